Background: an optimization exercise with open tools, aiming at small area and a short achievable clock period. Do not read the settings as production practice.
Function was checked by simulation only, so behaviour that the tests miss may differ from the original.
The runs stand in the order in which they began. Some may have run side by side, so a run need not build on the results above it, and the first need not be the original design.
The series may have gaps, and a smaller design here may also do less where the tests do not look.
Power and IR drop assume default switching activity.

**flow/config.mk**
```make
export PLATFORM = sky130hd
export DESIGN_NAME = cam_core
export DESIGN_NICKNAME = cam_core
export VERILOG_FILES = /design/flow/design.v
export SDC_FILE = /design/flow/constraint.sdc
export NUM_CORES = 4
export LEC_CHECK = 0
export CAP_MARGIN = 20
export CORE_MARGIN = 2
export CORE_UTILIZATION = 50
export PLACE_DENSITY = 0.65
export SLEW_MARGIN = 20
```
**flow/constraint.sdc**
```tcl
create_clock -name core_clock -period 3.2 [get_ports {clk}]
set_input_delay 0.6400 -clock core_clock [delete_from_list [all_inputs] [get_ports {clk}]]
set_output_delay 0.6400 -clock core_clock [all_outputs]
set_load 0.01 [all_outputs]
```
**flow/design.v**
```verilog
module cam_core #(
  parameter DATA_WIDTH = 32,
  parameter ADDR_WIDTH = 5
  ) (
  input  logic                  clk,
  input  logic                  reset,
  input  logic                  cam_we,
  input  logic [ADDR_WIDTH-1:0] cam_addr,
  input  logic [DATA_WIDTH-1:0] cam_data,
  input  logic                  cam_valid,
  input  logic [DATA_WIDTH-1:0] lookup_data,
  output logic [ADDR_WIDTH-1:0] lookup_addr,
  output logic                  lookup_hit
);
  localparam ADDR_DEPTH = 2**ADDR_WIDTH;
  logic [DATA_WIDTH-1:0] lookup_table [ADDR_DEPTH];
  logic [ADDR_DEPTH-1:0] lookup_valid;
  logic [ADDR_DEPTH-1:0] lookup_hit_onehot;
  logic [ADDR_DEPTH-1:0] lookup_hit_bin;
  always_ff @(posedge clk) begin
    if (cam_we) begin
      lookup_table[cam_addr] <= cam_data;
    end
  end
  always_ff @(posedge clk) begin
    if (reset) begin
      lookup_valid <= '0;
    end else if (cam_we) begin
      lookup_valid[cam_addr] <= cam_valid;
    end
  end
  genvar i;
  generate for (i=0; i<ADDR_DEPTH; i++) begin : lookup_gen
    assign lookup_hit_onehot[i] = {lookup_valid[i],lookup_table[i]} == {1'b1,lookup_data};
  end endgenerate
  always_comb begin
    lookup_hit_bin = 0;
    for (int j=0; j<ADDR_DEPTH; j++) begin
      if (lookup_hit_onehot[j]) begin
        lookup_hit_bin |= j[ADDR_DEPTH-1:0];
      end
    end
  end
  always_ff @(posedge clk) begin
    if (reset) begin
      lookup_addr <= '0;
      lookup_hit  <= 1'b0;
    end else begin
      lookup_addr <= lookup_hit_bin;
      lookup_hit  <= |lookup_hit_onehot;
    end
  end
endmodule
```
**flow/run.sh**
```bash
#!/bin/bash
# synth_recipe.tcl (not shown) runs the flow's synth.tcl, then flattens the netlist and writes it again
# the make line also repeats each setting of config.mk as NAME=value (left out here)
make -C /OpenROAD-flow-scripts/flow DESIGN_CONFIG=/design/flow/config.mk WORK_HOME=/design/flow/orfs CLKGATE_MAP_FILE= SYNTH_SCRIPT=/design/flow/synth_recipe.tcl finish
```
==> run notes, run 1 <==
* Setup Fix Bufs, Post-CTS at 0
* Switch share at 22.9%
* Routed vias/inst at 6.13
* Fin nets at 3193
* Relative slew slack at 25.3%
* Top Ports at 79
* Critical path endpoint category: register
* Critical path data required time at around 3800 ps
* DR iter-0 viols at 4035
* Area leader, netlist: edfxtp_1
* DIE WIDTH at between 300 and 400 um
* Register share of total power at 50.2%
* Crit path DAT at 3280 ps
* Die Footprint at 92200 um2
* Number of synthesized flops with an enable pin at approximately 1000
* Placed Cells at 4169
* Layout area overhead at 17.6%
* Type of the worst min-delay path: input pin to register
* Register area share after synthesis at between 70% and 80%
* Final worst slack at 502 ps
* #FFs+latches synth at 1062
* Fillers at 6755
* Vias in the first global route at 25900
* HPWL Detailed at 93.0 mm
* Num Clock Sinks at approximately 1100
* Clk slew on worst S/H paths at 60 ps
* Startpoint Class: input pin
* Clock power share at 41.7%
* First-pass GRT wire length at 207 mm
* Die height at just over 300 um
* Synth Cell Area at 44900 um2
* # rows at 109
* Effective utilization at floorplan at 50.7%
* Layout cells sized above 1 at 16.5%
* Pleak at 0.0166 uW
* DP Area at slightly below 50000 um2
* RSZ-0062 raised after global routing: no
* CTS tree: yes
* H-tree Lvls at 3
* FFs w/ async S/R, synth at 0%
* Clk Latency, worst-skew pair at 680 ps
* Residual DRC count at 0
* Count of final setup violators at 0
* DRT Wirelength at 151 mm
* Fin cells at around 4400
* Ys Warns at 1
* Combinational share of power at 8.1%
* Switch Pwr at between 7000 and 8000 uW
* Post-synthesis net count at 2888
* Pin count of the biggest net entering global routing at 39
* Main area contributors after synthesis: edfxtp_1, xnor2_1, xor2_1, nand4_1, dfxtp_1
* Post-place setup slack at -107 ps
* Final min period at 2700 ps
* Core Box Area at 88600 um2
* DR WL/cell at 34.5 um
* Initial antenna violation count at 20
* Slew Limit Fails at 0
* Placer Congestion at 0.950
* Power Density at 583 nW/um2
* Post_cts resized at 0
* Final Cycle Share at 84.3%
* Top cells by count, synth: edfxtp_1, xnor2_1, xor2_1
* Most numerous cell in the Yosys netlist: edfxtp_1
* CTS root buffer: clkbuf_16
* 1st-pass router iterations at 6
* CTS Buffer Depth at 3
* Ys flop type: edfxtp_1
* Cell count after synthesis at 2811
* Status: finished clean
* Overall routing resource usage at 32.6%
* Detailed-route via count at 26900
* Internal at 23700 uW
* Detail Route Antenna Nets at 0
* Fmax at 371 MHz
* Post-route cell area at around 53000 um2
* Grt ovf at 0
* Synth top area share at 68.5%
* Avg Inst Size Synth at 16.0 um2
* Kind of critical path: input pin to register
* Max-Cap Viols at 0
* Port bufs at 78
* Worst vdd ir at 0.463 mV
* Setup_tns at 0 ps
* Final Skew at 21.8 ps
* Slew @ Worst Pin at around 1100 ps
* Final hold vios at 0
* TritonCTS Buffers at 109
* Hold buffer count at CTS at 0
* Count of cell types in the netlist at 47
* Worst Path Max Fanout at 9
==> flip-flops by register name (all words and copies together), names as in the netlist <==
register,flops
lookup_table,1024
lookup_valid,32
lookup_addr,5
lookup_hit,1
==> per-layer routing <==
metal  share of wire [%]  GRT usage [%]
met4                 4.8           13.7
met5               0.020              0
met3                  10           5.35
met2                  47           52.2
met1                  38           44.5
==> power groups by stage <==
stage          Clock [uW]  Combinational (uW)  Sequential, uW
2_1_floorplan           0                1130           15800
3_3_place_gp            0                2410           15800
3_5_place_dp            0                2430           15800
4_1_cts             13000                2450           15500
5_1_grt             13500                2540           15500
6_report            12900                2480           15500
==> final timing paths <==
check,from,to,slack [ps],depth (start not counted)
worst max-delay path,lookup_data[19],lookup_addr[3]$_SDFF_PP0_,500,11
worst min register to register,lookup_valid[10]$_SDFFE_PP0P_,lookup_valid[10]$_SDFFE_PP0P_,550,2
worst max register to register,lookup_table[9][2]$_DFFE_PP_,lookup_addr[3]$_SDFF_PP0_,570,9
worst min-delay path,cam_data[1],lookup_table[19][1]$_DFFE_PP_,380,1
==> through the flow <==
| stage | util, % | hold slack, ps | power [uW] |
|---|---|---|---|
| finish | 59.6 | 384 | 30800 |
| global route | 59.6 | 351 | 31500 |
| CTS | 59.5 | 355 | 30900 |
| detailed placement | 55.5 | 519 | 18200 |
| global placement | 55.5 | 499 | 18200 |
| floorplan | - | 449 | 16900 |
==> cells by family (layout without fill, tap and decap cells) <==
| family | Yosys count | after routing | share of synthesized area (%) |
|---|---|---|---|
| flip-flops | 1062 | 1062 | 70.2 |
| XOR/XNOR | 1024 | 1024 | 20.0 |
| AO/OA/AOI/OAI | 43 | 43 | 0.789 |
| other | 0 | 1 | 0 |
| adder cells (fa/ha/maj) | 4 | 4 | 0.111 |
| AND/OR/NAND/NOR | 516 | 516 | 6.36 |
| buffers and inverters | 148 | 548 | 2.25 |
| multiplexers | 14 | 14 | 0.312 |
==> critical path, stage by stage <==
cell and delay, ps:
buf_2 180, buf_4 320, xnor2_1 170, nand4_1 130
nor4_1 240, buf_4 170, nand4_1 90, o41ai_1 800
buf_4 230, nor3_1 70, a21oi_1 210
==> layout by cell type, fill, tap and decap left out, types with 3 or more instances in the layout <==
cell type / synthesis / final
clkinvlp_4: 0 / 3
edfxtp_1: 1024 / 1024
nand3b_1: 4 / 4
xor2_1: 213 / 213
clkdlybuf4s50_1: 0 / 13
nand4_1: 195 / 195
nor3_1: 32 / 32
inv_1: 7 / 7
xnor2_1: 809 / 809
dfxtp_1: 38 / 38
clkinv_2: 0 / 27
bufinv_16: 0 / 12
nor4_1: 81 / 81
nor2_1: 83 / 51
mux2i_1: 14 / 14
o21ai_0: 3 / 3
buf_4: 23 / 150
clkinv_1: 0 / 21
o41ai_1: 4 / 4
nor2_2: 0 / 32
nand3_1: 54 / 54
or4_1: 3 / 3
o41ai_2: 3 / 3
buf_2: 75 / 64
buf_12: 2 / 107
a22oi_1: 16 / 16
a21oi_1: 6 / 6
clkbuf_16: 0 / 113
nand2_1: 37 / 37
clkbuf_8: 0 / 3
clkbuf_1: 9 / 22
and3_1: 17 / 17
ha_1: 4 / 4
==> layout make-up <==
type | count | area (um2) | share of cell area [%]
inverters | 7 | 26.3 | 0.0497
clock inverters | 68 | 656 | 1.24
flip-flops and latches | 1062 | 31500 | 59.7
repair buffers | 335 | 3750 | 7.09
diodes | 1 | 2.50 | 0.00474
multi-input cells | 1601 | 12500 | 23.6
clock buffers | 138 | 2950 | 5.59
well taps | 1165 | 1460 | 2.76
==> run 2, diff against run 1 <==
--- a/flow/config.mk
+++ b/flow/config.mk
@@ -7,6 +7,7 @@
 export LEC_CHECK = 0
 export CAP_MARGIN = 20
 export CORE_MARGIN = 2
-export CORE_UTILIZATION = 50
-export PLACE_DENSITY = 0.65
+export CORE_UTILIZATION = 65
+export PLACE_DENSITY = 0.75
+export SETUP_SLACK_MARGIN = 1.3
 export SLEW_MARGIN = 20
==> run notes, run 2 <==
* Status: finished clean
* Port bufs at 78 (unchanged)
* Power Density at 580 nW/um2 (-0.54%)
* CTS Buffer Depth at 3 (unchanged)
* Slew Limit Fails at 0 (unchanged)
* HPWL Detailed at 84.0 mm (-9.7%)
* Worst Setup SP: lookup_table[29][30]$_DFFE_PP_
* Top Ports at 79 (unchanged)
* Final core utilization at 77.6% (+18 points)
* Worst Path Max Fanout at 2 (-7)
* Worst vdd ir at 0.498 mV (+7.5%)
* Fin nets at 3201 (+0.25%)
* Most used cell along the critical path: buf_4
* DRT Wirelength at 145 mm (-4.1%)
* Biggest registers after layout: lookup_table (1024), lookup_valid (32), lookup_addr (5)
* Number of flip-flops in the largest register at 1024 (unchanged)
* Grt ovf at 0 (unchanged)
* R2R depth at 9 (unchanged)
* Slowest stage cell, crit path: or4_4
* Internal at 23900 uW (+0.53%)
* Placer Congestion at 0.958 (+0.82%)
* RSZ-0062 raised after global routing: yes
* Slew @ Worst Pin at 1150 ps (+29.3 ps)
* Synth top area share at 68.5% (unchanged)
* Core Box Area at 68500 um2 (-23%)
* Residual DRC count at 0 (unchanged)
* Critical path endpoint category: register
* Switch share at 22.6% (-0.32 points)
* Vias in the first global route at 26300 (+1.5%)
* Die Footprint at 71200 um2 (-23%)
* Count of cell types in the netlist at 47 (unchanged)
* Cell count after synthesis at 2811 (unchanged)
* Setup_tns at 0 ps (unchanged)
* Pleak at 0.0168 uW (+1.1%)
* Layout cells sized above 1 at 19.2% (+2.8 points)
* #FFs+latches synth at 1062 (unchanged)
* Worst path cell trace: xor2_1 -> nor4_2 -> buf_4 -> nand4_1 -> or4_4 -> o2111ai_4 -> buf_4 -> nor2_1 -> a21oi_1
* Final Skew at 15.2 ps (-6.56 ps)
* R2R Path Start: lookup_table[29][30]$_DFFE_PP_
* # rows at 96 (-12%)
* Placed Cells at 3861 (-7.4%)
* First-pass GRT wire length at 199 mm (-3.9%)
* Hold buffer count at CTS at 0 (unchanged)
* Avg Inst Size Synth at 16.0 um2 (unchanged)
* Final hold vios at 0 (unchanged)
* DR WL/cell at 35.3 um (+2.4%)
* Top cells by count, synth: edfxtp_1, xnor2_1, xor2_1
* Final Cycle Share at 74.2% (-10 points)
* Die height at 267 um (-12%)
* Relative slew slack at 23.4% (-2.0 points)
* H-tree Lvls at 3 (unchanged)
* Kind of critical path: register to register
* Register area share after synthesis at 70.2% (unchanged)
* CTS root buffer: clkbuf_16
* Crit path to: lookup_addr[4]$_SDFF_PP0_
* 1st-pass router iterations at 5 (-1)
* TritonCTS Buffers at 107 (-1.8%)
* Critical path's largest stage delay at 630 ps (-170 ps)
* FFs w/ async S/R, synth at 0% (unchanged)
* Most common cell after layout, fill and taps aside: edfxtp_1
* Number of synthesized flops with an enable pin at 1024 (unchanged)
* DR iter-0 viols at 4414 (+9.4%)
* Effective utilization at floorplan at 65.6% (+15 points)
* Fillers at 3862 (-43%)
* Crit path DAT at 2960 ps (-320 ps)
* Ys flop type: edfxtp_1
* Overall routing resource usage at 41.0% (+8.4 points)
* Clk slew on worst S/H paths at 70 ps (about the same)
* Clock power share at 41.6% (about the same)
* Main area contributors after synthesis: edfxtp_1, xnor2_1, xor2_1, nand4_1, dfxtp_1
* Switch Pwr at 6980 uW (-1.3%)
* Area leader, netlist: edfxtp_1
* Num Clock Sinks at 1062 (unchanged)
* Detailed-route via count at 27300 (+1.7%)
* R2R Path End: lookup_addr[4]$_SDFF_PP0_
* Ys Warns at 1 (unchanged)
* Register share of total power at 50.2% (about the same)
* Fmax at 421 MHz (+14%)
* R2r setup slk at 820 ps (+250 ps)
* Clk Latency, worst-skew pair at 670 ps (about the same)
* Final min period at 2380 ps (-322 ps)
* Fin cells at 4099 (-6.4%)
* Count of final setup violators at 0 (unchanged)
* CTS tree: yes
* Pin count of the biggest net entering global routing at 40 (+2.6%)
* Synth Cell Area at 44900 um2 (unchanged)
* Most numerous cell in the Yosys netlist: edfxtp_1
* Startpoint Class: register
* Highest-count cells in the layout ignoring fill and taps: edfxtp_1, xnor2_1, xor2_1
* Layout area overhead at 18.4%
* Reg with most FFs: lookup_table
* Critical path data required time at 3790 ps (about the same)
* DIE WIDTH at 267 um (-12%)
* Max-Cap Viols at 0 (unchanged)
* Routed vias/inst at 6.66 (+8.6%)
* Combinational share of power at 8.2% (about the same)
* Initial antenna violation count at 10 (-50%)
* Type of the worst min-delay path: input pin to register
* Detail Route Antenna Nets at 0 (unchanged)
* Post-synthesis net count at 2888 (unchanged)
==> run 2: cell counts after synthesis <==
No cell type changed its count.
==> run 2: layout make-up <==
| class | instances | area (um2) | share of cell area, % |
|---|---|---|---|
| Sequential cell | 1062 | 31500 | 59.3 |
| Multi-Input combinational cell | 1601 | 13200 | 24.8 |
| Timing Repair Buffer | 345 | 3750 | 7.06 |
| Clock buffer | 128 | 2840 | 5.35 |
| Tap cell | 882 | 1100 | 2.08 |
| Clock inverter | 70 | 733 | 1.38 |
| Inverter | 7 | 43.8 | 0.0824 |
| Antenna cell | 4 | 10.0 | 0.0188 |
==> run 2: worst max-delay path: cells and delay by family, from the launching register on <==
family          cells  cell delay (ps)
flops               1              390
xor+xnor            1              170
compound gates      2              270
buf+inv             2              310
simple gates        4             1150
==> run 2: what timing repair did <==
action                     4_1_cts  5_1_grt
resized for setup              110       59
setup endpoints to repair     1029       87
buffers inserted                15       17
cloned                           2        2
pin swaps                       20       37
==> run 2: cells by family (layout without fill, tap and decap cells) <==
logic type      after synthesis  count (layout)  share of synthesized area [%]
xor+xnor                   1024            1024                           20.0
fa+ha+maj                     4               4                          0.111
simple gates                516             516                           6.36
mux                          14              14                          0.312
buf+inv                     148             550                           2.25
flops                      1062            1062                           70.2
other cells                   0               4                              0
compound gates               43              43                          0.789
==> run 2: worst min path at each step <==
| stage | startpoint | endpoint | slack [ps] | cells after the start |
|---|---|---|---|---|
| 2_1_floorplan | lookup_valid[24]$_SDFFE_PP0P_ | lookup_valid[24]$_SDFFE_PP0P_ | 450 | 2 |
| 3_3_place_gp | lookup_valid[8]$_SDFFE_PP0P_ | lookup_valid[8]$_SDFFE_PP0P_ | 490 | 2 |
| 3_5_place_dp | lookup_valid[9]$_SDFFE_PP0P_ | lookup_valid[9]$_SDFFE_PP0P_ | 490 | 2 |
| 4_1_cts | cam_data[31] | lookup_table[22][31]$_DFFE_PP_ | 230 | 1 |
| 5_1_grt | cam_data[31] | lookup_table[22][31]$_DFFE_PP_ | 260 | 1 |
| 6_report | cam_data[31] | lookup_table[22][31]$_DFFE_PP_ | 250 | 1 |
==> run 2: layer usage <==
layer	global-route usage, %	vias up	share of wire (%)
li1	-	10900	-
met1	57.1	13700	35
met2	63.0	2306	46
met3	8.88	420	14
met4	18.3	8	5.1
met5	0	-	0.041
==> run 2: power groups by stage <==
stage | sequential (uW) | combinational (uW) | clock [uW]
finish | 15500 | 2540 | 12800
CTS | 15500 | 2390 | 12800
global route | 15500 | 2580 | 13400
floorplan | 15800 | 1150 | 0
detailed placement | 15800 | 2300 | 0
global placement | 15800 | 2260 | 0
==> run 2: metrics by stage <==
step / hold slack (ps) / power [uW] / cell area, um2 / setup WS, ps
after floorplan: 449 / 16900 / 45200 / 839
after global placement: 492 / 18000 / 48500 / 70.4
after detailed placement: 493 / 18100 / 48600 / 86.4
after CTS: 234 / 30700 / 52700 / 868
after global routing: 256 / 31400 / 53200 / 795
final: 254 / 30800 / 53200 / 824
==> run 3, diff against run 2 <==
--- a/flow/config.mk
+++ b/flow/config.mk
@@ -8,6 +8,8 @@
 export CAP_MARGIN = 20
 export CORE_MARGIN = 2
 export CORE_UTILIZATION = 65
+export CTS_CLUSTER_DIAMETER = 80
+export CTS_CLUSTER_SIZE = 30
 export PLACE_DENSITY = 0.75
 export SETUP_SLACK_MARGIN = 1.3
 export SLEW_MARGIN = 20
==> run notes, run 3 <==
* Layout cells sized above 1 at 16.3% (-3.0 points)
* Critical path endpoint category: register
* Relative slew slack at 25.7% (+2.3 points)
* DR iter-0 viols at 4287 (-2.9%)
* # rows at 96 (unchanged)
* Overall routing resource usage at 40.2% (-0.88 points)
* Clk slew on worst S/H paths at 120 ps (+50 ps)
* Synth top area share at 68.5% (unchanged)
* R2R depth at 8 (-1)
* Highest-count cells in the layout ignoring fill and taps: edfxtp_1, xnor2_1, xor2_1
* Final min period at 2310 ps (-62.3 ps)
* Num Clock Sinks at 1062 (unchanged)
* DIE WIDTH at 267 um (unchanged)
* Number of flip-flops in the largest register at 1024 (unchanged)
* Die height at 267 um (unchanged)
* Hold path depth at 1 (unchanged)
* GR peak layer: met2
* Detailed-route via count at 26500 (-2.9%)
* Count of cell types in the netlist at 47 (unchanged)
* Worst Path Max Fanout at 2 (unchanged)
* Top cells by count, synth: edfxtp_1, xnor2_1, xor2_1
* Layout area overhead at 12.8%
* Routed vias/inst at 6.71 (+0.70%)
* Hold endpoint: lookup_table[5][24]$_DFFE_PP_
* Area leader, netlist: edfxtp_1
* Fillers at 4188 (+8.4%)
* Top Ports at 79 (unchanged)
* Critical path data required time at 3780 ps (about the same)
* Startpoint Class: register
* R2r setup slk at 890 ps (+60 ps)
* Max-Cap Viols at 0 (unchanged)
* Core Box Area at 68500 um2 (unchanged)
* Number of synthesized flops with an enable pin at 1024 (unchanged)
* RSZ-0062 raised after global routing: yes
* First-pass GRT wire length at 194 mm (-2.3%)
* Clk Latency, worst-skew pair at 650 ps (-20 ps)
* Initial antenna violation count at 9 (-1)
* 1st-pass router iterations at 5 (unchanged)
* Final Cycle Share at 72.3% (-1.9 points)
* Port bufs at 78 (unchanged)
* Post-place setup slack at 86.4 ps (unchanged)
* Setup_tns at 0 ps (unchanged)
* Residual DRC count at 0 (unchanged)
* TritonCTS Buffers at 44 (-59%)
* Type of the worst min-delay path: input pin to register
* Placer Congestion at 0.958 (unchanged)
* Status: finished clean
* Pleak at 0.0156 uW (-7.3%)
* R2R Path End: lookup_addr[2]$_SDFF_PP0_
* Effective utilization at floorplan at 65.6% (unchanged)
* M2 GR Usage at 63.1% (+0.084 points)
* Avg Inst Size Synth at 16.0 um2 (unchanged)
* Die Footprint at 71200 um2 (unchanged)
* Slew Limit Fails at 0 (unchanged)
* Ys Warns at 1 (unchanged)
* H-tree Lvls at 2 (-1)
* Pin count of the biggest net entering global routing at 40 (unchanged)
* Final worst slack at 886 ps (+62.3 ps)
* Detail Route Antenna Nets at 0 (unchanged)
* CTS Buffer Depth at 3 (unchanged)
* Final hold vios at 0 (unchanged)
* Grt ovf at 0 (unchanged)
* Met1 usage in global routing at 56.7% (-0.38 points)
* CTS tree: yes
* Post-synthesis net count at 2888 (unchanged)
* HPWL Detailed at 84.0 mm (unchanged)
* Most numerous cell in the Yosys netlist: edfxtp_1
* GRT met3 Usage at 8.15% (-0.74 points)
* CTS root buffer: clkbuf_16
* Fmax at 432 MHz (+2.7%)
* Count of final setup violators at 0 (unchanged)
* Hold path startpoint: cam_data[24]
* Final Skew at 32.0 ps (+16.8 ps)
* Slew @ Worst Pin at 1120 ps (-33.9 ps)
* Main area contributors after synthesis: edfxtp_1, xnor2_1, xor2_1, nand4_1, dfxtp_1
* DR WL/cell at 35.5 um (+0.44%)
* Vias in the first global route at 25200 (-4.1%)
* Power Density at 494 nW/um2 (-15%)
* R2R Path Start: lookup_table[29][30]$_DFFE_PP_
* Reg with most FFs: lookup_table
* Biggest registers after layout: lookup_table (1024), lookup_valid (32), lookup_addr (5)
* Worst Setup SP: lookup_table[29][30]$_DFFE_PP_
* #FFs+latches synth at 1062 (unchanged)
* Cell count after synthesis at 2811 (unchanged)
* DRT Wirelength at 140 mm (-3.1%)
* Worst vdd ir at 0.585 mV (+17%)
* Ys flop type: edfxtp_1
* Register area share after synthesis at 70.2% (unchanged)
* Fin nets at 3121 (-2.5%)
* Synth Cell Area at 44900 um2 (unchanged)
* Most common cell after layout, fill and taps aside: edfxtp_1
* FFs w/ async S/R, synth at 0% (unchanged)
* Crit path DAT at 2890 ps (-70 ps)
* Kind of critical path: register to register
[run 3: timing repair]
action / 4_1_cts / 5_1_grt
hold buffers: 0 / 0
endpoints found under the setup margin: 1032 / 54
setup buffers: 13 / 4
pin swaps: 18 / 13
cloned: 2 / 0
resized for setup: 105 / 44
[run 3: layout make-up]
class	instances	area (um2)	share of cell area (%)
antenna	2	5.00	0.00988
clock buffer	54	1160	2.29
clock inverter	17	179	0.353
inverter	7	43.8	0.0865
multi-input combinational	1601	13100	25.8
sequential	1062	31500	62.2
tap	882	1100	2.18
timing repair buffer	328	3570	7.06
[run 3: how the worst max path moves through the flow]
stage	end	depth (start not counted)
finish	lookup_addr[2]$_SDFF_PP0_	8
global route	lookup_hit$_SDFF_PP0_	11
CTS	lookup_addr[4]$_SDFF_PP0_	9
detailed placement	lookup_hit$_SDFF_PP0_	10
global placement	lookup_hit$_SDFF_PP0_	10
floorplan	lookup_valid[26]$_SDFFE_PP0P_	9
[run 3: kinds of logic (layout without fill, tap and decap cells)]
group                    after synthesis  count (layout)  synth area share, %
AO/OA/AOI/OAI                         43              43                0.789
AND/OR/NAND/NOR                      516             516                 6.36
other                                  0               2                    0
multiplexers                          14              14                0.312
buffers and inverters                148             406                 2.25
adder cells (fa/ha/maj)                4               4                0.111
XOR/XNOR                            1024            1024                 20.0
flip-flops                          1062            1062                 70.2
[run 3: metal layers]
layer,routed length (um),vias up
met5,26,-
met4,6110,4
met3,19200,343
met2,64900,2059
met1,50000,13500
li1,-,10600
[run 3: critical path: stages (launching register included)]
cell	delay, ps
edfxtp_1	410
xor2_1	170
nor4_2	260
buf_4	160
nand4_1	190
or4_4	640
nand4_1	180
nor3_1	60
a21oi_1	160
[run 3: power by group]
group          internal, uW  switching, uW  leakage (uW)
logic                   861           1620       0.00540
registers             15400           69.0       0.00953
clock network          2770           4300      0.000650
[run 3: metrics by stage]
stage	power [uW]	std cells	instance area, um2	hold slack, ps	util (%)
6_report	25000	3953	50600	261	74.0
5_1_grt	25500	3951	50600	256	74.0
4_1_cts	24900	3947	50400	240	73.7
3_5_place_dp	18100	3861	48600	493	70.9
3_3_place_gp	18000	3860	48500	492	70.9
2_1_floorplan	16900	2811	45200	449	-
==> run 4, diff against run 3 <==
==> flow/design.v (replaced) <==
module cam_xnor2 (input logic a, b, output logic y);
  assign y = ~(a ^ b);
endmodule
module cam_nand4 (input logic a, b, c, d, output logic y);
  assign y = ~(a & b & c & d);
endmodule
module cam_nor4 (input logic a, b, c, d, output logic y);
  assign y = ~(a | b | c | d);
endmodule
module cam_nand3 (input logic a, b, c, output logic y);
  assign y = ~(a & b & c);
endmodule
module cam_nor2 (input logic a, b, output logic y);
  assign y = ~(a | b);
endmodule
module cam_match (
  input  logic [31:0] entry,
  input  logic        valid,
  input  logic [31:0] key,
  output logic        miss
);
  logic [31:0] eq;
  logic [7:0]  ne4;
  logic [1:0]  eq16;
  genvar j;
  generate
    for (j=0; j<32; j++) begin : bit_gen
      cam_xnor2 u_x (.a(entry[j]), .b(key[j]), .y(eq[j]));
    end
    for (j=0; j<8; j++) begin : n4_gen
      cam_nand4 u_n (.a(eq[4*j]), .b(eq[4*j+1]), .c(eq[4*j+2]), .d(eq[4*j+3]), .y(ne4[j]));
    end
    for (j=0; j<2; j++) begin : h_gen
      cam_nor4 u_h (.a(ne4[4*j]), .b(ne4[4*j+1]), .c(ne4[4*j+2]), .d(ne4[4*j+3]), .y(eq16[j]));
    end
  endgenerate
  cam_nand3 u_m (.a(eq16[0]), .b(eq16[1]), .c(valid), .y(miss));
endmodule
module cam_or16 (
  input  logic [15:0] miss,
  input  logic        reset,
  output logic        y
);
  logic [3:0] any4;
  logic       none;
  genvar j;
  generate for (j=0; j<4; j++) begin : g_gen
    cam_nand4 u_a (.a(miss[4*j]), .b(miss[4*j+1]), .c(miss[4*j+2]), .d(miss[4*j+3]), .y(any4[j]));
  end endgenerate
  cam_nor4 u_n (.a(any4[0]), .b(any4[1]), .c(any4[2]), .d(any4[3]), .y(none));
  cam_nor2 u_r (.a(none), .b(reset), .y(y));
endmodule
module cam_or32 (
  input  logic [31:0] miss,
  input  logic        reset,
  output logic        y
);
  logic [7:0] any4;
  logic [1:0] none;
  genvar j;
  generate
    for (j=0; j<8; j++) begin : g_gen
      cam_nand4 u_a (.a(miss[4*j]), .b(miss[4*j+1]), .c(miss[4*j+2]), .d(miss[4*j+3]), .y(any4[j]));
    end
    for (j=0; j<2; j++) begin : n_gen
      cam_nor4 u_n (.a(any4[4*j]), .b(any4[4*j+1]), .c(any4[4*j+2]), .d(any4[4*j+3]), .y(none[j]));
    end
  endgenerate
  logic both_none;
  assign both_none = none[0] & none[1];
  cam_nor2 u_r (.a(both_none), .b(reset), .y(y));
endmodule
module cam_core #(
  parameter DATA_WIDTH = 32,
  parameter ADDR_WIDTH = 5
  ) (
  input  logic                  clk,
  input  logic                  reset,
  input  logic                  cam_we,
  input  logic [ADDR_WIDTH-1:0] cam_addr,
  input  logic [DATA_WIDTH-1:0] cam_data,
  input  logic                  cam_valid,
  input  logic [DATA_WIDTH-1:0] lookup_data,
  output logic [ADDR_WIDTH-1:0] lookup_addr,
  output logic                  lookup_hit
);
  localparam ADDR_DEPTH = 2**ADDR_WIDTH;
  logic [DATA_WIDTH-1:0] lookup_table [ADDR_DEPTH];
  logic [ADDR_DEPTH-1:0] lookup_valid;
  logic [ADDR_DEPTH-1:0] lookup_miss;
  logic [ADDR_WIDTH-1:0] lookup_addr_d;
  logic                  lookup_hit_d;
  always_ff @(posedge clk) begin
    if (cam_we) begin
      lookup_table[cam_addr] <= cam_data;
    end
  end
  always_ff @(posedge clk) begin
    if (reset) begin
      lookup_valid <= '0;
    end else if (cam_we) begin
      lookup_valid[cam_addr] <= cam_valid;
    end
  end
  genvar i, k;
  generate for (i=0; i<ADDR_DEPTH; i++) begin : lookup_gen
    cam_match u_match (
      .entry(lookup_table[i]), .valid(lookup_valid[i]), .key(lookup_data),
      .miss(lookup_miss[i])
    );
  end endgenerate
  generate for (k=0; k<ADDR_WIDTH; k++) begin : enc_gen
    logic [15:0] sel;
    for (i=0; i<16; i++) begin : sel_gen
      localparam int IDX = ((i >> k) << (k+1)) | (1 << k) | (i & ((1 << k) - 1));
      assign sel[i] = lookup_miss[IDX];
    end
    cam_or16 u_or (.miss(sel), .reset(reset), .y(lookup_addr_d[k]));
  end endgenerate
  cam_or32 u_hit (.miss(lookup_miss), .reset(reset), .y(lookup_hit_d));
  always_ff @(posedge clk) begin
    lookup_addr <= lookup_addr_d;
    lookup_hit  <= lookup_hit_d;
  end
endmodule
--- a/flow/config.mk
+++ b/flow/config.mk
@@ -8,8 +8,7 @@
 export CAP_MARGIN = 20
 export CORE_MARGIN = 2
 export CORE_UTILIZATION = 65
-export CTS_CLUSTER_DIAMETER = 80
-export CTS_CLUSTER_SIZE = 30
 export PLACE_DENSITY = 0.75
-export SETUP_SLACK_MARGIN = 1.3
+export SETUP_SLACK_MARGIN = 1.4
 export SLEW_MARGIN = 20
+export SYNTH_HIERARCHICAL = 1
==> run notes, run 4 <==
* First-pass GRT wire length at 168 mm (-14%)
* Pleak at 0.0165 uW (+6.0%)
* Critical path's largest stage delay at 470 ps (-170 ps)
* DR WL met2 at 56.9 mm (-12%)
* Final worst slack at 1040 ps (+155 ps)
* DIE WIDTH at 266 um (-0.45%)
* Num Clock Sinks at 1062 (unchanged)
* Critical path data required time at 3780 ps (about the same)
* Post-place setup slack at 166 ps (+79.5 ps)
* Synth top area share at 69.1% (+0.63 points)
* Sequential Area at 31500 um2 (about the same)
* Effective utilization at floorplan at 65.9% (+0.32 points)
* Top layer in use: met5
* Core Box Area at 67500 um2 (-1.4%)
* Status: finished clean
* Number of flip-flops in the largest register at 1024 (unchanged)
* Final min period at 2160 ps (-155 ps)
* Crit path DAT at 2740 ps (-150 ps)
* Met3 Wirelength at 14.2 mm (-26%)
* Register area share after synthesis at 70.8% (+0.65 points)
* Cell count after synthesis at 2667 (-5.1%)
* FFs w/ async S/R, synth at 0% (unchanged)
* Power Density at 558 nW/um2 (+13%)
* Layout area overhead at 20.9%
* DRT Wirelength at 121 mm (-14%)
* Worst Path Max Fanout at 7 (+5)
* Area leader, netlist: edfxtp_1
* Multi-input logic area at 13800 um2 (+5.3%)
* Met1 WL at 45.1 mm (-9.8%)
* Main area contributors after synthesis: edfxtp_1, xnor2_1, nand4_1, nor4_2, dfxtp_1
* Final Skew at 23.7 ps (-8.29 ps)
* Final Cycle Share at 67.5% (-4.8 points)
* Worst vdd ir at 0.620 mV (+5.9%)
* Fillers at 3607 (-14%)
* Ys flop type: edfxtp_1
* TritonCTS Buffers at 104 (+140%)
* Detail Route Antenna Nets at 0 (unchanged)
* Clk slew on worst S/H paths at 60 ps (-60 ps)
* H-tree Lvls at 3 (+1)
* R2r setup slk at 1140 ps (+250 ps)
* Port bufs at 78 (unchanged)
* Pin count of the biggest net entering global routing at 33 (-18%)
* Residual DRC count at 0 (unchanged)
* Count of final setup violators at 0 (unchanged)
* Slew @ Worst Pin at 1040 ps (-71.6 ps)
* Worst path cell trace: buf_6 -> buf_12 -> buf_6 -> xnor2_1 -> nand4_1 -> nor4_4 -> nand3_2 -> nand4_1 -> nor4_2 -> and2_1 -> nor2_1
* Avg Inst Size Synth at 16.7 um2 (+4.4%)
* Grt ovf at 0 (unchanged)
* Post-synthesis net count at 2744 (-5.0%)
* Highest-count cells in the layout ignoring fill and taps: edfxtp_1, xnor2_1, nand4_1
* Buf/Inv on CP at 3 (+2)
* Fin nets at 3166 (+1.4%)
* Synth Cell Area at 44500 um2 (-0.91%)
* CTS root buffer: clkbuf_16
* Critical path endpoint category: register
* Relative slew slack at 30.4% (+4.8 points)
* Number of synthesized flops with an enable pin at 1024 (unchanged)
* 1st-pass router iterations at 5 (unchanged)
* Slew Limit Fails at 0 (unchanged)
* DR iter-0 viols at 2801 (-35%)
* CTS tree: yes
* Final hold vios at 0 (unchanged)
* Type of the worst min-delay path: register to register
* Slowest stage cell, crit path: nor4_4
* Fin cells at 4046 (+2.4%)
* Detailed-route via count at 25700 (-3.0%)
* Routed vias/inst at 6.36 (-5.2%)
* Fmax at 463 MHz (+7.2%)
* #FFs+latches synth at 1062 (unchanged)
* Layout cells sized above 1 at 20.1% (+3.8 points)
* # rows at 95 (-1.0%)
* Vias in the first global route at 25500 (+1.0%)
* Final core utilization at 79.6% (+5.7 points)
* Biggest registers after layout: lookup_table (1024), lookup_valid (32), lookup_addr (5)
* Setup_tns at 0 ps (unchanged)
* Most common cell after layout, fill and taps aside: edfxtp_1
* HPWL Detailed at 64.1 mm (-24%)
* Max-Cap Viols at 0 (unchanged)
* CTS Buffer Depth at 3 (unchanged)
* Largest delay contributor family on the critical path: simple AND/OR/NAND/NOR gates
* Startpoint Class: input pin
* Count of cell types in the netlist at 44 (-6.4%)
* DR WL/cell at 29.8 um (-16%)
* Die height at 266 um (-0.45%)
* Die Footprint at 70600 um2 (-0.90%)
* N_diodes at 0 (-2)
* Overall routing resource usage at 33.7% (-6.4 points)
* Top Ports at 79 (unchanged)
* Placed Cells at 3766 (-2.5%)
* Placer Congestion at 0.957 (-0.10%)
* Tot Pwr at 30000 uW (+20%)
* Reg with most FFs: lookup_table
* Ys Warns at 7 (+6)
* Kind of critical path: input pin to register
* RSZ-0062 raised after global routing: yes
* Top cells by count, synth: edfxtp_1, xnor2_1, nand4_1
* Hold buffer count at CTS at 0 (unchanged)
* Clk Latency, worst-skew pair at 660 ps (about the same)
* Initial antenna violation count at 2 (-7)
-- run 4: cell type report --
type                    count  share of cell area [%]
multi-input cells        1579                    25.6
inverters                   8                  0.0954
repair buffers            334                    7.34
flip-flops and latches   1062                    58.6
well taps                 873                    2.03
clock buffers             124                    5.06
clock inverters            66                    1.26
-- run 4: cells by family (layout without fill, tap and decap cells) --
logic type	Yosys count	count (layout)	share of synthesized area (%)
flops	1062	1062	70.8
xor+xnor	1026	1027	20.2
simple gates	476	476	7.29
compound gates	64	64	1.11
buf+inv	27	532	0.256
mux	8	8	0.180
fa+ha+maj	4	4	0.112
-- run 4: metrics by stage --
step | cell area, um2 | hold slack [ps]
after detailed placement | 48400 | 448
after global placement | 48400 | 447
after CTS | 53100 | 476
after floorplan | 45000 | 435
final | 53800 | 491
after global routing | 53800 | 507
-- run 4: final timing paths --
kind / cells after the start / start / to
min reg2reg: 2 / lookup_valid[10]$_SDFFE_PP0P_ / lookup_valid[10]$_SDFFE_PP0P_
max reg2reg: 8 / lookup_table[13][18]$_DFFE_PP_ / lookup_hit$_DFF_P_
min: 2 / lookup_valid[10]$_SDFFE_PP0P_ / lookup_valid[10]$_SDFFE_PP0P_
max: 11 / lookup_data[20] / lookup_hit$_DFF_P_
-- run 4: where the power goes --
| part | switching, uW | total (uW) | internal [uW] | leakage [uW] |
|---|---|---|---|---|
| combinational | 1410 | 2340 | 935 | 0.00532 |
| clock | 5050 | 12200 | 7160 | 0.00166 |
| sequential | 66.7 | 15500 | 15400 | 0.00953 |
| total | 6520 | 30000 | 23500 | 0.0165 |
-- run 4: worst min-delay path: stages (launching register included) --
cell and delay [ps]:
dfxtp_1 330, nand2_1 60, mux2i_1 50
-- run 4: per-module statistics from Yosys, one instance, submodules excluded, excerpt --
module	flops+latches	cell area (um2)	times used	cells
cam_nand4	0	6.26	284	1
cam_or32	0	6.26	1	1
cam_nor4	0	12.5	71	1
cam_nor2	0	3.75	6	1
cam_xnor2	0	8.76	1024	1
cam_core	1062	32700	1	1249
cam_nand3	0	5.00	32	1
-- run 4: layer usage --
layer,vias to the layer above,global-route usage (%)
met5,-,0.832
met4,4,13.9
met3,237,8.42
met2,1465,53.2
met1,13100,45.5
li1,10900,-
-- run 4: what timing repair did --
item,CTS,global route
endpoints found under the setup margin,1068,417
pin swaps,41,22
cloned,18,10
resized for setup,138,45
buffers inserted,23,39
==> run 5, diff against run 4 <==
--- a/flow/design.v
+++ b/flow/design.v
@@ -12,6 +12,9 @@
 endmodule
 module cam_nor2 (input logic a, b, output logic y);
   assign y = ~(a | b);
+endmodule
+module cam_hold (input logic q, d, we, we_n, output logic y);
+  assign y = (we & d) | (we_n & q);
 endmodule
 module cam_match (
   input  logic [31:0] entry,
@@ -90,11 +93,19 @@
   logic [ADDR_DEPTH-1:0] lookup_miss;
   logic [ADDR_WIDTH-1:0] lookup_addr_d;
   logic                  lookup_hit_d;
-  always_ff @(posedge clk) begin
-    if (cam_we) begin
-      lookup_table[cam_addr] <= cam_data;
+  logic [ADDR_DEPTH-1:0] wsel, wsel_n;
+  genvar i, k;
+  generate for (i=0; i<ADDR_DEPTH; i++) begin : store_gen
+    logic [DATA_WIDTH-1:0] nxt;
+    assign wsel[i]   = cam_we & (cam_addr == i);
+    assign wsel_n[i] = ~wsel[i];
+    for (k=0; k<DATA_WIDTH; k++) begin : bit_gen
+      cam_hold u_h (.q(lookup_table[i][k]), .d(cam_data[k]), .we(wsel[i]), .we_n(wsel_n[i]), .y(nxt[k]));
     end
-  end
+    always_ff @(posedge clk) begin
+      lookup_table[i] <= nxt;
+    end
+  end endgenerate
   always_ff @(posedge clk) begin
     if (reset) begin
       lookup_valid <= '0;
@@ -102,7 +113,6 @@
       lookup_valid[cam_addr] <= cam_valid;
     end
   end
-  genvar i, k;
   generate for (i=0; i<ADDR_DEPTH; i++) begin : lookup_gen
     cam_match u_match (
       .entry(lookup_table[i]), .valid(lookup_valid[i]), .key(lookup_data),
--- a/flow/config.mk
+++ b/flow/config.mk
@@ -8,6 +8,8 @@
 export CAP_MARGIN = 20
 export CORE_MARGIN = 2
 export CORE_UTILIZATION = 65
+export CTS_CLUSTER_DIAMETER = 80
+export CTS_CLUSTER_SIZE = 25
 export PLACE_DENSITY = 0.75
 export SETUP_SLACK_MARGIN = 1.4
 export SLEW_MARGIN = 20
==> run notes, run 5 <==
* Status: finished clean
* Largest delay contributor family on the critical path: buffers and inverters
* CTS Buffer Depth at 3 (unchanged)
* Met1 WL at 58.9 mm (+31%)
* Critical path endpoint category: register
* Cell count after synthesis at 3729 (+40%)
* Worst path cell trace: buf_12 -> buf_12 -> buf_16 -> buf_4 -> xnor2_1 -> nand4_1 -> nor4_2 -> buf_4 -> nand3_1 -> buf_4 -> nand4_1 -> nor4_2 -> and2_4 -> nor2_4
* Most used cell along the critical path: buf_4
* Worst Path Max Fanout at 7 (unchanged)
* DP Area at 47600 um2 (-1.8%)
* Relative slew slack at 17.7% (-13 points)
* Synth Cell Area at 43300 um2 (-2.6%)
* Final Cycle Share at 64.5% (-3.0 points)
* Slowest stage cell, crit path: nor4_2
* Synth top area share at 49.0% (-20 points)
* Top Ports at 79 (unchanged)
* Placer Congestion at 0.922 (-3.6%)
* Area leader, netlist: dfxtp_1
* Layout cells sized above 1 at 17.4% (-2.7 points)
* Port bufs at 78 (unchanged)
* # rows at 94 (-1.1%)
* FFs w/ async S/R, synth at 0% (unchanged)
* R2R Path End: lookup_hit$_DFF_P_
* H-tree Lvls at 2 (-1)
* Final min period at 2060 ps (-94.9 ps)
* Clk slew on worst S/H paths at 100 ps (+40 ps)
* Detail Route Antenna Nets at 0 (unchanged)
* Kind of critical path: input pin to register
* Placed Cells at 4875 (+29%)
* Stages on worst setup path at 14 (+3)
* Grt ovf at 0 (unchanged)
* Register area share after synthesis at 49.0% (-22 points)
* Critical path's largest stage delay at 240 ps (-230 ps)
* Post-route cell area at 51900 um2 (-3.6%)
* DR WL/cell at 30.5 um (+2.2%)
* Core Box Area at 65900 um2 (-2.4%)
* Clk Latency, worst-skew pair at 660 ps (about the same)
* Count of final setup violators at 0 (unchanged)
* Power Density at 622 nW/um2 (+11%)
* Count of cell types in the netlist at 34 (-23%)
* #FFs+latches synth at 1062 (unchanged)
* Number of synthesized flops with an enable pin at 0 (-100%)
* Num Clock Sinks at 1062 (unchanged)
* DR WL met2 at 69.3 mm (+22%)
* Layout area overhead at 19.6%
* Residual DRC count at 0 (unchanged)
* Vias in the first global route at 34800 (+37%)
* Startpoint Class: input pin
* Fillers at 4093 (+13%)
* Setup_tns at 0 ps (unchanged)
* DIE WIDTH at 262 um (-1.3%)
* Worst Setup SP: lookup_data[11]
* R2r setup slk at 1160 ps (+20 ps)
* Detailed-route via count at 36000 (+40%)
* Final hold vios at 0 (unchanged)
* Most common cell after layout, fill and taps aside: dfxtp_1
* First-pass GRT wire length at 222 mm (+32%)
* Critical path data required time at 3780 ps (about the same)
* Biggest registers after layout: lookup_table (1024), lookup_valid (32), lookup_addr (5)
* Main area contributors after synthesis: dfxtp_1, xnor2_1, a22o_1, nand4_1, nor4_2
* Die Footprint at 68800 um2 (-2.5%)
* Slew Limit Fails at 0 (unchanged)
* RSZ-0062 raised after global routing: yes
* Most numerous cell in the Yosys netlist: dfxtp_1
* Final Skew at 27.0 ps (+3.29 ps)
* Type of the worst min-delay path: register to register
* TritonCTS Buffers at 49 (-53%)
* Max-Cap Viols at 0 (unchanged)
* 1st-pass router iterations at 7 (+2)
* Ys flop type: dfxtp_1
* DR iter-0 viols at 4247 (+52%)
* CTS tree: yes
* Initial antenna violation count at 2 (unchanged)
* R2R Path Start: lookup_table[20][23]$_DFF_P_
* Fmax at 484 MHz (+4.6%)
* Crit path DAT at 2650 ps (-90 ps)
* Post-synthesis net count at 3808 (+39%)
* Met3 Wirelength at 17.0 mm (+19%)
* Pin count of the biggest net entering global routing at 34 (+3.0%)
* Buf/Inv on CP at 6 (+3)
* Fin cells at 5082 (+26%)
* Top cells by count, synth: dfxtp_1, xnor2_1, a22o_1
* Die height at 262 um (-1.3%)
* Reg with most FFs: lookup_table
* Top layer in use: met5
* DRT Wirelength at 155 mm (+28%)
* CTS root buffer: clkbuf_16
* Highest-count cells in the layout ignoring fill and taps: dfxtp_1, a22o_1, xnor2_1
* Number of flip-flops in the largest register at 1024 (unchanged)
* HPWL Detailed at 88.8 mm (+38%)
* Pleak at 0.0202 uW (+22%)
* Avg Inst Size Synth at 11.6 um2 (-30%)
* Effective utilization at floorplan at 65.8% (-0.091 points)
* N_diodes at 0 (unchanged)
* WHS at 472 ps (-18.7 ps)
* Ys Warns at 9 (+2)
* Crit path to: lookup_hit$_DFF_P_
* Worst vdd ir at 0.606 mV (-2.3%)
* Fin nets at 4286 (+35%)
* Routed vias/inst at 7.08 (+11%)
* Slew @ Worst Pin at 1230 ps (+190 ps)
* Final core utilization at 78.7% (-0.92 points)
* R2R depth at 8 (unchanged)
* Overall routing resource usage at 42.0% (+8.3 points)
run 5: cell types whose count changed after synthesis, moves of 29 or more:
| cell | before | now |
|---|---|---|
| edfxtp_1 | 1024 | 0 |
| nor2_1 | 42 | 13 |
| a22o_1 | 0 | 1024 |
| nand2_1 | 21 | 62 |
| inv_1 | 7 | 36 |
| dfxtp_1 | 38 | 1062 |
run 5: where the power goes:
group / total, uW / switching, uW / internal (uW) / leakage (uW)
combinational: 7190 / 3090 / 4100 / 0.0107
clock: 7410 / 4270 / 3140 / 0.000691
sequential: 17700 / 1900 / 15800 / 0.00883
total: 32300 / 9260 / 23000 / 0.0202
run 5: cell type report:
class / instances / area (um2) / share of cell area, %
clock inverter: 7 / 131 / 0.253
clock buffer: 55 / 1290 / 2.49
timing repair buffer: 434 / 4650 / 8.96
sequential: 1062 / 21300 / 41.0
multi-input combinational: 2621 / 23200 / 44.7
tap: 864 / 1080 / 2.08
inverter: 36 / 265 / 0.512
timing repair inverter: 3 / 22.5 / 0.0434
run 5: tightest hold or removal path: cells and delay by family (launching register included):
kind | cells | cell delay, ps
DFF | 1 | 320
muxes | 1 | 60
and+or+nand+nor | 1 | 50
run 5: per-module statistics from Yosys (local to each module, per instance), excerpt:
module	flops+latches	cells inside
cam_nand3	0	1
cam_nor4	0	1
cam_hold	0	1
cam_nand4	0	1
cam_xnor2	0	1
cam_core	1062	1287
cam_or32	0	1
cam_nor2	0	1
run 5: what timing repair did:
item                        CTS  global route
pin swaps                    55            91
setup buffers                62            55
setup endpoints to repair  1068           519
hold endpoints to repair      0             0
cloned                       17            11
gates resized for setup     208            95
hold buffers                  0             0
run 5: per-stage QoR:
stage          worst slack, ps  total power (uW)
5_1_grt                   1080             33300
2_1_floorplan              637             22200
3_5_place_dp              66.4             24300
3_3_place_gp              66.5             23800
4_1_cts                   1260             31800
6_report                  1140             32300
run 5: layer usage:
layer / track usage (%) / up-vias
met2: 66.2 / 2412
met1: 55.2 / 17900
li1: - / 15200
met4: 22.9 / 4
met3: 6.96 / 529
met5: 0 / -
run 5: worst min path at each step:
| stage | start | to | cells past startpoint |
|---|---|---|---|
| global route | lookup_valid[6]$_SDFFE_PP0P_ | lookup_valid[6]$_SDFFE_PP0P_ | 2 |
| detailed placement | lookup_valid[6]$_SDFFE_PP0P_ | lookup_valid[6]$_SDFFE_PP0P_ | 2 |
| floorplan | lookup_valid[2]$_SDFFE_PP0P_ | lookup_valid[2]$_SDFFE_PP0P_ | 2 |
| finish | lookup_valid[6]$_SDFFE_PP0P_ | lookup_valid[6]$_SDFFE_PP0P_ | 2 |
| global placement | lookup_valid[6]$_SDFFE_PP0P_ | lookup_valid[6]$_SDFFE_PP0P_ | 2 |
| CTS | lookup_valid[6]$_SDFFE_PP0P_ | lookup_valid[6]$_SDFFE_PP0P_ | 2 |
run 5: kinds of logic (layout without fill, tap and decap cells):
| logic type | Yosys count | in the layout | share of synthesized area, % |
|---|---|---|---|
| buf+inv | 54 | 535 | 0.546 |
| mux | 18 | 18 | 0.459 |
| xor+xnor | 1026 | 1026 | 20.7 |
| fa+ha+maj | 6 | 6 | 0.173 |
| flops | 1062 | 1062 | 49.0 |
| simple gates | 511 | 519 | 7.86 |
| compound gates | 1052 | 1052 | 21.2 |
==> run 6, diff against run 5 <==
==> flow/design.v (replaced) <==
module cam_xnor2 (input logic a, b, output logic y);
  assign y = ~(a ^ b);
endmodule
module cam_nand4 (input logic a, b, c, d, output logic y);
  assign y = ~(a & b & c & d);
endmodule
module cam_nand2 (input logic a, b, output logic y);
  assign y = ~(a & b);
endmodule
module cam_nor3 (input logic a, b, c, output logic y);
  assign y = ~(a | b | c);
endmodule
module cam_nor2 (input logic a, b, output logic y);
  assign y = ~(a | b);
endmodule
module cam_or2 (input logic a, b, output logic y);
  assign y = a | b;
endmodule
module cam_hold (input logic q, d, we, we_n, output logic y);
  assign y = (we & d) | (we_n & q);
endmodule
module cam_match (
  input  logic [31:0] entry,
  input  logic        off,
  input  logic [31:0] key,
  output logic        miss
);
  logic [31:0] eq;
  logic [7:0]  ne4;
  logic [3:0]  eq8;
  genvar j;
  generate
    for (j=0; j<32; j++) begin : bit_gen
      cam_xnor2 u_x (.a(entry[j]), .b(key[j]), .y(eq[j]));
    end
    for (j=0; j<8; j++) begin : n4_gen
      cam_nand4 u_n (.a(eq[4*j]), .b(eq[4*j+1]), .c(eq[4*j+2]), .d(eq[4*j+3]), .y(ne4[j]));
    end
    for (j=1; j<4; j++) begin : e8_gen
      cam_nor2 u_e (.a(ne4[2*j]), .b(ne4[2*j+1]), .y(eq8[j]));
    end
  endgenerate
  cam_nor3 u_e0 (.a(ne4[0]), .b(ne4[1]), .c(off), .y(eq8[0]));
  cam_nand4 u_m (.a(eq8[0]), .b(eq8[1]), .c(eq8[2]), .d(eq8[3]), .y(miss));
endmodule
module cam_any16 (
  input  logic [15:0] miss,
  output logic        y
);
  logic [3:0] any4;
  logic [1:0] none8;
  genvar j;
  generate
    for (j=0; j<4; j++) begin : a_gen
      cam_nand4 u_a (.a(miss[4*j]), .b(miss[4*j+1]), .c(miss[4*j+2]), .d(miss[4*j+3]), .y(any4[j]));
    end
    for (j=0; j<2; j++) begin : n_gen
      cam_nor2 u_n (.a(any4[2*j]), .b(any4[2*j+1]), .y(none8[j]));
    end
  endgenerate
  cam_nand2 u_y (.a(none8[0]), .b(none8[1]), .y(y));
endmodule
module cam_any32 (
  input  logic [31:0] miss,
  output logic        y
);
  logic [7:0] any4;
  logic [3:0] none8;
  genvar j;
  generate
    for (j=0; j<8; j++) begin : a_gen
      cam_nand4 u_a (.a(miss[4*j]), .b(miss[4*j+1]), .c(miss[4*j+2]), .d(miss[4*j+3]), .y(any4[j]));
    end
    for (j=0; j<4; j++) begin : n_gen
      cam_nor2 u_n (.a(any4[2*j]), .b(any4[2*j+1]), .y(none8[j]));
    end
  endgenerate
  cam_nand4 u_y (.a(none8[0]), .b(none8[1]), .c(none8[2]), .d(none8[3]), .y(y));
endmodule
module cam_core #(
  parameter DATA_WIDTH = 32,
  parameter ADDR_WIDTH = 5
  ) (
  input  logic                  clk,
  input  logic                  reset,
  input  logic                  cam_we,
  input  logic [ADDR_WIDTH-1:0] cam_addr,
  input  logic [DATA_WIDTH-1:0] cam_data,
  input  logic                  cam_valid,
  input  logic [DATA_WIDTH-1:0] lookup_data,
  output logic [ADDR_WIDTH-1:0] lookup_addr,
  output logic                  lookup_hit
);
  localparam ADDR_DEPTH = 2**ADDR_WIDTH;
  logic [DATA_WIDTH-1:0] lookup_table [ADDR_DEPTH];
  logic [ADDR_DEPTH-1:0] lookup_inval;
  logic [ADDR_DEPTH-1:0] lookup_off;
  logic [ADDR_DEPTH-1:0] lookup_miss;
  logic [ADDR_WIDTH-1:0] lookup_addr_d;
  logic                  lookup_hit_d;
  logic [ADDR_DEPTH-1:0] wsel, wsel_n;
  genvar i, k;
  generate for (i=0; i<ADDR_DEPTH; i++) begin : store_gen
    logic [DATA_WIDTH-1:0] nxt;
    assign wsel[i]   = cam_we & (cam_addr == i);
    assign wsel_n[i] = ~wsel[i];
    for (k=0; k<DATA_WIDTH; k++) begin : bit_gen
      cam_hold u_h (.q(lookup_table[i][k]), .d(cam_data[k]), .we(wsel[i]), .we_n(wsel_n[i]), .y(nxt[k]));
    end
    always_ff @(posedge clk) begin
      lookup_table[i] <= nxt;
    end
  end endgenerate
  always_ff @(posedge clk) begin
    if (reset) begin
      lookup_inval <= '1;
    end else if (cam_we) begin
      lookup_inval[cam_addr] <= ~cam_valid;
    end
  end
  generate for (i=0; i<ADDR_DEPTH; i++) begin : lookup_gen
    cam_or2 u_off (.a(lookup_inval[i]), .b(reset), .y(lookup_off[i]));
    cam_match u_match (
      .entry(lookup_table[i]), .off(lookup_off[i]), .key(lookup_data),
      .miss(lookup_miss[i])
    );
  end endgenerate
  generate for (k=0; k<ADDR_WIDTH; k++) begin : enc_gen
    logic [15:0] sel;
    for (i=0; i<16; i++) begin : sel_gen
      localparam int IDX = ((i >> k) << (k+1)) | (1 << k) | (i & ((1 << k) - 1));
      assign sel[i] = lookup_miss[IDX];
    end
    cam_any16 u_or (.miss(sel), .y(lookup_addr_d[k]));
  end endgenerate
  cam_any32 u_hit (.miss(lookup_miss), .y(lookup_hit_d));
  always_ff @(posedge clk) begin
    lookup_addr <= lookup_addr_d;
    lookup_hit  <= lookup_hit_d;
  end
endmodule
==> run notes, run 6 <==
* WHS at 356 ps (-116 ps)
* Worst Path Max Fanout at 16 (+9)
* Avg Inst Size Synth at 11.3 um2 (-2.5%)
* Crit path DAT at 2460 ps (-190 ps)
* Detail Route Antenna Nets at 0 (unchanged)
* First-pass GRT wire length at 236 mm (+6.3%)
* Largest delay contributor family on the critical path: simple AND/OR/NAND/NOR gates
* HPWL Detailed at 88.5 mm (-0.30%)
* Count of cell types in the netlist at 41 (+21%)
* Top Ports at 79 (unchanged)
* Grt ovf at 0 (unchanged)
* Biggest registers after layout: lookup_table (1024), lookup_inval (32), lookup_addr (5)
* Effective utilization at floorplan at 65.9% (about the same)
* Die height at 263 um (+0.13%)
* Hold path startpoint: reset
* Final Cycle Share at 62.7% (-1.8 points)
* Detailed-route via count at 37000 (+2.9%)
* Number of synthesized flops with an enable pin at 0 (unchanged)
* Final Skew at 24.2 ps (-2.82 ps)
* Pin count of the biggest net entering global routing at 37 (+8.8%)
* Critical path's largest stage delay at 410 ps (+170 ps)
* Placer Congestion at 0.917 (-0.62%)
* Ys flop type: dfxtp_1
* Hold path depth at 2 (unchanged)
* TritonCTS Buffers at 50 (+2.0%)
* Worst path cell trace: buf_4 -> bufbuf_16 -> xnor2_1 -> nand4_1 -> nor2_1 -> buf_4 -> nand4_1 -> nand4_1 -> nor2_1 -> nand4_1
* CTS tree: yes
* Top cells by count, synth: dfxtp_1, xnor2_1, a22o_1
* Port bufs at 78 (unchanged)
* Highest-count cells in the layout ignoring fill and taps: dfxtp_1, a22o_1, xnor2_1
* Layout cells sized above 1 at 14.1% (-3.3 points)
* Final hold vios at 0 (unchanged)
* Num Clock Sinks at 1062 (unchanged)
* #FFs+latches synth at 1062 (unchanged)
* Multi-input logic area at 22800 um2 (-1.3%)
* Fmax at 499 MHz (+2.9%)
* Slew Limit Fails at 0 (unchanged)
* Power Density at 632 nW/um2 (+1.5%)
* Final min period at 2010 ps (-58.7 ps)
* Initial antenna violation count at 5 (+3)
* Overall routing resource usage at 45.6% (+3.6 points)
* Synth top area share at 48.9% (-0.13 points)
* FFs w/ async S/R, synth at 0% (unchanged)
* Slew @ Worst Pin at 1230 ps (-4.02 ps)
* Kind of critical path: input pin to register
* Area leader, netlist: dfxtp_1
* Critical path endpoint category: register
* Status: finished clean
* Count of final setup violators at 0 (unchanged)
* Type of the worst min-delay path: input pin to register
* Number of flip-flops in the largest register at 1024 (unchanged)
* R2R Path Start: lookup_table[11][1]$_DFF_P_
* Clk Latency, worst-skew pair at 660 ps (about the same)
* R2R depth at 8 (unchanged)
* H-tree Lvls at 2 (unchanged)
* Fin nets at 4313 (+0.63%)
* Startpoint Class: input pin
* Relative slew slack at 18.0% (+0.27 points)
* DRT Wirelength at 168 mm (+8.2%)
* Residual DRC count at 0 (unchanged)
* DR WL/cell at 32.8 um (+7.5%)
* Core Box Area at 66000 um2 (+0.18%)
* Placed Cells at 4907 (+0.66%)
* 1st-pass router iterations at 6 (-1)
* Die Footprint at 68900 um2 (+0.26%)
* DIE WIDTH at 263 um (+0.13%)
* Hold endpoint: lookup_inval[8]$_SDFFE_PP1P_
* Ys Warns at 9 (unchanged)
* Most common cell after layout, fill and taps aside: dfxtp_1
* Synth Cell Area at 43500 um2 (+0.26%)
* Hold buffer count at CTS at 0 (unchanged)
* CTS Buffer Depth at 3 (unchanged)
* Register area share after synthesis at 48.9% (-0.13 points)
* Most used cell along the critical path: nand4_1
* Cell count after synthesis at 3834 (+2.8%)
* CTS root buffer: clkbuf_16
* Sequential Area at 21300 um2 (about the same)
* Reg with most FFs: lookup_table
* Clk slew on worst S/H paths at 100 ps (about the same)
* Vias in the first global route at 35500 (+2.1%)
* Layout area overhead at 17.7%
* Max-Cap Viols at 0 (unchanged)
* Pleak at 0.0193 uW (-4.5%)
* R2R Path End: lookup_hit$_DFF_P_
* R2r setup slk at 1250 ps (+90 ps)
* Critical path data required time at 3650 ps (-130 ps)
* Fin cells at 5114 (+0.63%)
* DR iter-0 viols at 5612 (+32%)
* Fillers at 4193 (+2.4%)
* Most numerous cell in the Yosys netlist: dfxtp_1
* Worst vdd ir at 0.542 mV (-10%)
* Buf/Inv on CP at 3 (-3)
* Post-synthesis net count at 3913 (+2.8%)
* Routed vias/inst at 7.24 (+2.2%)
* RSZ-0062 raised after global routing: yes
* Slowest stage cell, crit path: bufbuf_16
* # rows at 94 (unchanged)
* Final core utilization at 77.5% (-1.2 points)
* Main area contributors after synthesis: dfxtp_1, xnor2_1, a22o_1, nand4_1, nor2_1
## run 6: per-stage QoR
step	total power [uW]	setup TNS (ps)	setup slack (ps)	instance area (um2)
3_5_place_dp	24300	-60.6	-15.6	47200
3_3_place_gp	23900	0	89.8	47200
2_1_floorplan	22200	0	738	44300
5_1_grt	33300	0	1200	51100
4_1_cts	31800	0	1400	50400
6_report	32300	0	1190	51100
## run 6: worst max-delay path by stage
stage	start	cells past startpoint	slack, ps	endpoint
2_1_floorplan	cam_addr[3]	8	740	lookup_inval[25]$_SDFFE_PP1P_
3_3_place_gp	cam_addr[1]	8	90	lookup_table[11][19]$_DFF_P_
3_5_place_dp	cam_addr[1]	7	-20	lookup_table[30][12]$_DFF_P_
4_1_cts	cam_addr[1]	8	1400	lookup_table[14][28]$_DFF_P_
5_1_grt	lookup_data[21]	10	1200	lookup_hit$_DFF_P_
6_report	lookup_data[10]	10	1190	lookup_hit$_DFF_P_
## run 6: cell type report
cell class	count	area share (%)
diodes	1	0.00489
clock buffers	56	2.64
clock inverters	11	0.206
inverters	35	0.538
multi-input cells	2726	44.7
flip-flops and latches	1062	41.6
well taps	864	2.11
repair buffers	339	7.93
repair inverters	20	0.294
## run 6: power by group
group,internal (uW),switching (uW),leakage [uW],total [uW]
clock network,3120,4350,0.000713,7470
registers,15800,1870,0.00883,17600
logic,4030,3150,0.00974,7190
total,22900,9380,0.0193,32300
## run 6: kinds of logic (layout without fill, tap and decap cells)
kind of cell	after synthesis	in the layout	share of synthesized area, %
xor gates and xnor gates	1026	1026	20.7
and+or+nand+nor	614	618	8.05
buffers and inverters	50	461	0.443
DFF	1062	1062	48.9
adders and majority gates	6	6	0.173
AOI/OAI and AO/OA	1072	1072	21.6
other	0	1	0
muxes	4	4	0.0921
## run 6: modules after synthesis (local to each module, per instance), excerpt
module | area, um2 | cells inside | copies in the design | flip-flops and latches
cam_core | 22600 | 1290 | 1 | 1062
cam_hold | 8.76 | 1 | 1024 | 0
cam_nand2 | 3.75 | 1 | 5 | 0
cam_nand4 | 6.26 | 1 | 317 | 0
cam_nor2 | 3.75 | 1 | 110 | 0
cam_nor3 | 10.0 | 1 | 32 | 0
cam_or2 | 6.26 | 1 | 32 | 0
cam_xnor2 | 8.76 | 1 | 1024 | 0
## run 6: layer usage
metal	share of wire [%]	up-vias	global-route usage, %	wire (um)
met2	42	2791	67.1	70400
met3	15	650	13.6	25000
li1	-	15300	-	-
met5	0.062	-	0.762	104
met4	6.7	8	26.8	11200
met1	36	18300	59.5	61000
## run 6: what timing repair did
item / in CTS / in global routing
pin swaps: 51 / 23
resized for setup: 160 / 56
gates cloned: 37 / 11
buffers inserted: 68 / 23
setup endpoints to repair: 1068 / 429
==> run 7, diff against run 6 <==
--- a/flow/design.v
+++ b/flow/design.v
@@ -15,6 +15,15 @@
 endmodule
 module cam_or2 (input logic a, b, output logic y);
   assign y = a | b;
+endmodule
+module cam_and2 (input logic a, b, output logic y);
+  assign y = a & b;
+endmodule
+module cam_dec2 (input logic [1:0] a, output logic [3:0] y);
+  always_comb for (int n=0; n<4; n++) y[n] = (a == n);
+endmodule
+module cam_dec3 (input logic en, input logic [2:0] a, output logic [7:0] y);
+  always_comb for (int n=0; n<8; n++) y[n] = en & (a == n);
 endmodule
 module cam_hold (input logic q, d, we, we_n, output logic y);
   assign y = (we & d) | (we_n & q);
@@ -98,26 +107,32 @@
   logic [ADDR_DEPTH-1:0] lookup_miss;
   logic [ADDR_WIDTH-1:0] lookup_addr_d;
   logic                  lookup_hit_d;
+  logic [3:0] dec_lo;
+  logic [7:0] dec_hi;
   logic [ADDR_DEPTH-1:0] wsel, wsel_n;
+  logic cam_valid_n;
+  cam_dec2 u_dec_lo (.a(cam_addr[1:0]), .y(dec_lo));
+  cam_dec3 u_dec_hi (.en(cam_we), .a(cam_addr[4:2]), .y(dec_hi));
+  assign cam_valid_n = ~cam_valid;
   genvar i, k;
   generate for (i=0; i<ADDR_DEPTH; i++) begin : store_gen
     logic [DATA_WIDTH-1:0] nxt;
-    assign wsel[i]   = cam_we & (cam_addr == i);
-    assign wsel_n[i] = ~wsel[i];
+    logic inval_nxt;
+    cam_and2  u_ws  (.a(dec_lo[i%4]), .b(dec_hi[i/4]), .y(wsel[i]));
+    cam_nand2 u_wsn (.a(dec_lo[i%4]), .b(dec_hi[i/4]), .y(wsel_n[i]));
     for (k=0; k<DATA_WIDTH; k++) begin : bit_gen
       cam_hold u_h (.q(lookup_table[i][k]), .d(cam_data[k]), .we(wsel[i]), .we_n(wsel_n[i]), .y(nxt[k]));
     end
     always_ff @(posedge clk) begin
       lookup_table[i] <= nxt;
     end
+    logic inval_hold;
+    cam_hold u_vh (.q(lookup_inval[i]), .d(cam_valid_n), .we(wsel[i]), .we_n(wsel_n[i]), .y(inval_hold));
+    cam_or2 u_vr (.a(inval_hold), .b(reset), .y(inval_nxt));
+    always_ff @(posedge clk) begin
+      lookup_inval[i] <= inval_nxt;
+    end
   end endgenerate
-  always_ff @(posedge clk) begin
-    if (reset) begin
-      lookup_inval <= '1;
-    end else if (cam_we) begin
-      lookup_inval[cam_addr] <= ~cam_valid;
-    end
-  end
   generate for (i=0; i<ADDR_DEPTH; i++) begin : lookup_gen
     cam_or2 u_off (.a(lookup_inval[i]), .b(reset), .y(lookup_off[i]));
     cam_match u_match (
==> run notes, run 7 <==
* Register area share after synthesis at 49.4% (+0.45 points)
* Num Clock Sinks at 1062 (unchanged)
* Number of flip-flops in the largest register at 1024 (unchanged)
* DRT Wirelength at 163 mm (-3.1%)
* Final Skew at 15.2 ps (-8.95 ps)
* Layout cells sized above 1 at 14.5% (+0.38 points)
* DIE WIDTH at 261 um (-0.45%)
* Final hold vios at 0 (unchanged)
* Kind of critical path: input pin to register
* Clk slew on worst S/H paths at 100 ps (about the same)
* HPWL Detailed at 94.1 mm (+6.3%)
* Worst vdd ir at 0.537 mV (-0.91%)
* Max-Cap Viols at 0 (unchanged)
* Main area contributors after synthesis: dfxtp_1, a22o_1, xnor2_1, nand4_1, nor2_1
* Die Footprint at 68300 um2 (-0.90%)
* Count of cell types in the netlist at 17 (-59%)
* Die height at 261 um (-0.45%)
* Hold path depth at 2 (unchanged)
* Ys Warns at 11 (+2)
* Vias in the first global route at 34400 (-3.2%)
* Post-synthesis net count at 3820 (-2.4%)
* Type of the worst min-delay path: input pin to register
* Critical path data required time at 3780 ps (+130 ps)
* Reg with most FFs: lookup_table
* Power Density at 633 nW/um2 (+0.29%)
* Cell count after synthesis at 3747 (-2.3%)
* Overall routing resource usage at 43.4% (-2.2 points)
* Count of final setup violators at 0 (unchanged)
* Hold endpoint: lookup_table[24][1]$_DFF_P_
* Final Cycle Share at 58.3% (-4.4 points)
* Setup_tns at 0 ps (unchanged)
* Most numerous cell in the Yosys netlist: dfxtp_1
* Detailed-route via count at 36500 (-1.3%)
* N_diodes at 0 (-1)
* Highest-count cells in the layout ignoring fill and taps: a22o_1, dfxtp_1, xnor2_1
* Clk Latency, worst-skew pair at 650 ps (about the same)
* Worst Path Max Fanout at 8 (-8)
* Top Ports at 79 (unchanged)
* # rows at 94 (unchanged)
* Critical path endpoint category: register
* Initial antenna violation count at 1 (-4)
* Residual DRC count at 0 (unchanged)
* Core Box Area at 65600 um2 (-0.53%)
* Worst Setup SP: lookup_data[18]
* #FFs+latches synth at 1062 (unchanged)
* Number of synthesized flops with an enable pin at 0 (unchanged)
* Pleak at 0.0195 uW (+0.87%)
* Fin cells at 5106 (-0.16%)
* Avg Inst Size Synth at 11.5 um2 (+1.4%)
* Crit path DAT at 2440 ps (-20 ps)
* Fin nets at 4309 (-0.093%)
* Detail Route Antenna Nets at 0 (unchanged)
* Slew @ Worst Pin at 1240 ps (+10.7 ps)
* Routed vias/inst at 7.16 (-1.1%)
* Area leader, netlist: dfxtp_1
* Hold path startpoint: cam_data[1]
* Placed Cells at 4908 (+0.020%)
* Relative slew slack at 17.3% (-0.71 points)
* R2R depth at 7 (-1)
* Synth Cell Area at 43100 um2 (-0.92%)
* Placer Congestion at 0.927 (+1.2%)
* FFs w/ async S/R, synth at 0% (unchanged)
* R2r setup slk at 1420 ps (+170 ps)
* Port bufs at 78 (unchanged)
* Effective utilization at floorplan at 65.6% (-0.26 points)
* CTS root buffer: clkbuf_16
* Pin count of the biggest net entering global routing at 35 (-5.4%)
* 1st-pass router iterations at 6 (unchanged)
* R2R Path Start: lookup_table[26][4]$_DFF_P_
* DR iter-0 viols at 5426 (-3.3%)
* Hold buffer count at CTS at 0 (unchanged)
* R2R Path End: lookup_addr[1]$_DFF_P_
* Most used cell along the critical path: nand4_1
* Top cells by count, synth: dfxtp_1, a22o_1, xnor2_1
* Biggest registers after layout: lookup_table (1024), lookup_inval (32), lookup_addr (5)
* First-pass GRT wire length at 221 mm (-6.3%)
* CTS Buffer Depth at 3 (unchanged)
* Ys flop type: dfxtp_1
* Slew Limit Fails at 0 (unchanged)
* Final min period at 1860 ps (-141 ps)
* Worst path cell trace: clkbuf_4 -> buf_16 -> buf_4 -> xnor2_1 -> nand4_1 -> nor2_1 -> nand4_1 -> buf_4 -> nand4_1 -> nor2_4 -> nand4_1
* RSZ-0062 raised after global routing: yes
* CTS tree: yes
* Slowest stage cell, crit path: nor2_1
* Critical path's largest stage delay at 250 ps (-160 ps)
* Layout area overhead at 16.4%
* Grt ovf at 0 (unchanged)
* Final core utilization at 76.4% (-1.1 points)
* Startpoint Class: input pin
* H-tree Lvls at 2 (unchanged)
* Synth top area share at 49.4% (+0.45 points)
* DR WL/cell at 31.8 um (-2.9%)
* Fmax at 536 MHz (+7.6%)
* TritonCTS Buffers at 48 (-4.0%)
* Status: finished clean
==> run 7: repair_timing <==
| item | CTS | global route |
|---|---|---|
| setup buffers | 11 | 119 |
| pin swaps | 15 | 42 |
| gates cloned | 1 | 11 |
| resized for setup | 82 | 57 |
| setup endpoints to repair | 1047 | 80 |
==> run 7: worst max path at each step <==
stage          depth (start not counted)                      endpoint
3_3_place_gp                           5      lookup_inval[26]$_DFF_P_
3_5_place_dp                           5  lookup_table[30][20]$_DFF_P_
4_1_cts                                1                lookup_addr[1]
5_1_grt                                9        lookup_addr[1]$_DFF_P_
6_report                              11            lookup_hit$_DFF_P_
2_1_floorplan                          4       lookup_inval[1]$_DFF_P_
==> run 7: cell families after synthesis <==
group / share of synthesized area [%]
and+or+nand+nor: 8.31
xor gates and xnor gates: 20.8
DFF: 49.4
AOI/OAI and AO/OA: 21.5
buffers and inverters: 0.00871
==> run 7: per-layer routing <==
layer / track usage [%] / wire length [um] / vias up
met5: 0 / 13 / -
met4: 23.7 / 10500 / 2
met3: 8.76 / 22700 / 568
met2: 64.4 / 68600 / 2650
met1: 59.5 / 60800 / 18200
li1: - / - / 15100
==> run 7: cell type report <==
type                       count  area, um2
multi-input combinational   2685      22100
sequential                  1062      21300
fill                        4327      15500
timing repair buffer         438       4360
clock buffer                  54       1260
tap                          864       1080
clock inverter                 2       10.0
inverter                       1       3.75
==> run 7: critical path: cells and delay by family <==
kind                   cells  cell delay (ps)
buffers and inverters      4              800
XOR/XNOR                   1              110
AND/OR/NAND/NOR            6              880
==> run 7: per-stage QoR <==
step	area, um2	setup slack [ps]	hold slack [ps]	total power [uW]
after floorplan	43200	1130	461	22100
after detailed placement	47100	310	474	24400
final	50100	1340	326	31700
after global placement	47100	360	473	23900
after global routing	50100	1360	321	32700
after CTS	48600	1360	282	31200
==> run 7: modules after synthesis, one instance, submodules excluded, excerpt <==
module | flip-flops and latches | times used | cell area (um2)
cam_hold | 0 | 1056 | 8.76
cam_core | 1062 | 1 | 21300
cam_or2 | 0 | 64 | 6.26
cam_xnor2 | 0 | 1024 | 8.76
cam_nand4 | 0 | 317 | 6.26
cam_dec3 | 0 | 1 | 96.3
cam_nor2 | 0 | 110 | 3.75
cam_nand2 | 0 | 37 | 3.75
cam_nor3 | 0 | 32 | 10.0
cam_dec2 | 0 | 1 | 26.3
cam_and2 | 0 | 32 | 6.26
==> run 7: where the power goes <==
group / internal (uW) / switching [uW] / total [uW]
Sequential: 15800 / 1860 / 17600
Combinational: 4010 / 3080 / 7090
Clock: 2820 / 4220 / 7040
Total: 22600 / 9160 / 31700
==> run 8, diff against run 7 <==
--- a/flow/config.mk
+++ b/flow/config.mk
@@ -11,6 +11,6 @@
 export CTS_CLUSTER_DIAMETER = 80
 export CTS_CLUSTER_SIZE = 25
 export PLACE_DENSITY = 0.75
-export SETUP_SLACK_MARGIN = 1.4
+export SETUP_SLACK_MARGIN = 1.8
 export SLEW_MARGIN = 20
 export SYNTH_HIERARCHICAL = 1
==> run notes, run 8 <==
* Buf/Inv on CP at 1 (-3)
* Most numerous cell in the Yosys netlist: dfxtp_1
* Setup_tns at 0 ps (unchanged)
* Placed Cells at 4865 (-0.88%)
* Number of flip-flops in the largest register at 1024 (unchanged)
* Critical path's largest stage delay at 380 ps (+130 ps)
* Critical path endpoint category: output port
* Kind of critical path: register to output port
* 1st-pass router iterations at 9 (+3)
* Type of the worst min-delay path: input pin to register
* Slowest stage cell, crit path: dfxtp_4
* Layout area overhead at 23.3%
* Count of cell types in the netlist at 17 (unchanged)
* Largest delay contributor family on the critical path: flip-flops
* Residual DRC count at 0 (unchanged)
* Fin nets at 4398 (+2.1%)
* Register area share after synthesis at 49.4% (unchanged)
* Reg with most FFs: lookup_table
* Highest-count cells in the layout ignoring fill and taps: a22o_1, dfxtp_1, xnor2_1
* Area leader, netlist: dfxtp_1
* Max-Cap Viols at 0 (unchanged)
* Die Footprint at 68300 um2 (unchanged)
* Fmax at 555 MHz (+3.5%)
* Core Box Area at 65600 um2 (unchanged)
* Vias in the first global route at 36300 (+5.4%)
* DRT Wirelength at 179 mm (+10%)
* Crit path DAT at 1160 ps (-1280 ps)
* Layout cells sized above 1 at 18.0% (+3.5 points)
* HPWL Detailed at 87.4 mm (-7.1%)
* Synth Cell Area at 43100 um2 (unchanged)
* Effective utilization at floorplan at 65.6% (unchanged)
* Overall routing resource usage at 50.2% (+6.8 points)
* Cell count after synthesis at 3747 (unchanged)
* Slew @ Worst Pin at 998 ps (-242 ps)
* Number of synthesized flops with an enable pin at 0 (unchanged)
* Ys flop type: dfxtp_1
* Sequential Area at 21300 um2 (about the same)
* Top cells by count, synth: dfxtp_1, a22o_1, xnor2_1
* Worst vdd ir at 0.480 mV (-11%)
* Synth top area share at 49.4% (unchanged)
* Final worst slack at 1400 ps (+62.4 ps)
* RSZ-0062 raised after global routing: yes
* Die height at 261 um (unchanged)
* Critical path data required time at 2560 ps (-1220 ps)
* Multi-input logic area at 22900 um2 (+3.4%)
* Avg Inst Size Synth at 11.5 um2 (unchanged)
* Clk Latency, worst-skew pair at 660 ps (about the same)
* Placer Congestion at 0.935 (+0.78%)
* Pleak at 0.0208 uW (+7.1%)
* Final min period at 1800 ps (-62.4 ps)
* Initial antenna violation count at 5 (+4)
* Final hold vios at 0 (unchanged)
* Relative slew slack at 33.4% (+16 points)
* Slew Limit Fails at 0 (unchanged)
* Hold buffer count at CTS at 0 (unchanged)
* Final Cycle Share at 56.3% (-1.9 points)
* Detail Route Antenna Nets at 0 (unchanged)
* # rows at 94 (unchanged)
* H-tree Lvls at 2 (unchanged)
* Detailed-route via count at 38100 (+4.4%)
* CTS tree: yes
* Clk slew on worst S/H paths at 110 ps (about the same)
* Main area contributors after synthesis: dfxtp_1, a22o_1, xnor2_1, nand4_1, nor2_1
* Post-synthesis net count at 3820 (unchanged)
* Port bufs at 78 (unchanged)
* Grt ovf at 0 (unchanged)
* Count of final setup violators at 0 (unchanged)
* Power Density at 611 nW/um2 (-3.5%)
* Final Skew at 32.0 ps (+16.8 ps)
* R2r setup slk at 1480 ps (+60 ps)
* Biggest registers after layout: lookup_table (1024), lookup_inval (32), lookup_addr (5)
* DR WL/cell at 34.5 um (+8.4%)
* Worst Path Max Fanout at 1 (-7)
* Fillers at 3787 (-12%)
* Ys Warns at 11 (unchanged)
* Startpoint Class: register
* FFs w/ async S/R, synth at 0% (unchanged)
* Routed vias/inst at 7.34 (+2.5%)
* DIE WIDTH at 261 um (unchanged)
* First-pass GRT wire length at 248 mm (+12%)
* Top Ports at 79 (unchanged)
* TritonCTS Buffers at 48 (unchanged)
* DR iter-0 viols at 5935 (+9.4%)
* Pin count of the biggest net entering global routing at 65 (+86%)
* Fin cells at 5199 (+1.8%)
* CTS root buffer: clkbuf_16
* Most common cell after layout, fill and taps aside: a22o_1
* #FFs+latches synth at 1062 (unchanged)
* Status: finished clean
* Post-place setup slack at 368 ps (+58.0 ps)
* Worst path cell trace: buf_6
* Num Clock Sinks at 1062 (unchanged)
* CTS Buffer Depth at 3 (unchanged)
run 8: changes by cell type in the layout (fill, tap and decap cells not counted), moves of 13 or more:
cell | previous run | this run
nor2_2 | 5 | 18
buf_16 | 10 | 47
buf_6 | 13 | 46
xnor2_2 | 8 | 62
buf_2 | 56 | 42
buf_4 | 275 | 238
xnor2_1 | 1016 | 960
buf_12 | 59 | 110
run 8: power breakdown:
group / switching (uW) / internal (uW) / total, uW
clock network: 4260 / 2820 / 7080
registers: 1930 / 15800 / 17700
logic: 3330 / 4340 / 7670
total: 9520 / 22900 / 32400
run 8: cell type report:
cell class                      count  area share (%)
Inverter                            1         0.00707
Clock inverter                      1          0.0141
Multi-Input combinational cell   2705            43.1
Sequential cell                  1062            40.1
Clock buffer                       55            2.39
Antenna cell                        4          0.0189
Timing Repair Buffer              507            12.3
Tap cell                          864            2.04
run 8: through the flow:
stage                     utilization, %  instance area [um2]  power (uW)  hold slack, ps
after detailed placement            71.7                47100       24400             474
after global placement              71.7                47100       23900             473
after CTS                           79.8                52400       31800             454
after floorplan                        -                43500       22200             461
final                               80.9                53100       32400             482
after global routing                80.9                53100       33300             470
run 8: per-layer routing:
metal / global-route usage (%) / share of wire (%) / up-vias / wire, um
met5: 0 / 0.014 / - / 26
met4: 40.2 / 9.8 / 4 / 17500
met3: 16.8 / 15 / 926 / 27400
met2: 71.1 / 40 / 3226 / 72400
met1: 62.4 / 35 / 18600 / 62100
li1: - / - / 15400 / -
run 8: cell families (layout without fill, tap and decap cells):
family          after synthesis  in the layout  share of synthesized area (%)
xor+xnor                   1024           1024                           20.8
buf+inv                       1            564                        0.00871
simple gates                604            625                           8.31
flops                      1062           1062                           49.4
compound gates             1056           1056                           21.5
other cells                   0              4                              0
run 8: modules after synthesis (local to each module, per instance), excerpt:
module     copies in the design  cell area [um2]  flip-flops and latches
cam_xnor2                  1024             8.76                       0
cam_nor2                    110             3.75                       0
cam_hold                   1056             8.76                       0
cam_dec3                      1             96.3                       0
cam_nand2                    37             3.75                       0
cam_dec2                      1             26.3                       0
cam_or2                      64             6.26                       0
cam_and2                     32             6.26                       0
run 8: repair_timing:
action,in CTS,in global routing
gates cloned,53,8
endpoints found under the setup margin,1068,476
setup buffers,193,20
resized for setup,276,52
pin swaps,108,53
run 8: worst paths after layout:
path,startpoint,to,cells past startpoint
max reg2reg,lookup_table[5][5]$_DFF_P_,lookup_addr[2]$_DFF_P_,7
min reg2reg,lookup_table[5][4]$_DFF_P_,lookup_table[5][4]$_DFF_P_,1
max,lookup_addr[2]$_DFF_P_,lookup_addr[2],1
min,cam_data[16],lookup_table[13][16]$_DFF_P_,2
==> run 9, diff against run 8 <==
--- a/flow/config.mk
+++ b/flow/config.mk
@@ -11,6 +11,7 @@
 export CTS_CLUSTER_DIAMETER = 80
 export CTS_CLUSTER_SIZE = 25
 export PLACE_DENSITY = 0.75
-export SETUP_SLACK_MARGIN = 1.8
+export SETUP_SLACK_MARGIN = 1.5
 export SLEW_MARGIN = 20
 export SYNTH_HIERARCHICAL = 1
+export TNS_END_PERCENT = 5
==> run notes, run 9 <==
* Ys flop type: dfxtp_1
* Final Skew at 14.2 ps (-17.8 ps)
* Die Footprint at 68300 um2 (unchanged)
* # rows at 94 (unchanged)
* FFs w/ async S/R, synth at 0% (unchanged)
* Num Clock Sinks at 1062 (unchanged)
* Ys Warns at 11 (unchanged)
* Startpoint Class: input pin
* Setup_tns at 0 ps (unchanged)
* Post-route cell area at 50800 um2 (-4.2%)
* Count of final setup violators at 0 (unchanged)
* Final worst slack at 1320 ps (-80.9 ps)
* Crit path DAT at 2460 ps (+1300 ps)
* Synth top area share at 49.4% (unchanged)
* Slew Limit Fails at 0 (unchanged)
* Count of cell types in the netlist at 17 (unchanged)
* Power Density at 633 nW/um2 (+3.5%)
* Worst vdd ir at 0.511 mV (+6.4%)
* Layout cells sized above 1 at 14.7% (-3.3 points)
* Vias in the first global route at 34200 (-5.7%)
* Detailed-route via count at 36500 (-4.4%)
* RSZ-0062 raised after global routing: yes
* Placer Congestion at 0.919 (-1.7%)
* Worst path cell trace: buf_4 -> bufbuf_16 -> xnor2_1 -> nand4_1 -> nor2_1 -> nand4_1 -> nand4_1 -> nor2_1 -> nand2_2
* Residual DRC count at 0 (unchanged)
* Cell count after synthesis at 3747 (unchanged)
* Number of flip-flops in the largest register at 1024 (unchanged)
* Reg with most FFs: lookup_table
* Relative slew slack at 40.1% (+6.7 points)
* Core Box Area at 65600 um2 (unchanged)
* Critical path data required time at 3770 ps (+1210 ps)
* Main area contributors after synthesis: dfxtp_1, a22o_1, xnor2_1, nand4_1, nor2_1
* Die height at 261 um (unchanged)
* Type of the worst min-delay path: input pin to register
* Status: finished clean
* Pin count of the biggest net entering global routing at 35 (-46%)
* Post-synthesis net count at 3820 (unchanged)
* Clk Latency, worst-skew pair at 660 ps (about the same)
* DIE WIDTH at 261 um (unchanged)
* Number of synthesized flops with an enable pin at 0 (unchanged)
* Overall routing resource usage at 46.1% (-4.1 points)
* Slew @ Worst Pin at 899 ps (-99.9 ps)
* Largest delay contributor family on the critical path: simple AND/OR/NAND/NOR gates
* Biggest registers after layout: lookup_table (1024), lookup_inval (32), lookup_addr (5)
* Top Ports at 79 (unchanged)
* Routed vias/inst at 7.17 (-2.3%)
* DR WL/cell at 33.1 um (-4.2%)
* Most common cell after layout, fill and taps aside: a22o_1
* Avg Inst Size Synth at 11.5 um2 (unchanged)
* Pleak at 0.0197 uW (-5.5%)
* Highest-count cells in the layout ignoring fill and taps: a22o_1, dfxtp_1, xnor2_1
* DR iter-0 viols at 5567 (-6.2%)
* Grt ovf at 0 (unchanged)
* Initial antenna violation count at 2 (-3)
* Most used cell along the critical path: nand4_1
* DRT Wirelength at 168 mm (-6.2%)
* Final hold vios at 0 (unchanged)
* CTS root buffer: clkbuf_16
* Fillers at 4250 (+12%)
* Final Cycle Share at 58.8% (+2.5 points)
* Layout area overhead at 18.1%
* Fmax at 531 MHz (-4.3%)
* Clk slew on worst S/H paths at 100 ps (about the same)
* Area leader, netlist: dfxtp_1
* R2r setup slk at 1320 ps (-160 ps)
* Kind of critical path: input pin to register
* CTS tree: yes
* Post-place setup slack at 326 ps (-42.5 ps)
* H-tree Lvls at 2 (unchanged)
* #FFs+latches synth at 1062 (unchanged)
* Max-Cap Viols at 0 (unchanged)
* Hold buffer count at CTS at 0 (unchanged)
* Buf/Inv on CP at 2 (+1)
* Critical path endpoint category: register
* Port bufs at 78 (unchanged)
* Detail Route Antenna Nets at 0 (unchanged)
* First-pass GRT wire length at 230 mm (-7.3%)
* Most numerous cell in the Yosys netlist: dfxtp_1
* Fin nets at 4287 (-2.5%)
* TritonCTS Buffers at 49 (+2.1%)
* Register area share after synthesis at 49.4% (unchanged)
* Top cells by count, synth: dfxtp_1, a22o_1, xnor2_1
* Effective utilization at floorplan at 65.6% (unchanged)
* 1st-pass router iterations at 9 (unchanged)
* Synth Cell Area at 43100 um2 (unchanged)
* Slowest stage cell, crit path: bufbuf_16
* Critical path's largest stage delay at 370 ps (about the same)
* DP Area at 47100 um2 (about the same)
* Worst Path Max Fanout at 6 (+5)
* Final min period at 1880 ps (+80.9 ps)
* HPWL Detailed at 91.0 mm (+4.2%)
* CTS Buffer Depth at 3 (unchanged)
-- run 9: worst register-to-register path, cell delays in order (launching register included) --
cell and delay (ps):
dfxtp_4 400, xnor2_4 280, nand4_1 240, nor3_2 210, nand4_1 120, buf_6 160
nand4_1 190, nor2_2 80, nand2_2 130
-- run 9: worst paths after layout --
check | cells after the start | to | startpoint
setup / recovery | 9 | lookup_addr[0]$_DFF_P_ | lookup_data[16]
setup reg to reg | 8 | lookup_addr[0]$_DFF_P_ | lookup_table[7][3]$_DFF_P_
hold / removal | 3 | lookup_inval[27]$_DFF_P_ | reset
hold reg to reg | 1 | lookup_table[29][6]$_DFF_P_ | lookup_table[29][6]$_DFF_P_
-- run 9: cell type report --
class / count / area (um2) / share of cell area (%)
clock buffer: 52 / 1260 / 2.47
multi-input combinational: 2684 / 22300 / 43.9
inverter: 1 / 6.26 / 0.0123
tap: 864 / 1080 / 2.13
timing repair buffer: 416 / 4840 / 9.52
antenna: 3 / 7.51 / 0.0148
clock inverter: 6 / 68.8 / 0.135
sequential: 1062 / 21300 / 41.9
-- run 9: per-module statistics from Yosys (local to each module, per instance), a selection --
module | area (um2) | cells | flip-flops and latches
cam_dec2 | 26.3 | 4 | 0
cam_nand2 | 3.75 | 1 | 0
cam_nand4 | 6.26 | 1 | 0
cam_hold | 8.76 | 1 | 0
cam_or2 | 6.26 | 1 | 0
cam_nor3 | 10.0 | 1 | 0
cam_dec3 | 96.3 | 8 | 0
-- run 9: power by group --
part	internal, uW	switching (uW)	total [uW]
Sequential	15800	1910	17700
Combinational	4120	3150	7280
Clock	2910	4300	7210
-- run 9: routing by layer --
metal	vias up	part of all wire [%]	GRT usage, %	routed length, um
met4	2	8.1	30.0	13500
met1	17900	36	60.5	61300
li1	15100	-	-	-
met2	2752	41	66.4	69200
met3	661	14	13.3	24200
met5	-	0.0048	0	8
-- run 9: kinds of logic after synthesis --
| logic type | after synthesis | share of synthesized area, % |
|---|---|---|
| flops | 1062 | 49.4 |
| compound gates | 1056 | 21.5 |
| xor+xnor | 1024 | 20.8 |
| simple gates | 604 | 8.31 |
| buf+inv | 1 | 0.00871 |
-- run 9: stage by stage --
stage	hold slack, ps	total power (uW)	std cells	utilization [%]
final	482	32200	5088	77.5
after global routing	481	33100	5085	77.5
after CTS	464	31600	5017	75.7
after detailed placement	474	24400	4894	71.7
after global placement	473	23900	4894	71.7
after floorplan	461	22100	3747	-
-- run 9: what timing repair did --
item	in CTS	in global routing
endpoints found under the hold margin	0	0
cloned	17	7
resized for setup	114	94
setup endpoints to repair	1065	275
pin swaps	41	54
buffers inserted	48	61
==> run 10, diff against run 9 <==
--- a/flow/config.mk
+++ b/flow/config.mk
@@ -7,11 +7,10 @@
 export LEC_CHECK = 0
 export CAP_MARGIN = 20
 export CORE_MARGIN = 2
-export CORE_UTILIZATION = 65
+export CORE_UTILIZATION = 75
 export CTS_CLUSTER_DIAMETER = 80
 export CTS_CLUSTER_SIZE = 25
-export PLACE_DENSITY = 0.75
-export SETUP_SLACK_MARGIN = 1.5
+export PLACE_DENSITY = 0.85
+export SETUP_SLACK_MARGIN = 1.4
 export SLEW_MARGIN = 20
 export SYNTH_HIERARCHICAL = 1
-export TNS_END_PERCENT = 5
==> run notes, run 10 <==
* # rows at 87 (-7.4%)
* Status: finished clean
* Slowest stage cell, crit path: nand4_1
* Layout area overhead at 14.7%
* Most numerous cell in the Yosys netlist: dfxtp_1
* Power Density at 645 nW/um2 (+2.0%)
* R2R depth at 7 (-1)
* Ys flop type: dfxtp_1
* 1st-pass router iterations at 9 (unchanged)
* Worst path cell trace: clkbuf_4 -> buf_16 -> buf_12 -> xnor2_1 -> nand4_1 -> nor2_1 -> nand4_1 -> nand4_1 -> nor2_4 -> nand2_1
* Detail Route Antenna Nets at 0 (unchanged)
* Fillers at 2776 (-35%)
* Combinational share of power at 22.4% (-0.2 points)
* TritonCTS Buffers at 48 (-2.0%)
* Hold buffer count at CTS at 0 (unchanged)
* Crit path DAT at 2560 ps (+100 ps)
* Critical path's largest stage delay at 380 ps (about the same)
* Worst Setup SP: lookup_data[27]
* Overall routing resource usage at 48.6% (+2.5 points)
* Most common cell after layout, fill and taps aside: dfxtp_1
* R2R Path End: lookup_addr[1]$_DFF_P_
* Largest delay contributor family on the critical path: simple AND/OR/NAND/NOR gates
* Final min period at 1970 ps (+87.8 ps)
* Highest-count cells in the layout ignoring fill and taps: dfxtp_1, a22o_1, xnor2_1
* Switch share at 29.3% (+0.16 points)
* HPWL Detailed at 84.1 mm (-7.6%)
* Avg Inst Size Synth at 11.5 um2 (unchanged)
* Final Cycle Share at 61.6% (+2.7 points)
* Count of cell types in the netlist at 17 (unchanged)
* Synth Cell Area at 43100 um2 (unchanged)
* Internal at 22600 uW (-1.1%)
* Residual DRC count at 0 (unchanged)
* Placer Congestion at 0.894 (-2.7%)
* Synth top area share at 49.4% (unchanged)
* FFs w/ async S/R, synth at 0% (unchanged)
* Most used cell along the critical path: nand4_1
* Final Skew at 14.8 ps (+0.624 ps)
* Num Clock Sinks at 1062 (unchanged)
* Final hold vios at 0 (unchanged)
* Count of final setup violators at 0 (unchanged)
* Hold path depth at 2 (-1)
* Die Footprint at 59300 um2 (-13%)
* DRT Wirelength at 161 mm (-4.4%)
* Worst vdd ir at 0.556 mV (+8.8%)
* Kind of critical path: input pin to register
* Startpoint Class: input pin
* Post-place setup slack at 240 ps (-85.6 ps)
* Clock power share at 22.0% (-0.4 points)
* Effective utilization at floorplan at 76.1% (+10 points)
* Final worst slack at 1230 ps (-87.8 ps)
* Vias in the first global route at 36000 (+5.3%)
* Pin count of the biggest net entering global routing at 34 (-2.9%)
* Biggest registers after layout: lookup_table (1024), lookup_inval (32), lookup_addr (5)
* Cell count after synthesis at 3747 (unchanged)
* CTS tree: yes
* Hold path startpoint: cam_data[6]
* Initial antenna violation count at 1 (-1)
* Post-synthesis net count at 3820 (unchanged)
* #FFs+latches synth at 1062 (unchanged)
* Layout cells sized above 1 at 12.7% (-2.0 points)
* R2r setup slk at 1330 ps (about the same)
* Routed vias/inst at 7.61 (+6.2%)
* Clk slew on worst S/H paths at 100 ps (about the same)
* Fmax at 507 MHz (-4.5%)
* Detailed-route via count at 37400 (+2.6%)
* Switch Pwr at 9330 uW (-0.35%)
* Top Ports at 79 (unchanged)
* H-tree Lvls at 2 (unchanged)
* Max-Cap Viols at 0 (unchanged)
* DR WL/cell at 32.7 um (-0.98%)
* Number of flip-flops in the largest register at 1024 (unchanged)
* DR iter-0 viols at 6428 (+15%)
* Core Box Area at 56600 um2 (-14%)
* Critical path data required time at 3790 ps (+20 ps)
* CTS Buffer Depth at 3 (unchanged)
* Type of the worst min-delay path: input pin to register
* Register area share after synthesis at 49.4% (unchanged)
* Top cells by count, synth: dfxtp_1, a22o_1, xnor2_1
* Critical path endpoint category: register
* Die height at 244 um (-6.8%)
* Relative slew slack at 7.05% (-33 points)
* R2R Path Start: lookup_table[22][7]$_DFF_P_
* Worst Path Max Fanout at 15 (+9)
* Number of synthesized flops with an enable pin at 0 (unchanged)
* Ys Warns at 11 (unchanged)
* Reg with most FFs: lookup_table
* CTS root buffer: clkbuf_16
* Slew Limit Fails at 0 (unchanged)
* Buf/Inv on CP at 3 (+1)
* Setup_tns at 0 ps (unchanged)
* Hold endpoint: lookup_table[26][6]$_DFF_P_
* Port bufs at 78 (unchanged)
* Clk Latency, worst-skew pair at 640 ps (-20 ps)
* Slew @ Worst Pin at 1390 ps (+496 ps)
* Main area contributors after synthesis: dfxtp_1, a22o_1, xnor2_1, nand4_1, nor2_1
* First-pass GRT wire length at 219 mm (-4.7%)
* RSZ-0062 raised after global routing: yes
* Grt ovf at 0 (unchanged)
* DIE WIDTH at 244 um (-6.8%)
* Fin nets at 4226 (-1.4%)
* Register share of total power at 55.5% (+0.6 points)
* Pleak at 0.0190 uW (-3.4%)
* Area leader, netlist: dfxtp_1
## run 10: logic make-up (layout without fill, tap and decap cells)
| logic type | count (synthesis) | after routing | synth area share [%] |
|---|---|---|---|
| other | 0 | 2 | 0 |
| AOI/OAI and AO/OA | 1056 | 1056 | 21.5 |
| buffers and inverters | 1 | 408 | 0.00871 |
| DFF | 1062 | 1062 | 49.4 |
| xor gates and xnor gates | 1024 | 1024 | 20.8 |
| and+or+nand+nor | 604 | 605 | 8.31 |
## run 10: worst max-delay path by stage
stage	to	slack, ps	cells past startpoint
after floorplan	lookup_inval[1]$_DFF_P_	1130	4
after global placement	lookup_table[3][2]$_DFF_P_	340	5
after detailed placement	lookup_table[3][4]$_DFF_P_	240	5
after CTS	lookup_addr[2]	1290	1
after global routing	lookup_addr[0]$_DFF_P_	1240	11
final	lookup_addr[1]$_DFF_P_	1230	10
## run 10: repair_timing
action | 4_1_cts | 5_1_grt
pin swaps | 14 | 55
resized for setup | 70 | 74
setup buffers | 29 | 73
setup endpoints to repair | 986 | 107
endpoints found under the hold margin | 0 | 0
gates cloned | 6 | 13
## run 10: layout make-up
class | instances | area, um2 | share of cell area, %
Multi-Input combinational cell | 2685 | 22200 | 44.8
Sequential cell | 1062 | 21300 | 43.1
Timing Repair Buffer | 355 | 3750 | 7.59
Clock buffer | 50 | 1230 | 2.49
Tap cell | 756 | 946 | 1.91
Clock inverter | 2 | 38.8 | 0.0785
Inverter | 1 | 7.51 | 0.0152
Antenna cell | 2 | 5.00 | 0.0101
## run 10: power groups by stage
stage	clock network, uW	registers, uW	logic (uW)
finish	7020	17700	7150
global route	7380	17900	7420
CTS	6890	17600	6580
detailed placement	0	17900	6410
global placement	0	17600	6020
floorplan	0	17400	4660
## run 10: Yosys stat by module (local to each module, per instance), a selection
| module | times used | area [um2] | flip-flops and latches |
|---|---|---|---|
| cam_dec2 | 1 | 26.3 | 0 |
| cam_and2 | 32 | 6.26 | 0 |
| cam_nand4 | 317 | 6.26 | 0 |
| cam_nand2 | 37 | 3.75 | 0 |
| cam_dec3 | 1 | 96.3 | 0 |
| cam_nor3 | 32 | 10.0 | 0 |
| cam_hold | 1056 | 8.76 | 0 |
| cam_nor2 | 110 | 3.75 | 0 |
| cam_or2 | 64 | 6.26 | 0 |
| cam_core | 1 | 21300 | 1062 |
| cam_xnor2 | 1024 | 8.76 | 0 |
## run 10: stage by stage
step	total power (uW)	util, %	cells	cell area [um2]	hold WS (ps)
floorplan	22100	-	3747	43200	461
global placement	23700	81.9	4737	46400	473
detailed placement	24300	81.9	4737	46400	474
CTS	31100	85.1	4824	48200	381
global route	32700	87.3	4911	49400	376
finish	31900	87.3	4913	49400	395
## run 10: metal layers
layer | GRT usage, % | up-vias | routed length, um
met5 | 0.899 | - | 28
met4 | 29.4 | 2 | 12700
met3 | 15.6 | 943 | 27400
met2 | 71.3 | 3443 | 65800
met1 | 62.6 | 18000 | 54900
li1 | - | 15000 | -
==> run 11, diff against run 10 <==
==> flow/config.mk (replaced) <==
export PLATFORM = sky130hd
export DESIGN_NAME = cam_core
export DESIGN_NICKNAME = cam_core
export VERILOG_FILES = /design/flow/design.v
export SDC_FILE = /design/flow/constraint.sdc
export NUM_CORES = 4
export LEC_CHECK = 0
export CAP_MARGIN = 5
export CORE_MARGIN = 2
export CORE_UTILIZATION = 65
export CTS_CLUSTER_DIAMETER = 80
export CTS_CLUSTER_SIZE = 25
export PLACE_DENSITY = 0.75
export SETUP_SLACK_MARGIN = 1.4
export SLEW_MARGIN = 5
export SYNTH_HIERARCHICAL = 1
==> run notes, run 11 <==
* Type of the worst min-delay path: input pin to register
* Power Density at 633 nW/um2 (-1.9%)
* CTS Buffer Depth at 3 (unchanged)
* Pleak at 0.0195 uW (+2.3%)
* Die Footprint at 68300 um2 (+15%)
* # rows at 94 (+8.0%)
* Main area contributors after synthesis: dfxtp_1, a22o_1, xnor2_1, nand4_1, nor2_1
* Register area share after synthesis at 49.4% (unchanged)
* Most numerous cell in the Yosys netlist: dfxtp_1
* Fmax at 536 MHz (+5.7%)
* Worst Path Max Fanout at 8 (-7)
* Layout area overhead at 16.4%
* Avg Inst Size Synth at 11.5 um2 (unchanged)
* GRT met3 Usage at 8.76% (-6.8 points)
* Crit path DAT at 2440 ps (-120 ps)
* Slew @ Worst Pin at 1240 ps (-153 ps)
* Effective utilization at floorplan at 65.6% (-10 points)
* Status: finished clean
* Area leader, netlist: dfxtp_1
* RSZ-0062 raised after global routing: yes
* 1st-pass router iterations at 6 (-3)
* Biggest registers after layout: lookup_table (1024), lookup_inval (32), lookup_addr (5)
* Synth Cell Area at 43100 um2 (unchanged)
* Startpoint Class: input pin
* DRT Wirelength at 163 mm (+1.1%)
* Kind of critical path: input pin to register
* HPWL Detailed at 94.1 mm (+12%)
* Detail Route Antenna Nets at 0 (unchanged)
* GR peak layer: met2
* Routed vias/inst at 7.16 (-6.0%)
* Vias in the first global route at 34400 (-4.5%)
* Met1 usage in global routing at 59.5% (-3.1 points)
* Critical path endpoint category: register
* DIE WIDTH at 261 um (+7.3%)
* N_diodes at 0 (-2)
* Residual DRC count at 0 (unchanged)
* M2 GR Usage at 64.4% (-6.9 points)
* Clk Latency, worst-skew pair at 650 ps (about the same)
* Count of cell types in the netlist at 17 (unchanged)
* Critical path data required time at 3780 ps (about the same)
* Relative slew slack at 17.3% (+10 points)
* Fin nets at 4309 (+2.0%)
* Detailed-route via count at 36500 (-2.3%)
* Final Skew at 15.2 ps (+0.450 ps)
* Max-Cap Viols at 0 (unchanged)
* #FFs+latches synth at 1062 (unchanged)
* Post-synthesis net count at 3820 (unchanged)
* WHS at 326 ps (-68.8 ps)
* Overall routing resource usage at 43.4% (-5.2 points)
* Final core utilization at 76.4% (-11 points)
* Count of final setup violators at 0 (unchanged)
* Num Clock Sinks at 1062 (unchanged)
* Ys Warns at 11 (unchanged)
* TritonCTS Buffers at 48 (unchanged)
* Die height at 261 um (+7.3%)
* DR iter-0 viols at 5426 (-16%)
* CTS root buffer: clkbuf_16
* DR WL/cell at 31.8 um (-2.7%)
* CTS tree: yes
* Layout cells sized above 1 at 14.5% (+1.8 points)
* Reg with most FFs: lookup_table
* Fillers at 4327 (+56%)
* Final Cycle Share at 58.3% (-3.3 points)
* Final min period at 1860 ps (-106 ps)
* Pin count of the biggest net entering global routing at 35 (+2.9%)
* Highest-count cells in the layout ignoring fill and taps: a22o_1, dfxtp_1, xnor2_1
* Placer Congestion at 0.927 (+3.8%)
* Number of synthesized flops with an enable pin at 0 (unchanged)
* First-pass GRT wire length at 221 mm (+0.70%)
* Synth top area share at 49.4% (unchanged)
* Hold buffer count at CTS at 0 (unchanged)
* Slew Limit Fails at 0 (unchanged)
* Post-route cell area at 50100 um2 (+1.5%)
* DP Area at 47100 um2 (+1.5%)
* H-tree Lvls at 2 (unchanged)
* Top Ports at 79 (unchanged)
* Initial antenna violation count at 1 (unchanged)
* Final hold vios at 0 (unchanged)
* Clk slew on worst S/H paths at 100 ps (about the same)
* Grt ovf at 0 (unchanged)
* Core Box Area at 65600 um2 (+16%)
* Top cells by count, synth: dfxtp_1, a22o_1, xnor2_1
* Ys flop type: dfxtp_1
* Cell count after synthesis at 3747 (unchanged)
* Setup_tns at 0 ps (unchanged)
* Number of flip-flops in the largest register at 1024 (unchanged)
* FFs w/ async S/R, synth at 0% (unchanged)
* Worst vdd ir at 0.537 mV (-3.4%)
* Tot Pwr at 31700 uW (-0.41%)
* Port bufs at 78 (unchanged)
-- run 11: area by class of cell --
type	count	area, um2	share of cell area [%]
flip-flops and latches	1062	21300	42.4
clock buffers	54	1260	2.52
clock inverters	2	10.0	0.0200
inverters	1	3.75	0.00749
well taps	864	1080	2.16
multi-input cells	2685	22100	44.2
repair buffers	438	4360	8.69
-- run 11: stage by stage --
step | instances | worst slack [ps]
finish | 5106 | 1340
global route | 5106 | 1360
CTS | 4976 | 1360
detailed placement | 4908 | 310
global placement | 4908 | 360
floorplan | 3747 | 1130
-- run 11: final timing paths --
| kind | startpoint | to | slack, ps | cells after the start |
|---|---|---|---|---|
| min reg2reg | lookup_table[26][7]$_DFF_P_ | lookup_table[26][7]$_DFF_P_ | 490 | 1 |
| max | lookup_data[18] | lookup_hit$_DFF_P_ | 1340 | 11 |
| max reg2reg | lookup_table[26][4]$_DFF_P_ | lookup_addr[1]$_DFF_P_ | 1420 | 7 |
| min | cam_data[1] | lookup_table[24][1]$_DFF_P_ | 330 | 2 |
-- run 11: critical path: stages --
cell,delay [ps]
clkbuf_4,230
buf_16,210
buf_4,170
xnor2_1,110
nand4_1,130
nor2_1,250
nand4_1,160
buf_4,190
nand4_1,150
nor2_4,90
nand4_1,100
-- run 11: cells by family (layout without fill, tap and decap cells) --
family	count (synthesis)	count (layout)	synth area share, %
simple gates	604	605	8.31
compound gates	1056	1056	21.5
xor+xnor	1024	1024	20.8
flops	1062	1062	49.4
buf+inv	1	495	0.00871
-- run 11: what timing repair did --
| action | CTS | global route |
|---|---|---|
| resized for setup | 82 | 57 |
| setup endpoints to repair | 1047 | 80 |
| cloned | 1 | 11 |
| pin swaps | 15 | 42 |
| setup buffers | 11 | 119 |
-- run 11: metal layers --
metal | part of all wire, % | vias to the layer above
li1 | - | 15100
met1 | 37 | 18200
met2 | 42 | 2650
met3 | 14 | 568
met4 | 6.5 | 2
met5 | 0.0080 | -
-- run 11: power by group --
group | internal [uW] | switching (uW)
logic | 4010 | 3080
clock network | 2820 | 4220
registers | 15800 | 1860
total | 22600 | 9160
-- run 11: modules after synthesis (local to each module, per instance), excerpt --
module | cells inside | flip-flops and latches | area, um2
cam_core | 1063 | 1062 | 21300
cam_dec2 | 4 | 0 | 26.3
cam_hold | 1 | 0 | 8.76
cam_nand2 | 1 | 0 | 3.75
cam_nor2 | 1 | 0 | 3.75
cam_xnor2 | 1 | 0 | 8.76
==> run 12, diff against run 11 <==
--- a/flow/design.v
+++ b/flow/design.v
@@ -52,39 +52,27 @@
   cam_nor3 u_e0 (.a(ne4[0]), .b(ne4[1]), .c(off), .y(eq8[0]));
   cam_nand4 u_m (.a(eq8[0]), .b(eq8[1]), .c(eq8[2]), .d(eq8[3]), .y(miss));
 endmodule
-module cam_any16 (
-  input  logic [15:0] miss,
-  output logic        y
+module cam_grp4 (
+  input  logic [3:0] miss,
+  output logic       any, b0, b1
 );
-  logic [3:0] any4;
-  logic [1:0] none8;
+  cam_nand4 u_any (.a(miss[0]), .b(miss[1]), .c(miss[2]), .d(miss[3]), .y(any));
+  cam_nand2 u_b0  (.a(miss[1]), .b(miss[3]), .y(b0));
+  cam_nand2 u_b1  (.a(miss[2]), .b(miss[3]), .y(b1));
+endmodule
+module cam_or8 (input logic [7:0] a, output logic y);
+  logic [3:0] n;
   genvar j;
-  generate
-    for (j=0; j<4; j++) begin : a_gen
-      cam_nand4 u_a (.a(miss[4*j]), .b(miss[4*j+1]), .c(miss[4*j+2]), .d(miss[4*j+3]), .y(any4[j]));
-    end
-    for (j=0; j<2; j++) begin : n_gen
-      cam_nor2 u_n (.a(any4[2*j]), .b(any4[2*j+1]), .y(none8[j]));
-    end
-  endgenerate
-  cam_nand2 u_y (.a(none8[0]), .b(none8[1]), .y(y));
+  generate for (j=0; j<4; j++) begin : n_gen
+    cam_nor2 u_n (.a(a[2*j]), .b(a[2*j+1]), .y(n[j]));
+  end endgenerate
+  cam_nand4 u_y (.a(n[0]), .b(n[1]), .c(n[2]), .d(n[3]), .y(y));
 endmodule
-module cam_any32 (
-  input  logic [31:0] miss,
-  output logic        y
-);
-  logic [7:0] any4;
-  logic [3:0] none8;
-  genvar j;
-  generate
-    for (j=0; j<8; j++) begin : a_gen
-      cam_nand4 u_a (.a(miss[4*j]), .b(miss[4*j+1]), .c(miss[4*j+2]), .d(miss[4*j+3]), .y(any4[j]));
-    end
-    for (j=0; j<4; j++) begin : n_gen
-      cam_nor2 u_n (.a(any4[2*j]), .b(any4[2*j+1]), .y(none8[j]));
-    end
-  endgenerate
-  cam_nand4 u_y (.a(none8[0]), .b(none8[1]), .c(none8[2]), .d(none8[3]), .y(y));
+module cam_or4 (input logic [3:0] a, output logic y);
+  logic [1:0] n;
+  cam_nor2 u_n0 (.a(a[0]), .b(a[1]), .y(n[0]));
+  cam_nor2 u_n1 (.a(a[2]), .b(a[3]), .y(n[1]));
+  cam_nand2 u_y (.a(n[0]), .b(n[1]), .y(y));
 endmodule
 module cam_core #(
   parameter DATA_WIDTH = 32,
@@ -140,15 +128,16 @@
       .miss(lookup_miss[i])
     );
   end endgenerate
-  generate for (k=0; k<ADDR_WIDTH; k++) begin : enc_gen
-    logic [15:0] sel;
-    for (i=0; i<16; i++) begin : sel_gen
-      localparam int IDX = ((i >> k) << (k+1)) | (1 << k) | (i & ((1 << k) - 1));
-      assign sel[i] = lookup_miss[IDX];
-    end
-    cam_any16 u_or (.miss(sel), .y(lookup_addr_d[k]));
+  logic [7:0] grp_any, grp_b0, grp_b1;
+  generate for (k=0; k<8; k++) begin : grp_gen
+    cam_grp4 u_g (.miss(lookup_miss[4*k +: 4]), .any(grp_any[k]), .b0(grp_b0[k]), .b1(grp_b1[k]));
   end endgenerate
-  cam_any32 u_hit (.miss(lookup_miss), .y(lookup_hit_d));
+  cam_or8 u_a0 (.a(grp_b0), .y(lookup_addr_d[0]));
+  cam_or8 u_a1 (.a(grp_b1), .y(lookup_addr_d[1]));
+  cam_or4 u_a2 (.a({grp_any[7], grp_any[5], grp_any[3], grp_any[1]}), .y(lookup_addr_d[2]));
+  cam_or4 u_a3 (.a({grp_any[7], grp_any[6], grp_any[3], grp_any[2]}), .y(lookup_addr_d[3]));
+  cam_or4 u_a4 (.a({grp_any[7], grp_any[6], grp_any[5], grp_any[4]}), .y(lookup_addr_d[4]));
+  cam_or8 u_hit (.a(grp_any), .y(lookup_hit_d));
   always_ff @(posedge clk) begin
     lookup_addr <= lookup_addr_d;
     lookup_hit  <= lookup_hit_d;
--- a/flow/config.mk
+++ b/flow/config.mk
@@ -5,12 +5,12 @@
 export SDC_FILE = /design/flow/constraint.sdc
 export NUM_CORES = 4
 export LEC_CHECK = 0
-export CAP_MARGIN = 5
+export CAP_MARGIN = 20
 export CORE_MARGIN = 2
 export CORE_UTILIZATION = 65
 export CTS_CLUSTER_DIAMETER = 80
 export CTS_CLUSTER_SIZE = 25
 export PLACE_DENSITY = 0.75
 export SETUP_SLACK_MARGIN = 1.4
-export SLEW_MARGIN = 5
+export SLEW_MARGIN = 20
 export SYNTH_HIERARCHICAL = 1
==> run notes, run 12 <==
* Status: finished clean
* Ys Warns at 11 (unchanged)
* Fin cells at 5071 (-0.69%)
* Relative slew slack at 29.1% (+12 points)
* Vias in the first global route at 34500 (+0.23%)
* CTS Buffer Depth at 3 (unchanged)
* Number of flip-flops in the largest register at 1024 (unchanged)
* Met1 usage in global routing at 58.8% (-0.68 points)
* Final hold vios at 0 (unchanged)
* Critical path endpoint category: register
* Combinational share of power at 22.0% (-0.3 points)
* Detail Route Antenna Nets at 0 (unchanged)
* Pin count of the biggest net entering global routing at 38 (+8.6%)
* CTS root buffer: clkbuf_16
* Clock power share at 23.1% (+0.9 points)
* GRT met3 Usage at 11.2% (+2.5 points)
* Highest-count cells in the layout ignoring fill and taps: a22o_1, dfxtp_1, xnor2_1
* WHS at 224 ps (-102 ps)
* Max-Cap Viols at 0 (unchanged)
* Slowest stage cell, crit path: nand4_1
* TritonCTS Buffers at 49 (+2.1%)
* Die Footprint at 68300 um2 (-0.10%)
* Synth Cell Area at 43000 um2 (-0.10%)
* Buf/Inv on CP at 4 (unchanged)
* Residual DRC count at 0 (unchanged)
* Main area contributors after synthesis: dfxtp_1, a22o_1, xnor2_1, nand4_1, nor2_1
* Overall routing resource usage at 44.4% (+1.0 points)
* Fin nets at 4267 (-0.97%)
* Number of synthesized flops with an enable pin at 0 (unchanged)
* Worst vdd ir at 0.564 mV (+4.9%)
* Final core utilization at 76.4% (unchanged)
* Largest delay contributor family on the critical path: simple AND/OR/NAND/NOR gates
* Detailed-route via count at 35800 (-2.0%)
* Fmax at 524 MHz (-2.3%)
* Post-place setup slack at 350 ps (+39.9 ps)
* Pleak at 0.0194 uW (-0.50%)
* Grt ovf at 0 (unchanged)
* RSZ-0062 raised after global routing: yes
* DRT Wirelength at 158 mm (-2.6%)
* H-tree Lvls at 2 (unchanged)
* Num Clock Sinks at 1062 (unchanged)
* Core Box Area at 65600 um2 (unchanged)
* M2 GR Usage at 64.7% (+0.34 points)
* Port bufs at 78 (unchanged)
* Cell count after synthesis at 3747 (unchanged)
* Initial antenna violation count at 4 (+3)
* Power Density at 640 nW/um2 (+1.1%)
* Clk slew on worst S/H paths at 100 ps (about the same)
* R2r setup slk at 1420 ps (about the same)
* Final Cycle Share at 59.6% (+1.4 points)
* Effective utilization at floorplan at 65.5% (-0.069 points)
* Slew @ Worst Pin at 1060 ps (-177 ps)
* Die height at 261 um (about the same)
* Layout cells sized above 1 at 13.9% (-0.61 points)
* Ys flop type: dfxtp_1
* Most numerous cell in the Yosys netlist: dfxtp_1
* Placed Cells at 4925 (+0.35%)
* Kind of critical path: input pin to register
* HPWL Detailed at 94.9 mm (+0.89%)
* Critical path's largest stage delay at 330 ps (+80 ps)
* Type of the worst min-delay path: input pin to register
* #FFs+latches synth at 1062 (unchanged)
* Post-synthesis net count at 3820 (unchanged)
* Synth top area share at 49.4% (+0.052 points)
* Switch share at 28.7% (-0.13 points)
* CTS tree: yes
* Placer Congestion at 0.907 (-2.2%)
* GR peak layer: met2
* Area leader, netlist: dfxtp_1
* Critical path data required time at 3740 ps (-40 ps)
* Register share of total power at 54.9% (-0.6 points)
* DR WL/cell at 31.2 um (-1.9%)
* Worst Path Max Fanout at 7 (-1)
* Top Ports at 79 (unchanged)
* Crit path DAT at 2450 ps (about the same)
* Register area share after synthesis at 49.4% (+0.052 points)
* Biggest registers after layout: lookup_table (1024), lookup_inval (32), lookup_addr (5)
* Startpoint Class: input pin
* DIE WIDTH at 261 um (about the same)
* Worst path cell trace: buf_8 -> buf_12 -> buf_16 -> buf_6 -> xnor2_2 -> nand4_1 -> nor2_1 -> nand4_1 -> nand4_1 -> nor2_1 -> nand4_1
* # rows at 94 (unchanged)
* First-pass GRT wire length at 224 mm (+1.7%)
* Reg with most FFs: lookup_table
* Final min period at 1910 ps (+44.0 ps)
* Layout area overhead at 16.5%
* Switch Pwr at 9210 uW (+0.61%)
* Most used cell along the critical path: nand4_1
* Final Skew at 33.7 ps (+18.4 ps)
* Setup_tns at 0 ps (unchanged)
* Internal at 22900 uW (+1.3%)
* 1st-pass router iterations at 6 (unchanged)
* Avg Inst Size Synth at 11.5 um2 (-0.10%)
* Fillers at 4357 (+0.69%)
* FFs w/ async S/R, synth at 0% (unchanged)
* Count of cell types in the netlist at 17 (unchanged)
* Slew Limit Fails at 0 (unchanged)
* Clk Latency, worst-skew pair at 660 ps (about the same)
* Final worst slack at 1290 ps (-44.0 ps)
* Routed vias/inst at 7.06 (-1.3%)
* Most common cell after layout, fill and taps aside: a22o_1
* Top cells by count, synth: dfxtp_1, a22o_1, xnor2_1
* Count of final setup violators at 0 (unchanged)
* DR iter-0 viols at 4730 (-13%)
==> run 12: cell types whose count changed after synthesis <==
cell     previous run  this run
nand2_1            37        51
nor2_1            111       115
nand4_1           317       299
==> run 12: power groups by stage <==
| stage | clock network (uW) | registers [uW] | logic [uW] |
|---|---|---|---|
| 2_1_floorplan | 0 | 17400 | 4660 |
| 5_1_grt | 7840 | 17900 | 7430 |
| 6_report | 7420 | 17600 | 7060 |
| 3_3_place_gp | 0 | 17700 | 6220 |
| 4_1_cts | 7380 | 17600 | 6730 |
| 3_5_place_dp | 0 | 17800 | 6520 |
==> run 12: worst reg2reg max path, stage by stage (launching register included) <==
cell	delay, ps
dfxtp_1	390
xnor2_1	140
nand4_1	150
nor3_2	260
nand4_1	280
nand2_1	170
nor2_2	60
nand4_1	210
==> run 12: layer usage <==
metal	up-vias	part of all wire, %
li1	15000	-
met1	17700	37
met2	2524	42
met3	582	14
met4	2	7.5
met5	-	0.0050
==> run 12: layout make-up <==
class,count,area (um2),share of cell area [%]
multi-input cells,2686,22100,44.2
flip-flops and latches,1062,21300,42.5
repair buffers,394,4210,8.40
clock buffers,54,1310,2.61
well taps,864,1080,2.16
clock inverters,8,105,0.210
diodes,2,5.00,0.00998
inverters,1,3.75,0.00749
==> run 12: repair_timing <==
| action | CTS | global route |
|---|---|---|
| cloned | 7 | 4 |
| setup buffers | 34 | 37 |
| endpoints found under the hold margin | 0 | 0 |
| resized for setup | 106 | 83 |
| pin swaps | 16 | 50 |
| endpoints found under the setup margin | 996 | 31 |
| hold buffers | 0 | 0 |
==> run 12: path summary, 6_finish.rpt <==
kind,depth (start not counted),startpoint,to
max,11,lookup_data[25],lookup_hit$_DFF_P_
min,2,cam_data[7],lookup_table[7][7]$_DFF_P_
max reg2reg,7,lookup_table[13][7]$_DFF_P_,lookup_addr[0]$_DFF_P_
min reg2reg,1,lookup_table[9][31]$_DFF_P_,lookup_table[9][31]$_DFF_P_
==> run 12: modules after synthesis (local to each module, per instance), excerpt <==
module | cells inside | cell area (um2) | times used | flops+latches
cam_hold | 1 | 8.76 | 1056 | 0
cam_nor2 | 1 | 3.75 | 114 | 0
cam_or2 | 1 | 6.26 | 64 | 0
cam_and2 | 1 | 6.26 | 32 | 0
cam_dec3 | 8 | 96.3 | 1 | 0
cam_nand2 | 1 | 3.75 | 51 | 0
==> run 12: through the flow <==
step	total power (uW)	cell area (um2)
after floorplan	22100	43200
after detailed placement	24400	47200
after global placement	23900	47200
after global routing	33100	50100
after CTS	31700	49400
final	32100	50100
==> run 12: kinds of logic (layout without fill, tap and decap cells) <==
logic type	count (synthesis)	in the layout	share of synthesized area, %
other	0	2	0
and+or+nand+nor	604	606	8.21
xor gates and xnor gates	1024	1024	20.8
AOI/OAI and AO/OA	1056	1056	21.5
DFF	1062	1062	49.4
buffers and inverters	1	457	0.00872
==> run 13, diff against run 12 <==
==> flow/design.v: back to that of run 7 <==
--- a/flow/config.mk
+++ b/flow/config.mk
@@ -11,6 +11,6 @@
 export CTS_CLUSTER_DIAMETER = 80
 export CTS_CLUSTER_SIZE = 25
 export PLACE_DENSITY = 0.75
-export SETUP_SLACK_MARGIN = 1.4
+export SETUP_SLACK_MARGIN = 1.6
 export SLEW_MARGIN = 20
 export SYNTH_HIERARCHICAL = 1
==> run notes, run 13 <==
* Port bufs at 78 (unchanged)
* Max-Cap Viols at 0 (unchanged)
* DP Area at 47000 um2 (-0.44%)
* Pleak at 0.0204 uW (+5.2%)
* Effective utilization at floorplan at 65.6% (+0.069 points)
* Vias in the first global route at 35200 (+2.1%)
* Overall routing resource usage at 47.0% (+2.6 points)
* Post-synthesis net count at 3820 (unchanged)
* Number of flip-flops in the largest register at 1024 (unchanged)
* Slowest stage cell, crit path: dfxtp_2
* Layout cells sized above 1 at 17.2% (+3.3 points)
* Power Density at 625 nW/um2 (-2.3%)
* Ys flop type: dfxtp_1
* Pin count of the biggest net entering global routing at 34 (-11%)
* Post-Synth XOR/XNOR Area at 20.8% (-0.022 points)
* Main combinational cell family by area after synthesis: compound AO/OA/AOI/OAI gates
* Die height at 261 um (about the same)
* Clk slew on worst S/H paths at 110 ps (about the same)
* Top Ports at 79 (unchanged)
* Count of cell types in the netlist at 17 (unchanged)
* Cell count after synthesis at 3747 (unchanged)
* Top cells by count, synth: dfxtp_1, a22o_1, xnor2_1
* Fin nets at 4351 (+2.0%)
* Area leader, netlist: dfxtp_1
* Highest-count cells in the layout ignoring fill and taps: a22o_1, dfxtp_1, xnor2_1
* Placer Congestion at 0.922 (+1.7%)
* DRT Wirelength at 172 mm (+8.7%)
* Initial antenna violation count at 5 (+1)
* CTS Buffer Depth at 3 (unchanged)
* FFs w/ async S/R, synth at 0% (unchanged)
* Clk Latency, worst-skew pair at 660 ps (about the same)
* 1st-pass router iterations at 6 (unchanged)
* Worst vdd ir at 0.508 mV (-9.9%)
* HPWL Detailed at 90.3 mm (-4.8%)
* #FFs+latches synth at 1062 (unchanged)
* Slew Limit Fails at 0 (unchanged)
* Register area share after synthesis at 49.4% (-0.052 points)
* Type of the worst min-delay path: input pin to register
* Hold buffer count at CTS at 0 (unchanged)
* Crit path DAT at 2400 ps (-50 ps)
* Startpoint Class: register
* Core Box Area at 65600 um2 (unchanged)
* Synth Cell Area at 43100 um2 (+0.10%)
* Most used cell along the critical path: nand4_1
* Detailed-route via count at 37300 (+4.2%)
* Grt ovf at 0 (unchanged)
* CTS root buffer: clkbuf_16
* Most common cell after layout, fill and taps aside: a22o_1
* Buf/Inv on CP at 0 (-4)
* Multiplexer area fraction after synthesis at 0% (unchanged)
* Routed vias/inst at 7.24 (+2.6%)
* Synth Area in Simple Gates at 8.31% (+0.096 points)
* Reg with most FFs: lookup_table
* Relative slew slack at 36.9% (+7.8 points)
* RSZ-0062 raised after global routing: yes
* Layout area overhead at 21.2%
* Residual DRC count at 0 (unchanged)
* Number of synthesized flops with an enable pin at 0 (unchanged)
* Biggest registers after layout: lookup_table (1024), lookup_inval (32), lookup_addr (5)
* Main area contributors after synthesis: dfxtp_1, a22o_1, xnor2_1, nand4_1, nor2_1
* Setup_tns at 0 ps (unchanged)
* DIE WIDTH at 261 um (about the same)
* Num Clock Sinks at 1062 (unchanged)
* Final hold vios at 0 (unchanged)
* Largest delay contributor family on the critical path: simple AND/OR/NAND/NOR gates
* First-pass GRT wire length at 235 mm (+4.8%)
* Tot Pwr at 32600 uW (+1.7%)
* Post-route cell area at 52200 um2 (+4.1%)
* Most numerous cell in the Yosys netlist: dfxtp_1
* # rows at 94 (unchanged)
* Slew @ Worst Pin at 946 ps (-118 ps)
* Kind of critical path: register to register
* Final Cycle Share at 56.8% (-2.8 points)
* Compound-Gate Fraction of Synth Area at 21.5% (-0.022 points)
* Count of final setup violators at 0 (unchanged)
* DR WL/cell at 33.4 um (+7.1%)
* Status: finished clean
* Avg Inst Size Synth at 11.5 um2 (+0.10%)
* Final Skew at 23.9 ps (-9.81 ps)
* Critical path's largest stage delay at 340 ps (about the same)
* Worst path cell trace: xnor2_1 -> nand4_1 -> nor3_4 -> nand4_1 -> nand4_1 -> nor2_4 -> nand4_1
* Final min period at 1820 ps (-90.5 ps)
* Critical path endpoint category: register
* Synth top area share at 49.4% (-0.052 points)
* H-tree Lvls at 2 (unchanged)
* Adder-Cell Fraction of Synth Area at 0% (unchanged)
* Die Footprint at 68300 um2 (+0.10%)
* Detail Route Antenna Nets at 0 (unchanged)
* Critical path data required time at 3780 ps (+40 ps)
* N_diodes at 0 (-2)
* Fmax at 550 MHz (+5.0%)
* CTS tree: yes
* TritonCTS Buffers at 49 (unchanged)
* Ys Warns at 11 (unchanged)
* Worst Path Max Fanout at 2 (-5)
* DR iter-0 viols at 5856 (+24%)
## run 13: cell types whose count changed in the layout (fill, tap and decap cells not counted), moves of 13 or more
cell and delta:
nand4_1 +18, buf_16 +24, buf_12 +13, nand2_1 -16, dfxtp_2 +18, xnor2_2 +25, buf_4 +27, nor2_1 -20
dfxtp_1 -16, buf_6 +22, xnor2_1 -30
## run 13: kinds of logic (layout without fill, tap and decap cells)
logic type	count (synthesis)	count (layout)
DFF	1062	1062
and+or+nand+nor	604	607
xor gates and xnor gates	1024	1024
AOI/OAI and AO/OA	1056	1056
buffers and inverters	1	537
## run 13: what timing repair did
action                     in CTS  in global routing
pin swaps                      80                 86
setup buffers                 103                 69
gates cloned                   29                 10
setup endpoints to repair    1068                 14
gates resized for setup       219                110
## run 13: path summary, 6_finish.rpt
kind	from	end	slack, ps	cells after the start
max reg2reg	lookup_table[0][1]$_DFF_P_	lookup_hit$_DFF_P_	1380	7
min	cam_data[16]	lookup_table[3][16]$_DFF_P_	270	2
min reg2reg	lookup_table[10][4]$_DFF_P_	lookup_table[10][4]$_DFF_P_	480	1
max	lookup_table[0][1]$_DFF_P_	lookup_hit$_DFF_P_	1380	7
## run 13: where the power goes
part | internal [uW] | total (uW) | switching [uW]
registers | 15800 | 17700 | 1920
clock network | 3070 | 7390 | 4320
logic | 4290 | 7550 | 3260
## run 13: cell type report
class / count / area [um2]
multi-input cells: 2687 / 22600
flip-flops and latches: 1062 / 21300
fillers: 4040 / 13400
repair buffers: 477 / 5830
clock buffers: 52 / 1260
well taps: 864 / 1080
clock inverters: 7 / 120
inverters: 1 / 6.26
## run 13: per-stage QoR
stage                     worst slack [ps]  hold slack [ps]  std cells  util, %
after floorplan                       1130              461       3747        -
after global placement                 347              473       4880     71.6
after detailed placement               354              474       4880     71.6
after CTS                             1410              240       5071     77.3
after global routing                  1390              284       5150     79.5
final                                 1380              266       5150     79.5
## run 13: modules after synthesis (local to each module, per instance), excerpt
module / cell area, um2 / cells / flip-flops and latches
cam_core: 21300 / 1063 / 1062
cam_dec3: 96.3 / 8 / 0
cam_dec2: 26.3 / 4 / 0
cam_xnor2: 8.76 / 1 / 0
cam_hold: 8.76 / 1 / 0
cam_and2: 6.26 / 1 / 0
cam_or2: 6.26 / 1 / 0
cam_nand4: 6.26 / 1 / 0
cam_nand2: 3.75 / 1 / 0
## run 13: per-layer routing
| metal | global-route usage [%] | share of wire [%] | vias up |
|---|---|---|---|
| li1 | - | - | 15300 |
| met4 | 33.9 | 8.1 | 8 |
| met2 | 67.5 | 41 | 2960 |
| met5 | 0 | 0.031 | - |
| met1 | 60.7 | 36 | 18300 |
| met3 | 13.3 | 15 | 758 |
==> run 14, diff against run 13 <==
==> flow/flow/run.sh (new file) <==
#!/bin/bash
# Standard layout, but let timing repair resize gates to any footprint
# (the platform default restricts it to same-footprint swaps).
set -o pipefail
bash standard.sh MATCH_CELL_FOOTPRINT=0 finish > standard.log 2>&1
==> flow/standard.sh (new file) <==
#!/bin/bash
# synth_recipe.tcl (not shown) runs the flow's synth.tcl, then flattens the netlist and writes it again
# the make line also repeats each setting of config.mk as NAME=value (left out here)
make -C /OpenROAD-flow-scripts/flow DESIGN_CONFIG=/design/flow/config.mk WORK_HOME=/design/flow/orfs CLKGATE_MAP_FILE= SYNTH_SCRIPT=/design/flow/synth_recipe.tcl "${@:-finish}"
--- a/flow/config.mk
+++ b/flow/config.mk
@@ -11,6 +11,6 @@
 export CTS_CLUSTER_DIAMETER = 80
 export CTS_CLUSTER_SIZE = 25
 export PLACE_DENSITY = 0.75
-export SETUP_SLACK_MARGIN = 1.6
+export SETUP_SLACK_MARGIN = 1.4
 export SLEW_MARGIN = 20
 export SYNTH_HIERARCHICAL = 1
removed: flow/run.sh
==> run notes, run 14 <==
* Status: finished clean
* Initial antenna violation count at 0 (-5)
* N_diodes at 0 (unchanged)
* Fillers at 4378 (+8.4%)
* DIE WIDTH at 261 um (unchanged)
* Avg Inst Size Synth at 11.5 um2 (unchanged)
* Slew @ Worst Pin at 1260 ps (+316 ps)
* Multi-input logic area at 22100 um2 (-2.0%)
* Routed vias/inst at 7.10 (-2.0%)
* FFs w/ async S/R, synth at 0% (unchanged)
* DP Area at 47100 um2 (+0.16%)
* Post-route cell area at 49800 um2 (-4.7%)
* RSZ-0062 raised after global routing: yes
* Fmax at 524 MHz (-4.8%)
* TritonCTS Buffers at 48 (-2.0%)
* Type of the worst min-delay path: input pin to register
* Top cells by count, synth: dfxtp_1, a22o_1, xnor2_1
* Final Cycle Share at 59.6% (+2.8 points)
* DRT Wirelength at 159 mm (-7.9%)
* Clk slew on worst S/H paths at 100 ps (about the same)
* Detail Route Antenna Nets at 0 (unchanged)
* Hold buffer count at CTS at 0 (unchanged)
* DR iter-0 viols at 5327 (-9.0%)
* R2R Path End: lookup_addr[1]$_DFF_P_
* Overall routing resource usage at 43.4% (-3.6 points)
* WHS at 327 ps (+61.2 ps)
* Placer Congestion at 0.927 (+0.59%)
* Hold path startpoint: cam_data[1]
* Worst vdd ir at 0.526 mV (+3.7%)
* Layout cells sized above 1 at 13.7% (-3.5 points)
* Layout area overhead at 15.6%
* Synth top area share at 49.4% (unchanged)
* Number of synthesized flops with an enable pin at 0 (unchanged)
* Kind of critical path: input pin to register
* Main area contributors after synthesis: dfxtp_1, a22o_1, xnor2_1, nand4_1, nor2_1
* Synth Cell Area at 43100 um2 (unchanged)
* Worst Path Max Fanout at 16 (+14)
* Final hold vios at 0 (unchanged)
* Cell count after synthesis at 3747 (unchanged)
* CTS Buffer Depth at 3 (unchanged)
* R2R depth at 7 (unchanged)
* Max-Cap Viols at 0 (unchanged)
* Final Skew at 16.1 ps (-7.78 ps)
* Grt ovf at 0 (unchanged)
* Pin count of the biggest net entering global routing at 35 (+2.9%)
* Most common cell after layout, fill and taps aside: a22o_1
* Pleak at 0.0193 uW (-5.1%)
* Most numerous cell in the Yosys netlist: dfxtp_1
* R2r setup slk at 1410 ps (+30 ps)
* 1st-pass router iterations at 8 (+2)
* #FFs+latches synth at 1062 (unchanged)
* Port bufs at 78 (unchanged)
* H-tree Lvls at 2 (unchanged)
* Critical path endpoint category: register
* Die height at 261 um (unchanged)
* Count of cell types in the netlist at 17 (unchanged)
* Area leader, netlist: dfxtp_1
* Number of flip-flops in the largest register at 1024 (unchanged)
* Count of final setup violators at 0 (unchanged)
* Num Clock Sinks at 1062 (unchanged)
* Ys Warns at 11 (unchanged)
* Residual DRC count at 0 (unchanged)
* # rows at 94 (unchanged)
* Reg with most FFs: lookup_table
* Final min period at 1910 ps (+90.8 ps)
* Final core utilization at 75.8% (-3.7 points)
* Crit path DAT at 2490 ps (+90 ps)
* Top Ports at 79 (unchanged)
* R2R Path Start: lookup_table[26][5]$_DFF_P_
* DR WL/cell at 31.3 um (-6.4%)
* CTS root buffer: clkbuf_16
* Hold path depth at 2 (unchanged)
* Vias in the first global route at 34400 (-2.3%)
* Relative slew slack at 15.9% (-21 points)
* First-pass GRT wire length at 221 mm (-6.2%)
* Die Footprint at 68300 um2 (unchanged)
* Startpoint Class: input pin
* Hold endpoint: lookup_table[24][1]$_DFF_P_
* Post-synthesis net count at 3820 (unchanged)
* Ys flop type: dfxtp_1
* Placed Cells at 4908 (+0.57%)
* Effective utilization at floorplan at 65.6% (unchanged)
* Detailed-route via count at 36000 (-3.6%)
* Highest-count cells in the layout ignoring fill and taps: a22o_1, dfxtp_1, xnor2_1
* Clk Latency, worst-skew pair at 650 ps (about the same)
* HPWL Detailed at 94.1 mm (+4.2%)
* Fin cells at 5069 (-1.6%)
* Setup_tns at 0 ps (unchanged)
* Fin nets at 4272 (-1.8%)
* Power Density at 636 nW/um2 (+1.7%)
* Sequential Area at 21300 um2 (-0.14%)
* Slew Limit Fails at 0 (unchanged)
* Register area share after synthesis at 49.4% (unchanged)
* Biggest registers after layout: lookup_table (1024), lookup_inval (32), lookup_addr (5)
* Core Box Area at 65600 um2 (unchanged)
* CTS tree: yes
* Critical path data required time at 3780 ps (about the same)
-- run 14: cell types whose count changed in the layout (fill, tap and decap cells not counted), sizes merged --
cell and delta:
clkinvlp -1, bufbuf -8, dlymetal6s2s +9, inv -1, buf -74, bufinv -3, clkdlybuf4s15 -1, and2 -1
and4bb -1
-- run 14: stage by stage --
step | setup slack [ps] | total power, uW
floorplan | 1130 | 22100
global placement | 360 | 23900
detailed placement | 310 | 24400
CTS | 1370 | 31200
global route | 1310 | 32600
finish | 1290 | 31700
-- run 14: worst max-delay path, stage by stage --
cell and delay, ps:
clkbuf_4 230, buf_16 260, xnor2_1 150, nand4_1 110, nor3_2 220, nand4_1 300, nand4_1 350, nor2_4 100
nand2_2 110
-- run 14: logic make-up after synthesis --
kind of cell / share of synthesized area [%]
DFF: 49.4
AOI/OAI and AO/OA: 21.5
xor gates and xnor gates: 20.8
and+or+nand+nor: 8.31
buffers and inverters: 0.00871
-- run 14: per-module statistics from Yosys (local to each module, per instance), excerpt --
| module | cells inside | copies in the design | cell area (um2) |
|---|---|---|---|
| cam_dec3 | 8 | 1 | 96.3 |
| cam_hold | 1 | 1056 | 8.76 |
| cam_nor3 | 1 | 32 | 10.0 |
| cam_dec2 | 4 | 1 | 26.3 |
| cam_nand2 | 1 | 37 | 3.75 |
| cam_core | 1063 | 1 | 21300 |
| cam_or2 | 1 | 64 | 6.26 |
| cam_xnor2 | 1 | 1024 | 8.76 |
| cam_nand4 | 1 | 317 | 6.26 |
| cam_nor2 | 1 | 110 | 3.75 |
| cam_and2 | 1 | 32 | 6.26 |
-- run 14: where the power goes --
part | switching [uW] | internal [uW]
Combinational | 3020 | 3980
Clock | 4200 | 2820
Sequential | 1870 | 15800
Total | 9100 | 22600
-- run 14: layout make-up --
cell class / count / share of cell area, %
Multi-Input combinational cell: 2685 / 44.5
Sequential cell: 1062 / 42.7
Timing Repair Buffer: 401 / 8.01
Clock buffer: 54 / 2.54
Tap cell: 864 / 2.17
Clock inverter: 2 / 0.0201
Inverter: 1 / 0.00754
-- run 14: how the worst max path moves through the flow --
stage                       start                      endpoint  slack (ps)  cells past startpoint
3_3_place_gp          cam_addr[1]      lookup_inval[26]$_DFF_P_         360                      5
2_1_floorplan         cam_addr[3]       lookup_inval[1]$_DFF_P_        1130                      4
3_5_place_dp          cam_addr[1]  lookup_table[30][20]$_DFF_P_         310                      5
4_1_cts        lookup_hit$_DFF_P_                    lookup_hit        1370                      1
6_report           lookup_data[0]        lookup_addr[1]$_DFF_P_        1290                      9
5_1_grt            lookup_data[0]        lookup_addr[1]$_DFF_P_        1310                      9
-- run 14: per-layer routing --
metal	up-vias	global-route usage, %	part of all wire [%]
met4	0	23.3	5.5
li1	15100	-	-
met1	17800	59.7	38
met2	2637	64.4	43
met3	515	8.94	13
met5	-	0	0
-- run 14: timing repair --
| item | 4_1_cts | 5_1_grt |
|---|---|---|
| pin swaps | 13 | 35 |
| buffers inserted | 13 | 85 |
| gates resized for setup | 39 | 64 |
| setup endpoints to repair | 1047 | 91 |
| cloned | 1 | 6 |
==> run 15, diff against run 14 <==
--- a/flow/design.v
+++ b/flow/design.v
@@ -52,39 +52,14 @@
   cam_nor3 u_e0 (.a(ne4[0]), .b(ne4[1]), .c(off), .y(eq8[0]));
   cam_nand4 u_m (.a(eq8[0]), .b(eq8[1]), .c(eq8[2]), .d(eq8[3]), .y(miss));
 endmodule
-module cam_any16 (
-  input  logic [15:0] miss,
-  output logic        y
+module cam_none8 (
+  input  logic [7:0] miss,
+  output logic       none8
 );
-  logic [3:0] any4;
-  logic [1:0] none8;
-  genvar j;
-  generate
-    for (j=0; j<4; j++) begin : a_gen
-      cam_nand4 u_a (.a(miss[4*j]), .b(miss[4*j+1]), .c(miss[4*j+2]), .d(miss[4*j+3]), .y(any4[j]));
-    end
-    for (j=0; j<2; j++) begin : n_gen
-      cam_nor2 u_n (.a(any4[2*j]), .b(any4[2*j+1]), .y(none8[j]));
-    end
-  endgenerate
-  cam_nand2 u_y (.a(none8[0]), .b(none8[1]), .y(y));
-endmodule
-module cam_any32 (
-  input  logic [31:0] miss,
-  output logic        y
-);
-  logic [7:0] any4;
-  logic [3:0] none8;
-  genvar j;
-  generate
-    for (j=0; j<8; j++) begin : a_gen
-      cam_nand4 u_a (.a(miss[4*j]), .b(miss[4*j+1]), .c(miss[4*j+2]), .d(miss[4*j+3]), .y(any4[j]));
-    end
-    for (j=0; j<4; j++) begin : n_gen
-      cam_nor2 u_n (.a(any4[2*j]), .b(any4[2*j+1]), .y(none8[j]));
-    end
-  endgenerate
-  cam_nand4 u_y (.a(none8[0]), .b(none8[1]), .c(none8[2]), .d(none8[3]), .y(y));
+  logic [1:0] any4;
+  cam_nand4 u_a0 (.a(miss[0]), .b(miss[1]), .c(miss[2]), .d(miss[3]), .y(any4[0]));
+  cam_nand4 u_a1 (.a(miss[4]), .b(miss[5]), .c(miss[6]), .d(miss[7]), .y(any4[1]));
+  cam_nor2  u_n  (.a(any4[0]), .b(any4[1]), .y(none8));
 endmodule
 module cam_core #(
   parameter DATA_WIDTH = 32,
@@ -105,8 +80,6 @@
   logic [ADDR_DEPTH-1:0] lookup_inval;
   logic [ADDR_DEPTH-1:0] lookup_off;
   logic [ADDR_DEPTH-1:0] lookup_miss;
-  logic [ADDR_WIDTH-1:0] lookup_addr_d;
-  logic                  lookup_hit_d;
   logic [3:0] dec_lo;
   logic [7:0] dec_hi;
   logic [ADDR_DEPTH-1:0] wsel, wsel_n;
@@ -140,17 +113,27 @@
       .miss(lookup_miss[i])
     );
   end endgenerate
+  logic [1:0] addr_none_d [ADDR_WIDTH];
+  logic [1:0] addr_none_q [ADDR_WIDTH];
+  logic [3:0] hit_none_d, hit_none_q;
   generate for (k=0; k<ADDR_WIDTH; k++) begin : enc_gen
     logic [15:0] sel;
     for (i=0; i<16; i++) begin : sel_gen
       localparam int IDX = ((i >> k) << (k+1)) | (1 << k) | (i & ((1 << k) - 1));
       assign sel[i] = lookup_miss[IDX];
     end
-    cam_any16 u_or (.miss(sel), .y(lookup_addr_d[k]));
+    cam_none8 u_n0 (.miss(sel[7:0]),  .none8(addr_none_d[k][0]));
+    cam_none8 u_n1 (.miss(sel[15:8]), .none8(addr_none_d[k][1]));
+    always_ff @(posedge clk) begin
+      addr_none_q[k] <= addr_none_d[k];
+    end
+    cam_nand2 u_out (.a(addr_none_q[k][0]), .b(addr_none_q[k][1]), .y(lookup_addr[k]));
   end endgenerate
-  cam_any32 u_hit (.miss(lookup_miss), .y(lookup_hit_d));
+  generate for (k=0; k<4; k++) begin : hit_gen
+    cam_none8 u_n (.miss(lookup_miss[8*k +: 8]), .none8(hit_none_d[k]));
+  end endgenerate
   always_ff @(posedge clk) begin
-    lookup_addr <= lookup_addr_d;
-    lookup_hit  <= lookup_hit_d;
+    hit_none_q <= hit_none_d;
   end
+  cam_nand4 u_hit (.a(hit_none_q[0]), .b(hit_none_q[1]), .c(hit_none_q[2]), .d(hit_none_q[3]), .y(lookup_hit));
 endmodule
==> flow/run.sh (new file) <==
#!/bin/bash
# synth_recipe.tcl (not shown) runs the flow's synth.tcl, then flattens the netlist and writes it again
# the make line also repeats each setting of config.mk as NAME=value (left out here)
make -C /OpenROAD-flow-scripts/flow DESIGN_CONFIG=/design/flow/config.mk WORK_HOME=/design/flow/orfs CLKGATE_MAP_FILE= SYNTH_SCRIPT=/design/flow/synth_recipe.tcl finish
removed: flow/flow/run.sh
removed: flow/standard.sh
==> run notes, run 15 <==
* Setup_tns at 0 ps (unchanged)
* Critical path endpoint category: output port
* TritonCTS Buffers at 49 (+2.1%)
* Relative slew slack at 25.5% (+9.7 points)
* Ys flop type: dfxtp_1
* Port bufs at 78 (unchanged)
* Die height at 262 um (+0.18%)
* CTS tree: yes
* CTS Buffer Depth at 3 (unchanged)
* Clk slew on worst S/H paths at 100 ps (about the same)
* Most common cell after layout, fill and taps aside: dfxtp_1
* DR iter-0 viols at 5185 (-2.7%)
* Number of synthesized flops with an enable pin at 0 (unchanged)
* Placer Congestion at 0.898 (-3.1%)
* Detailed-route via count at 36300 (+0.96%)
* Top Ports at 79 (unchanged)
* Fmax at 511 MHz (-2.4%)
* Die Footprint at 68600 um2 (+0.36%)
* Fin nets at 4224 (-1.1%)
* Pleak at 0.0189 uW (-2.2%)
* Avg Inst Size Synth at 11.5 um2 (+0.16%)
* Post-route cell area at 49300 um2 (-0.85%)
* Main area contributors after synthesis: dfxtp_1, a22o_1, xnor2_1, nand4_1, nor2_1
* Worst vdd ir at 0.630 mV (+20%)
* Ys Warns at 14 (+3)
* Biggest registers after layout: lookup_table (1024), lookup_inval (32), addr_none_q (10)
* DP Area at 47100 um2 (about the same)
* H-tree Lvls at 2 (unchanged)
* Worst Path Max Fanout at 1 (-15)
* Kind of critical path: register to output port
* Highest-count cells in the layout ignoring fill and taps: dfxtp_1, a22o_1, xnor2_1
* CTS root buffer: clkbuf_16
* Vias in the first global route at 34400 (+0.029%)
* Startpoint Class: register
* Placed Cells at 4896 (-0.24%)
* Clk Latency, worst-skew pair at 650 ps (about the same)
* # rows at 94 (unchanged)
* DR WL/cell at 32.7 um (+4.6%)
* Num Clock Sinks at 1070 (+0.75%)
* WHS at 262 ps (-65.5 ps)
* Overall routing resource usage at 45.1% (+1.7 points)
* Final min period at 1960 ps (+47.6 ps)
* Grt ovf at 0 (unchanged)
* First-pass GRT wire length at 227 mm (+2.9%)
* Layout cells sized above 1 at 12.2% (-1.5 points)
* Count of final setup violators at 0 (unchanged)
* FFs w/ async S/R, synth at 0% (unchanged)
* Reg with most FFs: lookup_table
* Top cells by count, synth: dfxtp_1, a22o_1, xnor2_1
* RSZ-0062 raised after global routing: yes
* HPWL Detailed at 90.9 mm (-3.4%)
* Number of flip-flops in the largest register at 1024 (unchanged)
* Crit path DAT at 1320 ps (-1170 ps)
* Synth Cell Area at 43200 um2 (+0.37%)
* Initial antenna violation count at 6 (+6)
* Status: finished clean
* Slew Limit Fails at 0 (unchanged)
* Residual DRC count at 0 (unchanged)
* Count of cell types in the netlist at 17 (unchanged)
* #FFs+latches synth at 1070 (+0.75%)
* Register area share after synthesis at 49.6% (+0.19 points)
* Final Skew at 22.2 ps (+6.16 ps)
* Slew @ Worst Pin at 1120 ps (-145 ps)
* Type of the worst min-delay path: input pin to register
* Routed vias/inst at 7.23 (+1.9%)
* Core Box Area at 65700 um2 (+0.18%)
* Fin cells at 5021 (-0.95%)
* DIE WIDTH at 262 um (+0.18%)
* Post-synthesis net count at 3828 (+0.21%)
* Detail Route Antenna Nets at 0 (unchanged)
* Final Cycle Share at 61.1% (+1.5 points)
* 1st-pass router iterations at 6 (-2)
* Tot Pwr at 31700 uW (+0.26%)
* Critical path data required time at 2560 ps (-1220 ps)
* Pin count of the biggest net entering global routing at 35 (unchanged)
* Cell count after synthesis at 3755 (+0.21%)
* Area leader, netlist: dfxtp_1
* Most numerous cell in the Yosys netlist: dfxtp_1
* Synth top area share at 49.6% (+0.19 points)
* DRT Wirelength at 164 mm (+3.6%)
* Layout area overhead at 14.1%
* Effective utilization at floorplan at 65.7% (+0.13 points)
* Final hold vios at 0 (unchanged)
* Max-Cap Viols at 0 (unchanged)
* Power Density at 643 nW/um2 (+1.1%)
[run 15: per-module statistics from Yosys (local to each module, per instance), a selection]
module	flip-flops and latches	copies in the design	cells inside
cam_nor2	0	110	1
cam_dec2	0	1	4
cam_xnor2	0	1024	1
cam_hold	0	1056	1
cam_core	1070	1	1071
cam_nor3	0	32	1
cam_and2	0	32	1
cam_or2	0	64	1
[run 15: timing repair]
action / CTS / global route
gates cloned: 2 / 7
hold buffers: 0 / 0
hold endpoints to repair: 0 / 0
pin swaps: 16 / 29
endpoints found under the setup margin: 997 / 238
setup buffers: 20 / 39
gates resized for setup: 83 / 23
[run 15: routing by layer]
metal | wire (um) | vias to the layer above | track usage (%)
li1 | - | 15000 | -
met1 | 60100 | 17900 | 59.2
met2 | 69200 | 2792 | 67.0
met3 | 23300 | 681 | 11.9
met4 | 11700 | 6 | 26.8
met5 | 40 | - | 0
[run 15: report_power, final]
group | internal (uW) | switching (uW) | total, uW
Clock | 2790 | 4290 | 7070
Sequential | 15900 | 1860 | 17700
Combinational | 3890 | 3060 | 6950
Total | 22500 | 9200 | 31700
[run 15: cell type report]
type | instances | area (um2)
diodes | 2 | 5.00
clock buffers | 52 | 1240
clock inverters | 3 | 33.8
fillers | 4466 | 16400
inverters | 1 | 3.75
multi-input cells | 2685 | 22000
flip-flops and latches | 1070 | 21400
well taps | 864 | 1080
repair buffers | 344 | 3480
[run 15: worst paths after layout]
path / from / to / slack [ps] / cells after the start
hold / removal: cam_data[1] / lookup_table[5][1]$_DFF_P_ / 260 / 2
setup reg to reg: lookup_table[8][6]$_DFF_P_ / hit_none_q[1]$_DFF_P_ / 1580 / 6
hold reg to reg: lookup_table[17][21]$_DFF_P_ / lookup_table[17][21]$_DFF_P_ / 500 / 1
setup / recovery: hit_none_q[3]$_DFF_P_ / lookup_hit / 1240 / 2
[run 15: cell families (layout without fill, tap and decap cells)]
| family | Yosys count | count (layout) | share of synthesized area, % |
|---|---|---|---|
| AOI/OAI and AO/OA | 1056 | 1056 | 21.4 |
| DFF | 1070 | 1070 | 49.6 |
| buffers and inverters | 1 | 400 | 0.00868 |
| xor gates and xnor gates | 1024 | 1024 | 20.8 |
| and+or+nand+nor | 604 | 605 | 8.28 |
| other | 0 | 2 | 0 |
[run 15: metrics by stage]
stage	utilization (%)	worst slack (ps)
2_1_floorplan	-	1130
3_3_place_gp	71.6	355
3_5_place_dp	71.6	329
4_1_cts	74.0	1240
5_1_grt	75.0	1230
6_report	75.0	1240
[run 15: critical path: stages (launching register included)]
cell     delay, ps
dfxtp_2        330
nand4_1        150
buf_2          190
==> run 16, diff against run 15 <==
==> flow/flow/run.sh (new file) <==
#!/bin/bash
# Standard layout, but let timing repair resize gates to any footprint
# (the platform default restricts it to same-footprint swaps).
set -o pipefail
bash standard.sh MATCH_CELL_FOOTPRINT=0 finish > standard.log 2>&1
==> flow/standard.sh (new file) <==
#!/bin/bash
# synth_recipe.tcl (not shown) runs the flow's synth.tcl, then flattens the netlist and writes it again
# the make line also repeats each setting of config.mk as NAME=value (left out here)
make -C /OpenROAD-flow-scripts/flow DESIGN_CONFIG=/design/flow/config.mk WORK_HOME=/design/flow/orfs CLKGATE_MAP_FILE= SYNTH_SCRIPT=/design/flow/synth_recipe.tcl "${@:-finish}"
removed: flow/run.sh
==> run notes, run 16 <==
* DR WL/cell at 32.4 um (-0.95%)
* Biggest registers after layout: lookup_table (1024), lookup_inval (32), addr_none_q (10)
* CTS Buffer Depth at 3 (unchanged)
* Slew Limit Fails at 0 (unchanged)
* Die Footprint at 68600 um2 (unchanged)
* FFs w/ async S/R, synth at 0% (unchanged)
* Main area contributors after synthesis: dfxtp_1, a22o_1, xnor2_1, nand4_1, nor2_1
* Power Density at 644 nW/um2 (about the same)
* Slew @ Worst Pin at 1090 ps (-27.2 ps)
* Slowest stage cell, crit path: dfxtp_2
* Most common cell after layout, fill and taps aside: dfxtp_1
* Layout cells sized above 1 at 12.1% (-0.17 points)
* Final hold vios at 0 (unchanged)
* Main combinational cell family by area after synthesis: compound AO/OA/AOI/OAI gates
* Placer Congestion at 0.898 (unchanged)
* Synth Cell Area at 43200 um2 (unchanged)
* Largest delay contributor family on the critical path: flip-flops
* Final Skew at 21.1 ps (-1.12 ps)
* Residual DRC count at 0 (unchanged)
* #FFs+latches synth at 1070 (unchanged)
* Worst Path Max Fanout at 1 (unchanged)
* 1st-pass router iterations at 8 (+2)
* Critical path's largest stage delay at 330 ps (about the same)
* Kind of critical path: register to output port
* Detail Route Antenna Nets at 0 (unchanged)
* Synth top area share at 49.6% (unchanged)
* Top Ports at 79 (unchanged)
* Cell count after synthesis at 3755 (unchanged)
* Multiplexer area fraction after synthesis at 0% (unchanged)
* Port bufs at 78 (unchanged)
* Detailed-route via count at 36200 (-0.29%)
* Final min period at 1970 ps (+18.9 ps)
* HPWL Detailed at 90.9 mm (unchanged)
* Clk Latency, worst-skew pair at 650 ps (about the same)
* Compound-Gate Fraction of Synth Area at 21.4% (unchanged)
* Synth Area in Simple Gates at 8.28% (unchanged)
* Max-Cap Viols at 0 (unchanged)
* Status: finished clean
* Critical path data required time at 2560 ps (about the same)
* Register area share after synthesis at 49.6% (unchanged)
* Count of final setup violators at 0 (unchanged)
* TritonCTS Buffers at 49 (unchanged)
* Ys Warns at 14 (unchanged)
* Relative slew slack at 27.4% (+1.8 points)
* DR iter-0 viols at 5264 (+1.5%)
* Setup_tns at 0 ps (unchanged)
* Pin count of the biggest net entering global routing at 35 (unchanged)
* H-tree Lvls at 2 (unchanged)
* Startpoint Class: register
* # rows at 94 (unchanged)
* Avg Inst Size Synth at 11.5 um2 (unchanged)
* Hold buffer count at CTS at 0 (unchanged)
* Area leader, netlist: dfxtp_1
* Top cells by count, synth: dfxtp_1, a22o_1, xnor2_1
* First-pass GRT wire length at 227 mm (about the same)
* Final worst slack at 1230 ps (-18.9 ps)
* Initial antenna violation count at 4 (-2)
* Buf/Inv on CP at 1 (unchanged)
* Number of flip-flops in the largest register at 1024 (unchanged)
* Post-Synth XOR/XNOR Area at 20.8% (unchanged)
* Grt ovf at 0 (unchanged)
* Post-place setup slack at 329 ps (unchanged)
* Type of the worst min-delay path: input pin to register
* Layout area overhead at 13.9%
* Num Clock Sinks at 1070 (unchanged)
* Highest-count cells in the layout ignoring fill and taps: dfxtp_1, a22o_1, xnor2_1
* Clk slew on worst S/H paths at 100 ps (about the same)
* Number of synthesized flops with an enable pin at 0 (unchanged)
* Worst path cell trace: nand4_1 -> buf_2
* CTS root buffer: clkbuf_16
* Critical path endpoint category: output port
* Effective utilization at floorplan at 65.7% (unchanged)
* Overall routing resource usage at 45.2% (+0.053 points)
* Final Cycle Share at 61.7% (+0.59 points)
* Fillers at 4484 (+0.40%)
* RSZ-0062 raised after global routing: yes
* Reg with most FFs: lookup_table
* CTS tree: yes
* Worst vdd ir at 0.634 mV (+0.64%)
* Pleak at 0.0189 uW (-0.13%)
* Fin nets at 4215 (-0.21%)
* Most numerous cell in the Yosys netlist: dfxtp_1
* Die height at 262 um (unchanged)
* Adder-Cell Fraction of Synth Area at 0% (unchanged)
* Core Box Area at 65700 um2 (unchanged)
* Final core utilization at 74.9% (-0.19 points)
* Count of cell types in the netlist at 17 (unchanged)
* DIE WIDTH at 262 um (unchanged)
* DRT Wirelength at 163 mm (-1.1%)
* Post-synthesis net count at 3828 (unchanged)
* Routed vias/inst at 7.22 (-0.16%)
* Fmax at 506 MHz (-0.96%)
* Tot Pwr at 31700 uW (-0.19%)
* Crit path DAT at 1330 ps (about the same)
* Vias in the first global route at 34400 (+0.012%)
* Ys flop type: dfxtp_1
[run 16: path summary, 6_finish.rpt]
check	startpoint	to	slack [ps]	cells past startpoint
hold / removal	cam_data[1]	lookup_table[5][1]$_DFF_P_	260	2
setup / recovery	hit_none_q[3]$_DFF_P_	lookup_hit	1230	2
setup reg to reg	lookup_table[8][6]$_DFF_P_	hit_none_q[1]$_DFF_P_	1610	6
hold reg to reg	lookup_table[17][21]$_DFF_P_	lookup_table[17][21]$_DFF_P_	500	1
[run 16: metrics by stage]
stage | hold WS, ps | area (um2) | std cells
2_1_floorplan | 461 | 43400 | 3755
3_3_place_gp | 473 | 47100 | 4896
3_5_place_dp | 474 | 47100 | 4896
4_1_cts | 239 | 48700 | 4978
5_1_grt | 255 | 49200 | 5011
6_report | 263 | 49200 | 5014
[run 16: cell type report]
class | instances | area (um2) | area share (%)
multi-input cells | 2685 | 22100 | 44.8
diodes | 4 | 10.0 | 0.0203
flip-flops and latches | 1070 | 21400 | 43.6
clock inverters | 3 | 33.8 | 0.0686
repair buffers | 335 | 3340 | 6.79
inverters | 1 | 3.75 | 0.00763
well taps | 864 | 1080 | 2.20
clock buffers | 52 | 1240 | 2.51
[run 16: what timing repair did]
action	4_1_cts	5_1_grt
pin swaps	21	26
setup endpoints to repair	997	21
cloned	2	4
buffers inserted	25	28
resized for setup	78	28
[run 16: modules after synthesis (local to each module, per instance), a selection]
module     cells  cell area, um2  times used
cam_and2       1            6.26          32
cam_dec2       4            26.3           1
cam_hold       1            8.76        1056
cam_nand2      1            3.75          37
cam_nand4      1            6.26         317
cam_nor2       1            3.75         110
[run 16: kinds of logic after synthesis]
kind of cell / count (synthesis)
AO/OA/AOI/OAI: 1056
XOR/XNOR: 1024
buffers and inverters: 1
flip-flops: 1070
AND/OR/NAND/NOR: 604
[run 16: power breakdown]
part | leakage (uW) | switching [uW] | internal (uW)
Sequential | 0.00889 | 1850 | 15900
Combinational | 0.00936 | 3040 | 3870
Clock | 0.000623 | 4270 | 2790
Total | 0.0189 | 9160 | 22500
[run 16: layer usage]
metal  GRT usage [%]  wire length [um]
met2            66.7             69300
met1            58.9             60500
met4            27.9             10400
met3            12.3             22400
met5               0                41
==> run 17, diff against run 16 <==
==> flow/run.sh (new file) <==
#!/bin/bash
# synth_recipe.tcl (not shown) runs the flow's synth.tcl, then flattens the netlist and writes it again
# the make line also repeats each setting of config.mk as NAME=value (left out here)
make -C /OpenROAD-flow-scripts/flow DESIGN_CONFIG=/design/flow/config.mk WORK_HOME=/design/flow/orfs CLKGATE_MAP_FILE= SYNTH_SCRIPT=/design/flow/synth_recipe.tcl finish
--- a/flow/config.mk
+++ b/flow/config.mk
@@ -11,6 +11,6 @@
 export CTS_CLUSTER_DIAMETER = 80
 export CTS_CLUSTER_SIZE = 25
 export PLACE_DENSITY = 0.75
-export SETUP_SLACK_MARGIN = 1.4
+export SETUP_SLACK_MARGIN = 1.6
 export SLEW_MARGIN = 20
 export SYNTH_HIERARCHICAL = 1
removed: flow/flow/run.sh
removed: flow/standard.sh
==> run notes, run 17 <==
* Placer Congestion at 0.918 (+2.2%)
* CTS tree: yes
* Critical path endpoint category: output port
* Type of the worst min-delay path: input pin to register
* Port bufs at 78 (unchanged)
* #FFs+latches synth at 1070 (unchanged)
* Pin count of the biggest net entering global routing at 38 (+8.6%)
* Post-synthesis net count at 3828 (unchanged)
* Fillers at 4148 (-7.5%)
* Routed vias/inst at 7.18 (-0.54%)
* Combinational share of power at 22.5% (+0.7 points)
* Final Cycle Share at 67.3% (+5.6 points)
* DR WL/cell at 32.7 um (+0.80%)
* Residual DRC count at 0 (unchanged)
* Die height at 262 um (unchanged)
* Relative slew slack at 32.3% (+5.0 points)
* Hold path depth at 2 (unchanged)
* Ys flop type: dfxtp_1
* Reg with most FFs: lookup_table
* R2r setup slk at 1580 ps (-30 ps)
* Die Footprint at 68600 um2 (unchanged)
* Max-Cap Viols at 0 (unchanged)
* Final worst slack at 1050 ps (-179 ps)
* Final hold vios at 0 (unchanged)
* Grt ovf at 0 (unchanged)
* Cell count after synthesis at 3755 (unchanged)
* Pleak at 0.0202 uW (+6.8%)
* Most common cell after layout, fill and taps aside: a22o_1
* Most numerous cell in the Yosys netlist: dfxtp_1
* Switch share at 28.9% (-0.062 points)
* R2R Path Start: lookup_table[20][21]$_DFF_P_
* Number of synthesized flops with an enable pin at 0 (unchanged)
* Kind of critical path: register to output port
* Count of cell types in the netlist at 17 (unchanged)
* R2R Path End: addr_none_q[2][1]$_DFF_P_
* CTS root buffer: clkbuf_16
* Area leader, netlist: dfxtp_1
* FFs w/ async S/R, synth at 0% (unchanged)
* N_diodes at 0 (-4)
* Tot Pwr at 32700 uW (+3.3%)
* Count of final setup violators at 0 (unchanged)
* Register share of total power at 54.4% (-1.5 points)
* Number of flip-flops in the largest register at 1024 (unchanged)
* Vias in the first global route at 34800 (+1.1%)
* Clk Latency, worst-skew pair at 660 ps (about the same)
* Slew Limit Fails at 0 (unchanged)
* Main area contributors after synthesis: dfxtp_1, a22o_1, xnor2_1, nand4_1, nor2_1
* Biggest registers after layout: lookup_table (1024), lookup_inval (32), addr_none_q (10)
* Startpoint Class: register
* Register area share after synthesis at 49.6% (unchanged)
* TritonCTS Buffers at 50 (+2.0%)
* Layout area overhead at 19.9%
* Effective utilization at floorplan at 65.7% (unchanged)
* Fmax at 464 MHz (-8.3%)
* Critical path data required time at 2560 ps (about the same)
* Status: finished clean
* Clock power share at 23.1% (+0.8 points)
* Layout cells sized above 1 at 17.2% (+5.2 points)
* First-pass GRT wire length at 226 mm (-0.62%)
* Highest-count cells in the layout ignoring fill and taps: a22o_1, dfxtp_1, xnor2_1
* Worst Path Max Fanout at 1 (unchanged)
* Detail Route Antenna Nets at 0 (unchanged)
* Hold buffer count at CTS at 0 (unchanged)
* H-tree Lvls at 2 (unchanged)
* Top Ports at 79 (unchanged)
* 1st-pass router iterations at 8 (unchanged)
* Setup_tns at 0 ps (unchanged)
* Internal at 23300 uW (+3.3%)
* Detailed-route via count at 37000 (+2.3%)
* CTS Buffer Depth at 3 (unchanged)
* Avg Inst Size Synth at 11.5 um2 (unchanged)
* Hold endpoint: lookup_table[14][13]$_DFF_P_
* R2R depth at 6 (unchanged)
* Final min period at 2150 ps (+179 ps)
* Top cells by count, synth: dfxtp_1, a22o_1, xnor2_1
* Ys Warns at 14 (unchanged)
* Placed Cells at 4896 (unchanged)
* RSZ-0062 raised after global routing: yes
* Slew @ Worst Pin at 1020 ps (-74.3 ps)
* Switch Pwr at 9440 uW (+3.0%)
* # rows at 94 (unchanged)
* Fin nets at 4351 (+3.2%)
* Crit path DAT at 1510 ps (+180 ps)
* Power Density at 631 nW/um2 (-1.9%)
* Synth top area share at 49.6% (unchanged)
* Overall routing resource usage at 44.7% (-0.50 points)
* Initial antenna violation count at 2 (-2)
* Num Clock Sinks at 1070 (unchanged)
* Fin cells at 5156 (+2.8%)
* Hold path startpoint: cam_data[13]
* Clk slew on worst S/H paths at 100 ps (about the same)
* Final Skew at 22.1 ps (+1.02 ps)
* Worst vdd ir at 0.522 mV (-18%)
* Synth Cell Area at 43200 um2 (unchanged)
* Core Box Area at 65700 um2 (unchanged)
* Post-place setup slack at 366 ps (+37.4 ps)
* DRT Wirelength at 169 mm (+3.7%)
* HPWL Detailed at 95.2 mm (+4.7%)
* DIE WIDTH at 262 um (unchanged)
* DR iter-0 viols at 5599 (+6.4%)
## run 17: changes by cell type in the layout (fill, tap and decap cells not counted), sizes merged, moves of 2 or more
cell	previous run	this run
bufbuf	0	3
diode	4	0
clkbuf	60	75
clkinv	1	3
buf	320	436
clkinvlp	0	2
bufinv	0	2
and2	34	44
dlymetal6s2s	6	0
## run 17: repair_timing
item / CTS / global route
buffers inserted: 64 / 90
resized for setup: 152 / 199
endpoints found under the setup margin: 1076 / 446
cloned: 16 / 24
pin swaps: 54 / 86
## run 17: layer usage
metal	part of all wire, %	vias to the layer above	GRT usage [%]
li1	-	15300	-
met1	36	18200	57.4
met2	42	2882	66.3
met3	14	704	11.8
met4	7.8	2	29.6
met5	0.036	-	0
## run 17: worst max-delay path by stage
stage / startpoint / end / slack [ps] / cells after the start
6_report: hit_none_q[3]$_DFF_P_ / lookup_hit / 1050 / 2
5_1_grt: hit_none_q[3]$_DFF_P_ / lookup_hit / 1050 / 2
4_1_cts: hit_none_q[3]$_DFF_P_ / lookup_hit / 1120 / 2
3_5_place_dp: cam_addr[3] / lookup_inval[1]$_DFF_P_ / 370 / 6
3_3_place_gp: cam_addr[3] / lookup_inval[1]$_DFF_P_ / 430 / 6
2_1_floorplan: cam_addr[3] / lookup_inval[1]$_DFF_P_ / 1130 / 4
## run 17: cells by family (layout without fill, tap and decap cells)
logic type / after synthesis / after routing / share of synthesized area, %
flip-flops: 1070 / 1070 / 49.6
AO/OA/AOI/OAI: 1056 / 1056 / 21.4
XOR/XNOR: 1024 / 1024 / 20.8
AND/OR/NAND/NOR: 604 / 617 / 8.28
buffers and inverters: 1 / 525 / 0.00868
## run 17: worst max-delay path, cell delays in order, from the launching register on
cell	delay, ps
dfxtp_2	370
nand4_1	250
buf_2	240
## run 17: final cells by class
class                      count  area [um2]  share of cell area, %
clock buffer                  57        1360                   2.63
inverter                       1        8.76                 0.0169
timing repair buffer         458        5140                   9.93
sequential                  1070       21500                   41.4
multi-input combinational   2697       22600                   43.7
tap                          864        1080                   2.09
clock inverter                 9         118                  0.227
## run 17: through the flow
step | utilization (%) | instance area (um2) | hold slack (ps)
floorplan | - | 43500 | 461
global placement | 71.7 | 47100 | 473
detailed placement | 71.7 | 47100 | 474
CTS | 75.9 | 49900 | 305
global route | 78.8 | 51800 | 312
finish | 78.8 | 51800 | 322
## run 17: power groups by stage
stage	sequential [uW]	clock [uW]	combinational, uW
after floorplan	17500	0	4670
after global placement	17800	0	6200
after detailed placement	17900	0	6500
after CTS	17700	7520	6750
after global routing	18000	7980	7700
final	17800	7570	7360
## run 17: Yosys stat by module, one instance, submodules excluded, a selection
| module | times used | flops+latches | cells inside |
|---|---|---|---|
| cam_or2 | 64 | 0 | 1 |
| cam_hold | 1056 | 0 | 1 |
| cam_xnor2 | 1024 | 0 | 1 |
| cam_nor3 | 32 | 0 | 1 |
| cam_nor2 | 110 | 0 | 1 |
| cam_nand2 | 37 | 0 | 1 |
==> run 18, diff against run 17 <==
==> flow/design.v: back to that of run 7 <==
--- a/flow/config.mk
+++ b/flow/config.mk
@@ -11,6 +11,6 @@
 export CTS_CLUSTER_DIAMETER = 80
 export CTS_CLUSTER_SIZE = 25
 export PLACE_DENSITY = 0.75
-export SETUP_SLACK_MARGIN = 1.6
+export SETUP_SLACK_MARGIN = 1.3
 export SLEW_MARGIN = 20
 export SYNTH_HIERARCHICAL = 1
==> run notes, run 18 <==
* DR iter-0 viols at 4827 (-14%)
* Detailed-route via count at 35300 (-4.8%)
* Avg Inst Size Synth at 11.5 um2 (-0.16%)
* Clk Latency, worst-skew pair at 640 ps (-20 ps)
* Worst Setup SP: lookup_data[5]
* Residual DRC count at 0 (unchanged)
* Pin count of the biggest net entering global routing at 34 (-11%)
* TritonCTS Buffers at 49 (-2.0%)
* Vias in the first global route at 33700 (-3.2%)
* Biggest registers after layout: lookup_table (1024), lookup_inval (32), lookup_addr (5)
* Register area share after synthesis at 49.4% (-0.19 points)
* Number of synthesized flops with an enable pin at 0 (unchanged)
* Fmax at 522 MHz (+12%)
* Switch share at 28.5% (-0.32 points)
* Crit path DAT at 2500 ps (+990 ps)
* Register share of total power at 55.9% (+1.5 points)
* Main area contributors after synthesis: dfxtp_1, a22o_1, xnor2_1, nand4_1, nor2_1
* Synth top area share at 49.4% (-0.19 points)
* DRT Wirelength at 152 mm (-9.9%)
* Clock power share at 22.5% (-0.6 points)
* 1st-pass router iterations at 6 (-2)
* Count of final setup violators at 0 (unchanged)
* Fin nets at 4220 (-3.0%)
* Kind of critical path: input pin to register
* Clk slew on worst S/H paths at 100 ps (about the same)
* Slew @ Worst Pin at 1200 ps (+184 ps)
* CTS Buffer Depth at 3 (unchanged)
* Most common cell after layout, fill and taps aside: dfxtp_1
* Post-synthesis net count at 3820 (-0.21%)
* Max-Cap Viols at 0 (unchanged)
* Top Ports at 79 (unchanged)
* Highest-count cells in the layout ignoring fill and taps: dfxtp_1, a22o_1, xnor2_1
* Final Skew at 21.3 ps (-0.844 ps)
* Layout cells sized above 1 at 12.3% (-5.0 points)
* Die height at 261 um (-0.18%)
* Port bufs at 78 (unchanged)
* Routed vias/inst at 7.03 (-2.2%)
* Fin cells at 5019 (-2.7%)
* Switch Pwr at 8980 uW (-4.9%)
* Overall routing resource usage at 41.8% (-2.9 points)
* Power Density at 640 nW/um2 (+1.3%)
* Worst vdd ir at 0.549 mV (+5.3%)
* Startpoint Class: input pin
* Worst Path Max Fanout at 8 (+7)
* CTS root buffer: clkbuf_16
* N_diodes at 0 (unchanged)
* First-pass GRT wire length at 213 mm (-5.4%)
* Final hold vios at 0 (unchanged)
* Effective utilization at floorplan at 65.6% (-0.13 points)
* CTS tree: yes
* Placer Congestion at 0.906 (-1.3%)
* Cell count after synthesis at 3747 (-0.21%)
* Die Footprint at 68300 um2 (-0.36%)
* DR WL/cell at 30.3 um (-7.4%)
* Grt ovf at 0 (unchanged)
* RSZ-0062 raised after global routing: yes
* Status: finished clean
* Ys Warns at 11 (-3)
* Number of flip-flops in the largest register at 1024 (unchanged)
* Top cells by count, synth: dfxtp_1, a22o_1, xnor2_1
* Critical path data required time at 3780 ps (+1220 ps)
* Ys flop type: dfxtp_1
* Core Box Area at 65600 um2 (-0.18%)
* Hold buffer count at CTS at 0 (unchanged)
* Final min period at 1920 ps (-238 ps)
* FFs w/ async S/R, synth at 0% (unchanged)
* HPWL Detailed at 87.4 mm (-8.1%)
* Final core utilization at 75.0% (-3.8 points)
* Placed Cells at 4879 (-0.35%)
* Critical path endpoint category: register
* Relative slew slack at 20.0% (-12 points)
* Combinational share of power at 21.6% (-0.9 points)
* # rows at 94 (unchanged)
* Slew Limit Fails at 0 (unchanged)
* Initial antenna violation count at 1 (-1)
* Fillers at 4416 (+6.5%)
* Pleak at 0.0188 uW (-6.5%)
* Area leader, netlist: dfxtp_1
* Detail Route Antenna Nets at 0 (unchanged)
* Final Cycle Share at 59.9% (-7.4 points)
* H-tree Lvls at 2 (unchanged)
* Num Clock Sinks at 1062 (-0.75%)
* Synth Cell Area at 43100 um2 (-0.37%)
* Layout area overhead at 14.3%
* Setup_tns at 0 ps (unchanged)
* DIE WIDTH at 261 um (-0.18%)
* Count of cell types in the netlist at 17 (unchanged)
* Type of the worst min-delay path: input pin to register
* R2R Path Start: lookup_table[5][18]$_DFF_P_
* Internal at 22500 uW (-3.3%)
* Most numerous cell in the Yosys netlist: dfxtp_1
* Reg with most FFs: lookup_table
* Hold path startpoint: cam_data[5]
* #FFs+latches synth at 1062 (-0.75%)
## run 18: cell types whose count changed in the layout (fill, tap and decap cells not counted), moves of 16 or more
cell       change
and2_4        -19
buf_12        -17
buf_4         -54
buf_6         -34
clkbuf_16     -16
dfxtp_1       +24
dfxtp_2       -31
xnor2_1       +41
xnor2_2       -41
## run 18: repair_timing
action | CTS | global route
pin swaps | 3 | 39
buffers inserted | 18 | 58
setup endpoints to repair | 725 | 614
gates cloned | 0 | 5
resized for setup | 46 | 41
## run 18: area by class of cell
class	instances	area (um2)	area share, %
Multi-Input combinational cell	2684	22000	44.7
Sequential cell	1062	21300	43.2
Timing Repair Buffer	349	3540	7.19
Clock buffer	53	1260	2.56
Tap cell	864	1080	2.20
Clock inverter	6	45.0	0.0915
Inverter	1	3.75	0.00763
## run 18: logic make-up after synthesis
group / after synthesis / synth area share, %
compound gates: 1056 / 21.5
simple gates: 604 / 8.31
buf+inv: 1 / 0.00871
xor+xnor: 1024 / 20.8
flops: 1062 / 49.4
## run 18: modules after synthesis (local to each module, per instance), a selection
module | flip-flops and latches | cells
cam_nand4 | 0 | 1
cam_or2 | 0 | 1
cam_dec2 | 0 | 4
cam_nor3 | 0 | 1
cam_core | 1062 | 1063
cam_nand2 | 0 | 1
cam_and2 | 0 | 1
cam_dec3 | 0 | 8
cam_hold | 0 | 1
cam_nor2 | 0 | 1
cam_xnor2 | 0 | 1
## run 18: path summary, 6_finish.rpt
check / to / cells past startpoint / slack (ps)
worst max-delay path: lookup_addr[0]$_DFF_P_ / 10 / 1280
worst min-delay path: lookup_table[24][5]$_DFF_P_ / 2 / 330
worst max register to register: lookup_addr[0]$_DFF_P_ / 7 / 1430
worst min register to register: lookup_table[10][30]$_DFF_P_ / 1 / 500
## run 18: per-stage QoR
| step | total power [uW] | cell area (um2) | hold WS, ps | worst slack, ps |
|---|---|---|---|---|
| 2_1_floorplan | 22100 | 43200 | 461 | 1130 |
| 3_3_place_gp | 23800 | 46900 | 473 | 396 |
| 3_5_place_dp | 24300 | 46900 | 474 | 403 |
| 4_1_cts | 31100 | 48400 | 315 | 1230 |
| 5_1_grt | 32500 | 49200 | 338 | 1260 |
| 6_report | 31500 | 49200 | 327 | 1280 |
## run 18: power groups by stage
stage	Combinational [uW]	Clock (uW)	Sequential, uW
CTS	6520	7050	17600
detailed placement	6430	0	17800
global route	7180	7470	17900
finish	6800	7070	17600
global placement	6110	0	17700
floorplan	4660	0	17400
## run 18: critical path: stages
cell     delay, ps
buf_4          180
buf_16         170
buf_16         210
xnor2_1        140
nand4_1        140
nor3_2         200
nand4_1        250
nand4_1        320
nor2_2         100
nand2_1        120
## run 18: layer usage
metal	share of wire, %	vias up	track usage, %
met5	0	-	0
met4	5.8	0	21.0
li1	-	15000	-
met3	12	499	8.54
met2	43	2343	63.9
met1	39	17500	56.3
==> run 19, diff against run 18 <==
--- a/flow/config.mk
+++ b/flow/config.mk
@@ -7,10 +7,10 @@
 export LEC_CHECK = 0
 export CAP_MARGIN = 20
 export CORE_MARGIN = 2
-export CORE_UTILIZATION = 65
+export CORE_UTILIZATION = 60
 export CTS_CLUSTER_DIAMETER = 80
 export CTS_CLUSTER_SIZE = 25
-export PLACE_DENSITY = 0.75
-export SETUP_SLACK_MARGIN = 1.3
+export PLACE_DENSITY = 0.7
+export SETUP_SLACK_MARGIN = 1.4
 export SLEW_MARGIN = 20
 export SYNTH_HIERARCHICAL = 1
==> run notes, run 19 <==
* Effective utilization at floorplan at 60.4% (-5.2 points)
* Multi-input logic area at 22100 um2 (+0.28%)
* DP Area at 47100 um2 (+0.44%)
* #FFs+latches synth at 1062 (unchanged)
* Layout area overhead at 14.5%
* Slew @ Worst Pin at 1240 ps (+38.5 ps)
* Top cells by count, synth: dfxtp_1, a22o_1, xnor2_1
* Synth Cell Area at 43100 um2 (unchanged)
* Fmax at 532 MHz (+2.0%)
* Final min period at 1880 ps (-36.9 ps)
* TritonCTS Buffers at 49 (unchanged)
* Detailed-route via count at 35300 (+0.19%)
* Kind of critical path: input pin to register
* DR iter-0 viols at 5292 (+9.6%)
* FFs w/ async S/R, synth at 0% (unchanged)
* First-pass GRT wire length at 227 mm (+6.5%)
* Critical path endpoint category: register
* Status: finished clean
* Final worst slack at 1320 ps (+36.9 ps)
* Post-synthesis net count at 3820 (unchanged)
* Number of synthesized flops with an enable pin at 0 (unchanged)
* Initial antenna violation count at 4 (+3)
* DIE WIDTH at 272 um (+4.0%)
* CTS root buffer: clkbuf_16
* Ys Warns at 11 (unchanged)
* RSZ-0062 raised after global routing: yes
* Clk slew on worst S/H paths at 100 ps (about the same)
* Setup_tns at 0 ps (unchanged)
* Relative slew slack at 17.5% (-2.6 points)
* Most numerous cell in the Yosys netlist: dfxtp_1
* Num Clock Sinks at 1062 (unchanged)
* Post-route cell area at 49300 um2 (+0.18%)
* Main area contributors after synthesis: dfxtp_1, a22o_1, xnor2_1, nand4_1, nor2_1
* Ys flop type: dfxtp_1
* Fin nets at 4188 (-0.76%)
* Die height at 272 um (+4.0%)
* Highest-count cells in the layout ignoring fill and taps: dfxtp_1, a22o_1, xnor2_1
* Port bufs at 78 (unchanged)
* Area leader, netlist: dfxtp_1
* Max-Cap Viols at 0 (unchanged)
* H-tree Lvls at 2 (unchanged)
* Grt ovf at 0 (unchanged)
* Crit path DAT at 2410 ps (-90 ps)
* Number of flip-flops in the largest register at 1024 (unchanged)
* CTS Buffer Depth at 3 (unchanged)
* Most common cell after layout, fill and taps aside: dfxtp_1
* Final Cycle Share at 58.7% (-1.2 points)
* Die Footprint at 73900 um2 (+8.2%)
* Worst Path Max Fanout at 32 (+24)
* Placer Congestion at 0.871 (-3.9%)
* Post-place setup slack at 253 ps (-151 ps)
* Power Density at 648 nW/um2 (+1.2%)
* Worst vdd ir at 0.481 mV (-13%)
* Fillers at 5307 (+20%)
* Final Skew at 22.4 ps (+1.15 ps)
* Layout cells sized above 1 at 11.8% (-0.41 points)
* Final hold vios at 0 (unchanged)
* DRT Wirelength at 160 mm (+5.4%)
* CTS tree: yes
* Cell count after synthesis at 3747 (unchanged)
* Overall routing resource usage at 41.3% (-0.46 points)
* 1st-pass router iterations at 6 (unchanged)
* HPWL Detailed at 90.2 mm (+3.2%)
* Synth top area share at 49.4% (unchanged)
* Register area share after synthesis at 49.4% (unchanged)
* Startpoint Class: input pin
* Count of final setup violators at 0 (unchanged)
* Pin count of the biggest net entering global routing at 34 (unchanged)
* Reg with most FFs: lookup_table
* DR WL/cell at 31.5 um (+4.1%)
* Detail Route Antenna Nets at 0 (unchanged)
* # rows at 98 (+4.3%)
* Top Ports at 79 (unchanged)
* Critical path data required time at 3730 ps (-50 ps)
* Core Box Area at 71200 um2 (+8.6%)
* Type of the worst min-delay path: input pin to register
* Pleak at 0.0188 uW (-0.15%)
* Biggest registers after layout: lookup_table (1024), lookup_inval (32), lookup_addr (5)
* Residual DRC count at 0 (unchanged)
* Slew Limit Fails at 0 (unchanged)
* Tot Pwr at 31900 uW (+1.4%)
* Routed vias/inst at 6.96 (-0.99%)
* Avg Inst Size Synth at 11.5 um2 (unchanged)
* N_diodes at 0 (unchanged)
* Sequential Area at 21300 um2 (unchanged)
* Count of cell types in the netlist at 17 (unchanged)
* Clk Latency, worst-skew pair at 660 ps (+20 ps)
* Vias in the first global route at 34300 (+1.8%)
run 19: power by group:
group	switching (uW)	internal (uW)	leakage (uW)	total [uW]
sequential	1830	15800	0.00883	17600
clock	4290	3180	0.000705	7480
combinational	2970	3880	0.00928	6850
run 19: what timing repair did:
item / CTS / global route
setup endpoints to repair: 848 / 126
setup buffers: 23 / 17
gates cloned: 4 / 4
pin swaps: 19 / 26
resized for setup: 75 / 32
hold buffers: 0 / 0
run 19: critical path, cell delays in order:
cell and delay [ps]:
buf_2 100, buf_12 330, xnor2_1 160, nand4_1 150
nor2_1 80, nand4_1 180, nand4_1 320, nor2_2 270
nand2_1 130
run 19: modules after synthesis, one instance, submodules excluded, excerpt:
module | flip-flops and latches | copies in the design | cells
cam_dec2 | 0 | 1 | 4
cam_nor2 | 0 | 110 | 1
cam_nand2 | 0 | 37 | 1
cam_or2 | 0 | 64 | 1
cam_dec3 | 0 | 1 | 8
cam_xnor2 | 0 | 1024 | 1
cam_core | 1062 | 1 | 1063
cam_hold | 0 | 1056 | 1
cam_and2 | 0 | 32 | 1
cam_nor3 | 0 | 32 | 1
cam_nand4 | 0 | 317 | 1
run 19: layout make-up:
class | count | share of cell area, %
Multi-Input combinational cell | 2686 | 44.8
Tap cell | 950 | 2.41
Inverter | 1 | 0.00761
Sequential cell | 1062 | 43.1
Clock buffer | 56 | 2.67
Timing Repair Buffer | 315 | 6.73
Clock inverter | 9 | 0.261
run 19: metal layers:
layer	up-vias	global-route usage, %	wire length, um
met4	8	22.4	8980
met2	2322	62.7	69800
met1	17500	54.7	61900
met3	559	9.57	19300
li1	14900	-	-
met5	-	0	53
run 19: logic make-up after synthesis:
logic type | synth area share, %
compound gates | 21.5
xor+xnor | 20.8
flops | 49.4
buf+inv | 0.00871
simple gates | 8.31
run 19: stage by stage:
step / std cells / util [%] / hold slack (ps)
floorplan: 3747 / - / 461
global placement: 4966 / 66.1 / 473
detailed placement: 4966 / 66.1 / 474
CTS: 5058 / 68.7 / 457
global route: 5079 / 69.2 / 490
finish: 5079 / 69.2 / 494
run 19: path summary, 6_finish.rpt:
check                                   start                           to  slack [ps]  cells after the start
setup / recovery              lookup_data[28]       lookup_addr[2]$_DFF_P_        1320                      9
hold / removal                          reset     lookup_inval[28]$_DFF_P_         490                      2
setup reg to reg   lookup_table[5][6]$_DFF_P_       lookup_addr[2]$_DFF_P_        1450                      8
hold reg to reg   lookup_table[0][19]$_DFF_P_  lookup_table[0][19]$_DFF_P_         500                      1
==> run 20, diff against run 19 <==
--- a/flow/config.mk
+++ b/flow/config.mk
@@ -7,10 +7,10 @@
 export LEC_CHECK = 0
 export CAP_MARGIN = 20
 export CORE_MARGIN = 2
-export CORE_UTILIZATION = 60
+export CORE_UTILIZATION = 70
 export CTS_CLUSTER_DIAMETER = 80
 export CTS_CLUSTER_SIZE = 25
-export PLACE_DENSITY = 0.7
+export PLACE_DENSITY = 0.8
 export SETUP_SLACK_MARGIN = 1.4
 export SLEW_MARGIN = 20
 export SYNTH_HIERARCHICAL = 1
==> run notes, run 20 <==
* Status: finished clean
* Top Ports at 79 (unchanged)
* First-pass GRT wire length at 215 mm (-5.3%)
* Count of cell types in the netlist at 17 (unchanged)
* Post-synthesis net count at 3820 (unchanged)
* Final hold vios at 0 (unchanged)
* Final min period at 1910 ps (+26.4 ps)
* Max-Cap Viols at 0 (unchanged)
* H-tree Lvls at 2 (unchanged)
* Hold path startpoint: cam_data[1]
* R2r setup slk at 1490 ps (+40 ps)
* Tot Pwr at 31700 uW (-0.85%)
* Most common cell after layout, fill and taps aside: dfxtp_1
* Most used cell along the critical path: nand4_1
* Switch Pwr at 9120 uW (+0.25%)
* Post-place setup slack at 334 ps (+81.8 ps)
* Fmax at 525 MHz (-1.4%)
* Number of synthesized flops with an enable pin at 0 (unchanged)
* Core Box Area at 60600 um2 (-15%)
* Pleak at 0.0190 uW (+1.1%)
* Type of the worst min-delay path: input pin to register
* Worst Path Max Fanout at 16 (-50%)
* Switch share at 28.8% (+0.32 points)
* CTS root buffer: clkbuf_16
* Final core utilization at 81.4% (+12 points)
* Main area contributors after synthesis: dfxtp_1, a22o_1, xnor2_1, nand4_1, nor2_1
* CTS tree: yes
* Clk Latency, worst-skew pair at 650 ps (about the same)
* Placer Congestion at 0.934 (+7.2%)
* Reg with most FFs: lookup_table
* Highest-count cells in the layout ignoring fill and taps: dfxtp_1, a22o_1, xnor2_1
* Initial antenna violation count at 2 (-2)
* Top cells by count, synth: dfxtp_1, a22o_1, xnor2_1
* Ys flop type: dfxtp_1
* Power Density at 641 nW/um2 (-0.94%)
* TritonCTS Buffers at 48 (-2.0%)
* Cell count after synthesis at 3747 (unchanged)
* Routed vias/inst at 7.35 (+5.6%)
* CTS Buffer Depth at 3 (unchanged)
* DP Area at 46800 um2 (-0.61%)
* Critical path endpoint category: register
* Overall routing resource usage at 45.0% (+3.7 points)
* Register area share after synthesis at 49.4% (unchanged)
* Hold path depth at 2 (unchanged)
* Buf/Inv on CP at 2 (unchanged)
* Slowest stage cell, crit path: clkbuf_16
* Residual DRC count at 0 (unchanged)
* Avg Inst Size Synth at 11.5 um2 (unchanged)
* Die Footprint at 63500 um2 (-14%)
* Synth Cell Area at 43100 um2 (unchanged)
* Relative slew slack at 39.6% (+22 points)
* Fin nets at 4226 (+0.91%)
* Number of flip-flops in the largest register at 1024 (unchanged)
* Startpoint Class: input pin
* Die height at 252 um (-7.3%)
* Count of final setup violators at 0 (unchanged)
* Biggest registers after layout: lookup_table (1024), lookup_inval (32), lookup_addr (5)
* DR WL/cell at 32.2 um (+2.3%)
* Detail Route Antenna Nets at 0 (unchanged)
* DRT Wirelength at 159 mm (-0.48%)
* Hold buffer count at CTS at 0 (unchanged)
* Effective utilization at floorplan at 71.1% (+11 points)
* Worst path cell trace: clkbuf_4 -> clkbuf_16 -> xnor2_1 -> nand4_1 -> nor3_2 -> nand4_1 -> nand4_1 -> nor2_2 -> nand2_1
* Combinational share of power at 22.1% (+0.6 points)
* Layout cells sized above 1 at 12.6% (+0.76 points)
* Slew Limit Fails at 0 (unchanged)
* 1st-pass router iterations at 6 (unchanged)
* R2R Path End: lookup_addr[0]$_DFF_P_
* Most numerous cell in the Yosys netlist: dfxtp_1
* HPWL Detailed at 87.0 mm (-3.6%)
* Vias in the first global route at 34300 (-0.026%)
* Grt ovf at 0 (unchanged)
* Clk slew on worst S/H paths at 100 ps (about the same)
* RSZ-0062 raised after global routing: yes
* Setup_tns at 0 ps (unchanged)
* DIE WIDTH at 252 um (-7.3%)
* DR iter-0 viols at 5798 (+9.6%)
* Worst vdd ir at 0.611 mV (+27%)
* R2R depth at 8 (unchanged)
* Area leader, netlist: dfxtp_1
* Kind of critical path: input pin to register
* Final worst slack at 1290 ps (-26.4 ps)
* Final Cycle Share at 59.5% (+0.83 points)
* Num Clock Sinks at 1062 (unchanged)
* Slew @ Worst Pin at 906 ps (-332 ps)
* Pin count of the biggest net entering global routing at 34 (unchanged)
* Crit path DAT at 2480 ps (+70 ps)
* Synth top area share at 49.4% (unchanged)
* Register share of total power at 55.7% (+0.6 points)
* Clock power share at 22.2% (-1.2 points)
* Post-route cell area at 49300 um2 (about the same)
* R2R Path Start: lookup_table[31][24]$_DFF_P_
* Hold endpoint: lookup_table[24][1]$_DFF_P_
* Final Skew at 27.0 ps (+4.55 ps)
* #FFs+latches synth at 1062 (unchanged)
* Critical path's largest stage delay at 320 ps (about the same)
* Critical path data required time at 3780 ps (+50 ps)
* Layout area overhead at 14.6% (about the same)
* Internal at 22500 uW (-1.3%)
* Port bufs at 78 (unchanged)
* Ys Warns at 11 (unchanged)
* # rows at 90 (-8.2%)
* Largest delay contributor family on the critical path: simple AND/OR/NAND/NOR gates
* Detailed-route via count at 36300 (+2.8%)
* FFs w/ async S/R, synth at 0% (unchanged)
run 20: cell families after synthesis:
| group | synth area share (%) |
|---|---|
| flops | 49.4 |
| compound gates | 21.5 |
| xor+xnor | 20.8 |
| simple gates | 8.31 |
| buf+inv | 0.00871 |
run 20: timing repair:
action	in CTS	in global routing
gates resized for setup	81	54
setup endpoints to repair	971	17
buffers inserted	24	32
gates cloned	2	16
pin swaps	18	33
run 20: power groups by stage:
| stage | Clock (uW) | Combinational, uW | Sequential (uW) |
|---|---|---|---|
| after floorplan | 0 | 4660 | 17400 |
| after global placement | 0 | 6150 | 17700 |
| after detailed placement | 0 | 6460 | 17800 |
| after CTS | 6950 | 6560 | 17600 |
| after global routing | 7380 | 7330 | 17900 |
| final | 7010 | 7000 | 17600 |
run 20: modules after synthesis, one instance, submodules excluded, excerpt:
module	flip-flops and latches	cells	cell area, um2
cam_core	1062	1063	21300
cam_dec3	0	8	96.3
cam_dec2	0	4	26.3
cam_nor3	0	1	10.0
cam_hold	0	1	8.76
cam_xnor2	0	1	8.76
cam_and2	0	1	6.26
cam_nand4	0	1	6.26
cam_or2	0	1	6.26
cam_nand2	0	1	3.75
cam_nor2	0	1	3.75
run 20: through the flow:
| stage | hold slack [ps] | cells |
|---|---|---|
| CTS | 249 | 4892 |
| global placement | 473 | 4811 |
| floorplan | 461 | 3747 |
| global route | 283 | 4940 |
| detailed placement | 474 | 4811 |
| finish | 281 | 4941 |
run 20: cell type report:
class,instances,area (um2)
multi-input cells,2685,22100
clock buffers,52,1240
flip-flops and latches,1062,21300
fillers,3637,11200
inverters,1,3.75
repair buffers,355,3690
well taps,782,978
diodes,1,2.50
clock inverters,3,40.0
run 20: how the worst max path moves through the flow:
stage                                 from                  endpoint  slack [ps]  cells after the start
floorplan                      cam_addr[3]   lookup_inval[1]$_DFF_P_        1130                      4
global placement               cam_addr[1]  lookup_inval[26]$_DFF_P_         390                      5
detailed placement             cam_addr[1]  lookup_inval[26]$_DFF_P_         330                      5
CTS                 lookup_addr[0]$_DFF_P_            lookup_addr[0]        1350                      1
global route                lookup_data[6]    lookup_addr[2]$_DFF_P_        1340                     10
finish                      lookup_data[5]    lookup_addr[0]$_DFF_P_        1290                      9
run 20: per-layer routing:
| metal | vias up | GRT usage, % | part of all wire [%] |
|---|---|---|---|
| li1 | 15000 | - | - |
| met1 | 17700 | 60.2 | 36 |
| met2 | 2939 | 66.4 | 41 |
| met3 | 688 | 11.9 | 16 |
| met4 | 0 | 24.7 | 7.2 |
| met5 | - | 0 | 0 |
==> run 21, diff against run 20 <==
--- a/flow/design.v
+++ b/flow/design.v
@@ -32,7 +32,8 @@
   input  logic [31:0] entry,
   input  logic        off,
   input  logic [31:0] key,
-  output logic        miss
+  output logic        miss,
+  output logic        miss_h
 );
   logic [31:0] eq;
   logic [7:0]  ne4;
@@ -51,6 +52,7 @@
   endgenerate
   cam_nor3 u_e0 (.a(ne4[0]), .b(ne4[1]), .c(off), .y(eq8[0]));
   cam_nand4 u_m (.a(eq8[0]), .b(eq8[1]), .c(eq8[2]), .d(eq8[3]), .y(miss));
+  cam_nand4 u_mh (.a(eq8[0]), .b(eq8[1]), .c(eq8[2]), .d(eq8[3]), .y(miss_h));
 endmodule
 module cam_any16 (
   input  logic [15:0] miss,
@@ -105,6 +107,7 @@
   logic [ADDR_DEPTH-1:0] lookup_inval;
   logic [ADDR_DEPTH-1:0] lookup_off;
   logic [ADDR_DEPTH-1:0] lookup_miss;
+  logic [ADDR_DEPTH-1:0] lookup_miss_h;
   logic [ADDR_WIDTH-1:0] lookup_addr_d;
   logic                  lookup_hit_d;
   logic [3:0] dec_lo;
@@ -137,7 +140,7 @@
     cam_or2 u_off (.a(lookup_inval[i]), .b(reset), .y(lookup_off[i]));
     cam_match u_match (
       .entry(lookup_table[i]), .off(lookup_off[i]), .key(lookup_data),
-      .miss(lookup_miss[i])
+      .miss(lookup_miss[i]), .miss_h(lookup_miss_h[i])
     );
   end endgenerate
   generate for (k=0; k<ADDR_WIDTH; k++) begin : enc_gen
@@ -148,7 +151,7 @@
     end
     cam_any16 u_or (.miss(sel), .y(lookup_addr_d[k]));
   end endgenerate
-  cam_any32 u_hit (.miss(lookup_miss), .y(lookup_hit_d));
+  cam_any32 u_hit (.miss(lookup_miss_h), .y(lookup_hit_d));
   always_ff @(posedge clk) begin
     lookup_addr <= lookup_addr_d;
     lookup_hit  <= lookup_hit_d;
--- a/flow/config.mk
+++ b/flow/config.mk
@@ -7,10 +7,10 @@
 export LEC_CHECK = 0
 export CAP_MARGIN = 20
 export CORE_MARGIN = 2
-export CORE_UTILIZATION = 70
+export CORE_UTILIZATION = 65
 export CTS_CLUSTER_DIAMETER = 80
 export CTS_CLUSTER_SIZE = 25
-export PLACE_DENSITY = 0.8
+export PLACE_DENSITY = 0.75
 export SETUP_SLACK_MARGIN = 1.4
 export SLEW_MARGIN = 20
 export SYNTH_HIERARCHICAL = 1
==> run notes, run 21 <==
* Number of flip-flops in the largest register at 1024 (unchanged)
* Layout cells sized above 1 at 14.8% (+2.2 points)
* Core Box Area at 65900 um2 (+8.7%)
* Ys Warns at 11 (unchanged)
* CTS tree: yes
* Final min period at 1870 ps (-36.4 ps)
* R2r setup slk at 1390 ps (-100 ps)
* Detailed-route via count at 36200 (-0.36%)
* Final worst slack at 1330 ps (+36.4 ps)
* Num Clock Sinks at 1062 (unchanged)
* Worst path cell trace: buf_4 -> buf_12 -> buf_12 -> xnor2_2 -> nand4_1 -> nor2_2 -> nand4_1 -> nand4_1 -> nor2_2 -> nand2_1
* Max-Cap Viols at 0 (unchanged)
* DR WL/cell at 30.8 um (-4.6%)
* Pin count of the biggest net entering global routing at 34 (unchanged)
* R2R Path Start: lookup_table[23][6]$_DFF_P_
* Worst Path Max Fanout at 8 (-8)
* Grt ovf at 0 (unchanged)
* Critical path's largest stage delay at 340 ps (+20 ps)
* Routed vias/inst at 7.07 (-3.9%)
* Status: finished clean
* Top Ports at 79 (unchanged)
* Final Cycle Share at 58.4% (-1.1 points)
* # rows at 94 (+4.4%)
* CTS Buffer Depth at 3 (unchanged)
* Relative slew slack at 20.0% (-20 points)
* Die height at 262 um (+3.9%)
* Worst vdd ir at 0.608 mV (-0.43%)
* First-pass GRT wire length at 222 mm (+3.2%)
* Vias in the first global route at 34900 (+1.7%)
* Biggest registers after layout: lookup_table (1024), lookup_inval (32), lookup_addr (5)
* Buf/Inv on CP at 3 (+1)
* Largest delay contributor family on the critical path: simple AND/OR/NAND/NOR gates
* DRT Wirelength at 158 mm (-1.1%)
* Detail Route Antenna Nets at 0 (unchanged)
* Effective utilization at floorplan at 65.7% (-5.4 points)
* Synth Cell Area at 43300 um2 (+0.45%)
* Layout area overhead at 17.2%
* Reg with most FFs: lookup_table
* Avg Inst Size Synth at 11.4 um2 (-0.37%)
* 1st-pass router iterations at 7 (+1)
* Crit path DAT at 2450 ps (-30 ps)
* DIE WIDTH at 262 um (+3.9%)
* Post-synthesis net count at 3851 (+0.81%)
* Placer Congestion at 0.941 (+0.73%)
* Crit path to: lookup_addr[0]$_DFF_P_
* Clk slew on worst S/H paths at 100 ps (about the same)
* Pleak at 0.0196 uW (+3.2%)
* Die Footprint at 68600 um2 (+8.0%)
* Fmax at 535 MHz (+1.9%)
* Kind of critical path: input pin to register
* Fin nets at 4318 (+2.2%)
* R2R Path End: lookup_addr[0]$_DFF_P_
* Stages on worst setup path at 10 (+1)
* Power Density at 630 nW/um2 (-1.8%)
* HPWL Detailed at 96.2 mm (+11%)
* Type of the worst min-delay path: input pin to register
* RSZ-0062 raised after global routing: yes
* Port bufs at 78 (unchanged)
* Most common cell after layout, fill and taps aside: a22o_1
* WHS at 329 ps (+47.8 ps)
* Worst Setup SP: lookup_data[22]
* H-tree Lvls at 2 (unchanged)
* Tot Pwr at 31900 uW (+0.86%)
* Critical path data required time at 3780 ps (about the same)
* Hold buffer count at CTS at 0 (unchanged)
* Highest-count cells in the layout ignoring fill and taps: a22o_1, dfxtp_1, xnor2_1
* Cell count after synthesis at 3778 (+0.83%)
* Residual DRC count at 0 (unchanged)
* TritonCTS Buffers at 49 (+2.1%)
* Most used cell along the critical path: nand4_1
* Overall routing resource usage at 43.3% (-1.7 points)
* CTS root buffer: clkbuf_16
* Final hold vios at 0 (unchanged)
* Startpoint Class: input pin
* Count of final setup violators at 0 (unchanged)
* DR iter-0 viols at 4735 (-18%)
* Slowest stage cell, crit path: nand4_1
* Clk Latency, worst-skew pair at 640 ps (about the same)
* R2R depth at 7 (-1)
* Post-place setup slack at 332 ps (-2.52 ps)
* Final Skew at 19.6 ps (-7.36 ps)
* Slew @ Worst Pin at 1200 ps (+294 ps)
* Slew Limit Fails at 0 (unchanged)
* Critical path endpoint category: register
* Initial antenna violation count at 10 (+8)
* Setup_tns at 0 ps (unchanged)
[run 21: report_power, final]
part	total [uW]	switching, uW	internal (uW)
sequential	17600	1860	15800
combinational	7020	2980	4040
clock	7280	4250	3030
total	31900	9090	22800
[run 21: per-stage QoR]
stage / utilization [%] / cell area, um2 / cells
floorplan: - / 43400 / 3778
global placement: 71.9 / 47400 / 4949
detailed placement: 71.9 / 47400 / 4949
CTS: 75.1 / 49500 / 5059
global route: 77.0 / 50700 / 5121
finish: 77.0 / 50700 / 5121
[run 21: layer usage]
layer | routed length [um] | GRT usage [%] | vias to the layer above
li1 | - | - | 15300
met4 | 11900 | 26.1 | 10
met5 | 59 | 0 | -
met3 | 19300 | 11.1 | 662
met1 | 58100 | 54.6 | 17800
met2 | 68200 | 67.0 | 2419
[run 21: cell type report]
type	count	area, um2
Timing Repair Buffer	409	4430
Fill cell	4362	15200
Multi-Input combinational cell	2722	22500
Tap cell	864	1080
Clock buffer	52	1240
Inverter	1	3.75
Clock inverter	10	128
Antenna cell	1	2.50
Sequential cell	1062	21300
[run 21: repair_timing]
item,in CTS,in global routing
setup endpoints to repair,977,304
cloned,13,8
pin swaps,16,49
resized for setup,114,130
setup buffers,35,53
[run 21: how the worst min path moves through the flow]
stage / start / to / slack (ps) / cells after the start
3_5_place_dp: lookup_table[21][9]$_DFF_P_ / lookup_table[21][9]$_DFF_P_ / 470 / 1
6_report: cam_data[27] / lookup_table[16][27]$_DFF_P_ / 330 / 2
4_1_cts: cam_data[27] / lookup_table[16][27]$_DFF_P_ / 320 / 2
2_1_floorplan: lookup_table[0][0]$_DFF_P_ / lookup_table[0][0]$_DFF_P_ / 460 / 1
5_1_grt: cam_data[27] / lookup_table[16][27]$_DFF_P_ / 330 / 2
3_3_place_gp: lookup_table[8][15]$_DFF_P_ / lookup_table[8][15]$_DFF_P_ / 470 / 1
==> run 22, diff against run 21 <==
--- a/flow/design.v
+++ b/flow/design.v
@@ -54,22 +54,14 @@
   cam_nand4 u_m (.a(eq8[0]), .b(eq8[1]), .c(eq8[2]), .d(eq8[3]), .y(miss));
   cam_nand4 u_mh (.a(eq8[0]), .b(eq8[1]), .c(eq8[2]), .d(eq8[3]), .y(miss_h));
 endmodule
-module cam_any16 (
-  input  logic [15:0] miss,
-  output logic        y
+module cam_none8 (
+  input  logic [7:0] miss,
+  output logic       none8
 );
-  logic [3:0] any4;
-  logic [1:0] none8;
-  genvar j;
-  generate
-    for (j=0; j<4; j++) begin : a_gen
-      cam_nand4 u_a (.a(miss[4*j]), .b(miss[4*j+1]), .c(miss[4*j+2]), .d(miss[4*j+3]), .y(any4[j]));
-    end
-    for (j=0; j<2; j++) begin : n_gen
-      cam_nor2 u_n (.a(any4[2*j]), .b(any4[2*j+1]), .y(none8[j]));
-    end
-  endgenerate
-  cam_nand2 u_y (.a(none8[0]), .b(none8[1]), .y(y));
+  logic [1:0] any4;
+  cam_nand4 u_a0 (.a(miss[0]), .b(miss[1]), .c(miss[2]), .d(miss[3]), .y(any4[0]));
+  cam_nand4 u_a1 (.a(miss[4]), .b(miss[5]), .c(miss[6]), .d(miss[7]), .y(any4[1]));
+  cam_nor2  u_n  (.a(any4[0]), .b(any4[1]), .y(none8));
 endmodule
 module cam_any32 (
   input  logic [31:0] miss,
@@ -108,7 +100,6 @@
   logic [ADDR_DEPTH-1:0] lookup_off;
   logic [ADDR_DEPTH-1:0] lookup_miss;
   logic [ADDR_DEPTH-1:0] lookup_miss_h;
-  logic [ADDR_WIDTH-1:0] lookup_addr_d;
   logic                  lookup_hit_d;
   logic [3:0] dec_lo;
   logic [7:0] dec_hi;
@@ -143,17 +134,23 @@
       .miss(lookup_miss[i]), .miss_h(lookup_miss_h[i])
     );
   end endgenerate
+  logic [1:0] addr_none_d [ADDR_WIDTH];
+  logic [1:0] addr_none_q [ADDR_WIDTH];
   generate for (k=0; k<ADDR_WIDTH; k++) begin : enc_gen
     logic [15:0] sel;
     for (i=0; i<16; i++) begin : sel_gen
       localparam int IDX = ((i >> k) << (k+1)) | (1 << k) | (i & ((1 << k) - 1));
       assign sel[i] = lookup_miss[IDX];
     end
-    cam_any16 u_or (.miss(sel), .y(lookup_addr_d[k]));
+    cam_none8 u_n0 (.miss(sel[7:0]),  .none8(addr_none_d[k][0]));
+    cam_none8 u_n1 (.miss(sel[15:8]), .none8(addr_none_d[k][1]));
+    always_ff @(posedge clk) begin
+      addr_none_q[k] <= addr_none_d[k];
+    end
+    cam_nand2 u_out (.a(addr_none_q[k][0]), .b(addr_none_q[k][1]), .y(lookup_addr[k]));
   end endgenerate
   cam_any32 u_hit (.miss(lookup_miss_h), .y(lookup_hit_d));
   always_ff @(posedge clk) begin
-    lookup_addr <= lookup_addr_d;
     lookup_hit  <= lookup_hit_d;
   end
 endmodule
==> run notes, run 22 <==
* Status: finished clean
* Fillers at 4468 (+2.4%)
* Count of final setup violators at 0 (unchanged)
* Routed vias/inst at 6.99 (-1.1%)
* Slew Limit Fails at 0 (unchanged)
* Vias in the first global route at 34300 (-1.6%)
* Port bufs at 78 (unchanged)
* Worst Path Max Fanout at 12 (+4)
* R2r setup slk at 1360 ps (-30 ps)
* Detail Route Antenna Nets at 0 (unchanged)
* Placer Congestion at 0.946 (+0.56%)
* R2R Path Start: lookup_table[1][6]$_DFF_P_
* # rows at 94 (unchanged)
* Post-route cell area at 48900 um2 (-3.6%)
* H-tree Lvls at 2 (unchanged)
* Worst Setup SP: lookup_data[20]
* GRT met3 Usage at 6.25% (-4.9 points)
* Clk Latency, worst-skew pair at 650 ps (about the same)
* Final min period at 1940 ps (+71.9 ps)
* Startpoint Class: input pin
* Power Density at 641 nW/um2 (+1.7%)
* Core Box Area at 65900 um2 (unchanged)
* Num Clock Sinks at 1067 (+0.47%)
* Die height at 262 um (+0.11%)
* Fin cells at 4967 (-3.0%)
* Final core utilization at 74.2% (-2.8 points)
* CTS Buffer Depth at 3 (unchanged)
* Fin nets at 4166 (-3.5%)
* Critical path data required time at 3770 ps (about the same)
* GR peak layer: met2
* DP Area at 46700 um2 (-1.5%)
* R2R Path End: lookup_hit$_DFF_P_
* Reg with most FFs: lookup_table
* Pin count of the biggest net entering global routing at 34 (unchanged)
* Most common cell after layout, fill and taps aside: dfxtp_1
* Max-Cap Viols at 0 (unchanged)
* Initial antenna violation count at 3 (-7)
* First-pass GRT wire length at 209 mm (-5.8%)
* M2 GR Usage at 62.6% (-4.5 points)
* DR WL/cell at 28.7 um (-6.7%)
* Kind of critical path: input pin to register
* Crit path DAT at 2510 ps (+60 ps)
* CTS root buffer: clkbuf_16
* CTS tree: yes
* Type of the worst min-delay path: input pin to register
* Number of flip-flops in the largest register at 1024 (unchanged)
* Residual DRC count at 0 (unchanged)
* Ys Warns at 14 (+3)
* Layout area overhead at 12.7%
* TritonCTS Buffers at 49 (unchanged)
* Final Cycle Share at 60.7% (+2.2 points)
* Slew @ Worst Pin at 1220 ps (+15.0 ps)
* Hold path depth at 2 (unchanged)
* Grt ovf at 0 (unchanged)
* Final Skew at 21.1 ps (+1.48 ps)
* Placed Cells at 4861 (-1.8%)
* Setup_tns at 0 ps (unchanged)
* Critical path endpoint category: register
* Die Footprint at 68800 um2 (+0.23%)
* Post-synthesis net count at 3856 (+0.13%)
* Fmax at 515 MHz (-3.7%)
* Hold endpoint: lookup_table[21][23]$_DFF_P_
* 1st-pass router iterations at 8 (+1)
* Top Ports at 79 (unchanged)
* Met1 usage in global routing at 50.6% (-4.1 points)
* Clk slew on worst S/H paths at 100 ps (about the same)
* Avg Inst Size Synth at 11.5 um2 (about the same)
* R2R depth at 8 (+1)
* Effective utilization at floorplan at 65.8% (+0.15 points)
* DR iter-0 viols at 3554 (-25%)
* Synth Cell Area at 43400 um2 (+0.23%)
* Hold path startpoint: cam_data[23]
* Relative slew slack at 19.0% (-1.0 points)
* Overall routing resource usage at 39.3% (-4.1 points)
* Detailed-route via count at 34700 (-4.1%)
* Cell count after synthesis at 3783 (+0.13%)
* Highest-count cells in the layout ignoring fill and taps: dfxtp_1, a22o_1, xnor2_1
* DIE WIDTH at 262 um (+0.11%)
* Worst vdd ir at 0.611 mV (+0.56%)
* Biggest registers after layout: lookup_table (1024), lookup_inval (32), addr_none_q (10)
* Pleak at 0.0186 uW (-5.3%)
* Layout cells sized above 1 at 10.8% (-4.0 points)
* Final hold vios at 0 (unchanged)
* DRT Wirelength at 143 mm (-9.5%)
* HPWL Detailed at 84.8 mm (-12%)
* RSZ-0062 raised after global routing: yes
run 22: through the flow:
stage                     total power (uW)  worst slack [ps]  hold WS (ps)
final                                31300              1260           495
after global routing                 32500              1310           487
after CTS                            31100              1290           460
after detailed placement             24200               357           474
after global placement               23700               428           473
after floorplan                      22100              1130           461
run 22: per-layer routing:
layer  part of all wire [%]  wire length (um)
met1                     38             54800
met4                    6.5              9300
met3                    9.8             14000
met2                     45             64500
met5                  0.013                18
run 22: cell type report:
class                      count  area, um2  share of cell area, %
clock buffer                  52       1240                   2.53
antenna                        2       5.00                 0.0102
multi-input combinational   2716      22400                   45.9
tap                          864       1080                   2.21
sequential                  1067      21400                   43.7
clock inverter                 7       68.8                  0.141
timing repair buffer         258       2680                   5.48
inverter                       1       3.75                0.00768
run 22: where the power goes:
group / switching [uW] / internal [uW] / total [uW]
sequential: 1830 / 15800 / 17700
combinational: 2740 / 3830 / 6570
clock: 4210 / 2870 / 7080
total: 8780 / 22500 / 31300
run 22: critical path: stages:
cell	delay [ps]
buf_4	260
buf_12	250
xnor2_1	150
nand4_1	110
nor2_1	360
nand4_1	160
nand4_1	150
nor2_1	60
buf_4	160
nand4_1	180
run 22: how the worst max path moves through the flow:
stage,slack (ps),depth (start not counted),end
5_1_grt,1310,2,lookup_addr[1]
3_3_place_gp,430,6,lookup_inval[25]$_DFF_P_
4_1_cts,1290,2,lookup_addr[2]
2_1_floorplan,1130,4,lookup_inval[1]$_DFF_P_
3_5_place_dp,360,5,lookup_table[17][31]$_DFF_P_
6_report,1260,10,lookup_hit$_DFF_P_
run 22: what timing repair did:
item | 4_1_cts | 5_1_grt
resized for setup | 117 | 38
hold buffers | 0 | 0
endpoints found under the setup margin | 1034 | 24
setup buffers | 14 | 24
endpoints found under the hold margin | 0 | 0
cloned | 3 | 4
pin swaps | 9 | 6
==> run 23, diff against run 22 <==
--- a/flow/config.mk
+++ b/flow/config.mk
@@ -11,6 +11,6 @@
 export CTS_CLUSTER_DIAMETER = 80
 export CTS_CLUSTER_SIZE = 25
 export PLACE_DENSITY = 0.75
-export SETUP_SLACK_MARGIN = 1.4
+export SETUP_SLACK_MARGIN = 1.5
 export SLEW_MARGIN = 20
 export SYNTH_HIERARCHICAL = 1
==> run notes, run 23 <==
* Status: finished clean
* # rows at 94 (unchanged)
* DR WL/cell at 31.5 um (+9.5%)
* Detail Route Antenna Nets at 0 (unchanged)
* CTS tree: yes
* Layout area overhead at 18.0%
* Fin nets at 4299 (+3.2%)
* WHS at 231 ps (-264 ps)
* Largest delay contributor family on the critical path: flip-flops
* Clk Latency, worst-skew pair at 650 ps (about the same)
* 1st-pass router iterations at 5 (-3)
* DRT Wirelength at 161 mm (+13%)
* Number of flip-flops in the largest register at 1024 (unchanged)
* Biggest registers after layout: lookup_table (1024), lookup_inval (32), addr_none_q (10)
* Critical path data required time at 2560 ps (-1210 ps)
* Met1 WL at 59.8 mm (+9.1%)
* Avg Inst Size Synth at 11.5 um2 (unchanged)
* Initial antenna violation count at 4 (+1)
* CTS root buffer: clkbuf_16
* Synth Cell Area at 43400 um2 (unchanged)
* Fin cells at 5107 (+2.8%)
* Hold buffer count at CTS at 0 (unchanged)
* Slowest stage cell, crit path: dfxtp_4
* Final hold vios at 0 (unchanged)
* Grt ovf at 0 (unchanged)
* Core Box Area at 65900 um2 (unchanged)
* Power Density at 636 nW/um2 (-0.70%)
* Effective utilization at floorplan at 65.8% (unchanged)
* Type of the worst min-delay path: input pin to register
* H-tree Lvls at 2 (unchanged)
* Highest-count cells in the layout ignoring fill and taps: a22o_1, dfxtp_1, xnor2_1
* Post-synthesis net count at 3856 (unchanged)
* Tot Pwr at 32500 uW (+4.0%)
* Critical path endpoint category: output port
* Crit path DAT at 1260 ps (-1250 ps)
* Pleak at 0.0197 uW (+6.1%)
* Top Ports at 79 (unchanged)
* Sequential Area at 21400 um2 (about the same)
* TritonCTS Buffers at 50 (+2.0%)
* Die height at 262 um (unchanged)
* Routed vias/inst at 7.14 (+2.2%)
* CTS Buffer Depth at 3 (unchanged)
* First-pass GRT wire length at 218 mm (+4.1%)
* Clk slew on worst S/H paths at 100 ps (about the same)
* HPWL Detailed at 89.3 mm (+5.3%)
* Worst path cell trace: nand2_4 -> buf_6
* Placer Congestion at 0.947 (about the same)
* Post-place setup slack at 365 ps (+8.51 ps)
* Pin count of the biggest net entering global routing at 38 (+12%)
* Cell count after synthesis at 3783 (unchanged)
* Most common cell after layout, fill and taps aside: a22o_1
* Worst vdd ir at 0.579 mV (-5.4%)
* Slew @ Worst Pin at 1260 ps (+39.9 ps)
* Fmax at 526 MHz (+2.0%)
* Kind of critical path: register to output port
* Buf/Inv on CP at 1 (-2)
* Setup_tns at 0 ps (unchanged)
* Critical path's largest stage delay at 420 ps (+60 ps)
* Placed Cells at 4895 (+0.70%)
* Final Skew at 27.4 ps (+6.27 ps)
* Max-Cap Viols at 0 (unchanged)
* Multi-input logic area at 23000 um2 (+2.6%)
* Die Footprint at 68800 um2 (unchanged)
* Layout cells sized above 1 at 15.7% (+5.0 points)
* Worst Path Max Fanout at 1 (-11)
* Fillers at 4262 (-4.6%)
* DR iter-0 viols at 5191 (+46%)
* RSZ-0062 raised after global routing: yes
* Detailed-route via count at 36500 (+5.1%)
* Port bufs at 78 (unchanged)
* Met3 Wirelength at 19.7 mm (+41%)
* Ys Warns at 14 (unchanged)
* Vias in the first global route at 34500 (+0.46%)
* Final Cycle Share at 59.5% (-1.2 points)
* Final min period at 1900 ps (-38.6 ps)
* Relative slew slack at 16.3% (-2.7 points)
* Num Clock Sinks at 1067 (unchanged)
* Slew Limit Fails at 0 (unchanged)
* Final worst slack at 1300 ps (+38.6 ps)
* Startpoint Class: register
* DR WL met2 at 69.7 mm (+8.2%)
* DIE WIDTH at 262 um (unchanged)
* Count of final setup violators at 0 (unchanged)
* Overall routing resource usage at 41.3% (+2.0 points)
* Reg with most FFs: lookup_table
* Residual DRC count at 0 (unchanged)
* Top layer in use: met5
## run 23: power by group
part / switching (uW) / internal (uW) / total, uW
Combinational: 3030 / 4070 / 7100
Clock: 4360 / 3360 / 7720
Sequential: 1890 / 15800 / 17700
Total: 9290 / 23300 / 32500
## run 23: final timing paths
path / slack, ps / startpoint / depth (start not counted) / end
setup / recovery: 1300 / addr_none_q[1][1]$_DFF_P_ / 2 / lookup_addr[1]
setup reg to reg: 1520 / lookup_table[1][4]$_DFF_P_ / 8 / lookup_hit$_DFF_P_
hold reg to reg: 490 / lookup_table[1][7]$_DFF_P_ / 1 / lookup_table[1][7]$_DFF_P_
hold / removal: 230 / cam_data[8] / 2 / lookup_table[16][8]$_DFF_P_
## run 23: metrics by stage
stage / area (um2) / utilization, %
after floorplan: 43600 / -
after detailed placement: 46800 / 71.1
after CTS: 49100 / 74.5
final: 51100 / 77.7
after global placement: 46800 / 71.1
after global routing: 51100 / 77.7
## run 23: final cells by class
class	count	share of cell area (%)
multi-input combinational	2724	45.0
tap	864	2.11
antenna	3	0.0147
timing repair buffer	382	8.12
clock buffer	56	2.63
sequential	1067	41.8
inverter	1	0.00734
clock inverter	10	0.335
## run 23: repair_timing
| item | CTS | global route |
|---|---|---|
| resized for setup | 131 | 184 |
| buffers inserted | 31 | 85 |
| endpoints found under the hold margin | 0 | 0 |
| setup endpoints to repair | 1061 | 120 |
| cloned | 6 | 21 |
| pin swaps | 15 | 63 |
## run 23: layer usage
layer  global-route usage, %  up-vias
met5                       0        -
met4                    25.8        2
met3                    7.59      565
met2                    63.4     2584
met1                    53.8    18100
li1                        -    15300
==> run 24, diff against run 23 <==
--- a/flow/design.v
+++ b/flow/design.v
@@ -63,22 +63,14 @@
   cam_nand4 u_a1 (.a(miss[4]), .b(miss[5]), .c(miss[6]), .d(miss[7]), .y(any4[1]));
   cam_nor2  u_n  (.a(any4[0]), .b(any4[1]), .y(none8));
 endmodule
-module cam_any32 (
-  input  logic [31:0] miss,
+module cam_any16 (
+  input  logic [15:0] miss,
   output logic        y
 );
-  logic [7:0] any4;
-  logic [3:0] none8;
-  genvar j;
-  generate
-    for (j=0; j<8; j++) begin : a_gen
-      cam_nand4 u_a (.a(miss[4*j]), .b(miss[4*j+1]), .c(miss[4*j+2]), .d(miss[4*j+3]), .y(any4[j]));
-    end
-    for (j=0; j<4; j++) begin : n_gen
-      cam_nor2 u_n (.a(any4[2*j]), .b(any4[2*j+1]), .y(none8[j]));
-    end
-  endgenerate
-  cam_nand4 u_y (.a(none8[0]), .b(none8[1]), .c(none8[2]), .d(none8[3]), .y(y));
+  logic [1:0] none8;
+  cam_none8 u_n0 (.miss(miss[7:0]),  .none8(none8[0]));
+  cam_none8 u_n1 (.miss(miss[15:8]), .none8(none8[1]));
+  cam_nand2 u_y (.a(none8[0]), .b(none8[1]), .y(y));
 endmodule
 module cam_core #(
   parameter DATA_WIDTH = 32,
@@ -100,7 +92,6 @@
   logic [ADDR_DEPTH-1:0] lookup_off;
   logic [ADDR_DEPTH-1:0] lookup_miss;
   logic [ADDR_DEPTH-1:0] lookup_miss_h;
-  logic                  lookup_hit_d;
   logic [3:0] dec_lo;
   logic [7:0] dec_hi;
   logic [ADDR_DEPTH-1:0] wsel, wsel_n;
@@ -149,8 +140,11 @@
     end
     cam_nand2 u_out (.a(addr_none_q[k][0]), .b(addr_none_q[k][1]), .y(lookup_addr[k]));
   end endgenerate
-  cam_any32 u_hit (.miss(lookup_miss_h), .y(lookup_hit_d));
+  logic [1:0] hit_any_d, hit_any_q;
+  cam_any16 u_hit0 (.miss(lookup_miss_h[15:0]),  .y(hit_any_d[0]));
+  cam_any16 u_hit1 (.miss(lookup_miss_h[31:16]), .y(hit_any_d[1]));
   always_ff @(posedge clk) begin
-    lookup_hit  <= lookup_hit_d;
+    hit_any_q <= hit_any_d;
   end
+  cam_or2 u_hit (.a(hit_any_q[0]), .b(hit_any_q[1]), .y(lookup_hit));
 endmodule
--- a/flow/config.mk
+++ b/flow/config.mk
@@ -11,6 +11,6 @@
 export CTS_CLUSTER_DIAMETER = 80
 export CTS_CLUSTER_SIZE = 25
 export PLACE_DENSITY = 0.75
-export SETUP_SLACK_MARGIN = 1.5
+export SETUP_SLACK_MARGIN = 1.4
 export SLEW_MARGIN = 20
 export SYNTH_HIERARCHICAL = 1
==> run notes, run 24 <==
* Cell count after synthesis at 3786 (+0.079%)
* DR iter-0 viols at 4285 (-17%)
* Residual DRC count at 0 (unchanged)
* Detail Route Antenna Nets at 0 (unchanged)
* Type of the worst min-delay path: input pin to register
* Final min period at 2040 ps (+138 ps)
* Slew @ Worst Pin at 1200 ps (-54.9 ps)
* # rows at 94 (unchanged)
* Final hold vios at 0 (unchanged)
* Clk Latency, worst-skew pair at 640 ps (about the same)
* Final Skew at 24.6 ps (-2.74 ps)
* N_diodes at 0 (-3)
* Vias in the first global route at 34200 (-0.83%)
* DR WL met2 at 64.4 mm (-7.6%)
* DRT Wirelength at 143 mm (-11%)
* Overall routing resource usage at 38.7% (-2.5 points)
* Layout area overhead at 13.2%
* Routed vias/inst at 6.96 (-2.5%)
* Layout cells sized above 1 at 11.9% (-3.8 points)
* H-tree Lvls at 2 (unchanged)
* Die height at 262 um (about the same)
* Highest-count cells in the layout ignoring fill and taps: dfxtp_1, a22o_1, xnor2_1
* Biggest registers after layout: lookup_table (1024), lookup_inval (32), addr_none_q (10)
* DR WL/cell at 28.5 um (-9.4%)
* Placer Congestion at 0.973 (+2.8%)
* Synth Cell Area at 43400 um2 (about the same)
* Top layer in use: met4
* Power Density at 637 nW/um2 (+0.15%)
* Setup_tns at 0 ps (unchanged)
* Final Cycle Share at 63.8% (+4.3 points)
* First-pass GRT wire length at 207 mm (-5.0%)
* CTS root buffer: clkbuf_16
* Num Clock Sinks at 1068 (+0.094%)
* Kind of critical path: register to output port
* Die Footprint at 68800 um2 (about the same)
* Count of final setup violators at 0 (unchanged)
* Port bufs at 78 (unchanged)
* Met3 Wirelength at 13.9 mm (-29%)
* CTS tree: yes
* Final core utilization at 74.5% (-3.1 points)
* Core Box Area at 65900 um2 (unchanged)
* Slew Limit Fails at 0 (unchanged)
* Fillers at 4475 (+5.0%)
* Startpoint Class: register
* TritonCTS Buffers at 49 (-2.0%)
* RSZ-0062 raised after global routing: yes
* Pleak at 0.0188 uW (-4.4%)
* DIE WIDTH at 262 um (about the same)
* Critical path data required time at 2560 ps (about the same)
* Clk slew on worst S/H paths at 90 ps (about the same)
* Detailed-route via count at 34900 (-4.3%)
* Tot Pwr at 31300 uW (-3.9%)
* Initial antenna violation count at 0 (-4)
* Critical path endpoint category: output port
* Avg Inst Size Synth at 11.5 um2 (about the same)
* Effective utilization at floorplan at 65.9% (about the same)
* Relative slew slack at 20.0% (+3.7 points)
* Ys Warns at 14 (unchanged)
* Post-synthesis net count at 3859 (+0.078%)
* Max-Cap Viols at 0 (unchanged)
* Worst vdd ir at 0.540 mV (-6.7%)
* Grt ovf at 0 (unchanged)
* Pin count of the biggest net entering global routing at 58 (+53%)
* Reg with most FFs: lookup_table
* Number of flip-flops in the largest register at 1024 (unchanged)
* Crit path DAT at 1400 ps (+140 ps)
* Met1 WL at 56.7 mm (-5.2%)
* 1st-pass router iterations at 5 (unchanged)
* Fin nets at 4218 (-1.9%)
* Status: finished clean
* Fmax at 490 MHz (-6.8%)
* CTS Buffer Depth at 3 (unchanged)
* Top Ports at 79 (unchanged)
* Worst Path Max Fanout at 1 (unchanged)
* HPWL Detailed at 85.4 mm (-4.4%)
* Most common cell after layout, fill and taps aside: dfxtp_1
run 24: power by group:
part	leakage [uW]	internal, uW	total (uW)	switching (uW)
registers	0.00888	15800	17700	1830
logic	0.00933	3840	6600	2760
clock network	0.000638	2860	7020	4160
run 24: stage by stage:
step | std cells | instance area [um2] | hold slack (ps) | setup slack, ps
after global routing | 5015 | 49100 | 405 | 1150
final | 5015 | 49100 | 412 | 1160
after detailed placement | 4905 | 46800 | 474 | 341
after floorplan | 3786 | 43600 | 461 | 1130
after global placement | 4905 | 46800 | 473 | 408
after CTS | 4982 | 48400 | 398 | 1150
run 24: final cells by class:
class                           count  area [um2]  area share, %
Clock inverter                      6        67.6          0.138
Inverter                            1        3.75        0.00765
Sequential cell                  1068       21400           43.6
Timing Repair Buffer              303        2860           5.82
Clock buffer                       51        1230           2.51
Multi-Input combinational cell   2722       22500           45.7
Tap cell                          864        1080           2.20
run 24: worst paths after layout:
check,from,to,slack (ps),depth (start not counted)
hold reg to reg,lookup_table[8][26]$_DFF_P_,lookup_table[8][26]$_DFF_P_,500,1
setup reg to reg,lookup_table[23][30]$_DFF_P_,addr_none_q[0][1]$_DFF_P_,1430,6
setup / recovery,hit_any_q[0]$_DFF_P_,lookup_hit,1160,2
hold / removal,cam_data[27],lookup_table[11][27]$_DFF_P_,410,2
run 24: repair_timing:
action                                   CTS  global route
pin swaps                                  6            18
resized for setup                        116            73
gates cloned                               5             7
endpoints found under the setup margin  1029            90
setup buffers                             15            26
hold buffers                               0             0
run 24: metal layers:
metal	up-vias	global-route usage, %
met5	-	0
met4	0	20.7
met3	393	5.54
met2	2030	61.5
met1	17400	51.4
li1	15100	-
run 24: critical path, stage by stage (launching register included):
cell and delay, ps:
dfxtp_2 360, or2_1 250, buf_2 150

[static timing again, ports no longer ideal]
The results above use ideal ports. As a check the final layouts listed here were re-extracted and re-timed, cells and wires unchanged.
Step 1 assumes that a clkbuf_16 drives the clock port and a buf_2 every other input.
Step 2 also shifts input and output timing later by t, the mid clock arrival at the registers, as if the neighbouring blocks saw the same clock.
Three values: ideal, step 1, step 2; two values: the first two.
run	t (ns)	setup WS [ns]	clock arrival spread, ns	worst slew at a driven data input, ns
run 1	0.738	0.502 / 0.544 / -0.194	0.027 / 0.027	0.14
run 2	0.725	0.824 / 0.824 / 0.220	0.022 / 0.022	0.15
run 3	0.702	0.886 / 0.886 / 0.232	0.035 / 0.035	0.16
run 4	0.717	1.041 / 1.066 / 0.349	0.030 / 0.030	0.05
run 5	0.714	1.136 / 1.136 / 0.422	0.037 / 0.038	0.12
run 6	0.718	1.195 / 1.228 / 0.509	0.029 / 0.029	0.06
run 7	0.704	1.336 / 1.334 / 0.669	0.019 / 0.019	0.06
run 8	0.716	1.398 / 1.329 / 0.664	0.034 / 0.035	0.16
run 9	0.722	1.317 / 1.323 / 0.633	0.016 / 0.016	0.07
run 10	0.707	1.230 / 1.271 / 0.564	0.024 / 0.024	0.06
run 11	0.704	1.336 / 1.334 / 0.669	0.019 / 0.019	0.06
run 12	0.714	1.292 / 1.321 / 0.607	0.034 / 0.034	0.07
run 13	0.714	1.382 / 1.346 / 0.676	0.027 / 0.027	0.11
run 14	0.702	1.292 / 1.330 / 0.628	0.022 / 0.022	0.06
run 15	0.710	1.244 / 1.171 / 0.720	0.026 / 0.027	0.08
run 16	0.706	1.225 / 1.155 / 0.714	0.025 / 0.025	0.07
run 17	0.712	1.046 / 0.980 / 0.804	0.029 / 0.029	0.10
run 18	0.702	1.284 / 1.256 / 0.621	0.024 / 0.024	0.05
run 19	0.718	1.321 / 1.280 / 0.562	0.032 / 0.031	0.19
run 20	0.704	1.294 / 1.295 / 0.628	0.032 / 0.032	0.04
run 21	0.707	1.331 / 1.288 / 0.628	0.024 / 0.024	0.18
run 22	0.710	1.259 / 1.252 / 0.593	0.025 / 0.024	0.10
run 23	0.709	1.298 / 1.229 / 0.645	0.032 / 0.032	0.23
run 24	0.699	1.160 / 1.092 / 0.722	0.032 / 0.031	0.05
With both steps, setup timing fails in run 1, where it was met with ideal ports. For run 19, which loses most, drivers alone change the setup slack by -0.041 ns; drivers and shift together by -0.759 ns.
